What follows belongs to an exercise in optimizing a design on an open flow for small area; a production flow would make more cautious choices. RTL that was checked went through simulation tests only; none was proved equivalent to the original. Order is by start time. A run may have started before the one above it ended, and the first run may already hold edits. Some runs may be left out. An edit can pass the tests and still lose a function that they never use. Only the layout flow was run in run 2; the RTL was not checked for function there.

[flow/design.v]
module kbd_protocol (reset, clock, tick, ps2clk, ps2data, rel, code);
  input        reset, clock, tick, ps2clk, ps2data;
  output       rel;      
  output [7:0] code;     
  reg    [7:0] ps2clksamples;  
  always @(posedge clock or posedge reset)
    if (reset) ps2clksamples <= 8'd0;
      else if (tick) ps2clksamples <= {ps2clksamples[6:0], ps2clk};
  wire fall_edge;  
  assign fall_edge = (ps2clksamples[7:4] == 4'hF) & (ps2clksamples[3:0] == 4'h0);
  reg    [9:0] shift;    
  reg    [3:0] cnt;      
  reg          f0;       
  wire good = (shift[0] == 0) && (ps2data == 1) && (^shift[9:1]==1);
  assign rel  = tick & fall_edge & (cnt == 4'd10) & good & f0;
  assign code = shift[8:1];
  always @(posedge clock or posedge reset)
    if (reset)
      begin
        cnt      <= 4'd0;
        shift    <= 10'd0;
        f0       <= 1'b0;
      end
     else if (tick & fall_edge)
         begin
           if (cnt == 4'd10)  
             begin
               cnt <= 0;
               if (good)  
                 begin
                   if (f0)  
                     f0 <= 0;
                    else if (shift[8:1] == 8'hF0) f0 <= 1'b1;
                 end  
             end
            else
             begin
               shift <= {ps2data, shift[9:1]};  
               cnt <= cnt+1;
             end
         end
endmodule
module VGA(clock, tick, clk05H, reset, h_sync, v_sync, r, g, b, rel, scancode);
input clock, tick, clk05H, reset, rel;
input [7:0]scancode;
output [2:0]r;
output [2:0]g;
output [2:0]b;
output h_sync, v_sync;
reg [9:0]x;
reg [8:0]y;
wire h_sync_end;
always@(posedge clock or posedge reset)
begin
	if(reset)
	begin
		x <= 10'b0;
		y <= 9'b0;
	end
	else if (tick)
	begin
		if (x < 10'd799)
			x <= x + 1;
		else
			x <= 10'b0;
		if (h_sync_end)
		begin
			if (y < 9'd448)
				y <= y + 1;
			else
				y <= 9'b0;
		end
	end
end
	reg [9:0]w;
	reg [8:0]h;
	reg f;
	reg i;
	always@(posedge clock or posedge reset)
	if (reset)
	begin
		h <= 9'd20;
		w <= 10'd20;
		f <= 1'b0;
		i <= 1'b0;
	end
	else if (rel)
	begin
		h <= (scancode == 'h75) ? ((h < 9'd190)  ? h + 'd5 : h) :
			  (scancode == 'h72) ? ((h > 9'd10)   ? h - 'd5 : h) : h ;
		w <= (scancode == 'h6b) ? ((w < 10'd300) ? w + 'd5 : w) :
			  (scancode == 'h74) ? ((w > 10'd10)  ? w - 'd5 : w) : w ;
		f <= (scancode == 'h2B) ? ~f : f;
		i <= (scancode == 'h2D) ? ~i : i;
	end
	assign {r, g, b} = ((x < 10'd160) || (y < 9'd49))? 9'b000000000 :
                      ((x > 10'd475 - w && x < 10'd480 - w) && (y > 9'd244 - h && y < 9'd249 + h)) ? 9'b100110100 ^ ({9{f & clk05H}} | {9{i}}) :
                      ((x > 10'd475 + w && x < 10'd480 + w) && (y > 9'd244 - h && y < 9'd249 + h)) ? 9'b100110100 ^ ({9{f & clk05H}} | {9{i}}) :
					  ((x > 10'd475 - w && x < 10'd480 + w) && (y > 9'd244 - h && y < 9'd249 - h)) ? 9'b100110100 ^ ({9{f & clk05H}} | {9{i}}) :
					  ((x > 10'd475 - w && x < 10'd480 + w) && (y > 9'd244 + h && y < 9'd249 + h)) ? 9'b100110100 ^ ({9{f & clk05H}} | {9{i}}) : 9'b000000000 ^ {9{i}};
	assign h_sync_end = (x == 10'd799) ? 1'b1 : 1'b0;
	assign h_sync = ((x > 10'd15) && (x < 10'd112)) ? 1'b0 : 1'b1;
    assign v_sync = ((y > 9'd11)   && (y < 9'd14))  ? 1'b1 : 1'b0;
endmodule
module divider(clock, tick, reset, en);
	input clock, reset, en;
	output tick;  
	reg [1:0]count;
	always@(posedge clock or posedge reset)
	begin
	if (reset) count <= 0;
	else if (en) count <= count + 1;
	end
	assign tick = en & (count == 2'b01);
endmodule
module cnt25 (reset, clk, enable, clkdiv25);  
input reset, clk, enable;
output clkdiv25;
reg [5:0] cnt;
assign clkdiv25 = (cnt==5'd4);
always @(posedge reset or posedge clk)
  if (reset) cnt <= 0;
   else if (enable)
          if (clkdiv25) cnt <= 0;
            else cnt <= cnt + 1;
endmodule
module cnt9b (reset, clk, enable, clkdiv512);
input reset, clk, enable;
output clkdiv512;
reg [9:0] cnt;
assign clkdiv512 = cnt[9];
always@(posedge clk)
  if (reset) cnt <= 0;
   else if (enable) cnt <= cnt + 1;
endmodule
module half_hertz(reset, clk, clk05H);
input clk, reset;
output clk05H;
wire clk05H;
wire first, second, third, fourth, fifth, sixth, seventh;
cnt25 i0 (reset, clk, 1'b1, first);
cnt25 i1 (reset, clk, first, second);
cnt25 i2 (reset, clk, first & second, third);
cnt25 i3 (reset, clk, first & second & third, fourth);
cnt25 i4 (reset, clk, first & second & third & fourth, fifth);
cnt25 i5 (reset, clk, first & second & third & fourth & fifth, sixth );
cnt25 i6 (reset, clk, first & second & third & fourth & fifth & sixth, seventh);
cnt9b i7 (reset, clk, first & second & third & fourth & fifth & sixth & seventh, clk05H);
endmodule
module top(reset, en, clock, ps2clk, ps2data, h_sync, v_sync, r, g, b);
	input reset, en, clock, ps2clk, ps2data;
	output h_sync, v_sync;
	output [2:0]r;
	output [2:0]g;
   output [2:0]b;
	wire tick;
	wire rel;
	wire [7:0]code;
	wire clk05H;
	divider div(clock, tick, reset, en);
	half_hertz hhz(reset, clock, clk05H);
	kbd_protocol keyboard(reset, clock, tick, ps2clk, ps2data, rel, code);
	VGA vga(clock, tick, clk05H, reset, h_sync, v_sync, r, g, b, rel, code);
endmodule
[flow/run.sh]
#!/bin/bash
# synth_recipe.tcl (not shown) runs the flow's synth.tcl, then flattens the netlist and writes it again
# the make line also repeats each setting of config.mk as NAME=value (left out here)
make -C /OpenROAD-flow-scripts/flow DESIGN_CONFIG=/design/flow/config.mk WORK_HOME=/design/flow/orfs CLKGATE_MAP_FILE= SYNTH_SCRIPT=/design/flow/synth_recipe.tcl finish
[flow/constraint.sdc]
create_clock -name core_clock -period 10.0 [get_ports {clock}]
set_input_delay 2.0000 -clock core_clock [delete_from_list [all_inputs] [get_ports {clock}]]
set_output_delay 2.0000 -clock core_clock [all_outputs]
set_load 0.01 [all_outputs]
[flow/config.mk]
export PLATFORM = sky130hd
export DESIGN_NAME = top
export DESIGN_NICKNAME = top
export VERILOG_FILES = /design/flow/design.v
export SDC_FILE = /design/flow/constraint.sdc
export NUM_CORES = 4
export LEC_CHECK = 0
export CAP_MARGIN = 20
export CORE_MARGIN = 2
export CORE_UTILIZATION = 40
export SLEW_MARGIN = 20
==> qor.log, run 1 <==
qor: cts.tritoncts_num_sinks 117
qor: setup_path.crit_path_start_kind register
qor: synthesis.post_synth_num_cell_types 66
qor: hold_path.holdPathStages 1
qor: cts.worstSkewPairLatency 420 ps
qor: synthesis.number_of_nets_produced_by_synthesis 1144
qor: route.drtIter0Drc 342
qor: sta.fin_skew 10.1 ps
qor: floorplan.core_region_area 0.0219 mm²
qor: cells_and_area.finish.utilization 44.9%
qor: cells_and_area.layout-area-overhead-vs-synth 10.0%
qor: sta.period_minus_slack 6570 ps
qor: cts.root_buffer sky130_fd_sc_hd__clkbuf_16
qor: sta.final_max_slew_viol_count 0
qor: grt.grt_pass1_vias 6551
qor: sta.fin_crit_sh 65.7%
qor: setup_path.r2r_start keyboard.shift[8]
qor: floorplan.rows 54
qor: route.via_count 6813
qor: route.ant_nets 0
qor: route.wirelength 18300 µm
qor: floorplan.io_pins 16
qor: synthesis.synth.cell_area 0.00893 mm²
qor: synthesis.synthesis.instances 1002
qor: sta.hold_viol_final 0
qor: sta.tns 0 ps
qor: synthesis.synth_edf_count 0
qor: grt.overflow 0
qor: sta.timing_worst_slew_pin_value 1010 ps
qor: synthesis.synth_warnings 5
qor: cells_and_area.antennaDiodeCount 0
qor: cts.cts-resized-gates 0
qor: hold_path.timing.hold.worst_endpoint hhz.i5.cnt[5]
qor: synthesis.synth-async-reset-ratio 91.5%
qor: grt.grt_antenna_before_repair 0
qor: setup_path.path_max_fanout 16
qor: route.detail_route.drc_violations 0
qor: setup_path.reg2reg_depth 11
qor: cts.clock_tree.buffer_depth 2
qor: setup_path.crit_arrival 4570 ps
qor: cells_and_area.drive_above_1_share 5.59%
qor: cells_and_area.most_common_cell_after_layout_fill_and_taps_aside sky130_fd_sc_hd__ha_1
qor: hold_path.holdCritStartpoint hhz.i5.cnt[5]
qor: cts.cts_made_buffers 17
qor: floorplan.die_y 153 µm
qor: synthesis.ys_seq_area_share 32.3%
qor: cts.tritoncts yes
qor: setup_path.required 8000 ps
qor: setup_path.worstSetupEndpointType primary output
qor: grt.pin_count_of_the_biggest_net_entering_global_routing 61
qor: setup_path.setup.worst_path.start vga.h[3]
qor: route.vias_per_cell 5.24
qor: synthesis.syn_area_per_cell 8.91 µm²
qor: setup_path.critical_path.reg2reg.endpoint vga.w[8]
qor: setup_path.rrSetupSlack 6310 ps
qor: floorplan.start_util 40.8%
qor: route.drt_pass1_iterations 4
qor: route.avgRoutedWirePerCell 14.1 µm
qor: place.place_hpwl 13300 µm
qor: grt.grt.total_usage 16.3%
qor: cts.postCtsHoldBufs 0
qor: floorplan.die-area 0.0235 mm²
qor: cells_and_area.final_net_count 1149
qor: cts.post_cts_setup_buffer_count 0
qor: place.port_buffers 15
qor: synthesis.number_of_register_bits_inferred_by_synthesis 117
qor: sta.rsz0062_at_grt no
qor: floorplan.chipWidth 153 µm
qor: cts.cts.reportedPaths.clkPinSlew 60 ps
qor: synthesis.yosys_most_used_dff sky130_fd_sc_hd__dfrtp_1
qor: setup_path.crit_type register to primary output
qor: flow_run.cap_violations 0
qor: sta.final-setup-viol-count 0
qor: place.pre_cts_slack 3850 ps
qor: outcome.status complete, no violations
qor: sta.fmax 152 MHz
qor: place.routabilityCongestion 0.817
qor: cells_and_area.layout_common_cells sky130_fd_sc_hd__ha_1, sky130_fd_sc_hd__nand2_1, sky130_fd_sc_hd__dfrtp_1, sky130_fd_sc_hd__nor2_1, sky130_fd_sc_hd__o21ai_0
qor: sta.slew-limit-headroom 32.4%
qor: cts.cts_htree_levels 4
qor: grt.wire_length_of_the_first_global_routing_pass 31900 µm
qor: sta.finalWorstSetupSlack 3430 ps
qor: hold_path.min_path_type register to register
layer usage:
metal	global-route usage, %	share of wire, %	vias up
met5	0	0	-
met4	5.11	1.9	0
met3	2.84	3.1	25
met2	26.0	45	94
met1	22.7	50	3155
li1	-	-	3539
kinds of logic (layout without fill, tap and decap cells):
family / Yosys count / count (layout) / share of synthesized area (%)
AOI/OAI and AO/OA: 186 / 186 / 12.3
xor gates and xnor gates: 105 / 105 / 10.5
adders and majority gates: 137 / 137 / 19.4
DFF: 117 / 117 / 32.3
and+or+nand+nor: 357 / 357 / 19.8
muxes: 14 / 14 / 1.72
buffers and inverters: 86 / 104 / 4.02
worst max-delay path, cell delays in order (launching register included):
cell and delay, ps:
sky130_fd_sc_hd__dfrtp_1 680, sky130_fd_sc_hd__inv_1 190, sky130_fd_sc_hd__ha_1 240, sky130_fd_sc_hd__a21oi_1 270, sky130_fd_sc_hd__nand3_1 130, sky130_fd_sc_hd__xnor2_1 160
sky130_fd_sc_hd__ha_1 300, sky130_fd_sc_hd__a21o_1 160, sky130_fd_sc_hd__a21o_1 170, sky130_fd_sc_hd__a211o_1 280, sky130_fd_sc_hd__o32a_1 190, sky130_fd_sc_hd__a32o_1 220
sky130_fd_sc_hd__a32oi_1 210, sky130_fd_sc_hd__mux2i_1 340, sky130_fd_sc_hd__clkdlybuf4s50_1 600
layout make-up:
class                   count  area [µm²]
repair buffers             17         165
multi-input cells         799        5690
flip-flops and latches    117        2880
clock inverters            12        82.6
fillers                  2151       12100
well taps                 280         350
clock buffers              20         447
inverters                  55         209
worst max path at each step:
stage / cells past startpoint / end
finish: 14 / g[2]
CTS: 14 / g[2]
global route: 14 / g[1]
floorplan: 15 / g[1]
detailed placement: 14 / g[2]
global placement: 14 / g[2]
per-stage QoR:
stage	hold WS [ps]	cell area [µm²]	cells
2_1_floorplan	435	8930	1002
3_3_place_gp	454	9290	1268
3_5_place_dp	455	9290	1268
4_1_cts	464	9820	1300
5_1_grt	476	9820	1300
6_report	464	9820	1300
state kept, by name (all words and copies together), names as in the netlist:
name and flops:
div.count 2, hhz.i0.cnt 6, hhz.i1.cnt 6, hhz.i2.cnt 6, hhz.i3.cnt 6, hhz.i4.cnt 6, hhz.i5.cnt 6, hhz.i6.cnt 6
hhz.i7.cnt 10, keyboard.cnt 4, keyboard.f0 1, keyboard.ps2clksamples 8, keyboard.shift 10, vga.f 1, vga.h 9, vga.i 1
vga.w 10, vga.x 10, vga.y 9
synth_stat cells (all sizes together) (2+ instances only):
master | instances | share of area, %
ha | 135 | 19
nand2 | 125 | 5.3
dfrtp | 103 | 29
nor2 | 78 | 3.3
o21ai | 74 | 4.1
xnor2 | 65 | 6.4
inv | 55 | 2.3
a21oi | 54 | 3.0
nand3 | 39 | 2.3
xor2 | 39 | 3.8
nand4 | 35 | 2.5
clkbuf | 18 | 0.76
nor3 | 18 | 1.0
a21o | 13 | 1.1
buf | 13 | 0.95
mux2 | 11 | 1.4
dfxtp | 10 | 2.2
and3 | 8 | 0.56
nand2b | 8 | 0.56
nor2b | 8 | 0.56
or3 | 7 | 0.50
a211oi | 6 | 0.50
and2 | 6 | 0.43
nor4b | 6 | 1.1
a31oi | 5 | 0.35
o41ai | 5 | 0.49
dfstp | 4 | 1.2
nand4b | 4 | 0.39
o31ai | 4 | 0.34
or4 | 4 | 0.34
a2111oi | 3 | 0.29
and4b | 3 | 0.34
mux2i | 3 | 0.34
o211ai | 3 | 0.25
o21bai | 3 | 0.25
and4 | 2 | 0.20
fa | 2 | 0.45
nor3b | 2 | 0.17
nor4 | 2 | 0.14
o2111ai | 2 | 0.20
Power of run 1 is not shown: the default activity estimate is doubtful for this run.
==> run 2, diff against run 1 <==
==> flow/design.v (replaced) <==
module top(reset, en, clock, ps2clk, ps2data, h_sync, v_sync, r, g, b);
  input reset, en, clock, ps2clk, ps2data;
  output h_sync, v_sync;
  output [2:0] r;
  output [2:0] g;
  output [2:0] b;
  genvar k;
  reg [1:0] dc;
  always @(posedge clock or posedge reset)
    if (reset) dc <= 2'd0;
    else dc <= {dc[1] ^ (dc[0] & en), dc[0] ^ en};
  wire tick = en & ~dc[1] & dc[0];
  reg [3:0] ks;
  reg [3:0] ks_n;
  always @(*)
    case (ks)
      4'd0, 4'd1, 4'd2, 4'd3: ks_n = ps2clk ? ks + 4'd1 : 4'd0;
      4'd4:                   ks_n = ps2clk ? 4'd4 : 4'd5;
      4'd5, 4'd6, 4'd7:       ks_n = ps2clk ? 4'd1 : ks + 4'd1;
      default:                ks_n = ps2clk ? 4'd1 : 4'd0;
    endcase
  always @(posedge clock or posedge reset)
    if (reset) ks <= 4'd0;
    else if (tick) ks <= ks_n;
  wire fe = tick & ks[3];
  reg [3:0] cnt;
  reg       f0;
  reg [2:0] cc;
  reg       par;
  wire start = ~cnt[3] & cnt[1];
  wire last  = ~cnt[3] & ~cnt[1] & cnt[0];
  wire [2:0] d = cnt[2:0];
  reg e1;
  always @(*)
    case (d)
      3'd0: e1 = 1'b1;
      3'd1: e1 = cc[0];
      3'd2: e1 = ~(cc[0] | cc[2]);
      3'd3: e1 = cc[2];
      3'd4: e1 = ~cc[2];
      3'd5: e1 = 1'b1;
      3'd6: e1 = ~(cc[2] & cc[1]);
      default: e1 = 1'b0;
    endcase
  wire e = f0 ? e1 : d[2];
  wire mis = (ps2data ^ e) & ~(cc[1] & cc[0]);
  reg [2:0] t;
  always @(*)
    if (!f0) t = 3'b011;
    else case ({cc, d})
      {3'b000, 3'd0}: t = 3'b001;
      {3'b000, 3'd1}: t = 3'b100;
      {3'b000, 3'd3}: t = 3'b110;
      {3'b001, 3'd1}: t = 3'b010;
      {3'b100, 3'd6}: t = 3'b101;
      default:        t = 3'b011;
    endcase
  wire [2:0] cn = start  ? {3{ps2data}} :
                  cnt[3] ? (mis ? t : cc) :
                  cc | {3{~(par ^ ps2data)}};
  always @(posedge clock)
    if (fe) begin
      cc  <= cn;
      par <= (start ? 1'b0 : par) ^ ps2data;
    end
  wire good = ~(cc[2] & cc[1] & cc[0]) & ps2data;
  wire rel  = fe & last & good & f0;
  always @(posedge clock or posedge reset)
    if (reset) begin
      cnt <= 4'b0111;
      f0  <= 1'b0;
    end else if (fe) begin
      cnt <= last ? 4'b0111 : cnt + 4'd1;
      if (last & good) f0 <= ~f0 & (cc == 3'b000);
    end
  wire hu = (cc == 3'b000), hd = (cc == 3'b001);
  wire wu = (cc == 3'b100), wd = (cc == 3'b010);
  wire ft = (cc == 3'b101), it = (cc == 3'b110);
  localparam [25:0] LR = 26'h30a1746;
  localparam [25:0] LD = 26'h3850ba3;
  reg [25:0] lf;
  reg        blink;
  wire       lwrap = (lf == LD);
  always @(posedge clock or posedge reset)
    if (reset) begin
      lf    <= LR;
      blink <= 1'b0;
    end else begin
      lf    <= {lf[24:0], ~(lf[25] ^ lf[5] ^ lf[1] ^ lf[0]) ^ lwrap};
      blink <= blink ^ lwrap;
    end
  reg [9:0] xp;
  reg [8:0] yp;
  wire xend = (xp == 10'd321);
  wire yend = (yp == 9'd201);
  wire xwrap = tick & xend;
  wire ywrap = xwrap & yend;
  wire [10:0] xc; assign xc[0] = tick;
  wire [9:0]  yc; assign yc[0] = xwrap;
  generate
    for (k = 0; k < 10; k = k + 1) begin : gx
      assign xc[k+1] = xc[k] & xp[k];
    end
    for (k = 0; k < 9; k = k + 1) begin : gy
      assign yc[k+1] = yc[k] & yp[k];
    end
  endgenerate
  always @(posedge clock or posedge reset)
    if (reset) begin
      xp <= 10'h222;   
      yp <= 9'h109;    
    end else begin
      xp <= xwrap ? 10'h222 : xp ^ xc[9:0];
      yp <= ywrap ? 9'h109 : yp ^ yc[8:0];
    end
  reg [8:0] W1;
  reg [7:0] H1;
  reg f, i;
  wire w_max = W1[8] & W1[5] & W1[2];           
  wire w_min = (W1[8:4] == 5'd0);               
  wire h_max = H1[7] & H1[4] & H1[3] & H1[0];   
  wire h_min = (H1[7:4] == 4'd0);               
  wire wch = rel & ((wu & ~w_max) | (wd & ~w_min));
  wire hch = rel & ((hu & ~h_max) | (hd & ~h_min));
  wire [8:0] kw = {{6{wch & ~wu}}, wch & wu, wch & ~wu, wch};
  wire [7:0] kh = {{5{hch & ~hu}}, hch & hu, hch & ~hu, hch};
  wire [9:0] cw; assign cw[0] = 1'b0;
  wire [8:0] ch; assign ch[0] = 1'b0;
  wire [8:0] W1n;
  wire [7:0] H1n;
  generate
    for (k = 0; k < 9; k = k + 1) begin : gw
      assign W1n[k] = W1[k] ^ kw[k] ^ cw[k];
      assign cw[k+1] = (W1[k] & kw[k]) | (W1[k] & cw[k]) | (kw[k] & cw[k]);
    end
    for (k = 0; k < 8; k = k + 1) begin : gh
      assign H1n[k] = H1[k] ^ kh[k] ^ ch[k];
      assign ch[k+1] = (H1[k] & kh[k]) | (H1[k] & ch[k]) | (kh[k] & ch[k]);
    end
  endgenerate
  always @(posedge clock or posedge reset)
    if (reset) begin
      W1 <= 9'd21;
      H1 <= 8'd21;
      f  <= 1'b0;
      i  <= 1'b0;
    end else begin
      W1 <= W1n;
      H1 <= H1n;
      f  <= f ^ (rel & ft);
      i  <= i ^ (rel & it);
    end
  wire [8:0] dx = xp[8:0] ^ {9{xp[9]}};
  wire [7:0] dy = yp[7:0] ^ {8{yp[8]}};
  wire [7:0] kx; assign kx[0] = (dx[1:0] <= W1[1:0]);
  wire [6:0] ky; assign ky[0] = (dy[1:0] <= H1[1:0]);
  wire [6:0] sx;
  wire [5:0] sy;
  generate
    for (k = 0; k < 7; k = k + 1) begin : gsx
      assign sx[k] = W1[k+2] ^ ~dx[k+2] ^ kx[k];
      assign kx[k+1] = (W1[k+2] & ~dx[k+2]) | (W1[k+2] & kx[k]) | (~dx[k+2] & kx[k]);
    end
    for (k = 0; k < 6; k = k + 1) begin : gsy
      assign sy[k] = H1[k+2] ^ ~dy[k+2] ^ ky[k];
      assign ky[k+1] = (H1[k+2] & ~dy[k+2]) | (H1[k+2] & ky[k]) | (~dy[k+2] & ky[k]);
    end
  endgenerate
  wire outer_x = kx[7];
  wire outer_y = ky[6];
  wire inner_x = (sx != 7'd0);
  wire inner_y = (sy != 6'd0);
  wire outline = outer_x & outer_y & ~(inner_x & inner_y);
  wire blank = ($signed(xp) < -10'sd318) | ($signed(yp) < -9'sd198);
  wire inv = (f & blink) | i;
  wire p1 = ~blank & (outline ? ~inv : i);
  wire p0 = ~blank & (outline ?  inv : i);
  assign r = {p1, p0, p0};
  assign g = {p1, p1, p0};
  assign b = {p1, p0, p0};
  assign h_sync = ~(($signed(xp) >= -10'sd462) & ($signed(xp) <= -10'sd367));
  assign v_sync = ($signed(yp) == -9'sd235) | ($signed(yp) == -9'sd234);
endmodule
==> run 2 against run 1 <==
  * Routed wire length fell by 57%
  * Via count decreased by 58%
  * Sequential share of layout area up 10 points
  * Flip-flop and latch count down 37
  * Setup slack got worse by 1600 ps
  * Synthesized cell count shrank 60%
==> qor.log, run 2 <==
qor: floorplan.die_y 112 µm [-27%]
qor: grt.routing_layer_with_the_top_usage_in_global_route met2
qor: synthesis.synth_edf_count 4 [+4]
qor: place.place.detailed.instances 540 [-57%]
qor: cells_and_area.most_common_cell_after_layout_fill_and_taps_aside sky130_fd_sc_hd__dfrtp_1
qor: cells_and_area.layout-area-overhead-vs-synth 11.4%
qor: floorplan.io_pins 16 [unchanged]
qor: setup_path.worstSetupEndpointType primary output
qor: place.port_buffers 15 [unchanged]
qor: synthesis.yosys-top-cells-area sky130_fd_sc_hd__dfrtp_1, sky130_fd_sc_hd__dfstp_2, sky130_fd_sc_hd__fa_1
qor: cts.worstSkewPairLatency 330 ps [-90 ps]
qor: floorplan.rows 39 [-28%]
qor: setup_path.crit_path_start_kind register
qor: sta.fin_skew 6.59 ps [-3.51 ps]
qor: synthesis.synth-async-reset-ratio 95.0% [+3.5 points]
qor: synthesis.synth.cell_area 0.00468 mm² [-48%]
qor: route.detail_route.drc_violations 0 [unchanged]
qor: flow_run.cap_violations 0 [unchanged]
qor: place.place_hpwl 5660 µm [-57%]
qor: cts.cts-resized-gates 0 [unchanged]
qor: cells_and_area.finish.utilization 45.6% [+0.77 points]
qor: synthesis.number_of_register_bits_inferred_by_synthesis 80 [-32%]
qor: grt.grtUsageMet2 21.5% [-4.5 points]
qor: cells_and_area.antennaDiodeCount 0 [unchanged]
qor: grt.overflow 0 [unchanged]
qor: synthesis.number_of_nets_produced_by_synthesis 467 [-59%]
qor: sta.fin_crit_sh 82.0% [+16 points]
qor: synthesis.post_synth_num_cell_types 58 [-12%]
qor: setup_path.crit_type register to primary output
qor: cts.clock_tree.buffer_depth 2 [unchanged]
qor: cells_and_area.drive_above_1_share 13.6% [+8.0 points]
qor: grt.grt_antenna_before_repair 0 [unchanged]
qor: place.routabilityCongestion 0.803 [-1.8%]
qor: grt.wire_length_of_the_first_global_routing_pass 13800 µm [-57%]
qor: sta.timing_worst_slew_pin_value 948 ps [-61.4 ps]
qor: sta.fmax 122 MHz [-20%]
qor: cts.post_cts_setup_buffer_count 0 [unchanged]
qor: synthesis.syn_area_per_cell 11.8 µm² [+32%]
qor: floorplan.die-area 0.0126 mm² [-47%]
qor: setup_path.required 8000 ps [about the same]
qor: floorplan.chipWidth 112 µm [-27%]
qor: cells_and_area.largest_register lf
qor: cells_and_area.final.fill_count 1070 [-50%]
qor: hold_path.holdCritStartpoint lf[24]
qor: grt.pin_count_of_the_biggest_net_entering_global_routing 77 [+26%]
qor: cts.cts_made_buffers 9 [-8]
qor: setup_path.path_delay_family adder cells
qor: sta.final_max_slew_viol_count 0 [unchanged]
qor: cells_and_area.instances_no_fill 556 [-57%]
qor: cts.cts.reportedPaths.clkPinSlew 60 ps [about the same]
qor: synthesis.netlist.top_cell.by_area sky130_fd_sc_hd__dfrtp_1
qor: route.vias_per_cell 5.11 [-2.5%]
qor: synthesis.synthesis.instances 397 [-60%]
qor: route.ant_nets 0 [unchanged]
qor: sta.hold_viol_final 0 [unchanged]
qor: sta.final-setup-viol-count 0 [unchanged]
qor: route.via_count 2840 [-58%]
qor: route.wirelength 7900 µm [-57%]
qor: floorplan.start_util 41.0% [+0.20 points]
qor: setup_path.crit_path_frequent_cell sky130_fd_sc_hd__fa_1
qor: cts.postCtsHoldBufs 0 [unchanged]
qor: setup_path.worstPathBufferInverterCount 2 [unchanged]
qor: route.drtIter0Drc 177 [-48%]
qor: floorplan.core_region_area 0.0114 mm² [-48%]
qor: sta.rsz0062_at_grt no
qor: outcome.status complete, no violations
qor: setup_path.path_max_fanout 14 [-2]
qor: cells_and_area.layout_common_cells sky130_fd_sc_hd__dfrtp_1, sky130_fd_sc_hd__ha_1, sky130_fd_sc_hd__dfstp_2, sky130_fd_sc_hd__fa_1, sky130_fd_sc_hd__inv_1
qor: cts.root_buffer sky130_fd_sc_hd__clkbuf_16
qor: synthesis.synthDominantCellAreaShare 26.7% [-2.1 points]
qor: cells_and_area.flip_flop_count_of_the_largest_register_after_layout 26
qor: cts.cts_htree_levels 3 [-1]
qor: setup_path.critical_path.max_stage_delay 740 ps [+60 ps]
qor: grt.grt_pass1_vias 2908 [-56%]
qor: cts.tritoncts yes
qor: cells_and_area.top_regs lf: 26 flops, xp: 10 flops
qor: cells_and_area.final_net_count 478 [-58%]
qor: setup_path.crit_arrival 6200 ps [+1630 ps]
qor: route.drt_pass1_iterations 4 [unchanged]
qor: synthesis.synth_warnings 1 [-4]
qor: sta.period_minus_slack 8200 ps [+1630 ps]
qor: synthesis.ys_seq_area_share 43.9% [+12 points]
qor: grt.grt.met3_usage 2.32% [-0.51 points]
qor: setup_path.crit_chain ha_1 -> ha_1 -> a21oi_1 -> fa_1 -> inv_1 -> fa_1 -> fa_1 -> fa_1 -> fa_1 -> fa_1 -> fa_1 -> nor4b_1 -> nand2_1 -> a21oi_1 -> a31oi_1 -> nor3_1 -> clkdlybuf4s50_1
qor: synthesis.yosys.cell_count.top_type sky130_fd_sc_hd__dfrtp_1
qor: setup_path.setup.worst_path.start xp[9]
qor: sta.tns 0 ps [unchanged]
qor: synthesis.yosys_most_used_dff sky130_fd_sc_hd__dfrtp_1
qor: hold_path.min_path_type register to register
qor: grt.globalRouteMet1Util 18.9% [-3.8 points]
qor: grt.grt.total_usage 13.7% [-2.6 points]
qor: synthesis.most_instantiated_cells_after_synthesis sky130_fd_sc_hd__dfrtp_1, sky130_fd_sc_hd__ha_1, sky130_fd_sc_hd__dfstp_2, sky130_fd_sc_hd__fa_1, sky130_fd_sc_hd__inv_1
qor: cts.tritoncts_num_sinks 80 [-32%]
qor: setup_path.timing.critical_path.slowest_stage_cell sky130_fd_sc_hd__dfstp_2
qor: sta.slew-limit-headroom 36.8% [+4.3 points]
qor: setup_path.r2r_start W1[5]
qor: route.avgRoutedWirePerCell 14.2 µm [+1.1%]
==> run 2: metal layers <==
metal	vias up	wire length, µm
li1	1404	-
met1	1379	3870
met2	45	3600
met3	12	273
met4	0	155
met5	-	0
==> run 2: worst paths after layout <==
| kind | end | slack (ps) | cells after the start |
|---|---|---|---|
| setup / recovery | r[0] | 1800 | 17 |
| hold / removal | lf[25] | 370 | 0 |
| setup reg to reg | W1[8] | 5230 | 14 |
| hold reg to reg | lf[25] | 370 | 0 |
| max in group asynchronous | ks[0] | 7110 | 3 |
| min in group asynchronous | lf[15] | 2280 | 3 |
==> run 2: cell families after synthesis <==
group                      after synthesis  synth area share (%)
AOI/OAI and AO/OA                       57                  8.37
xor gates and xnor gates                32                  5.99
adders and majority gates               65                  21.6
DFF                                     80                  43.9
buffers and inverters                   42                  4.22
and+or+nand+nor                        117                  15.1
muxes                                    4                 0.856
==> run 2: cell type report <==
cell class / count / area [µm²] / share of cell area (%)
timing repair buffer: 16 / 158 / 3.03
multi-input combinational: 275 / 2430 / 46.6
sequential: 80 / 2050 / 39.4
tap: 143 / 179 / 3.43
clock buffer: 10 / 239 / 4.59
clock inverter: 6 / 50.0 / 0.960
inverter: 26 / 104 / 1.99
==> run 2: worst reg2reg max path, cell delays in order, from the launching register on <==
cell and delay [ps]:
sky130_fd_sc_hd__dfrtp_1 440, sky130_fd_sc_hd__or4_1 540, sky130_fd_sc_hd__o21ai_0 230, sky130_fd_sc_hd__o21a_1 160, sky130_fd_sc_hd__nor2_1 40, sky130_fd_sc_hd__ha_1 190, sky130_fd_sc_hd__fa_1 390, sky130_fd_sc_hd__fa_1 390
sky130_fd_sc_hd__fa_1 400, sky130_fd_sc_hd__fa_1 400, sky130_fd_sc_hd__fa_1 400, sky130_fd_sc_hd__fa_1 390, sky130_fd_sc_hd__fa_1 380, sky130_fd_sc_hd__xnor2_1 190, sky130_fd_sc_hd__xnor2_1 80
==> run 2: per-stage QoR <==
step           hold slack, ps  instance area (µm²)  worst slack, ps
6_report                  366                 5210             1800
3_5_place_dp              358                 4920             2200
2_1_floorplan             347                 4680             2790
4_1_cts                   368                 5210             1820
3_3_place_gp              354                 4920             2370
5_1_grt                   372                 5210             1470
Power of run 2 is not shown: the default activity estimate is doubtful for this run.
==> run 3, diff against run 2 <==
--- a/flow/design.v
+++ b/flow/design.v
@@ -172,5 +172,5 @@
   wire inner_y = (sy != 6'd0);
   wire outline = outer_x & outer_y & ~(inner_x & inner_y);
-  wire blank = ($signed(xp) < -10'sd318) | ($signed(yp) < -9'sd198);
+  wire blank = (xp[9] & (xp[8:0] <= 9'd193)) | (yp[8] & (yp[7:0] <= 8'd57));
   wire inv = (f & blink) | i;
   wire p1 = ~blank & (outline ? ~inv : i);
@@ -179,5 +179,5 @@
   assign g = {p1, p1, p0};
   assign b = {p1, p0, p0};
-  assign h_sync = ~(($signed(xp) >= -10'sd462) & ($signed(xp) <= -10'sd367));
-  assign v_sync = ($signed(yp) == -9'sd235) | ($signed(yp) == -9'sd234);
+  assign h_sync = ~(xp[9] & (xp[8:0] >= 9'd50) & (xp[8:0] <= 9'd145));     
+  assign v_sync = (yp == 9'd277) | (yp == 9'd278);                          
 endmodule
==> run 3 against run 2 <==
  * Still clean
  * Sequential share of layout area up 0.66 points
  * Global-route usage is 0.60 points higher
  * Setup slack worse by 5.3 ps
  * Count of clock-buffer cells in the layout shrank 1
  * Flip-flop and latch count did not move
  * Clock skew is 1.4 ps higher
  * Design area shrank 1.7%
  * Cell count decreased by 3.1%
==> qor.log, run 3 <==
qor: synthesis.synthDominantCellAreaShare 27.4% [+0.68 points]
qor: cts.tritoncts_num_sinks 80 [unchanged]
qor: flow_run.cap_violations 0 [unchanged]
qor: setup_path.path_max_fanout 12 [-2]
qor: setup_path.crit_path_frequent_cell sky130_fd_sc_hd__fa_1
qor: floorplan.start_util 40.5% [-0.50 points]
qor: setup_path.path_delay_family adder cells
qor: setup_path.crit_type register to primary output
qor: setup_path.critical_path.max_stage_delay 700 ps [-40 ps]
qor: setup_path.required 8000 ps [about the same]
qor: sta.final-setup-viol-count 0 [unchanged]
qor: cells_and_area.layout_common_cells sky130_fd_sc_hd__dfrtp_1, sky130_fd_sc_hd__ha_1, sky130_fd_sc_hd__dfstp_2, sky130_fd_sc_hd__fa_1, sky130_fd_sc_hd__inv_1
qor: synthesis.synth-async-reset-ratio 95.0% [unchanged]
qor: cells_and_area.drive_above_1_share 14.1% [+0.58 points]
qor: route.detail_route.drc_violations 0 [unchanged]
qor: cts.clock_tree.buffer_depth 2 [unchanged]
qor: setup_path.timing.critical_path.slowest_stage_cell sky130_fd_sc_hd__dfstp_2
qor: route.avgRoutedWirePerCell 14.5 µm [+2.0%]
qor: route.drtIter0Drc 112 [-37%]
qor: route.vias_per_cell 5.15 [+0.79%]
qor: synthesis.synthesis.instances 384 [-3.3%]
qor: cells_and_area.final_net_count 456 [-4.6%]
qor: sta.rsz0062_at_grt no
qor: sta.period_minus_slack 8200 ps [+5.30 ps]
qor: floorplan.core_region_area 0.0113 mm² [-1.3%]
qor: synthesis.synth.cell_area 0.00456 mm² [-2.5%]
qor: synthesis.number_of_nets_produced_by_synthesis 449 [-3.9%]
qor: cts.cts_htree_levels 3 [unchanged]
qor: floorplan.io_pins 16 [unchanged]
qor: cts.cts-resized-gates 0 [unchanged]
qor: cts.cts.reportedPaths.clkPinSlew 70 ps [about the same]
qor: synthesis.yosys-top-cells-area sky130_fd_sc_hd__dfrtp_1, sky130_fd_sc_hd__dfstp_2, sky130_fd_sc_hd__fa_1
qor: cells_and_area.most_common_cell_after_layout_fill_and_taps_aside sky130_fd_sc_hd__dfrtp_1
qor: cts.tritoncts yes
qor: cts.root_buffer sky130_fd_sc_hd__clkbuf_16
qor: setup_path.worstSetupEndpointType primary output
qor: synthesis.post_synth_num_cell_types 60 [+3.4%]
qor: synthesis.synth.area.mux_share 0.219% [-0.64 points]
qor: setup_path.crit_chain xor2_1 -> ha_1 -> a21oi_1 -> a21oi_1 -> fa_1 -> inv_1 -> fa_1 -> fa_1 -> fa_1 -> fa_1 -> fa_1 -> fa_1 -> nor4b_1 -> a22oi_1 -> or4b_2 -> a21oi_1 -> clkdlybuf4s50_1
qor: grt.wire_length_of_the_first_global_routing_pass 14100 µm [+2.2%]
qor: cells_and_area.layout-area-overhead-vs-synth 12.3%
qor: grt.grt_antenna_before_repair 0 [unchanged]
qor: floorplan.rows 39 [unchanged]
qor: sta.fmax 122 MHz [about the same]
qor: grt.pin_count_of_the_biggest_net_entering_global_routing 77 [unchanged]
qor: setup_path.crit_path_start_kind register
qor: synthesis.ys_seq_area_share 45.0% [+1.1 points]
qor: synthesis.main_combinational_cell_family_by_area_after_synthesis adder cells
qor: cts.post_cts_setup_buffer_count 0 [unchanged]
qor: setup_path.worstPathBufferInverterCount 2 [unchanged]
qor: cells_and_area.antennaDiodeCount 0 [unchanged]
qor: cts.worstSkewPairLatency 340 ps [about the same]
qor: synthesis.synth_adder_area_share 20.7% [-0.82 points]
qor: place.port_buffers 15 [unchanged]
qor: cells_and_area.flip_flop_count_of_the_largest_register_after_layout 26 [unchanged]
qor: synthesis.synth_warnings 1 [unchanged]
qor: synthesis.most_instantiated_cells_after_synthesis sky130_fd_sc_hd__dfrtp_1, sky130_fd_sc_hd__ha_1, sky130_fd_sc_hd__dfstp_2, sky130_fd_sc_hd__fa_1, sky130_fd_sc_hd__inv_1
qor: cells_and_area.top_regs lf: 26 flops, xp: 10 flops
qor: grt.grt_pass1_vias 2860 [-1.7%]
qor: sta.final_max_slew_viol_count 0 [unchanged]
qor: route.wirelength 7810 µm [-1.1%]
qor: sta.slew-limit-headroom 37.3% [+0.53 points]
qor: synthesis.number_of_register_bits_inferred_by_synthesis 80 [unchanged]
qor: hold_path.min_path_type register to register
qor: synthesis.synth_edf_count 4 [unchanged]
qor: sta.hold_viol_final 0 [unchanged]
qor: synthesis.netlist.top_cell.by_area sky130_fd_sc_hd__dfrtp_1
qor: sta.fin_skew 8.02 ps [+1.44 ps]
qor: synthesis.synth_simple_gate_area_share 14.8% [-0.33 points]
qor: floorplan.die-area 0.0123 mm² [-2.4%]
qor: synthesis.yosys_most_used_dff sky130_fd_sc_hd__dfrtp_1
qor: synthesis.yosys.cell_count.top_type sky130_fd_sc_hd__dfrtp_1
qor: synthesis.synth_xor_area_share 6.14% [+0.15 points]
qor: route.drt_pass1_iterations 4 [unchanged]
qor: cells_and_area.largest_register lf
qor: grt.overflow 0 [unchanged]
qor: cts.postCtsHoldBufs 0 [unchanged]
qor: sta.fin_crit_sh 82.0% [about the same]
qor: place.place_hpwl 5680 µm [+0.26%]
qor: route.ant_nets 0 [unchanged]
qor: place.routabilityCongestion 0.814 [+1.5%]
qor: cts.cts_made_buffers 9 [unchanged]
qor: setup_path.crit_arrival 6200 ps [about the same]
qor: floorplan.chipWidth 111 µm [-1.2%]
qor: synthesis.syn_area_per_cell 11.9 µm² [+0.81%]
qor: synthesis.synth_compound_gate_area_share 8.58% [+0.21 points]
qor: floorplan.die_y 111 µm [-1.2%]
qor: sta.tns 0 ps [unchanged]
qor: grt.grt.total_usage 14.3% [+0.60 points]
qor: sta.timing_worst_slew_pin_value 940 ps [-7.98 ps]
qor: route.via_count 2775 [-2.3%]
qor: outcome.status complete, no violations
==> run 3: kinds of logic (layout without fill, tap and decap cells) <==
kind of cell,count (synthesis),in the layout
compound gates,59,59
xor+xnor,32,32
fa+ha+maj,60,60
buf+inv,46,58
flops,80,80
mux,1,1
simple gates,106,106
==> run 3: per-layer routing <==
layer / track usage (%) / routed length [µm] / vias to the layer above
met3: 2.62 / 125 / 6
met2: 21.2 / 3700 / 18
met5: 0 / 0 / -
met1: 20.5 / 3930 / 1403
met4: 6.50 / 50 / 0
li1: - / - / 1348
==> run 3: final timing paths <==
kind / from / endpoint / slack [ps] / cells after the start
max: xp[9] / g[1] / 1800 / 17
min: lf[8] / lf[9] / 370 / 0
max reg2reg: dc[0] / W1[8] / 4920 / 16
min reg2reg: lf[8] / lf[9] / 370 / 0
max in group asynchronous: reset / lf[3] / 7130 / 3
min in group asynchronous: reset / yp[2] / 2260 / 3
==> run 3: per-stage QoR <==
stage,setup slack [ps],hold slack [ps],util [%],cell area (µm²),std cells
CTS,1770,368,45.5,5120,539
detailed placement,2140,355,42.5,4790,523
finish,1800,368,45.5,5120,539
global placement,2260,354,42.5,4790,523
global route,1540,377,45.5,5120,539
floorplan,2550,347,-,4560,384
==> run 3: final cells by class <==
cell class                 instances  area (µm²)
clock buffer                       9         225
clock inverter                     7         109
inverter                          26        97.6
tap                              143         179
fill                            1016        6150
multi-input combinational        258        2300
sequential                        80        2050
timing repair buffer              16         158
Power of run 3 is not shown: the default activity estimate is doubtful for this run.
==> run 4, diff against run 3 <==
--- a/flow/config.mk
+++ b/flow/config.mk
@@ -9,3 +9,6 @@
 export CORE_MARGIN = 2
 export CORE_UTILIZATION = 40
+export CTS_BUF_LIST = sky130_fd_sc_hd__clkbuf_8
+export CTS_CLUSTER_DIAMETER = 100
+export CTS_CLUSTER_SIZE = 30
 export SLEW_MARGIN = 20
==> run 4 against run 3 <==
  * Sequential share of layout area increased by 0.81 points
  * Register-to-register slack is essentially flat
  * Worst hold slack improved by 2.7 ps
  * Non-clock buffer count unchanged
  * Design area decreased by 2.0%
  * Routed wire length decreased by 1.6%
  * Clock skew up 5.7 ps
  * Maximum frequency fell by 0.28%
  * Die area is the same
  * Setup slack worse by 23 ps
  * Flip-flop and latch count unchanged
  * First-iteration DRC count up 13%
==> qor.log, run 4 <==
qor: floorplan.die-area 0.0123 mm² [unchanged]
qor: cells_and_area.largest_register lf
qor: route.ant_nets 0 [unchanged]
qor: floorplan.io_pins 16 [unchanged]
qor: sta.fin_skew 13.7 ps [+5.72 ps]
qor: synthesis.yosys_most_used_dff sky130_fd_sc_hd__dfrtp_1
qor: sta.final-setup-viol-count 0 [unchanged]
qor: setup_path.crit_chain xor2_1 -> ha_1 -> a21oi_1 -> a21oi_1 -> fa_1 -> inv_1 -> fa_1 -> fa_1 -> fa_1 -> fa_1 -> fa_1 -> fa_1 -> nor4b_1 -> a22oi_1 -> or4b_2 -> a21oi_1 -> clkdlybuf4s50_1
qor: cells_and_area.flip_flop_count_of_the_largest_register_after_layout 26 [unchanged]
qor: setup_path.crit_arrival 6230 ps [+30 ps]
qor: sta.slew-limit-headroom 36.9% [-0.42 points]
qor: synthesis.synth_adder_area_share 20.7% [unchanged]
qor: route.vias_per_cell 5.17 [+0.36%]
qor: synthesis.synth_warnings 1 [unchanged]
qor: synthesis.yosys-top-cells-area sky130_fd_sc_hd__dfrtp_1, sky130_fd_sc_hd__dfstp_2, sky130_fd_sc_hd__fa_1
qor: route.drtIter0Drc 127 [+13%]
qor: synthesis.synthesis.instances 384 [unchanged]
qor: synthesis.synth_compound_gate_area_share 8.58% [unchanged]
qor: floorplan.core_region_area 0.0113 mm² [unchanged]
qor: cells_and_area.final.fill_count 1025 [+0.89%]
qor: cells_and_area.seqCellArea 0.00205 mm² [unchanged]
qor: setup_path.r2r_start dc[0]
qor: cts.postCtsHoldBufs 0 [unchanged]
qor: cts.cts_htree_levels 3 [unchanged]
qor: floorplan.start_util 40.5% [unchanged]
qor: cells_and_area.layout-area-overhead-vs-synth 10.1%
qor: synthesis.netlist.top_cell.by_area sky130_fd_sc_hd__dfrtp_1
qor: sta.period_minus_slack 8230 ps [+23.1 ps]
qor: place.place_hpwl 5680 µm [unchanged]
qor: floorplan.chipWidth 111 µm [unchanged]
qor: setup_path.worstSetupEndpointType primary output
qor: outcome.status complete, no violations
qor: setup_path.crit_path_start_kind register
qor: route.via_count 2785 [+0.36%]
qor: hold_path.holdCritStartpoint lf[8]
qor: grt.grt_pass1_vias 2856 [-0.14%]
qor: synthesis.ys_seq_area_share 45.0% [unchanged]
qor: setup_path.worstPathBufferInverterCount 2 [unchanged]
qor: setup_path.timing.critical_path.slowest_stage_cell sky130_fd_sc_hd__dfstp_2
qor: setup_path.critical_path.reg2reg.endpoint W1[8]
qor: cells_and_area.finish.utilization 44.6% [-0.90 points]
qor: floorplan.die_y 111 µm [unchanged]
qor: cts.tritoncts yes
qor: cts.worstSkewPairLatency 350 ps [about the same]
qor: grt.pin_count_of_the_biggest_net_entering_global_routing 77 [unchanged]
qor: synthesis.synth_xor_area_share 6.14% [unchanged]
qor: sta.hold_viol_final 0 [unchanged]
qor: cts.tritoncts_num_sinks 80 [unchanged]
qor: place.port_buffers 15 [unchanged]
qor: setup_path.path_delay_family adder cells
qor: synthesis.synth-async-reset-ratio 95.0% [unchanged]
qor: place.pre_cts_slack 2140 ps [unchanged]
qor: sta.fmax 122 MHz [-0.28%]
qor: flow_run.cap_violations 0 [unchanged]
qor: cells_and_area.multi_input_comb_area 0.00230 mm² [unchanged]
qor: synthesis.number_of_register_bits_inferred_by_synthesis 80 [unchanged]
qor: grt.grt_antenna_before_repair 0 [unchanged]
qor: synthesis.synth.area.mux_share 0.219% [unchanged]
qor: setup_path.crit_path_frequent_cell sky130_fd_sc_hd__fa_1
qor: synthesis.synthDominantCellAreaShare 27.4% [unchanged]
qor: sta.finalWorstSetupSlack 1770 ps [-23.1 ps]
qor: cells_and_area.most_common_cell_after_layout_fill_and_taps_aside sky130_fd_sc_hd__dfrtp_1
qor: cts.clock_tree.buffer_depth 2 [unchanged]
qor: floorplan.rows 39 [unchanged]
qor: cells_and_area.layout.cell_area.non_filler 0.00502 mm² [-2.0%]
qor: setup_path.crit_type register to primary output
qor: sta.rsz0062_at_grt no
qor: grt.wire_length_of_the_first_global_routing_pass 13900 µm [-1.2%]
qor: synthesis.syn_area_per_cell 11.9 µm² [unchanged]
qor: synthesis.yosys.cell_count.top_type sky130_fd_sc_hd__dfrtp_1
qor: synthesis.main_combinational_cell_family_by_area_after_synthesis adder cells
qor: cts.cts.reportedPaths.clkPinSlew 90 ps [+20 ps]
qor: cts.post_cts_setup_buffer_count 0 [unchanged]
qor: synthesis.number_of_nets_produced_by_synthesis 449 [unchanged]
qor: cells_and_area.drive_above_1_share 14.1% [unchanged]
qor: cts.root_buffer sky130_fd_sc_hd__clkbuf_8
qor: cts.cts-resized-gates 0 [unchanged]
qor: cells_and_area.antennaDiodeCount 0 [unchanged]
qor: cells_and_area.layout_common_cells sky130_fd_sc_hd__dfrtp_1, sky130_fd_sc_hd__ha_1, sky130_fd_sc_hd__dfstp_2, sky130_fd_sc_hd__fa_1, sky130_fd_sc_hd__inv_1
qor: cells_and_area.final_net_count 456 [unchanged]
qor: route.drt_pass1_iterations 4 [unchanged]
qor: sta.final_max_slew_viol_count 0 [unchanged]
qor: sta.tns 0 ps [unchanged]
qor: synthesis.synth_edf_count 4 [unchanged]
qor: synthesis.post_synth_num_cell_types 60 [unchanged]
qor: hold_path.timing.hold.worst_endpoint lf[9]
qor: route.avgRoutedWirePerCell 14.3 µm [-1.6%]
qor: cts.cts_made_buffers 9 [unchanged]
qor: sta.fin_crit_sh 82.3% [+0.23 points]
qor: sta.timing_worst_slew_pin_value 947 ps [+6.28 ps]
qor: setup_path.path_max_fanout 12 [unchanged]
qor: route.detail_route.drc_violations 0 [unchanged]
qor: hold_path.holdPathStages 0 [unchanged]
qor: hold_path.min_path_type register to register
qor: place.routabilityCongestion 0.814 [unchanged]
qor: setup_path.rrSetupSlack 4920 ps [about the same]
qor: synthesis.synth.cell_area 0.00456 mm² [unchanged]
qor: synthesis.most_instantiated_cells_after_synthesis sky130_fd_sc_hd__dfrtp_1, sky130_fd_sc_hd__ha_1, sky130_fd_sc_hd__dfstp_2, sky130_fd_sc_hd__fa_1, sky130_fd_sc_hd__inv_1
qor: setup_path.critical_path.max_stage_delay 710 ps [about the same]
qor: place.dpl-instance-area 0.00479 mm² [unchanged]
qor: grt.overflow 0 [unchanged]
qor: route.wirelength 7680 µm [-1.6%]
qor: setup_path.reg2reg_depth 16 [unchanged]
qor: synthesis.synth_simple_gate_area_share 14.8% [unchanged]
qor: grt.grt.total_usage 14.0% [-0.33 points]
qor: setup_path.required 8000 ps [about the same]
qor: cells_and_area.top_regs lf: 26 flops, xp: 10 flops
[run 4: changes by cell type in the layout (fill, tap and decap cells not counted)]
cell / before / now
sky130_fd_sc_hd__clkbuf_16: 9 / 0
sky130_fd_sc_hd__clkbuf_8: 0 / 9
[run 4: stage by stage]
stage               std cells  hold slack [ps]
finish                    539              370
floorplan                 384              347
CTS                       539              372
detailed placement        523              355
global route              539              381
global placement          523              354
[run 4: worst max-delay path by stage]
stage,to,slack (ps),cells after the start,start
floorplan,b[2],2550,18,xp[9]
global placement,g[1],2260,17,xp[9]
detailed placement,b[2],2140,17,xp[9]
CTS,b[2],1740,17,xp[9]
global route,g[2],1500,17,xp[9]
finish,g[1],1770,17,xp[9]
[run 4: kinds of logic (layout without fill, tap and decap cells)]
kind of cell	Yosys count	after routing
simple gates	106	106
flops	80	80
fa+ha+maj	60	60
compound gates	59	59
buf+inv	46	58
xor+xnor	32	32
mux	1	1
[run 4: layout make-up]
cell class | count | area share [%]
well taps | 143 | 3.56
clock buffers | 9 | 2.47
repair buffers | 16 | 3.14
clock inverters | 7 | 2.17
flip-flops and latches | 80 | 40.9
inverters | 26 | 1.94
multi-input cells | 258 | 45.8
[run 4: routing by layer]
metal | global-route usage [%] | share of wire [%]
met5 | 0 | 0
met4 | 4.50 | 0.85
met3 | 2.95 | 2.0
met2 | 21.1 | 47
met1 | 20.2 | 50
[run 4: worst reg2reg max path, stage by stage, from the launching register on]
cell	delay, ps
sky130_fd_sc_hd__dfrtp_1	390
sky130_fd_sc_hd__nand3b_1	250
sky130_fd_sc_hd__inv_1	210
sky130_fd_sc_hd__nand2_1	190
sky130_fd_sc_hd__clkinv_1	280
sky130_fd_sc_hd__nand4_4	270
sky130_fd_sc_hd__a211oi_1	90
sky130_fd_sc_hd__ha_1	220
sky130_fd_sc_hd__fa_1	410
sky130_fd_sc_hd__fa_1	400
sky130_fd_sc_hd__fa_1	390
sky130_fd_sc_hd__fa_1	400
sky130_fd_sc_hd__fa_1	410
sky130_fd_sc_hd__fa_1	400
sky130_fd_sc_hd__fa_1	390
sky130_fd_sc_hd__xnor2_1	190
sky130_fd_sc_hd__xnor2_1	80
Power of run 4 is not shown: the default activity estimate is doubtful for this run.
==> run 5, diff against run 4 <==
--- a/flow/design.v
+++ b/flow/design.v
@@ -90,87 +90,99 @@
       blink <= blink ^ lwrap;
     end
-  reg [9:0] xp;
-  reg [8:0] yp;
-  wire xend = (xp == 10'd321);
-  wire yend = (yp == 9'd201);
+  reg f, i;
+  always @(posedge clock or posedge reset)
+    if (reset) begin
+      f <= 1'b0;
+      i <= 1'b0;
+    end else begin
+      f <= f ^ (rel & ft);
+      i <= i ^ (rel & it);
+    end
+  reg [7:0] xq; reg [2:0] xr;
+  reg [6:0] yq; reg [2:0] yr;
+  wire xr4 = xr[2] & ~xr[0];
+  wire yr4 = yr[2] & ~yr[0];
+  wire xend = ~xq[7] & xq[6] & xr[0] & ~xr[1];     
+  wire yend = ~yq[6] & yq[5] & yq[3] & yr[0] & ~yr[1];   
   wire xwrap = tick & xend;
   wire ywrap = xwrap & yend;
-  wire [10:0] xc; assign xc[0] = tick;
-  wire [9:0]  yc; assign yc[0] = xwrap;
+  wire xt = tick & ~xend;
+  wire yt = xwrap & ~yend;
+  wire [8:0] xc; assign xc[0] = xt & xr4;
+  wire [7:0] yc; assign yc[0] = yt & yr4;
   generate
-    for (k = 0; k < 10; k = k + 1) begin : gx
-      assign xc[k+1] = xc[k] & xp[k];
+    for (k = 0; k < 8; k = k + 1) begin : gx
+      assign xc[k+1] = xc[k] & xq[k];
     end
-    for (k = 0; k < 9; k = k + 1) begin : gy
-      assign yc[k+1] = yc[k] & yp[k];
+    for (k = 0; k < 7; k = k + 1) begin : gy
+      assign yc[k+1] = yc[k] & yq[k];
     end
   endgenerate
   always @(posedge clock or posedge reset)
     if (reset) begin
-      xp <= 10'h222;   
-      yp <= 9'h109;    
+      xq <= 8'd160; xr <= 3'b011;    
+      yq <= 7'd78;  yr <= 3'b111;    
     end else begin
-      xp <= xwrap ? 10'h222 : xp ^ xc[9:0];
-      yp <= ywrap ? 9'h109 : yp ^ yc[8:0];
+      if (xwrap) begin xq <= 8'd160; xr <= 3'b011; end
+      else begin
+        xq <= xq ^ xc[7:0];
+        if (xt) xr <= {xr[1] & xr[0], xr[0], ~xr[2]};
+      end
+      if (ywrap) begin yq <= 7'd78; yr <= 3'b111; end
+      else begin
+        yq <= yq ^ yc[6:0];
+        if (yt) yr <= {yr[1] & yr[0], yr[0], ~yr[2]};
+      end
     end
-  reg [8:0] W1;
-  reg [7:0] H1;
-  reg f, i;
-  wire w_max = W1[8] & W1[5] & W1[2];           
-  wire w_min = (W1[8:4] == 5'd0);               
-  wire h_max = H1[7] & H1[4] & H1[3] & H1[0];   
-  wire h_min = (H1[7:4] == 4'd0);               
-  wire wch = rel & ((wu & ~w_max) | (wd & ~w_min));
-  wire hch = rel & ((hu & ~h_max) | (hd & ~h_min));
-  wire [8:0] kw = {{6{wch & ~wu}}, wch & wu, wch & ~wu, wch};
-  wire [7:0] kh = {{5{hch & ~hu}}, hch & hu, hch & ~hu, hch};
-  wire [9:0] cw; assign cw[0] = 1'b0;
-  wire [8:0] ch; assign ch[0] = 1'b0;
-  wire [8:0] W1n;
-  wire [7:0] H1n;
+  reg [5:0] m, n;
+  wire m_max = m[5] & m[4] & m[3] & m[2];       
+  wire m_min = (m[5:2] == 4'd0) & ~(m[1] & m[0]);  
+  wire n_max = n[5] & n[2] & n[1];              
+  wire n_min = (n[5:2] == 4'd0) & ~(n[1] & n[0]);
+  wire mch = rel & ((wu & ~m_max) | (wd & ~m_min));
+  wire nch = rel & ((hu & ~n_max) | (hd & ~n_min));
+  wire [6:0] mc; assign mc[0] = mch;
+  wire [6:0] nc; assign nc[0] = nch;
   generate
-    for (k = 0; k < 9; k = k + 1) begin : gw
-      assign W1n[k] = W1[k] ^ kw[k] ^ cw[k];
-      assign cw[k+1] = (W1[k] & kw[k]) | (W1[k] & cw[k]) | (kw[k] & cw[k]);
-    end
-    for (k = 0; k < 8; k = k + 1) begin : gh
-      assign H1n[k] = H1[k] ^ kh[k] ^ ch[k];
-      assign ch[k+1] = (H1[k] & kh[k]) | (H1[k] & ch[k]) | (kh[k] & ch[k]);
+    for (k = 0; k < 6; k = k + 1) begin : gm
+      assign mc[k+1] = mc[k] & (m[k] ^ ~wu);
+      assign nc[k+1] = nc[k] & (n[k] ^ ~hu);
     end
   endgenerate
   always @(posedge clock or posedge reset)
     if (reset) begin
-      W1 <= 9'd21;
-      H1 <= 8'd21;
-      f  <= 1'b0;
-      i  <= 1'b0;
+      m <= 6'd4; n <= 6'd4;
     end else begin
-      W1 <= W1n;
-      H1 <= H1n;
-      f  <= f ^ (rel & ft);
-      i  <= i ^ (rel & it);
+      m <= m ^ mc[5:0];
+      n <= n ^ nc[5:0];
     end
-  wire [8:0] dx = xp[8:0] ^ {9{xp[9]}};
-  wire [7:0] dy = yp[7:0] ^ {8{yp[8]}};
-  wire [7:0] kx; assign kx[0] = (dx[1:0] <= W1[1:0]);
-  wire [6:0] ky; assign ky[0] = (dy[1:0] <= H1[1:0]);
-  wire [6:0] sx;
-  wire [5:0] sy;
+  wire sx = xq[7], sy = yq[6];
+  wire [6:0] qx = xq[6:0] ^ {7{sx}};
+  wire [5:0] qy = yq[5:0] ^ {6{sy}};
+  wire c1x = sx ? xr[2] : ~xr[1];      
+  wire c1y = sy ? yr[2] : ~yr[1];
+  wire r2x = xr[1] & ~xr[2];           
+  wire r2y = yr[1] & ~yr[2];
+  wire [7:0] kx; assign kx[0] = c1x;
+  wire [6:0] ky; assign ky[0] = c1y;
+  wire [6:0] tx; wire [5:0] ty;
+  wire [6:0] mx = {1'b0, m};
   generate
     for (k = 0; k < 7; k = k + 1) begin : gsx
-      assign sx[k] = W1[k+2] ^ ~dx[k+2] ^ kx[k];
-      assign kx[k+1] = (W1[k+2] & ~dx[k+2]) | (W1[k+2] & kx[k]) | (~dx[k+2] & kx[k]);
+      assign tx[k] = mx[k] ^ ~qx[k] ^ kx[k];
+      assign kx[k+1] = (mx[k] & ~qx[k]) | (mx[k] & kx[k]) | (~qx[k] & kx[k]);
     end
     for (k = 0; k < 6; k = k + 1) begin : gsy
-      assign sy[k] = H1[k+2] ^ ~dy[k+2] ^ ky[k];
-      assign ky[k+1] = (H1[k+2] & ~dy[k+2]) | (H1[k+2] & ky[k]) | (~dy[k+2] & ky[k]);
+      assign ty[k] = n[k] ^ ~qy[k] ^ ky[k];
+      assign ky[k+1] = (n[k] & ~qy[k]) | (n[k] & ky[k]) | (~qy[k] & ky[k]);
     end
   endgenerate
   wire outer_x = kx[7];
   wire outer_y = ky[6];
-  wire inner_x = (sx != 7'd0);
-  wire inner_y = (sy != 6'd0);
+  wire inner_x = r2x | (tx != 7'd0);
+  wire inner_y = r2y | (ty != 6'd0);
   wire outline = outer_x & outer_y & ~(inner_x & inner_y);
-  wire blank = (xp[9] & (xp[8:0] <= 9'd193)) | (yp[8] & (yp[7:0] <= 8'd57));
+  wire blank = (xq[7] & ~xq[6]) | ((xq == 8'd192) & ~xr[1]) |
+               (yq[6] & (yq[5:0] < 6'd24)) | ((yq == 7'd88) & ~yr[1]);
   wire inv = (f & blink) | i;
   wire p1 = ~blank & (outline ? ~inv : i);
@@ -179,5 +191,7 @@
   assign g = {p1, p1, p0};
   assign b = {p1, p0, p0};
-  assign h_sync = ~(xp[9] & (xp[8:0] >= 9'd50) & (xp[8:0] <= 9'd145));     
-  assign v_sync = (yp == 9'd277) | (yp == 9'd278);                          
+  wire xge = ((xq > 8'd163) & ~xq[6]) | ((xq == 8'd163) & xr[2]);
+  wire xle = ((xq < 8'd182) & xq[7]) | ((xq == 8'd182) & ~(xr[2] & ~xr[0]));
+  assign h_sync = ~(xge & xle);
+  assign v_sync = (yq == 7'd81) & ~yr[1];
 endmodule
--- a/flow/config.mk
+++ b/flow/config.mk
@@ -9,6 +9,3 @@
 export CORE_MARGIN = 2
 export CORE_UTILIZATION = 40
-export CTS_BUF_LIST = sky130_fd_sc_hd__clkbuf_8
-export CTS_CLUSTER_DIAMETER = 100
-export CTS_CLUSTER_SIZE = 30
 export SLEW_MARGIN = 20
==> run 5 against run 4 <==
  * Highest routed layer unchanged
  * Design area fell by 5.2%
  * Sequential share of layout area rose by 0.67 points
  * Maximum frequency is 9.2% higher
  * Critical endpoint is now g[0]
  * Still clean on timing, DRC and antenna
==> qor.log, run 5 <==
qor: cells_and_area.antennaDiodeCount 0 [unchanged]
qor: setup_path.crit_chain inv_1 -> mux2_2 -> fa_1 -> inv_1 -> fa_1 -> inv_1 -> fa_1 -> fa_1 -> fa_1 -> fa_1 -> ha_1 -> nor4_1 -> o2111ai_1 -> a21oi_1 -> a31oi_1 -> nor2b_1 -> clkdlybuf4s50_1
qor: sta.hold_viol_final 0 [unchanged]
qor: setup_path.crit_path_start_kind register
qor: flow_run.cap_violations 0 [unchanged]
qor: synthesis.synth_xor_area_share 7.67% [+1.5 points]
qor: floorplan.die_y 108 µm [-2.4%]
qor: cells_and_area.largest_register lf
qor: synthesis.netlist.top_cell.by_area sky130_fd_sc_hd__dfrtp_1
qor: setup_path.critical_path.max_stage_delay 690 ps [-20 ps]
qor: setup_path.crit_type register to primary output
qor: cts.worstSkewPairLatency 350 ps [about the same]
qor: cells_and_area.layout_common_cells sky130_fd_sc_hd__dfrtp_1, sky130_fd_sc_hd__nand2_1, sky130_fd_sc_hd__ha_1, sky130_fd_sc_hd__dfstp_2, sky130_fd_sc_hd__xnor2_1
qor: cts.postCtsHoldBufs 0 [unchanged]
qor: synthesis.most_instantiated_cells_after_synthesis sky130_fd_sc_hd__dfrtp_1, sky130_fd_sc_hd__nand2_1, sky130_fd_sc_hd__ha_1, sky130_fd_sc_hd__dfstp_2, sky130_fd_sc_hd__xnor2_1
qor: sta.timing_worst_slew_pin_value 918 ps [-29.0 ps]
qor: cts.cts_made_buffers 9 [unchanged]
qor: synthesis.main_combinational_cell_family_by_area_after_synthesis simple AND/OR/NAND/NOR gates
qor: hold_path.holdCritStartpoint lf[15]
qor: synthesis.yosys.cell_count.top_type sky130_fd_sc_hd__dfrtp_1
qor: place.port_buffers 15 [unchanged]
qor: cells_and_area.finish.utilization 44.5% [about the same]
qor: floorplan.die-area 0.0117 mm² [-4.7%]
qor: setup_path.crit_path_frequent_cell sky130_fd_sc_hd__fa_1
qor: route.vias_per_cell 5.13 [-0.76%]
qor: sta.final-setup-viol-count 0 [unchanged]
qor: synthesis.yosys_most_used_dff sky130_fd_sc_hd__dfrtp_1
qor: hold_path.min_path_type register to register
qor: route.via_count 2815 [+1.1%]
qor: grt.routing_layer_with_the_top_usage_in_global_route met2
qor: synthesis.synth_warnings 1 [unchanged]
qor: cts.clock_tree.buffer_depth 2 [unchanged]
qor: place.routabilityCongestion 0.827 [+1.6%]
qor: grt.overflow 0 [unchanged]
qor: synthesis.synth.cell_area 0.00434 mm² [-4.9%]
qor: grt.grt.total_usage 14.8% [+0.89 points]
qor: synthesis.synthesis.instances 397 [+3.4%]
qor: synthesis.ys_seq_area_share 45.6% [+0.60 points]
qor: route.ant_nets 0 [unchanged]
qor: synthesis.post_synth_num_cell_types 65 [+8.3%]
qor: grt.grt_antenna_before_repair 0 [unchanged]
qor: sta.period_minus_slack 7540 ps [-692 ps]
qor: setup_path.worstSetupEndpointType primary output
qor: sta.tns 0 ps [unchanged]
qor: sta.fin_hold_ws 375 ps [+4.47 ps]
qor: setup_path.rrSetupSlack 7020 ps [+2100 ps]
qor: cells_and_area.drive_above_1_share 13.7% [-0.45 points]
qor: synthesis.syn_area_per_cell 10.9 µm² [-8.0%]
qor: setup_path.path_max_fanout 11 [-1]
qor: cts.post_cts_setup_buffer_count 0 [unchanged]
qor: sta.fin_crit_sh 75.4% [-6.9 points]
qor: floorplan.core_region_area 0.0107 mm² [-5.1%]
qor: sta.fin_skew 9.12 ps [-4.63 ps]
qor: floorplan.io_pins 16 [unchanged]
qor: synthesis.synth.area.mux_share 1.21% [+0.99 points]
qor: route.wirelength 7880 µm [+2.6%]
qor: route.drt_pass1_iterations 4 [unchanged]
qor: synthesis.number_of_nets_produced_by_synthesis 442 [-1.6%]
qor: synthesis.synth_compound_gate_area_share 10.4% [+1.8 points]
qor: grt.wire_length_of_the_first_global_routing_pass 13600 µm [-2.2%]
qor: hold_path.holdPathStages 0 [unchanged]
qor: synthesis.synth_edf_count 4 [unchanged]
qor: place.place_hpwl 5580 µm [-1.7%]
qor: cts.cts-resized-gates 0 [unchanged]
qor: setup_path.reg2reg_depth 12 [-4]
qor: route.detail_route.drc_violations 0 [unchanged]
qor: cts.cts.reportedPaths.clkPinSlew 80 ps [about the same]
qor: floorplan.start_util 40.6% [+0.10 points]
qor: grt.globalRouteMet1Util 19.9% [-0.32 points]
qor: setup_path.critical_path.reg2reg.endpoint yq[5]
qor: route.avgRoutedWirePerCell 14.4 µm [+0.77%]
qor: synthesis.synth_adder_area_share 13.6% [-7.1 points]
qor: grt.grt.met3_usage 3.38% [+0.42 points]
qor: setup_path.required 8000 ps [about the same]
qor: sta.fmax 133 MHz [+9.2%]
qor: setup_path.r2r_start xq[7]
qor: cells_and_area.flip_flop_count_of_the_largest_register_after_layout 26 [unchanged]
qor: cts.tritoncts yes
qor: cells_and_area.final_net_count 449 [-1.5%]
qor: sta.finalWorstSetupSlack 2460 ps [+692 ps]
qor: grt.grt_pass1_vias 2892 [+1.3%]
qor: outcome.status complete, no violations
qor: setup_path.timing.critical_path.slowest_stage_cell sky130_fd_sc_hd__dfstp_2
qor: floorplan.rows 38 [-2.6%]
qor: cells_and_area.top_regs lf: 26 flops, xq: 8 flops, yq: 7 flops
qor: cells_and_area.layout-area-overhead-vs-synth 9.74%
qor: synthesis.synth_simple_gate_area_share 16.6% [+1.8 points]
qor: synthesis.number_of_register_bits_inferred_by_synthesis 77 [-3.8%]
qor: synthesis.yosys-top-cells-area sky130_fd_sc_hd__dfrtp_1, sky130_fd_sc_hd__dfstp_2, sky130_fd_sc_hd__ha_1
qor: sta.final_max_slew_viol_count 0 [unchanged]
qor: place.pre_cts_slack 2820 ps [+675 ps]
qor: cells_and_area.most_common_cell_after_layout_fill_and_taps_aside sky130_fd_sc_hd__dfrtp_1
qor: setup_path.crit_arrival 5540 ps [-690 ps]
qor: hold_path.timing.hold.worst_endpoint lf[16]
qor: grt.grtUsageMet2 24.2% [+3.1 points]
qor: route.drtIter0Drc 117 [-7.9%]
qor: cts.tritoncts_num_sinks 77 [-3.8%]
qor: cts.cts_htree_levels 3 [unchanged]
qor: grt.pin_count_of_the_biggest_net_entering_global_routing 74 [-3.9%]
qor: sta.slew-limit-headroom 38.8% [+1.9 points]
qor: synthesis.synth-async-reset-ratio 94.8% [-0.19 points]
qor: cts.root_buffer sky130_fd_sc_hd__clkbuf_8
qor: synthesis.synthDominantCellAreaShare 26.5% [-0.91 points]
qor: sta.rsz0062_at_grt no
qor: floorplan.chipWidth 108 µm [-2.4%]
## run 5: cell types whose count changed in the layout (fill, tap and decap cells not counted), moves of 4 or more
cell,change
sky130_fd_sc_hd__fa_1,-14
sky130_fd_sc_hd__nand2_1,+14
sky130_fd_sc_hd__ha_1,-6
sky130_fd_sc_hd__and3_1,+4
sky130_fd_sc_hd__dfrtp_1,-4
sky130_fd_sc_hd__nor2_1,+4
sky130_fd_sc_hd__o21ai_0,+4
## run 5: final cells by class
type	instances	area, µm²
Tap cell	140	175
Sequential cell	77	1980
Timing Repair Buffer	16	158
Clock buffer	12	155
Inverter	24	90.1
Clock inverter	4	55.1
Fill cell	1007	5930
Multi-Input combinational cell	276	2150
## run 5: logic make-up (layout without fill, tap and decap cells)
logic type,count (synthesis),count (layout)
compound gates,67,67
fa+ha+maj,40,40
buf+inv,44,56
xor+xnor,38,38
flops,77,77
mux,5,5
simple gates,126,126
## run 5: worst max path at each step
stage	startpoint	end	cells past startpoint
finish	xq[7]	g[0]	17
global route	xq[7]	g[0]	17
CTS	xq[7]	g[0]	17
detailed placement	xq[7]	g[0]	17
global placement	xq[7]	b[0]	17
floorplan	xq[7]	b[0]	18
## run 5: critical path, delay by kind of cell, from the launching register on
kind,cells,cell delay [ps]
AND/OR/NAND/NOR,2,440
buffers and inverters,4,840
flip-flops,1,690
adder cells (fa/ha/maj),7,2370
multiplexers,1,290
AO/OA/AOI/OAI,3,560
## run 5: metal layers
metal / share of wire [%] / vias up
met5: 0 / -
met4: 0.81 / 0
met3: 3.2 / 6
met2: 47 / 39
met1: 49 / 1368
li1: - / 1402
## run 5: through the flow
stage | cell area, µm² | instances
after detailed placement | 4550 | 533
after global placement | 4550 | 533
after floorplan | 4340 | 397
after global routing | 4760 | 549
final | 4760 | 549
after CTS | 4760 | 549
Power of run 5 is not shown: the default activity estimate is doubtful for this run.
==> run 6, diff against run 5 <==
--- a/flow/config.mk
+++ b/flow/config.mk
@@ -9,3 +9,6 @@
 export CORE_MARGIN = 2
 export CORE_UTILIZATION = 40
+export CTS_BUF_LIST = sky130_fd_sc_hd__clkbuf_8
+export CTS_CLUSTER_DIAMETER = 100
+export CTS_CLUSTER_SIZE = 30
 export SLEW_MARGIN = 20
==> run 6 against run 5 <==
  * Flip-flop and latch count unchanged
  * Die area unchanged
  * Largest cell class unchanged
  * Critical endpoint unchanged
  * Still clean on timing, DRC and antenna
  * Routed wire length barely moved
  * Non-clock buffer count unchanged
==> qor.log, run 6 <==
qor: place.port_buffers 15 [unchanged]
qor: cts.tritoncts_num_sinks 77 [unchanged]
qor: cts.cts_htree_levels 3 [unchanged]
qor: setup_path.reg2reg_depth 12 [unchanged]
qor: hold_path.holdPathStages 0 [unchanged]
qor: place.place_hpwl 5580 µm [unchanged]
qor: cts.post_cts_setup_buffer_count 0 [unchanged]
qor: sta.fin_crit_sh 75.4% [about the same]
qor: cells_and_area.flip_flop_count_of_the_largest_register_after_layout 26 [unchanged]
qor: synthesis.synthesis.instances 397 [unchanged]
qor: synthesis.syn_area_per_cell 10.9 µm² [unchanged]
qor: hold_path.min_path_type register to register
qor: setup_path.critical_path.max_stage_delay 690 ps [about the same]
qor: route.m1WireLength 3830 µm [about the same]
qor: floorplan.core_region_area 0.0107 mm² [unchanged]
qor: setup_path.rrSetupSlack 7010 ps [about the same]
qor: synthesis.most_instantiated_cells_after_synthesis sky130_fd_sc_hd__dfrtp_1, sky130_fd_sc_hd__nand2_1, sky130_fd_sc_hd__ha_1, sky130_fd_sc_hd__dfstp_2, sky130_fd_sc_hd__xnor2_1
qor: cts.root_buffer sky130_fd_sc_hd__clkbuf_8
qor: synthesis.synth-async-reset-ratio 94.8% [unchanged]
qor: cells_and_area.layout_common_cells sky130_fd_sc_hd__dfrtp_1, sky130_fd_sc_hd__nand2_1, sky130_fd_sc_hd__ha_1, sky130_fd_sc_hd__dfstp_2, sky130_fd_sc_hd__xnor2_1
qor: synthesis.number_of_nets_produced_by_synthesis 442 [unchanged]
qor: sta.fin_hold_ws 375 ps [-0.00200 ps]
qor: synthesis.synthDominantCellAreaShare 26.5% [unchanged]
qor: setup_path.timing.critical_path.slowest_stage_cell sky130_fd_sc_hd__dfstp_2
qor: sta.fin_skew 9.10 ps [-0.0130 ps]
qor: sta.final_max_slew_viol_count 0 [unchanged]
qor: cells_and_area.final_net_count 449 [unchanged]
qor: route.ant_nets 0 [unchanged]
qor: setup_path.path_max_fanout 11 [unchanged]
qor: route.via_count 2815 [unchanged]
qor: floorplan.rows 38 [unchanged]
qor: synthesis.ys_seq_area_share 45.6% [unchanged]
qor: cts.cts.reportedPaths.clkPinSlew 80 ps [about the same]
qor: synthesis.synth.cell_area 0.00434 mm² [unchanged]
qor: hold_path.holdCritStartpoint lf[15]
qor: sta.final-setup-viol-count 0 [unchanged]
qor: cts.postCtsHoldBufs 0 [unchanged]
qor: route.vias_per_cell 5.13 [unchanged]
qor: setup_path.critical_path.reg2reg.endpoint yq[5]
qor: cts.tritoncts yes
qor: sta.hold_viol_final 0 [unchanged]
qor: flow_run.cap_violations 0 [unchanged]
qor: cells_and_area.layout-area-overhead-vs-synth 9.74% [unchanged]
qor: floorplan.die_y 108 µm [unchanged]
qor: route.drtIter0Drc 117 [unchanged]
qor: cts.clock_tree.buffer_depth 2 [unchanged]
qor: sta.timing_worst_slew_pin_value 917 ps [-0.786 ps]
qor: route.wl_met2 3730 µm [-0.19%]
qor: setup_path.r2r_start xq[7]
qor: cells_and_area.antennaDiodeCount 0 [unchanged]
qor: place.routabilityCongestion 0.827 [unchanged]
qor: route.detail_route.drc_violations 0 [unchanged]
qor: floorplan.die-area 0.0117 mm² [unchanged]
qor: outcome.status complete, no violations
qor: hold_path.timing.hold.worst_endpoint lf[16]
qor: synthesis.post_synth_num_cell_types 65 [unchanged]
qor: route.wirelength 7880 µm [about the same]
qor: grt.grt_antenna_before_repair 0 [unchanged]
qor: cells_and_area.largest_register lf
qor: setup_path.required 8000 ps [about the same]
qor: route.top_signal_layer_used met4
qor: cells_and_area.finish.utilization 44.5% [unchanged]
qor: sta.slew-limit-headroom 38.9% [+0.052 points]
qor: place.dpl-instance-area 0.00455 mm² [unchanged]
qor: setup_path.crit_type register to primary output
qor: grt.grt_pass1_vias 2892 [unchanged]
qor: synthesis.yosys_most_used_dff sky130_fd_sc_hd__dfrtp_1
qor: sta.fmax 133 MHz [about the same]
qor: synthesis.yosys-top-cells-area sky130_fd_sc_hd__dfrtp_1, sky130_fd_sc_hd__dfstp_2, sky130_fd_sc_hd__ha_1
qor: route.route.met3.wl 254 µm [+0.40%]
qor: grt.pin_count_of_the_biggest_net_entering_global_routing 74 [unchanged]
qor: route.drt_pass1_iterations 4 [unchanged]
qor: synthesis.number_of_register_bits_inferred_by_synthesis 77 [unchanged]
qor: setup_path.crit_arrival 5540 ps [about the same]
qor: grt.overflow 0 [unchanged]
qor: setup_path.worstSetupEndpointType primary output
qor: floorplan.start_util 40.6% [unchanged]
qor: sta.rsz0062_at_grt no
qor: cells_and_area.top_regs lf: 26 flops, xq: 8 flops, yq: 7 flops
qor: cts.cts-resized-gates 0 [unchanged]
qor: floorplan.io_pins 16 [unchanged]
qor: grt.grt.total_usage 14.8% [unchanged]
qor: setup_path.crit_chain inv_1 -> mux2_2 -> fa_1 -> inv_1 -> fa_1 -> inv_1 -> fa_1 -> fa_1 -> fa_1 -> fa_1 -> ha_1 -> nor4_1 -> o2111ai_1 -> a21oi_1 -> a31oi_1 -> nor2b_1 -> clkdlybuf4s50_1
qor: sta.period_minus_slack 7540 ps [+4.53 ps]
qor: floorplan.chipWidth 108 µm [unchanged]
qor: setup_path.crit_path_frequent_cell sky130_fd_sc_hd__fa_1
qor: cells_and_area.drive_above_1_share 13.7% [unchanged]
qor: cts.worstSkewPairLatency 350 ps [about the same]
qor: cells_and_area.layout.cell_area.non_filler 0.00476 mm² [unchanged]
qor: route.avgRoutedWirePerCell 14.4 µm [about the same]
qor: cts.cts_made_buffers 9 [unchanged]
qor: synthesis.yosys.cell_count.top_type sky130_fd_sc_hd__dfrtp_1
qor: grt.wire_length_of_the_first_global_routing_pass 13600 µm [unchanged]
qor: synthesis.synth_warnings 1 [unchanged]
qor: synthesis.netlist.top_cell.by_area sky130_fd_sc_hd__dfrtp_1
qor: cells_and_area.most_common_cell_after_layout_fill_and_taps_aside sky130_fd_sc_hd__dfrtp_1
qor: setup_path.crit_path_start_kind register
qor: sta.tns 0 ps [unchanged]
qor: synthesis.synth_edf_count 4 [unchanged]
## run 6: worst max-delay path by stage
stage	from	end	slack (ps)
2_1_floorplan	xq[7]	b[0]	3350
3_3_place_gp	xq[7]	b[0]	2970
3_5_place_dp	xq[7]	g[0]	2820
4_1_cts	xq[7]	g[0]	2420
5_1_grt	xq[7]	g[0]	2100
6_report	xq[7]	g[0]	2460
## run 6: layer usage
metal / vias up / GRT usage (%)
met2: 39 / 24.2
met3: 6 / 3.38
li1: 1403 / -
met4: 0 / 4.21
met1: 1367 / 19.9
met5: - / 0
## run 6: layout make-up
cell class,count,area (µm²)
sequential,77,1980
fill,1007,5930
tap,140,175
timing repair buffer,16,158
inverter,24,90.1
multi-input combinational,276,2150
clock inverter,5,58.8
clock buffer,11,151
## run 6: logic make-up after synthesis
family          count (synthesis)  synth area share, %
xor+xnor                       38                 7.67
compound gates                 67                 10.4
buf+inv                        44                 4.84
simple gates                  126                 16.6
flops                          77                 45.6
mux                             5                 1.21
fa+ha+maj                      40                 13.6
## run 6: through the flow
step	cells	setup WS (ps)
2_1_floorplan	397	3350
3_3_place_gp	533	2970
3_5_place_dp	533	2820
4_1_cts	549	2420
5_1_grt	549	2100
6_report	549	2460
## run 6: worst max-delay path, delay by kind of cell, from the launching register on
kind / cells / cell delay (ps)
compound gates: 3 / 560
fa+ha+maj: 7 / 2370
buf+inv: 4 / 850
flops: 1 / 690
mux: 1 / 290
simple gates: 2 / 440
Power of run 6 is not shown: the default activity estimate is doubtful for this run.
==> run 7, diff against run 6 <==
--- a/flow/config.mk
+++ b/flow/config.mk
@@ -8,7 +8,7 @@
 export CAP_MARGIN = 20
 export CORE_MARGIN = 2
-export CORE_UTILIZATION = 40
+export CORE_UTILIZATION = 65
 export CTS_BUF_LIST = sky130_fd_sc_hd__clkbuf_8
-export CTS_CLUSTER_DIAMETER = 100
-export CTS_CLUSTER_SIZE = 30
+export CTS_CLUSTER_DIAMETER = 150
+export CTS_CLUSTER_SIZE = 40
 export SLEW_MARGIN = 20
==> run 7 against run 6 <==
  * Synthesized area unchanged
  * Global-route usage increased by 8.4 points
  * Still clean
  * Largest cell class unchanged
  * Critical path depth unchanged
  * Critical endpoint is now r[1]
  * Worst hold slack got worse by 5.5 ps
  * Count of clock-buffer cells in the layout decreased by 2
==> qor.log, run 7 <==
qor: outcome.status complete, no violations
qor: floorplan.die-area 0.00735 mm² [-37%]
qor: setup_path.worstSetupEndpointType primary output
qor: place.port_buffers 15 [unchanged]
qor: setup_path.rrSetupSlack 7000 ps [about the same]
qor: grt.grt_antenna_before_repair 0 [unchanged]
qor: sta.hold_viol_final 0 [unchanged]
qor: setup_path.path_max_fanout 11 [unchanged]
qor: synthesis.most_instantiated_cells_after_synthesis sky130_fd_sc_hd__dfrtp_1, sky130_fd_sc_hd__nand2_1, sky130_fd_sc_hd__ha_1, sky130_fd_sc_hd__dfstp_2, sky130_fd_sc_hd__xnor2_1
qor: route.ant_nets 0 [unchanged]
qor: cts.clock_tree.buffer_depth 2 [unchanged]
qor: synthesis.netlist.top_cell.by_area sky130_fd_sc_hd__dfrtp_1
qor: synthesis.synth.cell_area 0.00434 mm² [unchanged]
qor: sta.fin_crit_sh 74.9% [-0.54 points]
qor: sta.final_max_slew_viol_count 0 [unchanged]
qor: synthesis.synth_warnings 1 [unchanged]
qor: sta.tns 0 ps [unchanged]
qor: cells_and_area.flip_flop_count_of_the_largest_register_after_layout 26 [unchanged]
qor: synthesis.post_synth_num_cell_types 65 [unchanged]
qor: cells_and_area.drive_above_1_share 13.9% [+0.24 points]
qor: cells_and_area.top_regs lf: 26 flops, xq: 8 flops, yq: 7 flops
qor: place.place.detailed.instances 470 [-12%]
qor: route.drt_pass1_iterations 6 [+2]
qor: synthesis.syn_area_per_cell 10.9 µm² [unchanged]
qor: cells_and_area.layout_common_cells sky130_fd_sc_hd__dfrtp_1, sky130_fd_sc_hd__nand2_1, sky130_fd_sc_hd__ha_1, sky130_fd_sc_hd__dfstp_2, sky130_fd_sc_hd__xnor2_1
qor: setup_path.r2r_start xq[7]
qor: route.avgRoutedWirePerCell 15.7 µm [+9.1%]
qor: setup_path.crit_type register to primary output
qor: route.wirelength 7610 µm [-3.4%]
qor: cts.root_buffer sky130_fd_sc_hd__clkbuf_8
qor: setup_path.required 8000 ps [about the same]
qor: cts.tritoncts yes
qor: synthesis.synth.area.mux_share 1.21% [unchanged]
qor: setup_path.critical_path.reg2reg.endpoint yq[5]
qor: synthesis.number_of_nets_produced_by_synthesis 442 [unchanged]
qor: setup_path.crit_chain inv_1 -> mux2_2 -> fa_1 -> inv_1 -> fa_1 -> inv_1 -> fa_1 -> fa_1 -> fa_1 -> fa_1 -> ha_1 -> nor4_1 -> o2111ai_1 -> a21oi_1 -> a31oi_1 -> nor2b_1 -> clkdlybuf4s50_1
qor: sta.final-setup-viol-count 0 [unchanged]
qor: setup_path.crit_path_start_kind register
qor: hold_path.min_path_type register to register
qor: cells_and_area.final_net_count 449 [unchanged]
qor: synthesis.main_combinational_cell_family_by_area_after_synthesis simple AND/OR/NAND/NOR gates
qor: hold_path.holdCritStartpoint lf[8]
qor: setup_path.crit_arrival 5490 ps [-50 ps]
qor: cts.cts-resized-gates 0 [unchanged]
qor: place.routabilityCongestion 0.820 [-0.87%]
qor: floorplan.rows 29 [-24%]
qor: synthesis.synthesis.instances 397 [unchanged]
qor: route.vias_per_cell 5.92 [+15%]
qor: setup_path.critical_path.max_stage_delay 690 ps [about the same]
qor: floorplan.start_util 67.6% [+27 points]
qor: sta.slew-limit-headroom 41.3% [+2.5 points]
qor: floorplan.die_y 85.7 µm [-21%]
qor: cells_and_area.layout-area-overhead-vs-synth 7.41%
qor: setup_path.reg2reg_depth 12 [unchanged]
qor: setup_path.path_delay_family adder cells
qor: floorplan.chipWidth 85.7 µm [-21%]
qor: cts.tritoncts_num_sinks 77 [unchanged]
qor: setup_path.timing.critical_path.slowest_stage_cell sky130_fd_sc_hd__dfstp_2
qor: sta.fmax 134 MHz [+0.72%]
qor: cts.postCtsHoldBufs 0 [unchanged]
qor: cts.cts.reportedPaths.clkPinSlew 90 ps [about the same]
qor: cts.worstSkewPairLatency 360 ps [about the same]
qor: hold_path.timing.hold.worst_endpoint lf[9]
qor: synthesis.ys_seq_area_share 45.6% [unchanged]
qor: synthesis.synth-async-reset-ratio 94.8% [unchanged]
qor: route.via_count 2877 [+2.2%]
qor: synthesis.synth_compound_gate_area_share 10.4% [unchanged]
qor: floorplan.core_region_area 0.00642 mm² [-40%]
qor: cells_and_area.antennaDiodeCount 0 [unchanged]
qor: setup_path.crit_path_frequent_cell sky130_fd_sc_hd__fa_1
qor: sta.period_minus_slack 7490 ps [-53.7 ps]
qor: synthesis.yosys.cell_count.top_type sky130_fd_sc_hd__dfrtp_1
qor: synthesis.synth_xor_area_share 7.67% [unchanged]
qor: synthesis.yosys_most_used_dff sky130_fd_sc_hd__dfrtp_1
qor: grt.wire_length_of_the_first_global_routing_pass 13400 µm [-1.5%]
qor: sta.timing_worst_slew_pin_value 880 ps [-37.0 ps]
qor: cells_and_area.most_common_cell_after_layout_fill_and_taps_aside sky130_fd_sc_hd__dfrtp_1
qor: cts.cts_htree_levels 3 [unchanged]
qor: sta.fin_skew 12.6 ps [+3.49 ps]
qor: flow_run.cap_violations 0 [unchanged]
qor: cells_and_area.largest_register lf
qor: route.detail_route.drc_violations 0 [unchanged]
qor: synthesis.synth_adder_area_share 13.6% [unchanged]
qor: sta.rsz0062_at_grt no
qor: cts.post_cts_setup_buffer_count 0 [unchanged]
qor: cells_and_area.instances_no_fill 486 [-11%]
qor: grt.grt.total_usage 23.3% [+8.4 points]
qor: hold_path.holdPathStages 0 [unchanged]
qor: route.drtIter0Drc 147 [+26%]
qor: synthesis.synth_simple_gate_area_share 16.6% [unchanged]
qor: floorplan.io_pins 16 [unchanged]
qor: place.place_hpwl 5490 µm [-1.6%]
qor: grt.pin_count_of_the_biggest_net_entering_global_routing 74 [unchanged]
qor: grt.overflow 0 [unchanged]
qor: grt.grt_pass1_vias 2854 [-1.3%]
qor: synthesis.synth_edf_count 4 [unchanged]
qor: setup_path.worstPathBufferInverterCount 4 [unchanged]
qor: synthesis.synthDominantCellAreaShare 26.5% [unchanged]
qor: synthesis.number_of_register_bits_inferred_by_synthesis 77 [unchanged]
qor: cts.cts_made_buffers 9 [unchanged]
qor: synthesis.yosys-top-cells-area sky130_fd_sc_hd__dfrtp_1, sky130_fd_sc_hd__dfstp_2, sky130_fd_sc_hd__ha_1
==> run 7: cell families after synthesis <==
logic type      after synthesis
mux                           5
flops                        77
simple gates                126
fa+ha+maj                    40
buf+inv                      44
xor+xnor                     38
compound gates               67
==> run 7: worst max path at each step <==
| stage | startpoint | end | slack [ps] | depth (start not counted) |
|---|---|---|---|---|
| floorplan | xq[7] | b[0] | 3350 | 18 |
| global placement | xq[7] | b[1] | 3010 | 17 |
| detailed placement | xq[7] | r[1] | 2870 | 17 |
| CTS | xq[7] | r[1] | 2470 | 17 |
| global route | xq[7] | r[1] | 2200 | 17 |
| finish | xq[7] | r[1] | 2510 | 17 |
==> run 7: worst reg2reg max path, cell delays in order, from the launching register on <==
cell,delay [ps]
sky130_fd_sc_hd__dfstp_2,690
sky130_fd_sc_hd__inv_1,100
sky130_fd_sc_hd__ha_1,200
sky130_fd_sc_hd__nor2b_1,150
sky130_fd_sc_hd__nand3_1,330
sky130_fd_sc_hd__nor3b_1,100
sky130_fd_sc_hd__ha_1,200
sky130_fd_sc_hd__ha_1,180
sky130_fd_sc_hd__ha_1,180
sky130_fd_sc_hd__ha_1,180
sky130_fd_sc_hd__ha_1,180
sky130_fd_sc_hd__ha_1,260
sky130_fd_sc_hd__nor2b_1,130
==> run 7: metal layers <==
| metal | share of wire, % | global-route usage, % | vias up |
|---|---|---|---|
| met5 | 0 | 0 | - |
| met4 | 1.1 | 7.36 | 0 |
| met3 | 2.8 | 4.04 | 9 |
| met2 | 50 | 37.0 | 38 |
| met1 | 46 | 32.9 | 1428 |
| li1 | - | - | 1402 |
==> run 7: stage by stage <==
step,setup slack [ps],hold slack (ps),util [%],cell area (µm²)
floorplan,3350,347,-,4340
global placement,3010,351,69.7,4480
detailed placement,2870,356,69.7,4480
CTS,2470,371,72.6,4660
global route,2200,374,72.6,4660
finish,2510,369,72.6,4660
==> run 7: cell type report <==
cell class                      count  area, µm²
Fill cell                         457       1760
Multi-Input combinational cell    276       2150
Clock inverter                      7       63.8
Timing Repair Buffer               16        158
Tap cell                           77       96.3
Sequential cell                    77       1980
Clock buffer                        9        124
Inverter                           24       90.1
Power of run 7 is not shown: the default activity estimate is doubtful for this run.
==> run 8, diff against run 7 <==
==> flow/flow/run.sh (new file) <==
#!/bin/bash
# Standard layout flow with single-strength port buffers, a clock tree
# with a clkbuf_8 root and clkbuf_4 branches without dummy loads, and downsizing of gates
# off the critical paths after global routing.
set -euo pipefail
export BUFFER_PORTS_ARGS="-buffer_cell sky130_fd_sc_hd__buf_1"
export CTS_ARGS="-sink_clustering_enable -repair_clock_nets -root_buf sky130_fd_sc_hd__clkbuf_8 -buf_list sky130_fd_sc_hd__clkbuf_4 -dont_use_dummy_load"
export RECOVER_POWER=100
bash standard.sh > standard.log 2>&1
==> flow/standard.sh (new file) <==
#!/bin/bash
# synth_recipe.tcl (not shown) runs the flow's synth.tcl, then flattens the netlist and writes it again
# the make line also repeats each setting of config.mk as NAME=value (left out here)
make -C /OpenROAD-flow-scripts/flow DESIGN_CONFIG=/design/flow/config.mk WORK_HOME=/design/flow/orfs CLKGATE_MAP_FILE= SYNTH_SCRIPT=/design/flow/synth_recipe.tcl "${@:-finish}"
--- a/flow/config.mk
+++ b/flow/config.mk
@@ -9,6 +9,3 @@
 export CORE_MARGIN = 2
 export CORE_UTILIZATION = 65
-export CTS_BUF_LIST = sky130_fd_sc_hd__clkbuf_8
-export CTS_CLUSTER_DIAMETER = 150
-export CTS_CLUSTER_SIZE = 40
 export SLEW_MARGIN = 20
removed: flow/run.sh
==> run 8 against run 7 <==
  * Now fails the layout checks on capacitance limit, slew limit
  * Die area unchanged
  * First-iteration DRC count shrank 31%
  * Via count fell by 1.4%
  * Critical path depth did not move
  * Clock skew grew 17 ps
  * Flip-flop and latch count unchanged
  * Critical endpoint is now b[1]
  * Setup slack improved by 280 ps
  * Register-to-register slack worse by 110 ps
  * Non-clock buffer count unchanged
==> qor.log, run 8 <==
qor: synthesis.most_instantiated_cells_after_synthesis sky130_fd_sc_hd__dfrtp_1, sky130_fd_sc_hd__nand2_1, sky130_fd_sc_hd__ha_1, sky130_fd_sc_hd__dfstp_2, sky130_fd_sc_hd__xnor2_1
qor: synthesis.yosys-top-cells-area sky130_fd_sc_hd__dfrtp_1, sky130_fd_sc_hd__dfstp_2, sky130_fd_sc_hd__ha_1
qor: setup_path.worstSetupEndpointType primary output
qor: cts.worstSkewPairLatency 350 ps [about the same]
qor: cts.cts_made_buffers 9 [unchanged]
qor: cells_and_area.layout_common_cells sky130_fd_sc_hd__dfrtp_1, sky130_fd_sc_hd__nand2_1, sky130_fd_sc_hd__ha_1, sky130_fd_sc_hd__xnor2_1, sky130_fd_sc_hd__inv_1
qor: setup_path.crit_arrival 5210 ps [-280 ps]
qor: route.avgRoutedWirePerCell 15.7 µm [+0.17%]
qor: synthesis.synth_warnings 1 [unchanged]
qor: cts.post_cts_setup_buffer_count 0 [unchanged]
qor: sta.slew-limit-headroom -147% [-190 points]
qor: grt.pin_count_of_the_biggest_net_entering_global_routing 74 [unchanged]
qor: cells_and_area.instances_no_fill 479 [-1.4%]
qor: sta.fin_skew 29.5 ps [+16.9 ps]
qor: setup_path.reg2reg_depth 12 [unchanged]
qor: setup_path.path_max_fanout 11 [unchanged]
qor: cells_and_area.antennaDiodeCount 0 [unchanged]
qor: floorplan.io_pins 16 [unchanged]
qor: synthesis.synth_edf_count 4 [unchanged]
qor: route.vias_per_cell 5.92 [about the same]
qor: sta.tns 0 ps [unchanged]
qor: synthesis.number_of_register_bits_inferred_by_synthesis 77 [unchanged]
qor: sta.hold_viol_final 0 [unchanged]
qor: flow_run.cap_violations 1 [+1]
qor: cells_and_area.drive_above_1_share 9.95% [-4.0 points]
qor: cts.tritoncts_num_sinks 77 [unchanged]
qor: cts.cts.reportedPaths.clkPinSlew 80 ps [about the same]
qor: synthesis.number_of_nets_produced_by_synthesis 442 [unchanged]
qor: hold_path.holdPathStages 0 [unchanged]
qor: grt.overflow 0 [unchanged]
qor: place.place_hpwl 5470 µm [-0.38%]
qor: cells_and_area.final_net_count 449 [unchanged]
qor: grt.grt_antenna_before_repair 0 [unchanged]
qor: floorplan.chipWidth 85.7 µm [unchanged]
qor: cells_and_area.largest_register lf
qor: cells_and_area.final.fill_count 503 [+10%]
qor: route.ant_nets 0 [unchanged]
qor: grt.grt_pass1_vias 2891 [+1.3%]
qor: route.drtIter0Drc 101 [-31%]
qor: synthesis.post_synth_num_cell_types 65 [unchanged]
qor: sta.final_max_slew_viol_count 74 [+74]
qor: outcome.check-failures capacitance limit, slew limit
qor: synthesis.syn_area_per_cell 10.9 µm² [unchanged]
qor: cts.tritoncts yes
qor: synthesis.yosys_most_used_dff sky130_fd_sc_hd__dfrtp_1
qor: synthesis.synth.cell_area 0.00434 mm² [unchanged]
qor: floorplan.start_util 67.6% [unchanged]
qor: sta.fmax 139 MHz [+3.9%]
qor: floorplan.die_y 85.7 µm [unchanged]
qor: sta.rsz0062_at_grt no
qor: synthesis.synthesis.instances 397 [unchanged]
qor: cells_and_area.flip_flop_count_of_the_largest_register_after_layout 26 [unchanged]
qor: route.drt_pass1_iterations 17 [+11]
qor: sta.fin_crit_sh 72.1% [-2.8 points]
qor: setup_path.required 8000 ps [about the same]
qor: route.wirelength 7510 µm [-1.3%]
qor: floorplan.core_region_area 0.00642 mm² [unchanged]
qor: grt.wire_length_of_the_first_global_routing_pass 13800 µm [+3.0%]
qor: grt.grt.total_usage 23.7% [+0.46 points]
qor: cts.root_buffer sky130_fd_sc_hd__clkbuf_8
qor: cells_and_area.layout-area-overhead-vs-synth 2.85%
qor: synthesis.netlist.top_cell.by_area sky130_fd_sc_hd__dfrtp_1
qor: cells_and_area.top_regs lf: 26 flops, xq: 8 flops, yq: 7 flops
qor: cts.cts_htree_levels 3 [unchanged]
qor: cts.clock_tree.buffer_depth 2 [unchanged]
qor: place.port_buffers 15 [unchanged]
qor: synthesis.yosys.cell_count.top_type sky130_fd_sc_hd__dfrtp_1
qor: place.routabilityCongestion 0.871 [+6.2%]
qor: route.detail_route.drc_violations 0 [unchanged]
qor: synthesis.synth-async-reset-ratio 94.8% [unchanged]
qor: cells_and_area.most_common_cell_after_layout_fill_and_taps_aside sky130_fd_sc_hd__dfrtp_1
qor: sta.timing_worst_slew_pin_value 3700 ps [+2820 ps]
qor: place.place.detailed.instances 470 [unchanged]
qor: cts.postCtsHoldBufs 0 [unchanged]
qor: synthesis.synthDominantCellAreaShare 26.5% [unchanged]
qor: cells_and_area.finish.utilization 69.5% [-3.1 points]
qor: synthesis.ys_seq_area_share 45.6% [unchanged]
qor: floorplan.rows 29 [unchanged]
qor: sta.final-setup-viol-count 0 [unchanged]
qor: floorplan.die-area 0.00735 mm² [unchanged]
qor: route.via_count 2838 [-1.4%]
qor: setup_path.crit_path_start_kind register
qor: cts.cts-resized-gates 0 [unchanged]
qor: outcome.status finished with violations
qor: setup_path.crit_type register to primary output
qor: sta.period_minus_slack 7210 ps [-281 ps]
qor: hold_path.min_path_type register to register
## run 8: cell counts after synthesis
No cell type changed its count.
## run 8: logic make-up after synthesis
| kind of cell | share of synthesized area [%] |
|---|---|
| XOR/XNOR | 7.67 |
| adder cells (fa/ha/maj) | 13.6 |
| AND/OR/NAND/NOR | 16.6 |
| AO/OA/AOI/OAI | 10.4 |
| multiplexers | 1.21 |
| flip-flops | 45.6 |
| buffers and inverters | 4.84 |
## run 8: area by class of cell
class	instances	area, µm²	area share (%)
clock buffers	9	124	2.77
inverters	24	90.1	2.02
repair buffers	16	60.1	1.34
well taps	77	96.3	2.16
flip-flops and latches	77	1980	44.4
multi-input cells	276	2110	47.4
## run 8: worst max-delay path, stage by stage, from the launching register on
cell	delay, ps
sky130_fd_sc_hd__dfstp_1	800
sky130_fd_sc_hd__inv_1	130
sky130_fd_sc_hd__mux2_2	300
sky130_fd_sc_hd__fa_1	360
sky130_fd_sc_hd__inv_1	80
sky130_fd_sc_hd__fa_1	160
sky130_fd_sc_hd__inv_1	50
sky130_fd_sc_hd__fa_1	370
sky130_fd_sc_hd__fa_1	390
sky130_fd_sc_hd__fa_1	390
sky130_fd_sc_hd__fa_1	370
sky130_fd_sc_hd__ha_1	280
sky130_fd_sc_hd__nor4_1	180
sky130_fd_sc_hd__o2111ai_1	150
sky130_fd_sc_hd__a21oi_1	270
sky130_fd_sc_hd__a31oi_1	120
sky130_fd_sc_hd__nor2b_1	280
sky130_fd_sc_hd__buf_1	200
## run 8: path summary, 6_finish.rpt
path,start,end,slack (ps)
max reg2reg,xq[7],yq[5],6890
max in group asynchronous,reset,xq[6],4860
min,lf[3],lf[4],360
min in group asynchronous,reset,lf[16],3040
max,xq[7],b[1],2790
min reg2reg,lf[3],lf[4],360
## run 8: layer usage
layer,GRT usage (%),wire length (µm),vias up
li1,-,-,1395
met1,34.2,3740,1397
met2,37.1,3500,34
met3,4.04,166,12
met4,7.79,114,0
met5,0,0,-
## run 8: metrics by stage
step / hold WS, ps / setup slack [ps] / instance area [µm²]
6_report: 361 / 2790 / 4470
5_1_grt: 370 / 2440 / 4470
4_1_cts: 359 / 2930 / 4510
3_5_place_dp: 360 / 3280 / 4380
3_3_place_gp: 355 / 3420 / 4380
2_1_floorplan: 347 / 3350 / 4340
Power of run 8 is not shown: the default activity estimate is doubtful for this run.
==> run 9, diff against run 8 <==
==> flow/flow/run.sh (replaced) <==
#!/bin/bash
# Standard layout flow with single-strength port buffers, a clock tree
# built from clkbuf_8 cells without dummy loads, and downsizing of gates
# off the critical paths after global routing.
set -euo pipefail
export BUFFER_PORTS_ARGS="-buffer_cell sky130_fd_sc_hd__buf_1"
export CTS_ARGS="-sink_clustering_enable -repair_clock_nets -buf_list sky130_fd_sc_hd__clkbuf_8 -dont_use_dummy_load"
export RECOVER_POWER=100
bash standard.sh > standard.log 2>&1
==> run 9 against run 8 <==
  * The layout still fails its checks (capacitance limit, slew limit)
  * Synthesized cell count did not move
  * Utilization did not move
  * Cell count did not move
  * Via count did not move
  * Critical path depth did not move
  * Sequential share of layout area did not move
  * Synthesized area did not move
  * Routed wire length did not move
  * Global-route usage did not move
  * Die area did not move
  * Count of clock-buffer cells in the layout did not move
  * Non-clock buffer count did not move
  * Critical path type unchanged
  * Largest cell class unchanged
==> qor.log, run 9 <==
qor: synthesis.yosys.cell_count.top_type sky130_fd_sc_hd__dfrtp_1
qor: setup_path.crit_path_start_kind register
qor: cells_and_area.layout_common_cells sky130_fd_sc_hd__dfrtp_1, sky130_fd_sc_hd__nand2_1, sky130_fd_sc_hd__ha_1, sky130_fd_sc_hd__xnor2_1, sky130_fd_sc_hd__inv_1
qor: cells_and_area.antennaDiodeCount 0 [unchanged]
qor: cells_and_area.top_regs lf: 26 flops, xq: 8 flops, yq: 7 flops
qor: cells_and_area.largest_register lf
qor: synthesis.post_synth_num_cell_types 65 [unchanged]
qor: floorplan.io_pins 16 [unchanged]
qor: grt.pin_count_of_the_biggest_net_entering_global_routing 74 [unchanged]
qor: setup_path.crit_arrival 5210 ps [about the same]
qor: synthesis.synth-async-reset-ratio 94.8% [unchanged]
qor: route.wirelength 7510 µm [unchanged]
qor: floorplan.chipWidth 85.7 µm [unchanged]
qor: cells_and_area.seqCellArea 0.00198 mm² [unchanged]
qor: floorplan.start_util 67.6% [unchanged]
qor: synthesis.synth_warnings 1 [unchanged]
qor: sta.timing_worst_slew_pin_value 3700 ps [unchanged]
qor: cells_and_area.finish.utilization 69.5% [unchanged]
qor: synthesis.number_of_register_bits_inferred_by_synthesis 77 [unchanged]
qor: setup_path.setup.worst_path.start xq[7]
qor: cells_and_area.most_common_cell_after_layout_fill_and_taps_aside sky130_fd_sc_hd__dfrtp_1
qor: outcome.status finished with violations
qor: floorplan.die-area 0.00735 mm² [unchanged]
qor: sta.fin_skew 29.5 ps [unchanged]
qor: outcome.check-failures capacitance limit, slew limit
qor: cts.tritoncts_num_sinks 77 [unchanged]
qor: hold_path.holdPathStages 0 [unchanged]
qor: floorplan.core_region_area 0.00642 mm² [unchanged]
qor: sta.hold_viol_final 0 [unchanged]
qor: setup_path.crit_type register to primary output
qor: synthesis.syn_area_per_cell 10.9 µm² [unchanged]
qor: sta.period_minus_slack 7210 ps [unchanged]
qor: synthesis.synthesis.instances 397 [unchanged]
qor: route.vias_per_cell 5.92 [unchanged]
qor: grt.overflow 0 [unchanged]
qor: synthesis.synth_edf_count 4 [unchanged]
qor: setup_path.crit_path_frequent_cell sky130_fd_sc_hd__fa_1
qor: sta.fin_hold_ws 361 ps [unchanged]
qor: cells_and_area.layout-area-overhead-vs-synth 2.85% [unchanged]
qor: route.ant_nets 0 [unchanged]
qor: place.place_hpwl 5470 µm [unchanged]
qor: cts.worstSkewPairLatency 350 ps [about the same]
qor: synthesis.most_instantiated_cells_after_synthesis sky130_fd_sc_hd__dfrtp_1, sky130_fd_sc_hd__nand2_1, sky130_fd_sc_hd__ha_1, sky130_fd_sc_hd__dfstp_2, sky130_fd_sc_hd__xnor2_1
qor: sta.tns 0 ps [unchanged]
qor: setup_path.required 8000 ps [about the same]
qor: route.via_count 2838 [unchanged]
qor: cts.root_buffer sky130_fd_sc_hd__clkbuf_8
qor: cts.cts-resized-gates 0 [unchanged]
qor: hold_path.min_path_type register to register
qor: hold_path.timing.hold.worst_endpoint lf[4]
qor: setup_path.timing.critical_path.slowest_stage_cell sky130_fd_sc_hd__dfstp_1
qor: grt.grt_antenna_before_repair 0 [unchanged]
qor: synthesis.synth.cell_area 0.00434 mm² [unchanged]
qor: sta.fin_crit_sh 72.1% [unchanged]
qor: place.port_buffers 15 [unchanged]
qor: sta.rsz0062_at_grt no
qor: flow_run.cap_violations 1 [unchanged]
qor: grt.wire_length_of_the_first_global_routing_pass 13800 µm [unchanged]
qor: synthesis.ys_seq_area_share 45.6% [unchanged]
qor: cts.postCtsHoldBufs 0 [unchanged]
qor: cts.post_cts_setup_buffer_count 0 [unchanged]
qor: setup_path.worstSetupEndpointType primary output
qor: cells_and_area.final.fill_count 503 [unchanged]
qor: route.drtIter0Drc 101 [unchanged]
qor: floorplan.rows 29 [unchanged]
qor: setup_path.critical_path.max_stage_delay 800 ps [about the same]
qor: cells_and_area.flip_flop_count_of_the_largest_register_after_layout 26 [unchanged]
qor: grt.grt_pass1_vias 2891 [unchanged]
qor: cts.cts_htree_levels 3 [unchanged]
qor: cells_and_area.final_net_count 449 [unchanged]
qor: cts.cts.reportedPaths.clkPinSlew 80 ps [about the same]
qor: setup_path.crit_chain inv_1 -> mux2_2 -> fa_1 -> inv_1 -> fa_1 -> inv_1 -> fa_1 -> fa_1 -> fa_1 -> fa_1 -> ha_1 -> nor4_1 -> o2111ai_1 -> a21oi_1 -> a31oi_1 -> nor2b_1 -> buf_1
qor: route.avgRoutedWirePerCell 15.7 µm [unchanged]
qor: place.routabilityCongestion 0.871 [unchanged]
qor: setup_path.critical_path.reg2reg.endpoint yq[5]
qor: route.detail_route.drc_violations 0 [unchanged]
qor: setup_path.r2r_start xq[7]
qor: sta.slew-limit-headroom -147% [unchanged]
qor: synthesis.yosys-top-cells-area sky130_fd_sc_hd__dfrtp_1, sky130_fd_sc_hd__dfstp_2, sky130_fd_sc_hd__ha_1
qor: cts.tritoncts yes
qor: cells_and_area.drive_above_1_share 9.95% [unchanged]
qor: synthesis.synthDominantCellAreaShare 26.5% [unchanged]
qor: floorplan.die_y 85.7 µm [unchanged]
qor: cts.cts_made_buffers 9 [unchanged]
qor: setup_path.rrSetupSlack 6890 ps [about the same]
qor: sta.fmax 139 MHz [unchanged]
qor: synthesis.yosys_most_used_dff sky130_fd_sc_hd__dfrtp_1
qor: setup_path.reg2reg_depth 12 [unchanged]
qor: synthesis.netlist.top_cell.by_area sky130_fd_sc_hd__dfrtp_1
qor: cells_and_area.multi_input_comb_area 0.00211 mm² [unchanged]
qor: sta.final-setup-viol-count 0 [unchanged]
qor: grt.grt.total_usage 23.7% [unchanged]
qor: route.drt_pass1_iterations 17 [unchanged]
qor: cts.clock_tree.buffer_depth 2 [unchanged]
qor: synthesis.number_of_nets_produced_by_synthesis 442 [unchanged]
qor: sta.final_max_slew_viol_count 74 [unchanged]
qor: setup_path.path_max_fanout 11 [unchanged]
qor: hold_path.holdCritStartpoint lf[3]
-- run 9: cell counts after synthesis --
No cell type changed its count.
-- run 9: how the worst max path moves through the flow --
stage                      end  cells past startpoint  slack (ps)
after detailed placement  b[1]                     17        3280
after floorplan           b[0]                     18        3350
after global routing      b[1]                     17        2440
after global placement    b[1]                     17        3420
final                     b[1]                     17        2790
after CTS                 b[1]                     17        2930
-- run 9: area by class of cell --
| class | count | area share, % |
|---|---|---|
| timing repair buffer | 16 | 1.34 |
| inverter | 24 | 2.02 |
| tap | 77 | 2.16 |
| clock buffer | 9 | 2.77 |
| multi-input combinational | 276 | 47.4 |
| sequential | 77 | 44.4 |
-- run 9: critical path, delay by kind of cell, from the launching register on --
| kind | cells | cell delay [ps] |
|---|---|---|
| AO/OA/AOI/OAI | 3 | 540 |
| multiplexers | 1 | 300 |
| flip-flops | 1 | 800 |
| AND/OR/NAND/NOR | 2 | 460 |
| buffers and inverters | 4 | 460 |
| adder cells (fa/ha/maj) | 7 | 2320 |
-- run 9: through the flow --
step                setup slack, ps  instances  cell area (µm²)
finish                         2790        479             4470
global route                   2440        479             4470
detailed placement             3280        470             4380
CTS                            2930        479             4510
floorplan                      3350        397             4340
global placement               3420        470             4380
-- run 9: cells by family after synthesis --
kind of cell | synth area share (%)
and+or+nand+nor | 16.6
DFF | 45.6
AOI/OAI and AO/OA | 10.4
buffers and inverters | 4.84
adders and majority gates | 13.6
xor gates and xnor gates | 7.67
muxes | 1.21
-- run 9: layer usage --
layer  vias to the layer above  global-route usage [%]  share of wire (%)  wire, µm
li1                       1395                       -                  -         -
met4                         0                    7.79                1.5       114
met3                        12                    4.04                2.2       166
met1                      1397                    34.2                 50      3740
met2                        34                    37.1                 47      3500
met5                         -                       0                  0         0
Power of run 9 is not shown: the default activity estimate is doubtful for this run.
==> run 10, diff against run 9 <==
==> flow/flow/run.sh (replaced) <==
#!/bin/bash
# Standard layout flow with single-strength port buffers and a clock tree
# built from clkbuf_8 cells without dummy loads.
set -euo pipefail
export BUFFER_PORTS_ARGS="-buffer_cell sky130_fd_sc_hd__buf_1"
export CTS_ARGS="-sink_clustering_enable -repair_clock_nets -buf_list sky130_fd_sc_hd__clkbuf_8 -dont_use_dummy_load"
bash standard.sh > standard.log 2>&1
==> run 10 against run 9 <==
  * Now clean on timing, DRC and antenna
  * Cell count stayed put
  * Register-to-register slack better by 170 ps
  * Count of clock-buffer cells in the layout did not move
  * Via count grew 0.18%
  * Largest cell class unchanged
  * Design area grew 0.90%
  * Synthesized cell count unchanged
  * Clock skew barely moved
  * Routed wire length fell by 0.44%
  * Worst hold slack got worse by 2.3 ps
  * Critical path depth unchanged
==> qor.log, run 10 <==
qor: outcome.status complete, no violations
qor: floorplan.die_y 85.7 µm [unchanged]
qor: synthesis.syn_area_per_cell 10.9 µm² [unchanged]
qor: grt.wire_length_of_the_first_global_routing_pass 13800 µm [unchanged]
qor: synthesis.netlist.top_cell.by_area sky130_fd_sc_hd__dfrtp_1
qor: route.avgRoutedWirePerCell 15.6 µm [-0.44%]
qor: sta.hold_viol_final 0 [unchanged]
qor: setup_path.crit_type register to primary output
qor: cells_and_area.top_regs lf: 26 flops, xq: 8 flops, yq: 7 flops
qor: setup_path.last_element_of_the_critical_path b[1]
qor: synthesis.yosys.cell_count.top_type sky130_fd_sc_hd__dfrtp_1
qor: setup_path.critical_path.max_stage_delay 680 ps [-120 ps]
qor: setup_path.path_max_fanout 11 [unchanged]
qor: synthesis.number_of_register_bits_inferred_by_synthesis 77 [unchanged]
qor: place.dpl-instance-area 0.00438 mm² [unchanged]
qor: cts.post_cts_setup_buffer_count 0 [unchanged]
qor: synthesis.number_of_nets_produced_by_synthesis 442 [unchanged]
qor: route.drtIter0Drc 88 [-13%]
qor: setup_path.critical_path.reg2reg.endpoint yq[5]
qor: cells_and_area.seqCellArea 0.00198 mm² [unchanged]
qor: setup_path.setup.worst_path.start xq[7]
qor: grt.overflow 0 [unchanged]
qor: synthesis.synth-async-reset-ratio 94.8% [unchanged]
qor: setup_path.crit_path_start_kind register
qor: route.wirelength 7480 µm [-0.44%]
qor: synthesis.synth.cell_area 0.00434 mm² [unchanged]
qor: cells_and_area.final.fill_count 496 [-1.4%]
qor: setup_path.worstSetupEndpointType primary output
qor: cts.root_buffer sky130_fd_sc_hd__clkbuf_8
qor: sta.tns 0 ps [unchanged]
qor: setup_path.crit_chain inv_1 -> mux2_2 -> fa_1 -> inv_1 -> fa_1 -> inv_1 -> fa_1 -> fa_1 -> fa_1 -> fa_1 -> ha_1 -> nor4_1 -> o2111ai_1 -> a21oi_1 -> a31oi_1 -> nor2b_1 -> buf_1
qor: cts.clock_tree.buffer_depth 2 [unchanged]
qor: setup_path.r2r_start xq[7]
qor: setup_path.reg2reg_depth 12 [unchanged]
qor: cells_and_area.layout_common_cells sky130_fd_sc_hd__dfrtp_1, sky130_fd_sc_hd__nand2_1, sky130_fd_sc_hd__ha_1, sky130_fd_sc_hd__dfstp_2, sky130_fd_sc_hd__xnor2_1
qor: sta.fmax 142 MHz [+2.2%]
qor: place.place_hpwl 5470 µm [unchanged]
qor: synthesis.ys_seq_area_share 45.6% [unchanged]
qor: floorplan.io_pins 16 [unchanged]
qor: cells_and_area.layout-area-overhead-vs-synth 3.78%
qor: cells_and_area.antennaDiodeCount 0 [unchanged]
qor: floorplan.core_region_area 0.00642 mm² [unchanged]
qor: cells_and_area.most_common_cell_after_layout_fill_and_taps_aside sky130_fd_sc_hd__dfrtp_1
qor: floorplan.rows 29 [unchanged]
qor: sta.fin_hold_ws 359 ps [-2.31 ps]
qor: sta.slew-limit-headroom 41.7% [+190 points]
qor: cts.tritoncts_num_sinks 77 [unchanged]
qor: place.port_buffers 15 [unchanged]
qor: cts.worstSkewPairLatency 350 ps [about the same]
qor: synthesis.synth_edf_count 4 [unchanged]
qor: hold_path.holdPathStages 0 [unchanged]
qor: grt.grt_antenna_before_repair 0 [unchanged]
qor: cts.cts_htree_levels 3 [unchanged]
qor: setup_path.crit_path_frequent_cell sky130_fd_sc_hd__fa_1
qor: sta.fin_crit_sh 70.5% [-1.6 points]
qor: cells_and_area.instances_no_fill 479 [unchanged]
qor: route.ant_nets 0 [unchanged]
qor: synthesis.synthDominantCellAreaShare 26.5% [unchanged]
qor: sta.timing_worst_slew_pin_value 875 ps [-2830 ps]
qor: synthesis.yosys_most_used_dff sky130_fd_sc_hd__dfrtp_1
qor: cts.cts-resized-gates 0 [unchanged]
qor: setup_path.required 8000 ps [about the same]
qor: cells_and_area.flip_flop_count_of_the_largest_register_after_layout 26 [unchanged]
qor: place.place.detailed.instances 470 [unchanged]
qor: route.detail_route.drc_violations 0 [unchanged]
qor: route.drt_pass1_iterations 17 [unchanged]
qor: route.via_count 2843 [+0.18%]
qor: grt.pin_count_of_the_biggest_net_entering_global_routing 74 [unchanged]
qor: synthesis.most_instantiated_cells_after_synthesis sky130_fd_sc_hd__dfrtp_1, sky130_fd_sc_hd__nand2_1, sky130_fd_sc_hd__ha_1, sky130_fd_sc_hd__dfstp_2, sky130_fd_sc_hd__xnor2_1
qor: synthesis.post_synth_num_cell_types 65 [unchanged]
qor: flow_run.cap_violations 0 [-1]
qor: synthesis.synth_warnings 1 [unchanged]
qor: cells_and_area.largest_register lf
qor: setup_path.rrSetupSlack 7060 ps [+170 ps]
qor: cells_and_area.final_net_count 449 [unchanged]
qor: cells_and_area.drive_above_1_share 12.4% [+2.5 points]
qor: cts.cts_made_buffers 9 [unchanged]
qor: sta.fin_skew 29.2 ps [-0.319 ps]
qor: cts.tritoncts yes
qor: synthesis.yosys-top-cells-area sky130_fd_sc_hd__dfrtp_1, sky130_fd_sc_hd__dfstp_2, sky130_fd_sc_hd__ha_1
qor: sta.final-setup-viol-count 0 [unchanged]
qor: cts.postCtsHoldBufs 0 [unchanged]
qor: sta.period_minus_slack 7050 ps [-158 ps]
qor: setup_path.crit_arrival 5050 ps [-160 ps]
qor: route.vias_per_cell 5.94 [+0.18%]
qor: cells_and_area.layout.cell_area.non_filler 0.00451 mm² [+0.90%]
qor: floorplan.chipWidth 85.7 µm [unchanged]
qor: sta.rsz0062_at_grt no
qor: synthesis.synthesis.instances 397 [unchanged]
qor: cells_and_area.multi_input_comb_area 0.00215 mm² [+1.7%]
qor: setup_path.timing.critical_path.slowest_stage_cell sky130_fd_sc_hd__dfstp_2
qor: grt.grt_pass1_vias 2891 [unchanged]
qor: floorplan.start_util 67.6% [unchanged]
qor: floorplan.die-area 0.00735 mm² [unchanged]
qor: cts.cts.reportedPaths.clkPinSlew 80 ps [about the same]
qor: place.routabilityCongestion 0.871 [unchanged]
qor: sta.final_max_slew_viol_count 0 [-100%]
qor: grt.grt.total_usage 23.7% [unchanged]
qor: hold_path.min_path_type register to register
run 10: cell counts after synthesis:
No cell type changed its count.
run 10: kinds of logic (layout without fill, tap and decap cells):
kind of cell | Yosys count | in the layout | share of synthesized area [%]
buf+inv | 44 | 49 | 4.84
mux | 5 | 5 | 1.21
fa+ha+maj | 40 | 40 | 13.6
simple gates | 126 | 126 | 16.6
xor+xnor | 38 | 38 | 7.67
compound gates | 67 | 67 | 10.4
flops | 77 | 77 | 45.6
run 10: final cells by class:
| cell class | instances | area share, % |
|---|---|---|
| multi-input combinational | 276 | 47.7 |
| sequential | 77 | 44.0 |
| clock buffer | 9 | 2.75 |
| tap | 77 | 2.14 |
| inverter | 24 | 2.00 |
| timing repair buffer | 16 | 1.42 |
run 10: worst max-delay path, delay by kind of cell (launching register included):
family / cells / cell delay, ps
fa+ha+maj: 7 / 2320
mux: 1 / 290
compound gates: 3 / 540
flops: 1 / 680
simple gates: 2 / 460
buf+inv: 4 / 430
run 10: how the worst min path moves through the flow:
stage | slack [ps] | from | end
floorplan | 350 | lf[16] | lf[17]
global placement | 350 | lf[8] | lf[9]
detailed placement | 360 | lf[24] | lf[25]
CTS | 360 | lf[3] | lf[4]
global route | 370 | lf[3] | lf[4]
finish | 360 | lf[3] | lf[4]
run 10: stage by stage:
| stage | utilization (%) | setup slack, ps |
|---|---|---|
| floorplan | - | 3350 |
| global placement | 68.2 | 3420 |
| detailed placement | 68.2 | 3280 |
| CTS | 70.2 | 2930 |
| global route | 70.2 | 2620 |
| finish | 70.2 | 2950 |
run 10: metal layers:
layer | up-vias | wire length [µm] | GRT usage [%]
li1 | 1400 | - | -
met1 | 1403 | 3760 | 34.2
met2 | 33 | 3500 | 37.1
met3 | 7 | 147 | 4.04
met4 | 0 | 77 | 7.79
met5 | - | 0 | 0
Power of run 10 is not shown: the default activity estimate is doubtful for this run.
==> run 11, diff against run 10 <==
--- a/flow/config.mk
+++ b/flow/config.mk
@@ -6,6 +6,6 @@
 export NUM_CORES = 4
 export LEC_CHECK = 0
-export CAP_MARGIN = 20
+export CAP_MARGIN = 5
 export CORE_MARGIN = 2
 export CORE_UTILIZATION = 65
-export SLEW_MARGIN = 20
+export SLEW_MARGIN = 5
==> run 11 against run 10 <==
  * Global-route usage did not move
  * Design area did not move
  * Via count did not move
  * Register-to-register slack barely moved
  * First-iteration DRC count did not move
  * Die area did not move
  * Still clean
  * Sequential share of layout area did not move
  * Maximum frequency did not move
  * Worst hold slack did not move
  * Synthesized cell count did not move
  * Clock skew did not move
  * Utilization did not move
==> qor.log, run 11 <==
qor: synthesis.synthDominantCellAreaShare 26.5% [unchanged]
qor: route.vias_per_cell 5.94 [unchanged]
qor: synthesis.synth_edf_count 4 [unchanged]
qor: synthesis.number_of_nets_produced_by_synthesis 442 [unchanged]
qor: cells_and_area.flip_flop_count_of_the_largest_register_after_layout 26 [unchanged]
qor: route.ant_nets 0 [unchanged]
qor: cts.root_buffer sky130_fd_sc_hd__clkbuf_8
qor: cts.clock_tree.buffer_depth 2 [unchanged]
qor: place.routabilityCongestion 0.871 [unchanged]
qor: synthesis.synth_warnings 1 [unchanged]
qor: floorplan.rows 29 [unchanged]
qor: synthesis.main_combinational_cell_family_by_area_after_synthesis simple AND/OR/NAND/NOR gates
qor: setup_path.path_max_fanout 11 [unchanged]
qor: synthesis.yosys_most_used_dff sky130_fd_sc_hd__dfrtp_1
qor: cts.worstSkewPairLatency 350 ps [about the same]
qor: cts.cts-resized-gates 0 [unchanged]
qor: cts.tritoncts yes
qor: grt.grt_antenna_before_repair 0 [unchanged]
qor: cts.tritoncts_num_sinks 77 [unchanged]
qor: grt.wire_length_of_the_first_global_routing_pass 13800 µm [unchanged]
qor: synthesis.yosys-top-cells-area sky130_fd_sc_hd__dfrtp_1, sky130_fd_sc_hd__dfstp_2, sky130_fd_sc_hd__ha_1
qor: sta.fin_skew 29.2 ps [unchanged]
qor: synthesis.most_instantiated_cells_after_synthesis sky130_fd_sc_hd__dfrtp_1, sky130_fd_sc_hd__nand2_1, sky130_fd_sc_hd__ha_1, sky130_fd_sc_hd__dfstp_2, sky130_fd_sc_hd__xnor2_1
qor: sta.final-setup-viol-count 0 [unchanged]
qor: synthesis.number_of_register_bits_inferred_by_synthesis 77 [unchanged]
qor: floorplan.core_region_area 0.00642 mm² [unchanged]
qor: outcome.status complete, no violations
qor: synthesis.yosys.cell_count.top_type sky130_fd_sc_hd__dfrtp_1
qor: synthesis.synthesis.instances 397 [unchanged]
qor: sta.timing_worst_slew_pin_value 875 ps [unchanged]
qor: cts.postCtsHoldBufs 0 [unchanged]
qor: synthesis.synth.area.mux_share 1.21% [unchanged]
qor: setup_path.worstSetupEndpointType primary output
qor: synthesis.synth_simple_gate_area_share 16.6% [unchanged]
qor: synthesis.synth_xor_area_share 7.67% [unchanged]
qor: place.place_hpwl 5470 µm [unchanged]
qor: setup_path.path_delay_family adder cells
qor: sta.fmax 142 MHz [unchanged]
qor: grt.grt.total_usage 23.7% [unchanged]
qor: cts.cts_made_buffers 9 [unchanged]
qor: cells_and_area.largest_register lf
qor: synthesis.post_synth_num_cell_types 65 [unchanged]
qor: sta.tns 0 ps [unchanged]
qor: cts.cts_htree_levels 3 [unchanged]
qor: setup_path.critical_path.max_stage_delay 680 ps [about the same]
qor: synthesis.synth-async-reset-ratio 94.8% [unchanged]
qor: cells_and_area.layout-area-overhead-vs-synth 3.78% [unchanged]
qor: cts.post_cts_setup_buffer_count 0 [unchanged]
qor: route.avgRoutedWirePerCell 15.6 µm [unchanged]
qor: floorplan.chipWidth 85.7 µm [unchanged]
qor: hold_path.min_path_type register to register
qor: cts.cts.reportedPaths.clkPinSlew 80 ps [about the same]
qor: sta.rsz0062_at_grt no
qor: route.detail_route.drc_violations 0 [unchanged]
qor: cells_and_area.final.fill_count 496 [unchanged]
qor: grt.overflow 0 [unchanged]
qor: sta.period_minus_slack 7050 ps [unchanged]
qor: synthesis.synth.cell_area 0.00434 mm² [unchanged]
qor: synthesis.netlist.top_cell.by_area sky130_fd_sc_hd__dfrtp_1
qor: setup_path.crit_path_frequent_cell sky130_fd_sc_hd__fa_1
qor: cells_and_area.antennaDiodeCount 0 [unchanged]
qor: cells_and_area.final_net_count 449 [unchanged]
qor: place.port_buffers 15 [unchanged]
qor: place.place.detailed.instances 470 [unchanged]
qor: route.wirelength 7480 µm [unchanged]
qor: flow_run.cap_violations 0 [unchanged]
qor: grt.pin_count_of_the_biggest_net_entering_global_routing 74 [unchanged]
qor: cells_and_area.instances_no_fill 479 [unchanged]
qor: cells_and_area.layout_common_cells sky130_fd_sc_hd__dfrtp_1, sky130_fd_sc_hd__nand2_1, sky130_fd_sc_hd__ha_1, sky130_fd_sc_hd__dfstp_2, sky130_fd_sc_hd__xnor2_1
qor: setup_path.crit_type register to primary output
qor: floorplan.start_util 67.6% [unchanged]
qor: synthesis.syn_area_per_cell 10.9 µm² [unchanged]
qor: setup_path.worstPathBufferInverterCount 4 [unchanged]
qor: place.dpl-instance-area 0.00438 mm² [unchanged]
qor: sta.final_max_slew_viol_count 0 [unchanged]
qor: setup_path.crit_chain inv_1 -> mux2_2 -> fa_1 -> inv_1 -> fa_1 -> inv_1 -> fa_1 -> fa_1 -> fa_1 -> fa_1 -> ha_1 -> nor4_1 -> o2111ai_1 -> a21oi_1 -> a31oi_1 -> nor2b_1 -> buf_1
qor: setup_path.crit_path_start_kind register
qor: sta.slew-limit-headroom 41.7% [unchanged]
qor: grt.grt_pass1_vias 2891 [unchanged]
qor: sta.fin_crit_sh 70.5% [unchanged]
qor: floorplan.io_pins 16 [unchanged]
qor: setup_path.required 8000 ps [about the same]
qor: sta.hold_viol_final 0 [unchanged]
qor: cells_and_area.drive_above_1_share 12.4% [unchanged]
qor: synthesis.synth_adder_area_share 13.6% [unchanged]
qor: floorplan.die_y 85.7 µm [unchanged]
qor: synthesis.ys_seq_area_share 45.6% [unchanged]
qor: route.drt_pass1_iterations 17 [unchanged]
qor: setup_path.timing.critical_path.slowest_stage_cell sky130_fd_sc_hd__dfstp_2
qor: cells_and_area.layout.cell_area.non_filler 0.00451 mm² [unchanged]
qor: cells_and_area.most_common_cell_after_layout_fill_and_taps_aside sky130_fd_sc_hd__dfrtp_1
qor: route.via_count 2843 [unchanged]
qor: route.drtIter0Drc 88 [unchanged]
qor: floorplan.die-area 0.00735 mm² [unchanged]
qor: setup_path.crit_arrival 5050 ps [about the same]
qor: cells_and_area.top_regs lf: 26 flops, xq: 8 flops, yq: 7 flops
qor: synthesis.synth_compound_gate_area_share 10.4% [unchanged]
[run 11: metal layers]
layer | up-vias | global-route usage [%] | share of wire [%]
li1 | 1400 | - | -
met5 | - | 0 | 0
met3 | 7 | 4.04 | 2.0
met2 | 33 | 37.1 | 47
met4 | 0 | 7.79 | 1.0
met1 | 1403 | 34.2 | 50
[run 11: final timing paths]
| check | start | end | slack (ps) | depth (start not counted) |
|---|---|---|---|---|
| worst min register to register | lf[3] | lf[4] | 360 | 0 |
| min in group asynchronous | reset | lf[16] | 1890 | 3 |
| max in group asynchronous | reset | xq[6] | 7530 | 3 |
| worst min-delay path | lf[3] | lf[4] | 360 | 0 |
| worst max register to register | xq[7] | yq[5] | 7060 | 12 |
| worst max-delay path | xq[7] | b[1] | 2950 | 17 |
[run 11: layout make-up]
type / count / area (µm²) / share of cell area, %
multi-input combinational: 276 / 2150 / 47.7
sequential: 77 / 1980 / 44.0
clock buffer: 9 / 124 / 2.75
tap: 77 / 96.3 / 2.14
inverter: 24 / 90.1 / 2.00
timing repair buffer: 16 / 63.8 / 1.42
[run 11: cells by family (layout without fill, tap and decap cells)]
group           Yosys count  in the layout
simple gates            126            126
flops                    77             77
compound gates           67             67
buf+inv                  44             49
fa+ha+maj                40             40
xor+xnor                 38             38
mux                       5              5
[run 11: metrics by stage]
| stage | util [%] | worst slack (ps) | hold WS [ps] |
|---|---|---|---|
| floorplan | - | 3350 | 347 |
| global placement | 68.2 | 3420 | 355 |
| detailed placement | 68.2 | 3280 | 360 |
| CTS | 70.2 | 2930 | 359 |
| global route | 70.2 | 2620 | 370 |
| finish | 70.2 | 2950 | 359 |
Power of run 11 is not shown: the default activity estimate is doubtful for this run.
==> run 12, diff against run 11 <==
--- a/flow/config.mk
+++ b/flow/config.mk
@@ -6,6 +6,6 @@
 export NUM_CORES = 4
 export LEC_CHECK = 0
-export CAP_MARGIN = 5
+export CAP_MARGIN = 20
 export CORE_MARGIN = 2
-export CORE_UTILIZATION = 65
-export SLEW_MARGIN = 5
+export CORE_UTILIZATION = 40
+export SLEW_MARGIN = 20
==> run 12 against run 11 <==
  * Critical endpoint is now b[0]
  * Global-route usage is 8.9 points lower
  * Flip-flop and latch count is the same
  * Largest cell class unchanged
  * Maximum frequency grew 0.39%
  * Die area is 59% higher
  * Register-to-register slack got worse by 40 ps
==> qor.log, run 12 <==
qor: sta.hold_viol_final 0 [unchanged]
qor: route.ant_nets 0 [unchanged]
qor: sta.fin_skew 19.9 ps [-9.26 ps]
qor: synthesis.ys_seq_area_share 45.6% [unchanged]
qor: synthesis.synth_edf_count 4 [unchanged]
qor: synthesis.synth-async-reset-ratio 94.8% [unchanged]
qor: cells_and_area.finish.utilization 42.9% [-27 points]
qor: synthesis.yosys_most_used_dff sky130_fd_sc_hd__dfrtp_1
qor: sta.final-setup-viol-count 0 [unchanged]
qor: place.place_hpwl 5500 µm [+0.59%]
qor: sta.rsz0062_at_grt no
qor: flow_run.cap_violations 0 [unchanged]
qor: hold_path.holdCritStartpoint lf[8]
qor: floorplan.chipWidth 108 µm [+26%]
qor: cts.worstSkewPairLatency 340 ps [about the same]
qor: setup_path.timing.critical_path.slowest_stage_cell sky130_fd_sc_hd__dfstp_2
qor: synthesis.syn_area_per_cell 10.9 µm² [unchanged]
qor: grt.wire_length_of_the_first_global_routing_pass 13800 µm [-0.30%]
qor: place.port_buffers 15 [unchanged]
qor: setup_path.worstSetupEndpointType primary output
qor: route.wirelength 7730 µm [+3.3%]
qor: cts.postCtsHoldBufs 0 [unchanged]
qor: route.detail_route.drc_violations 0 [unchanged]
qor: cts.cts-resized-gates 0 [unchanged]
qor: sta.period_minus_slack 7020 ps [-27.5 ps]
qor: grt.grt_antenna_before_repair 0 [unchanged]
qor: synthesis.yosys.cell_count.top_type sky130_fd_sc_hd__dfrtp_1
qor: floorplan.die-area 0.0117 mm² [+59%]
qor: place.place.detailed.instances 533 [+13%]
qor: grt.overflow 0 [unchanged]
qor: cells_and_area.instances_no_fill 542 [+13%]
qor: setup_path.crit_arrival 5020 ps [-30 ps]
qor: cells_and_area.layout-area-overhead-vs-synth 5.59%
qor: synthesis.synth_warnings 1 [unchanged]
qor: sta.slew-limit-headroom 39.3% [-2.4 points]
qor: cells_and_area.drive_above_1_share 12.4% [unchanged]
qor: route.via_count 2880 [+1.3%]
qor: cts.post_cts_setup_buffer_count 0 [unchanged]
qor: sta.timing_worst_slew_pin_value 911 ps [+36.2 ps]
qor: floorplan.die_y 108 µm [+26%]
qor: cells_and_area.flip_flop_count_of_the_largest_register_after_layout 26 [unchanged]
qor: synthesis.yosys-top-cells-area sky130_fd_sc_hd__dfrtp_1, sky130_fd_sc_hd__dfstp_2, sky130_fd_sc_hd__ha_1
qor: cells_and_area.final_net_count 449 [unchanged]
qor: route.drt_pass1_iterations 5 [-12]
qor: cts.tritoncts yes
qor: floorplan.start_util 40.6% [-27 points]
qor: sta.tns 0 ps [unchanged]
qor: cts.cts.reportedPaths.clkPinSlew 70 ps [about the same]
qor: grt.grt.total_usage 14.8% [-8.9 points]
qor: setup_path.worstPathBufferInverterCount 4 [unchanged]
qor: place.routabilityCongestion 0.827 [-5.1%]
qor: setup_path.crit_path_start_kind register
qor: synthesis.most_instantiated_cells_after_synthesis sky130_fd_sc_hd__dfrtp_1, sky130_fd_sc_hd__nand2_1, sky130_fd_sc_hd__ha_1, sky130_fd_sc_hd__dfstp_2, sky130_fd_sc_hd__xnor2_1
qor: cts.tritoncts_num_sinks 77 [unchanged]
qor: sta.fin_crit_sh 70.2% [-0.27 points]
qor: cells_and_area.layout_common_cells sky130_fd_sc_hd__dfrtp_1, sky130_fd_sc_hd__nand2_1, sky130_fd_sc_hd__ha_1, sky130_fd_sc_hd__dfstp_2, sky130_fd_sc_hd__xnor2_1
qor: cells_and_area.antennaDiodeCount 0 [unchanged]
qor: setup_path.r2r_start xq[7]
qor: synthesis.synthesis.instances 397 [unchanged]
qor: setup_path.path_max_fanout 11 [unchanged]
qor: setup_path.critical_path.max_stage_delay 680 ps [about the same]
qor: cts.cts_made_buffers 9 [unchanged]
qor: setup_path.required 8000 ps [about the same]
qor: synthesis.synthDominantCellAreaShare 26.5% [unchanged]
qor: floorplan.core_region_area 0.0107 mm² [+67%]
qor: grt.pin_count_of_the_biggest_net_entering_global_routing 74 [unchanged]
qor: route.vias_per_cell 5.31 [-10%]
qor: cells_and_area.most_common_cell_after_layout_fill_and_taps_aside sky130_fd_sc_hd__dfrtp_1
qor: setup_path.setup.worst_path.start xq[7]
qor: synthesis.number_of_register_bits_inferred_by_synthesis 77 [unchanged]
qor: sta.final_max_slew_viol_count 0 [unchanged]
qor: sta.fin_hold_ws 370 ps [+11.5 ps]
qor: grt.grt_pass1_vias 2926 [+1.2%]
qor: route.avgRoutedWirePerCell 14.3 µm [-8.7%]
qor: synthesis.synth.cell_area 0.00434 mm² [unchanged]
qor: synthesis.netlist.top_cell.by_area sky130_fd_sc_hd__dfrtp_1
qor: cts.root_buffer sky130_fd_sc_hd__clkbuf_8
qor: setup_path.crit_chain inv_1 -> mux2_2 -> fa_1 -> inv_1 -> fa_1 -> inv_1 -> fa_1 -> fa_1 -> fa_1 -> fa_1 -> ha_1 -> nor4_1 -> o2111ai_1 -> a21oi_1 -> a31oi_1 -> nor2b_1 -> buf_1
qor: cells_and_area.largest_register lf
qor: hold_path.min_path_type register to register
qor: setup_path.crit_type register to primary output
qor: setup_path.path_delay_family adder cells
qor: route.drtIter0Drc 149 [+69%]
qor: synthesis.number_of_nets_produced_by_synthesis 442 [unchanged]
qor: setup_path.crit_path_frequent_cell sky130_fd_sc_hd__fa_1
qor: outcome.status complete, no violations
qor: sta.fmax 142 MHz [+0.39%]
qor: cells_and_area.top_regs lf: 26 flops, xq: 8 flops, yq: 7 flops
qor: cts.clock_tree.buffer_depth 2 [unchanged]
qor: floorplan.io_pins 16 [unchanged]
qor: synthesis.post_synth_num_cell_types 65 [unchanged]
qor: floorplan.rows 38 [+31%]
qor: cts.cts_htree_levels 3 [unchanged]
## run 12: final cells by class
type / count / area, µm²
timing repair buffer: 16 / 63.8
sequential: 77 / 1980
clock buffer: 9 / 124
inverter: 24 / 90.1
multi-input combinational: 276 / 2150
fill: 1030 / 6110
tap: 140 / 175
## run 12: per-layer routing
| layer | share of wire, % | GRT usage (%) | up-vias | routed length [µm] |
|---|---|---|---|---|
| met5 | 0 | 0 | - | 0 |
| met4 | 1.1 | 3.85 | 0 | 87 |
| met3 | 3.5 | 3.50 | 9 | 269 |
| met2 | 47 | 23.9 | 50 | 3600 |
| met1 | 49 | 20.0 | 1422 | 3770 |
| li1 | - | - | 1399 | - |
## run 12: per-stage QoR
stage / setup slack, ps / cell area, µm²
detailed placement: 3310 / 4460
floorplan: 3350 / 4340
CTS: 2940 / 4580
global placement: 3410 / 4460
finish: 2980 / 4580
global route: 2550 / 4580
## run 12: worst paths after layout
kind                                to  slack (ps)  depth (start not counted)
worst max-delay path              b[0]        2980                         17
worst min register to register   lf[9]         370                          0
max in group asynchronous        xq[4]        7480                          3
worst max register to register   yq[5]        7020                         12
worst min-delay path             lf[9]         370                          0
min in group asynchronous       lf[15]        1910                          3
## run 12: cells by family after synthesis
logic type | synth area share (%)
AO/OA/AOI/OAI | 10.4
XOR/XNOR | 7.67
adder cells (fa/ha/maj) | 13.6
buffers and inverters | 4.84
flip-flops | 45.6
multiplexers | 1.21
AND/OR/NAND/NOR | 16.6
Power of run 12 is not shown: the default activity estimate is doubtful for this run.
==> run 13, diff against run 12 <==
==> flow/flow/run.sh (replaced) <==
#!/bin/bash
# Layout flow: the standard flow (standard.sh) with three changes.
#  - Synthesis is synth_recipe.tcl unchanged except that ABC maps the
#    combinational logic with an area-oriented script (area.abc) instead of
#    the speed script; registers are mapped exactly as in the standard flow.
#  - The ports get single-strength buffers (buf_1).
#  - The clock tree is built from clkbuf_8 cells, without dummy loads.
set -euo pipefail
here=$(pwd)
export AREA_ABC_SCRIPT="$here/flow/area.abc"
export FLOW_SYNTH_TCL="$here/synth_recipe.tcl"
export BUFFER_PORTS_ARGS="-buffer_cell sky130_fd_sc_hd__buf_1"
export CTS_ARGS="-sink_clustering_enable -repair_clock_nets -buf_list sky130_fd_sc_hd__clkbuf_8 -dont_use_dummy_load"
sed "s#SYNTH_SCRIPT=[^ ]*#SYNTH_SCRIPT=$here/flow/area_synth.tcl#" standard.sh > area_standard.sh
grep -q "SYNTH_SCRIPT=$here/flow/area_synth.tcl" area_standard.sh
bash area_standard.sh > standard.log 2>&1
==> flow/flow/area.abc (new file) <==
strash
&get -n
&deepsyn -J 200 -T 300
&put
dch -f
amap
==> flow/flow/area_synth.tcl (new file) <==
# synth_recipe.tcl with one change: the abc call uses the script in
# $AREA_ABC_SCRIPT (area-oriented) in place of ORFS's speed script.
proc abc {args} {
  set i [lsearch -exact $args -script]
  if { $i >= 0 } { lset args [expr {$i + 1}] $::env(AREA_ABC_SCRIPT) }
  yosys abc {*}$args
}
source $::env(FLOW_SYNTH_TCL)
==> run 13 against run 12 <==
  * Utilization rose by 1.7 points
  * Cell count increased by 4.1%
  * Critical path depth decreased by 2
  * Synthesized cell count rose by 4.5%
==> qor.log, run 13 <==
qor: outcome.status complete, no violations
qor: route.drt_pass1_iterations 4 [-1]
qor: cts.postCtsHoldBufs 0 [unchanged]
qor: place.place_hpwl 5710 µm [+3.7%]
qor: cells_and_area.layout_common_cells sky130_fd_sc_hd__clkinv_1, sky130_fd_sc_hd__nor2_1, sky130_fd_sc_hd__dfrtp_1, sky130_fd_sc_hd__nand2_1, sky130_fd_sc_hd__ha_1
qor: setup_path.crit_type register to primary output
qor: grt.pin_count_of_the_biggest_net_entering_global_routing 74 [unchanged]
qor: cts.cts_htree_levels 3 [unchanged]
qor: setup_path.required 8000 ps [about the same]
qor: route.avgRoutedWirePerCell 13.7 µm [-3.9%]
qor: cells_and_area.final_net_count 478 [+6.5%]
qor: cts.tritoncts_num_sinks 77 [unchanged]
qor: synthesis.main_combinational_cell_family_by_area_after_synthesis simple AND/OR/NAND/NOR gates
qor: sta.fmax 133 MHz [-6.7%]
qor: synthesis.synth_simple_gate_area_share 16.5% [-0.078 points]
qor: setup_path.path_max_fanout 11 [unchanged]
qor: cells_and_area.top_regs lf: 26 flops, xq: 8 flops, yq: 7 flops
qor: cells_and_area.drive_above_1_share 8.82% [-3.6 points]
qor: cts.root_buffer sky130_fd_sc_hd__clkbuf_8
qor: floorplan.core_region_area 0.00986 mm² [-7.8%]
qor: hold_path.min_path_type register to register
qor: setup_path.path_depth 15 [-2]
qor: cts.post_cts_setup_buffer_count 0 [unchanged]
qor: synthesis.post_synth_num_cell_types 40 [-38%]
qor: synthesis.synthDominantCellAreaShare 28.0% [+1.5 points]
qor: synthesis.synth.area.mux_share 0% [-1.2 points]
qor: cells_and_area.largest_register lf
qor: floorplan.start_util 41.6% [+1.0 points]
qor: cts.clock_tree.buffer_depth 2 [unchanged]
qor: setup_path.crit_chain clkinv_1 -> o22ai_1 -> fa_1 -> clkinv_1 -> fa_1 -> fa_1 -> fa_1 -> fa_1 -> fa_1 -> or4_1 -> a2111oi_0 -> o211ai_1 -> a211o_1 -> nor2_1 -> buf_1
qor: route.ant_nets 0 [unchanged]
qor: setup_path.worstPathBufferInverterCount 3 [-1]
qor: sta.final-setup-viol-count 0 [unchanged]
qor: floorplan.die-area 0.0111 mm² [-5.3%]
qor: sta.hold_viol_final 0 [unchanged]
qor: floorplan.io_pins 16 [unchanged]
qor: setup_path.crit_path_frequent_cell sky130_fd_sc_hd__fa_1
qor: synthesis.synth-async-reset-ratio 94.8% [unchanged]
qor: place.place.detailed.instances 555 [+4.1%]
qor: setup_path.rrSetupSlack 6270 ps [-750 ps]
qor: cts.cts_made_buffers 9 [unchanged]
qor: sta.rsz0062_at_grt no
qor: grt.grt.total_usage 15.6% [+0.80 points]
qor: flow_run.cap_violations 0 [unchanged]
qor: setup_path.worstSetupEndpointType primary output
qor: synthesis.synth_edf_count 4 [unchanged]
qor: grt.grt_antenna_before_repair 0 [unchanged]
qor: synthesis.yosys-top-cells-area sky130_fd_sc_hd__dfrtp_1, sky130_fd_sc_hd__dfstp_2, sky130_fd_sc_hd__ha_1
qor: setup_path.critical_path.max_stage_delay 600 ps [-80 ps]
qor: grt.globalRouteMet1Util 20.6% [+0.56 points]
qor: sta.fin_crit_sh 75.3% [+5.0 points]
qor: setup_path.crit_arrival 5530 ps [+510 ps]
qor: grt.grt.met3_usage 4.70% [+1.2 points]
qor: sta.fin_hold_ws 356 ps [-14.5 ps]
qor: setup_path.crit_path_start_kind register
qor: place.port_buffers 15 [unchanged]
qor: cts.worstSkewPairLatency 350 ps [about the same]
qor: route.wirelength 7730 µm [unchanged]
qor: cells_and_area.flip_flop_count_of_the_largest_register_after_layout 26 [unchanged]
qor: setup_path.reg2reg_depth 10 [-2]
qor: cts.cts.reportedPaths.clkPinSlew 90 ps [+20 ps]
qor: setup_path.path_delay_family adder cells
qor: sta.timing_worst_slew_pin_value 934 ps [+23.1 ps]
qor: floorplan.die_y 105 µm [-2.7%]
qor: grt.routing_layer_with_the_top_usage_in_global_route met2
qor: synthesis.number_of_nets_produced_by_synthesis 460 [+4.1%]
qor: place.routabilityCongestion 0.838 [+1.3%]
qor: synthesis.syn_area_per_cell 9.89 µm² [-9.5%]
qor: sta.final_max_slew_viol_count 0 [unchanged]
qor: synthesis.number_of_register_bits_inferred_by_synthesis 77 [unchanged]
qor: synthesis.synth.cell_area 0.00411 mm² [-5.4%]
qor: synthesis.yosys.cell_count.top_type sky130_fd_sc_hd__clkinv_1
qor: synthesis.synth_adder_area_share 14.4% [+0.78 points]
qor: cells_and_area.antennaDiodeCount 0 [unchanged]
qor: synthesis.synth_xor_area_share 0% [-7.7 points]
qor: sta.period_minus_slack 7530 ps [+505 ps]
qor: setup_path.r2r_start dc[1]
qor: cells_and_area.layout-area-overhead-vs-synth 6.98%
qor: route.via_count 2923 [+1.5%]
qor: floorplan.chipWidth 105 µm [-2.7%]
qor: grt.grtUsageMet2 24.4% [+0.43 points]
qor: route.vias_per_cell 5.18 [-2.5%]
qor: cts.tritoncts yes
qor: route.detail_route.drc_violations 0 [unchanged]
qor: synthesis.synth_compound_gate_area_share 14.0% [+3.5 points]
qor: synthesis.synth_warnings 1 [unchanged]
qor: cts.cts-resized-gates 0 [unchanged]
qor: synthesis.yosys_most_used_dff sky130_fd_sc_hd__dfrtp_1
qor: cells_and_area.most_common_cell_after_layout_fill_and_taps_aside sky130_fd_sc_hd__clkinv_1
qor: grt.grt_pass1_vias 2967 [+1.4%]
qor: setup_path.last_element_of_the_critical_path r[1]
qor: place.pre_cts_slack 2800 ps [-510 ps]
qor: cells_and_area.instances_no_fill 564 [+4.1%]
qor: setup_path.timing.critical_path.slowest_stage_cell sky130_fd_sc_hd__dfstp_2
qor: synthesis.netlist.top_cell.by_area sky130_fd_sc_hd__dfrtp_1
qor: sta.tns 0 ps [unchanged]
qor: grt.wire_length_of_the_first_global_routing_pass 13900 µm [+0.85%]
qor: setup_path.setup.worst_path.start yq[6]
qor: synthesis.most_instantiated_cells_after_synthesis sky130_fd_sc_hd__clkinv_1, sky130_fd_sc_hd__nor2_1, sky130_fd_sc_hd__dfrtp_1, sky130_fd_sc_hd__nand2_1, sky130_fd_sc_hd__ha_1
qor: synthesis.synthesis.instances 415 [+4.5%]
qor: sta.slew-limit-headroom 37.7% [-1.5 points]
qor: setup_path.critical_path.reg2reg.endpoint n[5]
qor: route.drtIter0Drc 126 [-15%]
qor: floorplan.rows 36 [-5.3%]
qor: sta.fin_skew 26.1 ps [+6.17 ps]
qor: synthesis.ys_seq_area_share 48.2% [+2.6 points]
qor: sta.finalWorstSetupSlack 2470 ps [-505 ps]
qor: grt.overflow 0 [unchanged]
run 13: changes by cell type after synthesis, sizes merged, moves of 8 or more:
cell	before	now
a21oi	11	20
nor2	17	47
clkinv	0	57
xor2	12	0
xnor2	26	0
inv	24	0
and2	9	0
o22ai	5	13
run 13: kinds of logic after synthesis:
group           after synthesis
buf+inv                      66
flops                        77
compound gates               89
fa+ha+maj                    40
simple gates                143
run 13: layout make-up:
class | instances | area (µm²)
sequential | 77 | 1980
fill | 916 | 5470
clock buffer | 9 | 124
inverter | 57 | 214
timing repair buffer | 16 | 63.8
multi-input combinational | 272 | 1840
tap | 133 | 166
run 13: how the worst min path moves through the flow:
stage	start	to	cells after the start
6_report	lf[1]	lf[2]	0
5_1_grt	lf[1]	lf[2]	0
3_5_place_dp	lf[14]	lf[15]	0
4_1_cts	lf[1]	lf[2]	0
2_1_floorplan	lf[3]	lf[4]	0
3_3_place_gp	lf[14]	lf[15]	0
run 13: worst reg2reg max path, stage by stage, from the launching register on:
cell	delay (ps)
sky130_fd_sc_hd__dfrtp_1	400
sky130_fd_sc_hd__nor2_1	490
sky130_fd_sc_hd__nand2_1	330
sky130_fd_sc_hd__clkinv_1	200
sky130_fd_sc_hd__nand3_1	140
sky130_fd_sc_hd__or3_1	450
sky130_fd_sc_hd__a2111oi_0	570
sky130_fd_sc_hd__o221ai_1	310
sky130_fd_sc_hd__nor2_1	260
sky130_fd_sc_hd__o21ai_0	220
sky130_fd_sc_hd__o22a_1	250
run 13: per-layer routing:
layer  part of all wire (%)  vias to the layer above  wire length, µm
met2                     45                       52             3500
met5                      0                        -                0
met4                    1.4                        0              106
li1                       -                     1470                -
met1                     50                     1390             3830
met3                    3.7                       11              287
run 13: stage by stage:
step	util, %	area [µm²]
after CTS	44.5	4390
after global routing	44.5	4390
after floorplan	-	4110
after global placement	43.3	4270
final	44.5	4390
after detailed placement	43.3	4270
Power of run 13 is not shown: the default activity estimate is doubtful for this run.
==> run 14, diff against run 13 <==
--- a/flow/flow/run.sh
+++ b/flow/flow/run.sh
@@ -11,5 +11,5 @@
 export FLOW_SYNTH_TCL="$here/synth_recipe.tcl"
 export BUFFER_PORTS_ARGS="-buffer_cell sky130_fd_sc_hd__buf_1"
-export CTS_ARGS="-sink_clustering_enable -repair_clock_nets -buf_list sky130_fd_sc_hd__clkbuf_8 -dont_use_dummy_load"
+export CTS_ARGS="-sink_clustering_enable -repair_clock_nets -buf_list sky130_fd_sc_hd__clkbuf_8 -dont_use_dummy_load -sink_clustering_size 40 -sink_clustering_max_diameter 400 -sink_clustering_levels 1"
 sed "s#SYNTH_SCRIPT=[^ ]*#SYNTH_SCRIPT=$here/flow/area_synth.tcl#" standard.sh > area_standard.sh
 grep -q "SYNTH_SCRIPT=$here/flow/area_synth.tcl" area_standard.sh
==> run 14 against run 13 <==
  * Still clean on timing, DRC and antenna
  * Via count unchanged
  * Global-route usage unchanged
  * Critical path depth unchanged
  * Setup slack unchanged
  * Flip-flop and latch count unchanged
  * Routed wire length unchanged
  * Cell count unchanged
==> qor.log, run 14 <==
qor: outcome.status complete, no violations
qor: synthesis.number_of_nets_produced_by_synthesis 460 [unchanged]
qor: route.drt_pass1_iterations 4 [unchanged]
qor: cells_and_area.antennaDiodeCount 0 [unchanged]
qor: setup_path.crit_type register to primary output
qor: synthesis.most_instantiated_cells_after_synthesis sky130_fd_sc_hd__clkinv_1, sky130_fd_sc_hd__nor2_1, sky130_fd_sc_hd__dfrtp_1, sky130_fd_sc_hd__nand2_1, sky130_fd_sc_hd__ha_1
qor: cells_and_area.most_common_cell_after_layout_fill_and_taps_aside sky130_fd_sc_hd__clkinv_1
qor: synthesis.yosys-top-cells-area sky130_fd_sc_hd__dfrtp_1, sky130_fd_sc_hd__dfstp_2, sky130_fd_sc_hd__ha_1
qor: synthesis.synth-async-reset-ratio 94.8% [unchanged]
qor: place.place.detailed.instances 555 [unchanged]
qor: sta.final-setup-viol-count 0 [unchanged]
qor: route.avgRoutedWirePerCell 13.7 µm [unchanged]
qor: grt.overflow 0 [unchanged]
qor: floorplan.rows 36 [unchanged]
qor: sta.fin_skew 26.1 ps [unchanged]
qor: sta.hold_viol_final 0 [unchanged]
qor: synthesis.yosys.cell_count.top_type sky130_fd_sc_hd__clkinv_1
qor: cts.tritoncts_num_sinks 77 [unchanged]
qor: sta.slew-limit-headroom 37.7% [unchanged]
qor: grt.grt.total_usage 15.6% [unchanged]
qor: cts.worstSkewPairLatency 350 ps [about the same]
qor: synthesis.syn_area_per_cell 9.89 µm² [unchanged]
qor: cts.cts_htree_levels 3 [unchanged]
qor: sta.final_max_slew_viol_count 0 [unchanged]
qor: cells_and_area.final.fill_count 916 [unchanged]
qor: setup_path.crit_arrival 5530 ps [about the same]
qor: hold_path.min_path_type register to register
qor: setup_path.critical_path.max_stage_delay 600 ps [about the same]
qor: setup_path.crit_path_frequent_cell sky130_fd_sc_hd__fa_1
qor: sta.tns 0 ps [unchanged]
qor: grt.wire_length_of_the_first_global_routing_pass 13900 µm [unchanged]
qor: synthesis.yosys_most_used_dff sky130_fd_sc_hd__dfrtp_1
qor: cells_and_area.instances_no_fill 564 [unchanged]
qor: setup_path.worstSetupEndpointType primary output
qor: floorplan.start_util 41.6% [unchanged]
qor: grt.grt_pass1_vias 2967 [unchanged]
qor: setup_path.crit_path_start_kind register
qor: cells_and_area.drive_above_1_share 8.82% [unchanged]
qor: cts.cts_made_buffers 9 [unchanged]
qor: cts.cts-resized-gates 0 [unchanged]
qor: setup_path.path_max_fanout 11 [unchanged]
qor: synthesis.synthesis.instances 415 [unchanged]
qor: setup_path.required 8000 ps [about the same]
qor: place.place_hpwl 5710 µm [unchanged]
qor: flow_run.cap_violations 0 [unchanged]
qor: sta.rsz0062_at_grt no
qor: synthesis.synth_warnings 1 [unchanged]
qor: cts.post_cts_setup_buffer_count 0 [unchanged]
qor: synthesis.ys_seq_area_share 48.2% [unchanged]
qor: sta.period_minus_slack 7530 ps [unchanged]
qor: place.port_buffers 15 [unchanged]
qor: cells_and_area.layout_common_cells sky130_fd_sc_hd__clkinv_1, sky130_fd_sc_hd__nor2_1, sky130_fd_sc_hd__dfrtp_1, sky130_fd_sc_hd__nand2_1, sky130_fd_sc_hd__ha_1
qor: sta.fin_hold_ws 356 ps [unchanged]
qor: floorplan.die_y 105 µm [unchanged]
qor: sta.finalWorstSetupSlack 2470 ps [unchanged]
qor: synthesis.post_synth_num_cell_types 40 [unchanged]
qor: synthesis.synth_edf_count 4 [unchanged]
qor: setup_path.timing.critical_path.slowest_stage_cell sky130_fd_sc_hd__dfstp_2
qor: route.detail_route.drc_violations 0 [unchanged]
qor: floorplan.core_region_area 0.00986 mm² [unchanged]
qor: route.wirelength 7730 µm [unchanged]
qor: route.ant_nets 0 [unchanged]
qor: cts.root_buffer sky130_fd_sc_hd__clkbuf_8
qor: floorplan.chipWidth 105 µm [unchanged]
qor: grt.grt_antenna_before_repair 0 [unchanged]
qor: cts.tritoncts yes
qor: cells_and_area.final_net_count 478 [unchanged]
qor: synthesis.netlist.top_cell.by_area sky130_fd_sc_hd__dfrtp_1
qor: cts.postCtsHoldBufs 0 [unchanged]
qor: cells_and_area.largest_register lf
qor: cts.clock_tree.buffer_depth 2 [unchanged]
qor: floorplan.io_pins 16 [unchanged]
qor: sta.fmax 133 MHz [unchanged]
qor: place.routabilityCongestion 0.838 [unchanged]
qor: setup_path.crit_chain clkinv_1 -> o22ai_1 -> fa_1 -> clkinv_1 -> fa_1 -> fa_1 -> fa_1 -> fa_1 -> fa_1 -> or4_1 -> a2111oi_0 -> o211ai_1 -> a211o_1 -> nor2_1 -> buf_1
qor: cts.cts.reportedPaths.clkPinSlew 90 ps [about the same]
qor: route.vias_per_cell 5.18 [unchanged]
qor: cells_and_area.flip_flop_count_of_the_largest_register_after_layout 26 [unchanged]
qor: route.via_count 2923 [unchanged]
qor: synthesis.number_of_register_bits_inferred_by_synthesis 77 [unchanged]
qor: cells_and_area.layout-area-overhead-vs-synth 6.98% [unchanged]
qor: synthesis.synth.cell_area 0.00411 mm² [unchanged]
qor: route.drtIter0Drc 126 [unchanged]
qor: sta.timing_worst_slew_pin_value 934 ps [unchanged]
qor: sta.fin_crit_sh 75.3% [unchanged]
qor: floorplan.die-area 0.0111 mm² [unchanged]
qor: grt.pin_count_of_the_biggest_net_entering_global_routing 74 [unchanged]
qor: cells_and_area.top_regs lf: 26 flops, xq: 8 flops, yq: 7 flops
qor: place.pre_cts_slack 2800 ps [unchanged]
qor: synthesis.synthDominantCellAreaShare 28.0% [unchanged]
## run 14: cell counts after synthesis
Identical to the previous run, type by type.
## run 14: cell type report
class                           count  area, µm²  area share (%)
Multi-Input combinational cell    272       1840            42.0
Timing Repair Buffer               16       63.8            1.45
Clock buffer                        9        124            2.82
Inverter                           57        214            4.87
Tap cell                          133        166            3.79
Sequential cell                    77       1980            45.1
## run 14: final timing paths
kind / from / slack (ps) / endpoint / cells after the start
worst min register to register: lf[1] / 360 / lf[2] / 0
worst max register to register: dc[1] / 6270 / n[5] / 10
worst min-delay path: lf[1] / 360 / lf[2] / 0
max in group asynchronous: reset / 7470 / m[3] / 3
min in group asynchronous: reset / 1900 / lf[5] / 3
worst max-delay path: yq[6] / 2470 / r[1] / 15
## run 14: layer usage
| metal | GRT usage (%) | routed length [µm] | vias up |
|---|---|---|---|
| li1 | - | - | 1470 |
| met1 | 20.6 | 3830 | 1390 |
| met2 | 24.4 | 3500 | 52 |
| met3 | 4.70 | 287 | 11 |
| met4 | 5.33 | 106 | 0 |
| met5 | 0 | 0 | - |
## run 14: cells by family after synthesis
family                     count (synthesis)  synth area share [%]
AOI/OAI and AO/OA                         89                  14.0
and+or+nand+nor                          143                  16.6
DFF                                       77                  48.2
buffers and inverters                     66                  6.86
adders and majority gates                 40                  14.4
## run 14: per-stage QoR
stage	utilization, %	area (µm²)
2_1_floorplan	-	4110
3_3_place_gp	43.3	4270
3_5_place_dp	43.3	4270
4_1_cts	44.5	4390
5_1_grt	44.5	4390
6_report	44.5	4390
## run 14: critical path, delay by kind of cell, from the launching register on
kind            cells  cell delay (ps)
simple gates        2              680
buf+inv             3              510
compound gates      4             1190
fa+ha+maj           6             2200
flops               1              600
Power of run 14 is not shown: the default activity estimate is doubtful for this run.
==> run 15, diff against run 14 <==
--- a/flow/flow/run.sh
+++ b/flow/flow/run.sh
@@ -11,5 +11,5 @@
 export FLOW_SYNTH_TCL="$here/synth_recipe.tcl"
 export BUFFER_PORTS_ARGS="-buffer_cell sky130_fd_sc_hd__buf_1"
-export CTS_ARGS="-sink_clustering_enable -repair_clock_nets -buf_list sky130_fd_sc_hd__clkbuf_8 -dont_use_dummy_load -sink_clustering_size 40 -sink_clustering_max_diameter 400 -sink_clustering_levels 1"
+export CTS_ARGS="-sink_clustering_enable -repair_clock_nets -buf_list sky130_fd_sc_hd__clkbuf_16 -dont_use_dummy_load"
 sed "s#SYNTH_SCRIPT=[^ ]*#SYNTH_SCRIPT=$here/flow/area_synth.tcl#" standard.sh > area_standard.sh
 grep -q "SYNTH_SCRIPT=$here/flow/area_synth.tcl" area_standard.sh
==> run 15 against run 14 <==
  * Still clean
  * Critical path depth unchanged
  * Highest routed layer unchanged
  * Register-to-register slack got worse by 30 ps
  * First-iteration DRC count is 22% higher
==> qor.log, run 15 <==
qor: outcome.status complete, no violations
qor: setup_path.worstSetupEndpointType primary output
qor: setup_path.required 8000 ps [about the same]
qor: route.drt_pass1_iterations 4 [unchanged]
qor: grt.routing_layer_with_the_top_usage_in_global_route met2
qor: setup_path.crit_arrival 5620 ps [+90 ps]
qor: setup_path.rrSetupSlack 6240 ps [-30 ps]
qor: synthesis.netlist.top_cell.by_area sky130_fd_sc_hd__dfrtp_1
qor: cts.clock_tree.buffer_depth 2 [unchanged]
qor: cells_and_area.top_regs lf: 26 flops, xq: 8 flops, yq: 7 flops
qor: setup_path.crit_path_start_kind register
qor: floorplan.die-area 0.0111 mm² [unchanged]
qor: cells_and_area.drive_above_1_share 8.82% [unchanged]
qor: route.ant_nets 0 [unchanged]
qor: synthesis.yosys_most_used_dff sky130_fd_sc_hd__dfrtp_1
qor: setup_path.critical_path.max_stage_delay 590 ps [about the same]
qor: cts.post_cts_setup_buffer_count 0 [unchanged]
qor: grt.grtUsageMet2 24.7% [+0.32 points]
qor: sta.slew-limit-headroom 37.9% [+0.19 points]
qor: cts.cts_htree_levels 3 [unchanged]
qor: floorplan.rows 36 [unchanged]
qor: setup_path.crit_type register to primary output
qor: place.port_buffers 15 [unchanged]
qor: cts.tritoncts yes
qor: grt.grt_antenna_before_repair 0 [unchanged]
qor: setup_path.r2r_start dc[1]
qor: place.place_hpwl 5710 µm [unchanged]
qor: grt.pin_count_of_the_biggest_net_entering_global_routing 74 [unchanged]
qor: synthesis.yosys-top-cells-area sky130_fd_sc_hd__dfrtp_1, sky130_fd_sc_hd__dfstp_2, sky130_fd_sc_hd__ha_1
qor: route.detail_route.drc_violations 0 [unchanged]
qor: grt.globalRouteMet1Util 20.9% [+0.26 points]
qor: cells_and_area.final_net_count 478 [unchanged]
qor: route.wirelength 7840 µm [+1.5%]
qor: cells_and_area.layout_common_cells sky130_fd_sc_hd__clkinv_1, sky130_fd_sc_hd__nor2_1, sky130_fd_sc_hd__dfrtp_1, sky130_fd_sc_hd__nand2_1, sky130_fd_sc_hd__ha_1
qor: hold_path.timing.hold.worst_endpoint lf[2]
qor: grt.grt_pass1_vias 2987 [+0.67%]
qor: hold_path.min_path_type register to register
qor: setup_path.crit_path_frequent_cell sky130_fd_sc_hd__fa_1
qor: synthesis.syn_area_per_cell 9.89 µm² [unchanged]
qor: place.routabilityCongestion 0.838 [unchanged]
qor: setup_path.timing.critical_path.slowest_stage_cell sky130_fd_sc_hd__dfstp_2
qor: route.vias_per_cell 5.24 [+1.0%]
qor: synthesis.yosys.cell_count.top_type sky130_fd_sc_hd__clkinv_1
qor: hold_path.holdPathStages 0 [unchanged]
qor: route.via_count 2953 [+1.0%]
qor: synthesis.synth.cell_area 0.00411 mm² [unchanged]
qor: synthesis.post_synth_num_cell_types 40 [unchanged]
qor: synthesis.ys_seq_area_share 48.2% [unchanged]
qor: floorplan.start_util 41.6% [unchanged]
qor: setup_path.path_max_fanout 11 [unchanged]
qor: cts.cts-resized-gates 0 [unchanged]
qor: synthesis.most_instantiated_cells_after_synthesis sky130_fd_sc_hd__clkinv_1, sky130_fd_sc_hd__nor2_1, sky130_fd_sc_hd__dfrtp_1, sky130_fd_sc_hd__nand2_1, sky130_fd_sc_hd__ha_1
qor: synthesis.synthDominantCellAreaShare 28.0% [unchanged]
qor: cts.postCtsHoldBufs 0 [unchanged]
qor: cells_and_area.layout-area-overhead-vs-synth 9.45%
qor: cells_and_area.flip_flop_count_of_the_largest_register_after_layout 26 [unchanged]
qor: sta.fin_crit_sh 76.2% [+0.92 points]
qor: synthesis.synth-async-reset-ratio 94.8% [unchanged]
qor: grt.grt.total_usage 15.6% [about the same]
qor: sta.final-setup-viol-count 0 [unchanged]
qor: sta.tns 0 ps [unchanged]
qor: synthesis.synth_warnings 1 [unchanged]
qor: floorplan.chipWidth 105 µm [unchanged]
qor: synthesis.number_of_register_bits_inferred_by_synthesis 77 [unchanged]
qor: grt.wire_length_of_the_first_global_routing_pass 14000 µm [+0.70%]
qor: grt.overflow 0 [unchanged]
qor: grt.grt.met3_usage 4.14% [-0.56 points]
qor: cts.worstSkewPairLatency 330 ps [-20 ps]
qor: sta.timing_worst_slew_pin_value 931 ps [-2.86 ps]
qor: cells_and_area.antennaDiodeCount 0 [unchanged]
qor: sta.hold_viol_final 0 [unchanged]
qor: floorplan.die_y 105 µm [unchanged]
qor: cts.root_buffer sky130_fd_sc_hd__clkbuf_16
qor: sta.fin_skew 20.5 ps [-5.59 ps]
qor: floorplan.io_pins 16 [unchanged]
qor: cts.tritoncts_num_sinks 77 [unchanged]
qor: flow_run.cap_violations 0 [unchanged]
qor: cells_and_area.most_common_cell_after_layout_fill_and_taps_aside sky130_fd_sc_hd__clkinv_1
qor: sta.final_max_slew_viol_count 0 [unchanged]
qor: setup_path.reg2reg_depth 10 [unchanged]
qor: floorplan.core_region_area 0.00986 mm² [unchanged]
qor: cts.cts.reportedPaths.clkPinSlew 70 ps [-20 ps]
qor: sta.rsz0062_at_grt no
qor: hold_path.holdCritStartpoint lf[1]
qor: route.avgRoutedWirePerCell 13.9 µm [+1.5%]
qor: setup_path.critical_path.reg2reg.endpoint n[5]
qor: route.drtIter0Drc 154 [+22%]
qor: synthesis.number_of_nets_produced_by_synthesis 460 [unchanged]
qor: synthesis.synthesis.instances 415 [unchanged]
qor: cts.cts_made_buffers 9 [unchanged]
qor: sta.period_minus_slack 7620 ps [+92.4 ps]
qor: synthesis.synth_edf_count 4 [unchanged]
qor: setup_path.crit_chain clkinv_1 -> o22ai_1 -> fa_1 -> clkinv_1 -> fa_1 -> fa_1 -> fa_1 -> fa_1 -> fa_1 -> or4_1 -> a2111oi_0 -> o211ai_1 -> a211o_1 -> nor2_1 -> buf_1
qor: sta.fmax 131 MHz [-1.2%]
qor: cells_and_area.largest_register lf
run 15: critical path: cells and delay by family (launching register included):
family | cells | cell delay, ps
adders and majority gates | 6 | 2200
AOI/OAI and AO/OA | 4 | 1300
and+or+nand+nor | 2 | 680
DFF | 1 | 590
buffers and inverters | 3 | 510
run 15: how the worst max path moves through the flow:
stage / from / end / slack, ps / depth (start not counted)
detailed placement: yq[6] / r[1] / 2800 / 15
global route: yq[6] / r[0] / 2040 / 15
floorplan: yq[6] / b[0] / 3250 / 15
global placement: yq[6] / b[0] / 3030 / 15
finish: yq[6] / r[1] / 2380 / 15
CTS: yq[6] / r[1] / 2330 / 15
run 15: final cells by class:
class	instances	area (µm²)
fillers	908	5370
inverters	57	214
well taps	133	166
flip-flops and latches	77	1980
multi-input cells	272	1840
clock buffers	9	225
repair buffers	16	63.8
run 15: kinds of logic after synthesis:
group / synth area share [%]
AOI/OAI and AO/OA: 14.0
adders and majority gates: 14.4
buffers and inverters: 6.86
DFF: 48.2
and+or+nand+nor: 16.6
run 15: stage by stage:
step | worst slack, ps | instance area, µm² | hold slack (ps) | utilization, % | instances
after global routing | 2040 | 4490 | 358 | 45.5 | 564
after global placement | 3030 | 4270 | 354 | 43.3 | 555
after CTS | 2330 | 4490 | 361 | 45.5 | 564
final | 2380 | 4490 | 358 | 45.5 | 564
after detailed placement | 2800 | 4270 | 359 | 43.3 | 555
after floorplan | 3250 | 4110 | 346 | - | 415
run 15: layer usage:
metal	wire length, µm	vias to the layer above
li1	-	1474
met1	3850	1416
met2	3590	52
met3	294	11
met4	108	0
met5	0	-
Power of run 15 is not shown: the default activity estimate is doubtful for this run.
==> run 16, diff against run 15 <==
--- a/flow/design.v
+++ b/flow/design.v
@@ -99,44 +99,58 @@
       i <= i ^ (rel & it);
     end
-  reg [7:0] xq; reg [2:0] xr;
-  reg [6:0] yq; reg [2:0] yr;
-  wire xr4 = xr[2] & ~xr[0];
-  wire yr4 = yr[2] & ~yr[0];
-  wire xend = ~xq[7] & xq[6] & xr[0] & ~xr[1];     
-  wire yend = ~yq[6] & yq[5] & yq[3] & yr[0] & ~yr[1];   
+  reg       sx, sy;
+  reg [6:0] xq;
+  reg [5:0] yq;
+  reg [2:0] xr, yr;
+  wire xr0 = ~xr[2] & ~xr[0];
+  wire xr3 =  xr[2] &  xr[0];
+  wire xr4 =  xr[2] & ~xr[0];
+  wire yr0 = ~yr[2] & ~yr[0];
+  wire yr3 =  yr[2] &  yr[0];
+  wire yr4 =  yr[2] & ~yr[0];
+  wire xturn = sx & (xq == 7'd0) & xr3;      
+  wire xend  = ~sx & xq[6] & xr4;            
+  wire yturn = sy & (yq == 6'd0) & yr3;      
+  wire yend  = ~sy & yq[5] & yq[3] & yr4;    
   wire xwrap = tick & xend;
   wire ywrap = xwrap & yend;
-  wire xt = tick & ~xend;
-  wire yt = xwrap & ~yend;
-  wire [8:0] xc; assign xc[0] = xt & xr4;
-  wire [7:0] yc; assign yc[0] = yt & yr4;
+  wire xstep = tick & ~xend & ~xturn;
+  wire ystep = xwrap & ~yend & ~yturn;
+  wire [7:0] xc; assign xc[0] = xstep & (sx ? xr0 : xr4);
+  wire [6:0] yc; assign yc[0] = ystep & (sy ? yr0 : yr4);
   generate
-    for (k = 0; k < 8; k = k + 1) begin : gx
-      assign xc[k+1] = xc[k] & xq[k];
-    end
-    for (k = 0; k < 7; k = k + 1) begin : gy
-      assign yc[k+1] = yc[k] & yq[k];
+    for (k = 0; k < 7; k = k + 1) begin : gx
+      assign xc[k+1] = xc[k] & (xq[k] ^ sx);
+    end
+    for (k = 0; k < 6; k = k + 1) begin : gy
+      assign yc[k+1] = yc[k] & (yq[k] ^ sy);
     end
   endgenerate
   always @(posedge clock or posedge reset)
     if (reset) begin
-      xq <= 8'd160; xr <= 3'b011;    
-      yq <= 7'd78;  yr <= 3'b111;    
-    end else begin
-      if (xwrap) begin xq <= 8'd160; xr <= 3'b011; end
-      else begin
-        xq <= xq ^ xc[7:0];
-        if (xt) xr <= {xr[1] & xr[0], xr[0], ~xr[2]};
+      sx <= 1'b1; xq <= 7'd96; xr <= 3'b000;    
+      sy <= 1'b1; yq <= 6'd49; yr <= 3'b110;    
+    end else begin
+      if (xwrap) begin
+        sx <= 1'b1; xq <= 7'd96; xr <= 3'b000;
+      end else begin
+        if (tick & xturn) sx <= 1'b0;
+        xq <= xq ^ xc[6:0];
+        if (xstep) xr <= sx ? {~xr[0], xr[2] | ~xr[0], xr[1]}
+                            : {xr[1] & xr[0], xr[0], ~xr[2]};
       end
-      if (ywrap) begin yq <= 7'd78; yr <= 3'b111; end
-      else begin
-        yq <= yq ^ yc[6:0];
-        if (yt) yr <= {yr[1] & yr[0], yr[0], ~yr[2]};
+      if (ywrap) begin
+        sy <= 1'b1; yq <= 6'd49; yr <= 3'b110;
+      end else begin
+        if (xwrap & yturn) sy <= 1'b0;
+        yq <= yq ^ yc[5:0];
+        if (ystep) yr <= sy ? {~yr[0], yr[2] | ~yr[0], yr[1]}
+                            : {yr[1] & yr[0], yr[0], ~yr[2]};
       end
     end
   reg [5:0] m, n;
-  wire m_max = m[5] & m[4] & m[3] & m[2];       
+  wire m_max = m[5] & m[4] & m[3] & m[2];          
   wire m_min = (m[5:2] == 4'd0) & ~(m[1] & m[0]);  
-  wire n_max = n[5] & n[2] & n[1];              
+  wire n_max = n[5] & n[2] & n[1];                 
   wire n_min = (n[5:2] == 4'd0) & ~(n[1] & n[0]);
   wire mch = rel & ((wu & ~m_max) | (wd & ~m_min));
@@ -152,37 +166,28 @@
   always @(posedge clock or posedge reset)
     if (reset) begin
-      m <= 6'd4; n <= 6'd4;
+      m <= 6'd4;
+      n <= 6'd4;
     end else begin
       m <= m ^ mc[5:0];
       n <= n ^ nc[5:0];
     end
-  wire sx = xq[7], sy = yq[6];
-  wire [6:0] qx = xq[6:0] ^ {7{sx}};
-  wire [5:0] qy = yq[5:0] ^ {6{sy}};
-  wire c1x = sx ? xr[2] : ~xr[1];      
-  wire c1y = sy ? yr[2] : ~yr[1];
-  wire r2x = xr[1] & ~xr[2];           
-  wire r2y = yr[1] & ~yr[2];
-  wire [7:0] kx; assign kx[0] = c1x;
-  wire [6:0] ky; assign ky[0] = c1y;
-  wire [6:0] tx; wire [5:0] ty;
   wire [6:0] mx = {1'b0, m};
+  wire [7:0] ox; assign ox[0] = 1'b1;
+  wire [7:0] ix; assign ix[0] = xr0;
+  wire [6:0] oy; assign oy[0] = 1'b1;
+  wire [6:0] iy; assign iy[0] = yr0;
   generate
-    for (k = 0; k < 7; k = k + 1) begin : gsx
-      assign tx[k] = mx[k] ^ ~qx[k] ^ kx[k];
-      assign kx[k+1] = (mx[k] & ~qx[k]) | (mx[k] & kx[k]) | (~qx[k] & kx[k]);
-    end
-    for (k = 0; k < 6; k = k + 1) begin : gsy
-      assign ty[k] = n[k] ^ ~qy[k] ^ ky[k];
-      assign ky[k+1] = (n[k] & ~qy[k]) | (n[k] & ky[k]) | (~qy[k] & ky[k]);
+    for (k = 0; k < 7; k = k + 1) begin : gcx
+      assign ox[k+1] = (mx[k] & ~xq[k]) | ((mx[k] | ~xq[k]) & ox[k]);
+      assign ix[k+1] = (mx[k] & ~xq[k]) | ((mx[k] | ~xq[k]) & ix[k]);
+    end
+    for (k = 0; k < 6; k = k + 1) begin : gcy
+      assign oy[k+1] = (n[k] & ~yq[k]) | ((n[k] | ~yq[k]) & oy[k]);
+      assign iy[k+1] = (n[k] & ~yq[k]) | ((n[k] | ~yq[k]) & iy[k]);
     end
   endgenerate
-  wire outer_x = kx[7];
-  wire outer_y = ky[6];
-  wire inner_x = r2x | (tx != 7'd0);
-  wire inner_y = r2y | (ty != 6'd0);
-  wire outline = outer_x & outer_y & ~(inner_x & inner_y);
-  wire blank = (xq[7] & ~xq[6]) | ((xq == 8'd192) & ~xr[1]) |
-               (yq[6] & (yq[5:0] < 6'd24)) | ((yq == 7'd88) & ~yr[1]);
+  wire outline = ox[7] & oy[6] & ~(ix[7] & iy[6]);
+  wire blank = (sx & ((xq > 7'd64) | ((xq == 7'd64) & ~xr0))) |
+               (sy & ((yq > 6'd40) | ((yq == 6'd40) & ~yr0)));
   wire inv = (f & blink) | i;
   wire p1 = ~blank & (outline ? ~inv : i);
@@ -191,7 +196,5 @@
   assign g = {p1, p1, p0};
   assign b = {p1, p0, p0};
-  wire xge = ((xq > 8'd163) & ~xq[6]) | ((xq == 8'd163) & xr[2]);
-  wire xle = ((xq < 8'd182) & xq[7]) | ((xq == 8'd182) & ~(xr[2] & ~xr[0]));
-  assign h_sync = ~(xge & xle);
-  assign v_sync = (yq == 7'd81) & ~yr[1];
+  assign h_sync = ~(sx & (((xq == 7'd73) & xr4) | ((xq >= 7'd74) & (xq <= 7'd92))));
+  assign v_sync = sy & (yq == 6'd47) & yr[0] & ~yr[2];
 endmodule
--- a/flow/flow/run.sh
+++ b/flow/flow/run.sh
@@ -11,5 +11,5 @@
 export FLOW_SYNTH_TCL="$here/synth_recipe.tcl"
 export BUFFER_PORTS_ARGS="-buffer_cell sky130_fd_sc_hd__buf_1"
-export CTS_ARGS="-sink_clustering_enable -repair_clock_nets -buf_list sky130_fd_sc_hd__clkbuf_16 -dont_use_dummy_load"
+export CTS_ARGS="-sink_clustering_enable -repair_clock_nets -buf_list sky130_fd_sc_hd__clkbuf_8 -dont_use_dummy_load"
 sed "s#SYNTH_SCRIPT=[^ ]*#SYNTH_SCRIPT=$here/flow/area_synth.tcl#" standard.sh > area_standard.sh
 grep -q "SYNTH_SCRIPT=$here/flow/area_synth.tcl" area_standard.sh
==> run 16 against run 15 <==
  * Flip-flop and latch count is the same
  * Worst hold slack gained 4.6 ps
  * Design area shrank 6.2%
  * Utilization shrank 1.8 points
  * Clock skew grew 4.4 ps
  * First-iteration DRC count shrank 32%
  * Synthesized cell count grew 7.2%
  * Non-clock buffer count is the same
  * Global-route usage grew 1.6 points
  * Via count grew 7.1%
  * Synthesized area shrank 4.3%
  * Critical path depth grew 2
==> qor.log, run 16 <==
qor: setup_path.critical_path.reg2reg.endpoint m[5]
qor: place.routabilityCongestion 0.891 [+6.3%]
qor: grt.grt.met3_usage 4.34% [+0.20 points]
qor: place.port_buffers 15 [unchanged]
qor: synthesis.yosys.cell_count.top_type sky130_fd_sc_hd__nor2_1
qor: setup_path.r2r_start dc[1]
qor: synthesis.most_instantiated_cells_after_synthesis sky130_fd_sc_hd__nor2_1, sky130_fd_sc_hd__clkinv_1, sky130_fd_sc_hd__dfrtp_1, sky130_fd_sc_hd__o21ai_0, sky130_fd_sc_hd__nand2_1
qor: sta.slew-limit-headroom 39.8% [+1.9 points]
qor: synthesis.synthesis.instances 445 [+7.2%]
qor: floorplan.core_region_area 0.00964 mm² [-2.3%]
qor: place.place_hpwl 5940 µm [+4.1%]
qor: cts.root_buffer sky130_fd_sc_hd__clkbuf_8
qor: hold_path.holdCritStartpoint lf[16]
qor: floorplan.die_y 103 µm [-2.1%]
qor: route.avgRoutedWirePerCell 13.7 µm [-1.3%]
qor: synthesis.number_of_nets_produced_by_synthesis 460 [unchanged]
qor: cells_and_area.layout_common_cells sky130_fd_sc_hd__nor2_1, sky130_fd_sc_hd__clkinv_1, sky130_fd_sc_hd__dfrtp_1, sky130_fd_sc_hd__o21ai_0, sky130_fd_sc_hd__nand2_1
qor: floorplan.die-area 0.0106 mm² [-4.1%]
qor: route.drt_pass1_iterations 4 [unchanged]
qor: setup_path.crit_path_start_kind input pin
qor: sta.fmax 186 MHz [+42%]
qor: synthesis.synth.cell_area 0.00393 mm² [-4.3%]
qor: grt.grt.total_usage 17.1% [+1.6 points]
qor: grt.grtUsageMet2 26.7% [+2.0 points]
qor: floorplan.start_util 40.8% [-0.86 points]
qor: setup_path.critical_path.max_stage_delay 460 ps [-130 ps]
qor: setup_path.worstSetupEndpointType register
qor: cts.postCtsHoldBufs 0 [unchanged]
qor: synthesis.yosys_most_used_dff sky130_fd_sc_hd__dfrtp_1
qor: grt.pin_count_of_the_biggest_net_entering_global_routing 74 [unchanged]
qor: setup_path.timing.critical_path.slowest_stage_cell sky130_fd_sc_hd__or3_1
qor: grt.globalRouteMet1Util 22.7% [+1.9 points]
qor: cells_and_area.flip_flop_count_of_the_largest_register_after_layout 26 [unchanged]
qor: synthesis.number_of_register_bits_inferred_by_synthesis 77 [unchanged]
qor: synthesis.yosys-top-cells-area sky130_fd_sc_hd__dfrtp_1, sky130_fd_sc_hd__dfstp_2, sky130_fd_sc_hd__nor2_1
qor: hold_path.holdPathStages 0 [unchanged]
qor: route.vias_per_cell 5.33 [+1.7%]
qor: synthesis.synth-async-reset-ratio 94.8% [unchanged]
qor: sta.rsz0062_at_grt no
qor: route.via_count 3164 [+7.1%]
qor: cells_and_area.drive_above_1_share 7.81% [-1.0 points]
qor: cells_and_area.layout-area-overhead-vs-synth 7.29%
qor: cts.cts-resized-gates 0 [unchanged]
qor: sta.final-setup-viol-count 0 [unchanged]
qor: cells_and_area.top_regs lf: 26 flops, xq: 7 flops
qor: grt.overflow 0 [unchanged]
qor: setup_path.crit_path_frequent_cell sky130_fd_sc_hd__nor2_1
qor: setup_path.path_delay_family simple AND/OR/NAND/NOR gates
qor: sta.fin_skew 24.9 ps [+4.43 ps]
qor: cells_and_area.antennaDiodeCount 0 [unchanged]
qor: route.drtIter0Drc 104 [-32%]
qor: outcome.status complete, no violations
qor: cts.cts.reportedPaths.clkPinSlew 90 ps [+20 ps]
qor: sta.timing_worst_slew_pin_value 902 ps [-28.7 ps]
qor: route.ant_nets 0 [unchanged]
qor: setup_path.crit_arrival 5620 ps [about the same]
qor: cts.clock_tree.buffer_depth 2 [unchanged]
qor: sta.tns 0 ps [unchanged]
qor: sta.fin_crit_sh 53.8% [-22 points]
qor: cells_and_area.most_common_cell_after_layout_fill_and_taps_aside sky130_fd_sc_hd__nor2_1
qor: cells_and_area.largest_register lf
qor: setup_path.path_max_fanout 7 [-4]
qor: grt.grt_antenna_before_repair 0 [unchanged]
qor: hold_path.min_path_type register to register
qor: setup_path.rrSetupSlack 6030 ps [-210 ps]
qor: grt.wire_length_of_the_first_global_routing_pass 14100 µm [+0.64%]
qor: cts.worstSkewPairLatency 350 ps [+20 ps]
qor: cells_and_area.final_net_count 478 [unchanged]
qor: cts.tritoncts_num_sinks 77 [unchanged]
qor: setup_path.crit_chain buf_1 -> nand2_1 -> nor2_1 -> clkinv_1 -> nor2_1 -> nand3_1 -> or3_1 -> nor3_1 -> o311ai_0 -> o41ai_1 -> o221ai_1 -> nor2_1 -> o221ai_1 -> a21oi_1 -> clkinv_1 -> nor2_1 -> o21ai_0
qor: synthesis.synth_warnings 1 [unchanged]
qor: cts.cts_made_buffers 9 [unchanged]
qor: sta.fin_hold_ws 363 ps [+4.58 ps]
qor: grt.routing_layer_with_the_top_usage_in_global_route met2
qor: floorplan.io_pins 16 [unchanged]
qor: cts.cts_htree_levels 3 [unchanged]
qor: cts.post_cts_setup_buffer_count 0 [unchanged]
qor: sta.period_minus_slack 5380 ps [-2240 ps]
qor: synthesis.ys_seq_area_share 50.4% [+2.1 points]
qor: floorplan.rows 36 [unchanged]
qor: flow_run.cap_violations 0 [unchanged]
qor: setup_path.required 10240 ps [+2240 ps]
qor: synthesis.syn_area_per_cell 8.83 µm² [-11%]
qor: hold_path.timing.hold.worst_endpoint lf[17]
qor: setup_path.worstPathBufferInverterCount 3 [unchanged]
qor: sta.final_max_slew_viol_count 0 [unchanged]
qor: setup_path.reg2reg_depth 15 [+5]
qor: cts.tritoncts yes
qor: route.wirelength 8150 µm [+4.0%]
qor: route.detail_route.drc_violations 0 [unchanged]
qor: setup_path.crit_type input pin to register
qor: sta.hold_viol_final 0 [unchanged]
qor: grt.grt_pass1_vias 3008 [+0.70%]
qor: synthesis.netlist.top_cell.by_area sky130_fd_sc_hd__dfrtp_1
qor: synthesis.synth_edf_count 4 [unchanged]
qor: floorplan.chipWidth 103 µm [-2.1%]
qor: synthesis.synthDominantCellAreaShare 30.6% [+2.5 points]
qor: synthesis.post_synth_num_cell_types 42 [+5.0%]
## run 16: worst max path at each step
stage | end | startpoint | cells after the start
after floorplan | m[5] | en | 16
after global placement | m[5] | en | 17
after detailed placement | m[5] | en | 17
after CTS | m[5] | en | 17
after global routing | m[5] | en | 17
final | m[5] | en | 17
## run 16: per-stage QoR
stage | instance area (µm²) | worst slack, ps | instances | util [%]
finish | 4220 | 4620 | 594 | 43.7
global route | 4220 | 4140 | 594 | 43.7
CTS | 4220 | 4630 | 594 | 43.7
detailed placement | 4090 | 4290 | 585 | 42.4
global placement | 4090 | 4510 | 585 | 42.4
floorplan | 3930 | 5020 | 445 | -
## run 16: layout make-up
cell class	count	area, µm²
Fill cell	952	5420
Sequential cell	77	1980
Multi-Input combinational cell	292	1630
Inverter	67	251
Tap cell	133	166
Clock buffer	9	124
Timing Repair Buffer	16	63.8
## run 16: logic make-up after synthesis
group,after synthesis,synth area share [%]
fa+ha+maj,10,3.18
flops,77,50.4
buf+inv,76,8.12
simple gates,160,18.2
compound gates,122,20.1
## run 16: routing by layer
metal	up-vias	part of all wire [%]
met5	-	0
met1	1492	47
met2	53	47
met3	10	3.7
li1	1609	-
met4	0	1.5
Power of run 16 is not shown: the default activity estimate is doubtful for this run.
==> run 17, diff against run 16 <==
--- a/flow/design.v
+++ b/flow/design.v
@@ -149,5 +149,7 @@
       end
     end
-  reg [5:0] m, n;
+  reg [5:0] mn, nn;          
+  wire [5:0] m = ~mn;
+  wire [5:0] n = ~nn;
   wire m_max = m[5] & m[4] & m[3] & m[2];          
   wire m_min = (m[5:2] == 4'd0) & ~(m[1] & m[0]);  
@@ -166,9 +168,9 @@
   always @(posedge clock or posedge reset)
     if (reset) begin
-      m <= 6'd4;
-      n <= 6'd4;
-    end else begin
-      m <= m ^ mc[5:0];
-      n <= n ^ nc[5:0];
+      mn <= ~6'd4;
+      nn <= ~6'd4;
+    end else begin
+      mn <= mn ^ mc[5:0];
+      nn <= nn ^ nc[5:0];
     end
   wire [6:0] mx = {1'b0, m};
==> run 17 against run 16 <==
  * Routed wire length is 3.3% lower
  * Register-to-register slack better by 180 ps
  * Design area shrank 1.1%
  * Still clean on timing, DRC and antenna
  * Setup slack gained 200 ps
  * Synthesized cell count rose by 0.22%
  * Synthesized area fell by 1.1%
==> qor.log, run 17 <==
qor: cells_and_area.top_regs lf: 26 flops, xq: 7 flops
qor: cells_and_area.drive_above_1_share 9.52% [+1.7 points]
qor: floorplan.rows 35 [-2.8%]
qor: cts.post_cts_setup_buffer_count 0 [unchanged]
qor: place.routabilityCongestion 0.881 [-1.1%]
qor: sta.fin_skew 15.0 ps [-9.96 ps]
qor: synthesis.synth_compound_gate_area_share 19.5% [-0.59 points]
qor: synthesis.synth-async-reset-ratio 94.8% [unchanged]
qor: cts.postCtsHoldBufs 0 [unchanged]
qor: route.drt_pass1_iterations 4 [unchanged]
qor: setup_path.crit_path_frequent_cell sky130_fd_sc_hd__nand2_1
qor: setup_path.critical_path.max_stage_delay 560 ps [+100 ps]
qor: sta.slew-limit-headroom 35.6% [-4.2 points]
qor: sta.timing_worst_slew_pin_value 957 ps [+54.7 ps]
qor: sta.fmax 193 MHz [+3.8%]
qor: setup_path.worstSetupEndpointType register
qor: synthesis.number_of_register_bits_inferred_by_synthesis 77 [unchanged]
qor: sta.rsz0062_at_grt no
qor: grt.pin_count_of_the_biggest_net_entering_global_routing 59 [-20%]
qor: route.detail_route.drc_violations 0 [unchanged]
qor: cts.clock_tree.buffer_depth 2 [unchanged]
qor: sta.period_minus_slack 5180 ps [-199 ps]
qor: synthesis.synthDominantCellAreaShare 25.7% [-4.8 points]
qor: hold_path.min_path_type register to register
qor: route.wirelength 7890 µm [-3.3%]
qor: route.avgRoutedWirePerCell 13.3 µm [-2.8%]
qor: flow_run.cap_violations 0 [unchanged]
qor: synthesis.ys_seq_area_share 51.1% [+0.79 points]
qor: grt.grt_antenna_before_repair 0 [unchanged]
qor: sta.hold_viol_final 0 [unchanged]
qor: floorplan.io_pins 16 [unchanged]
qor: sta.final-setup-viol-count 0 [unchanged]
qor: grt.wire_length_of_the_first_global_routing_pass 13800 µm [-2.3%]
qor: route.vias_per_cell 5.31 [-0.29%]
qor: grt.grt.total_usage 16.6% [-0.59 points]
qor: cts.root_buffer sky130_fd_sc_hd__clkbuf_8
qor: place.place_hpwl 5910 µm [-0.51%]
qor: cts.worstSkewPairLatency 340 ps [about the same]
qor: cells_and_area.most_common_cell_after_layout_fill_and_taps_aside sky130_fd_sc_hd__nor2_1
qor: cells_and_area.final_net_count 479 [+0.21%]
qor: synthesis.netlist.top_cell.by_area sky130_fd_sc_hd__dfrtp_1
qor: synthesis.yosys.cell_count.top_type sky130_fd_sc_hd__nor2_1
qor: setup_path.crit_path_start_kind input pin
qor: synthesis.yosys-top-cells-area sky130_fd_sc_hd__dfrtp_1, sky130_fd_sc_hd__dfstp_2, sky130_fd_sc_hd__nor2_1
qor: route.ant_nets 0 [unchanged]
qor: synthesis.most_instantiated_cells_after_synthesis sky130_fd_sc_hd__nor2_1, sky130_fd_sc_hd__clkinv_1, sky130_fd_sc_hd__dfrtp_1, sky130_fd_sc_hd__o21ai_0, sky130_fd_sc_hd__nand2_1
qor: cells_and_area.antennaDiodeCount 0 [unchanged]
qor: cts.tritoncts_num_sinks 77 [unchanged]
qor: cells_and_area.largest_register lf
qor: synthesis.synth_xor_area_share 0.225% [+0.23 points]
qor: outcome.status complete, no violations
qor: cts.cts-resized-gates 0 [unchanged]
qor: floorplan.chipWidth 103 µm [-0.50%]
qor: sta.tns 0 ps [unchanged]
qor: cts.tritoncts yes
qor: floorplan.die-area 0.0105 mm² [-1.0%]
qor: synthesis.synth_adder_area_share 3.22% [+0.034 points]
qor: setup_path.path_max_fanout 9 [+2]
qor: synthesis.number_of_nets_produced_by_synthesis 461 [+0.22%]
qor: grt.overflow 0 [unchanged]
qor: synthesis.synth.cell_area 0.00389 mm² [-1.1%]
qor: synthesis.synth_warnings 1 [unchanged]
qor: setup_path.crit_arrival 5450 ps [-170 ps]
qor: synthesis.yosys_most_used_dff sky130_fd_sc_hd__dfrtp_1
qor: cts.cts_htree_levels 3 [unchanged]
qor: cells_and_area.flip_flop_count_of_the_largest_register_after_layout 26 [unchanged]
qor: cells_and_area.layout-area-overhead-vs-synth 7.24% [about the same]
qor: cells_and_area.layout_common_cells sky130_fd_sc_hd__nor2_1, sky130_fd_sc_hd__clkinv_1, sky130_fd_sc_hd__dfrtp_1, sky130_fd_sc_hd__o21ai_0, sky130_fd_sc_hd__nand2_1
qor: synthesis.post_synth_num_cell_types 37 [-12%]
qor: route.via_count 3139 [-0.79%]
qor: synthesis.synth.area.mux_share 0% [unchanged]
qor: synthesis.synth_simple_gate_area_share 17.8% [-0.45 points]
qor: sta.final_max_slew_viol_count 0 [unchanged]
qor: floorplan.core_region_area 0.00933 mm² [-3.2%]
qor: floorplan.die_y 103 µm [-0.50%]
qor: synthesis.synth_edf_count 4 [unchanged]
qor: synthesis.main_combinational_cell_family_by_area_after_synthesis compound AO/OA/AOI/OAI gates
qor: setup_path.crit_chain buf_1 -> nand2_1 -> nor2_1 -> clkinv_1 -> nor2_1 -> nand2_1 -> nor3_1 -> nand2_1 -> a2111oi_0 -> o221ai_1 -> nor2_1 -> o221ai_1 -> clkinv_1 -> nand2_1 -> o21a_1
qor: cts.cts_made_buffers 9 [unchanged]
qor: place.port_buffers 15 [unchanged]
qor: setup_path.crit_type input pin to register
qor: route.drtIter0Drc 159 [+53%]
qor: setup_path.required 10270 ps [+30 ps]
qor: floorplan.start_util 41.7% [+0.92 points]
qor: synthesis.syn_area_per_cell 8.72 µm² [-1.3%]
qor: grt.grt_pass1_vias 3031 [+0.76%]
qor: synthesis.synthesis.instances 446 [+0.22%]
qor: sta.fin_crit_sh 51.8% [-2.0 points]
qor: setup_path.timing.critical_path.slowest_stage_cell sky130_fd_sc_hd__a2111oi_0
qor: cts.cts.reportedPaths.clkPinSlew 80 ps [about the same]
[run 17: area by class of cell]
class	instances	area, µm²
clock buffer	9	124
multi-input combinational	294	1580
timing repair buffer	16	63.8
tap	129	161
fill	942	5160
inverter	66	248
sequential	77	1990
[run 17: stage by stage]
step	hold slack, ps	instances	utilization (%)	cell area, µm²	worst slack, ps
floorplan	346	446	-	3890	5280
global placement	360	582	43.4	4050	4630
detailed placement	356	582	43.4	4050	4480
CTS	369	591	44.7	4170	4830
global route	377	591	44.7	4170	4370
finish	369	591	44.7	4170	4820
[run 17: path summary, 6_finish.rpt]
| path | from | endpoint | slack [ps] | depth (start not counted) |
|---|---|---|---|---|
| hold / removal | lf[9] | lf[10] | 370 | 0 |
| hold reg to reg | lf[9] | lf[10] | 370 | 0 |
| setup reg to reg | dc[1] | nn[4] | 6210 | 13 |
| min in group asynchronous | reset | dc[1] | 1600 | 2 |
| setup / recovery | en | nn[4] | 4820 | 15 |
| max in group asynchronous | reset | lf[23] | 7380 | 3 |
[run 17: kinds of logic after synthesis]
| group | after synthesis |
|---|---|
| compound gates | 123 |
| xor+xnor | 1 |
| fa+ha+maj | 10 |
| buf+inv | 75 |
| flops | 77 |
| simple gates | 160 |
[run 17: per-layer routing]
layer | wire (µm) | vias up | GRT usage (%)
met4 | 86 | 0 | 5.03
met3 | 262 | 9 | 4.14
li1 | - | 1581 | -
met5 | 0 | - | 0
met2 | 3940 | 60 | 28.4
met1 | 3600 | 1489 | 20.6
[run 17: critical path, delay by kind of cell]
| family | cells | cell delay, ps |
|---|---|---|
| and+or+nand+nor | 8 | 1810 |
| AOI/OAI and AO/OA | 4 | 1170 |
| buffers and inverters | 3 | 440 |
Power of run 17 is not shown: the default activity estimate is doubtful for this run.
==> run 18, diff against run 17 <==
--- a/flow/flow/run.sh
+++ b/flow/flow/run.sh
@@ -11,5 +11,5 @@
 export FLOW_SYNTH_TCL="$here/synth_recipe.tcl"
 export BUFFER_PORTS_ARGS="-buffer_cell sky130_fd_sc_hd__buf_1"
-export CTS_ARGS="-sink_clustering_enable -repair_clock_nets -buf_list sky130_fd_sc_hd__clkbuf_8 -dont_use_dummy_load"
+export CTS_ARGS="-repair_clock_nets -buf_list sky130_fd_sc_hd__clkbuf_8 -dont_use_dummy_load"
 sed "s#SYNTH_SCRIPT=[^ ]*#SYNTH_SCRIPT=$here/flow/area_synth.tcl#" standard.sh > area_standard.sh
 grep -q "SYNTH_SCRIPT=$here/flow/area_synth.tcl" area_standard.sh
==> run 18 against run 17 <==
  * Still clean
  * Synthesized area unchanged
  * Die area unchanged
  * Critical path depth unchanged
  * Flip-flop and latch count unchanged
  * Via count unchanged
  * First-iteration DRC count unchanged
  * Synthesized cell count unchanged
  * Global-route usage unchanged
  * Routed wire length unchanged
  * Non-clock buffer count unchanged
  * Critical endpoint unchanged
==> qor.log, run 18 <==
qor: cells_and_area.top_regs lf: 26 flops, xq: 7 flops
qor: route.drt_pass1_iterations 4 [unchanged]
qor: cts.cts-resized-gates 0 [unchanged]
qor: sta.final_max_slew_viol_count 0 [unchanged]
qor: setup_path.crit_chain buf_1 -> nand2_1 -> nor2_1 -> clkinv_1 -> nor2_1 -> nand2_1 -> nor3_1 -> nand2_1 -> a2111oi_0 -> o221ai_1 -> nor2_1 -> o221ai_1 -> clkinv_1 -> nand2_1 -> o21a_1
qor: setup_path.path_max_fanout 9 [unchanged]
qor: grt.routing_layer_with_the_top_usage_in_global_route met2
qor: cts.post_cts_setup_buffer_count 0 [unchanged]
qor: synthesis.number_of_register_bits_inferred_by_synthesis 77 [unchanged]
qor: floorplan.chipWidth 103 µm [unchanged]
qor: synthesis.number_of_nets_produced_by_synthesis 461 [unchanged]
qor: grt.grt.met3_usage 4.14% [unchanged]
qor: cts.cts.reportedPaths.clkPinSlew 80 ps [about the same]
qor: setup_path.crit_type input pin to register
qor: cts.worstSkewPairLatency 340 ps [about the same]
qor: floorplan.io_pins 16 [unchanged]
qor: place.routabilityCongestion 0.881 [unchanged]
qor: route.drtIter0Drc 159 [unchanged]
qor: grt.grtUsageMet2 28.4% [unchanged]
qor: floorplan.die-area 0.0105 mm² [unchanged]
qor: sta.fin_hold_ws 369 ps [unchanged]
qor: sta.rsz0062_at_grt no
qor: cts.cts_made_buffers 9 [unchanged]
qor: sta.final-setup-viol-count 0 [unchanged]
qor: synthesis.most_instantiated_cells_after_synthesis sky130_fd_sc_hd__nor2_1, sky130_fd_sc_hd__clkinv_1, sky130_fd_sc_hd__dfrtp_1, sky130_fd_sc_hd__o21ai_0, sky130_fd_sc_hd__nand2_1
qor: cts.cts_htree_levels 3 [unchanged]
qor: cells_and_area.layout_common_cells sky130_fd_sc_hd__nor2_1, sky130_fd_sc_hd__clkinv_1, sky130_fd_sc_hd__dfrtp_1, sky130_fd_sc_hd__o21ai_0, sky130_fd_sc_hd__nand2_1
qor: cells_and_area.antennaDiodeCount 0 [unchanged]
qor: cells_and_area.final.fill_count 942 [unchanged]
qor: sta.tns 0 ps [unchanged]
qor: cts.postCtsHoldBufs 0 [unchanged]
qor: cells_and_area.most_common_cell_after_layout_fill_and_taps_aside sky130_fd_sc_hd__nor2_1
qor: setup_path.reg2reg_depth 13 [unchanged]
qor: cts.tritoncts_num_sinks 77 [unchanged]
qor: synthesis.synthesis.instances 446 [unchanged]
qor: cells_and_area.instances_no_fill 591 [unchanged]
qor: setup_path.timing.critical_path.slowest_stage_cell sky130_fd_sc_hd__a2111oi_0
qor: route.detail_route.drc_violations 0 [unchanged]
qor: floorplan.core_region_area 0.00933 mm² [unchanged]
qor: place.place_hpwl 5910 µm [unchanged]
qor: place.port_buffers 15 [unchanged]
qor: outcome.status complete, no violations
qor: cts.tritoncts yes
qor: grt.grt_pass1_vias 3031 [unchanged]
qor: synthesis.post_synth_num_cell_types 37 [unchanged]
qor: cells_and_area.finish.utilization 44.7% [unchanged]
qor: route.avgRoutedWirePerCell 13.3 µm [unchanged]
qor: cells_and_area.layout-area-overhead-vs-synth 7.24% [unchanged]
qor: hold_path.holdPathStages 0 [unchanged]
qor: synthesis.yosys_most_used_dff sky130_fd_sc_hd__dfrtp_1
qor: grt.globalRouteMet1Util 20.6% [unchanged]
qor: setup_path.crit_path_frequent_cell sky130_fd_sc_hd__nand2_1
qor: grt.grt.total_usage 16.6% [unchanged]
qor: cells_and_area.multi_input_comb_area 0.00158 mm² [unchanged]
qor: cts.root_buffer sky130_fd_sc_hd__clkbuf_8
qor: sta.slew-limit-headroom 35.6% [unchanged]
qor: setup_path.crit_path_start_kind input pin
qor: synthesis.synth_edf_count 4 [unchanged]
qor: cells_and_area.final_net_count 479 [unchanged]
qor: floorplan.rows 35 [unchanged]
qor: synthesis.synth.cell_area 0.00389 mm² [unchanged]
qor: hold_path.min_path_type register to register
qor: setup_path.critical_path.max_stage_delay 560 ps [about the same]
qor: synthesis.yosys.cell_count.top_type sky130_fd_sc_hd__nor2_1
qor: grt.wire_length_of_the_first_global_routing_pass 13800 µm [unchanged]
qor: cells_and_area.flip_flop_count_of_the_largest_register_after_layout 26 [unchanged]
qor: synthesis.ys_seq_area_share 51.1% [unchanged]
qor: synthesis.synth_warnings 1 [unchanged]
qor: sta.timing_worst_slew_pin_value 957 ps [unchanged]
qor: synthesis.syn_area_per_cell 8.72 µm² [unchanged]
qor: grt.overflow 0 [unchanged]
qor: sta.fin_crit_sh 51.8% [unchanged]
qor: synthesis.synthDominantCellAreaShare 25.7% [unchanged]
qor: sta.fmax 193 MHz [unchanged]
qor: setup_path.worstSetupEndpointType register
qor: synthesis.synth-async-reset-ratio 94.8% [unchanged]
qor: setup_path.crit_arrival 5450 ps [about the same]
qor: route.vias_per_cell 5.31 [unchanged]
qor: sta.hold_viol_final 0 [unchanged]
qor: route.via_count 3139 [unchanged]
qor: grt.pin_count_of_the_biggest_net_entering_global_routing 59 [unchanged]
qor: floorplan.start_util 41.7% [unchanged]
qor: cells_and_area.largest_register lf
qor: synthesis.netlist.top_cell.by_area sky130_fd_sc_hd__dfrtp_1
qor: cts.clock_tree.buffer_depth 2 [unchanged]
qor: synthesis.yosys-top-cells-area sky130_fd_sc_hd__dfrtp_1, sky130_fd_sc_hd__dfstp_2, sky130_fd_sc_hd__nor2_1
qor: cells_and_area.drive_above_1_share 9.52% [unchanged]
qor: route.wirelength 7890 µm [unchanged]
qor: grt.grt_antenna_before_repair 0 [unchanged]
qor: cells_and_area.seqCellArea 0.00199 mm² [unchanged]
qor: flow_run.cap_violations 0 [unchanged]
qor: sta.period_minus_slack 5180 ps [unchanged]
qor: setup_path.required 10270 ps [about the same]
qor: route.ant_nets 0 [unchanged]
qor: sta.fin_skew 15.0 ps [unchanged]
qor: floorplan.die_y 103 µm [unchanged]
qor: place.place.detailed.instances 582 [unchanged]
## run 18: stage by stage
| stage | setup WS, ps | cell area [µm²] |
|---|---|---|
| after floorplan | 5280 | 3890 |
| after global routing | 4370 | 4170 |
| final | 4820 | 4170 |
| after global placement | 4630 | 4050 |
| after detailed placement | 4480 | 4050 |
| after CTS | 4830 | 4170 |
## run 18: final timing paths
kind	start	endpoint	slack [ps]
min in group asynchronous	reset	dc[1]	1600
worst max register to register	dc[1]	nn[4]	6210
worst min register to register	lf[9]	lf[10]	370
worst min-delay path	lf[9]	lf[10]	370
worst max-delay path	en	nn[4]	4820
max in group asynchronous	reset	lf[23]	7380
## run 18: cell type report
cell class / instances / area share [%]
Sequential cell: 77 / 47.7
Multi-Input combinational cell: 294 / 38.0
Inverter: 66 / 5.94
Tap cell: 129 / 3.87
Clock buffer: 9 / 2.97
Timing Repair Buffer: 16 / 1.53
## run 18: per-layer routing
layer  vias up  wire, µm
li1       1581         -
met1      1489      3600
met2        60      3940
met3         9       262
met4         0        86
met5         -         0
## run 18: kinds of logic after synthesis
logic type                 after synthesis  share of synthesized area [%]
adders and majority gates               10                           3.22
DFF                                     77                           51.1
xor gates and xnor gates                 1                          0.225
AOI/OAI and AO/OA                      123                           19.5
buffers and inverters                   75                           8.11
and+or+nand+nor                        160                           17.8
## run 18: worst max-delay path: cells and delay by family
family,cells,cell delay [ps]
buffers and inverters,3,440
AND/OR/NAND/NOR,8,1810
AO/OA/AOI/OAI,4,1170
Power of run 18 is not shown: the default activity estimate is doubtful for this run.
==> run 19, diff against run 18 <==
--- a/flow/flow/run.sh
+++ b/flow/flow/run.sh
@@ -11,5 +11,5 @@
 export FLOW_SYNTH_TCL="$here/synth_recipe.tcl"
 export BUFFER_PORTS_ARGS="-buffer_cell sky130_fd_sc_hd__buf_1"
-export CTS_ARGS="-repair_clock_nets -buf_list sky130_fd_sc_hd__clkbuf_8 -dont_use_dummy_load"
+export CTS_ARGS="-sink_clustering_enable -repair_clock_nets -buf_list sky130_fd_sc_hd__clkbuf_8 -dont_use_dummy_load -num_static_layers 1 -sink_clustering_levels 2"
 sed "s#SYNTH_SCRIPT=[^ ]*#SYNTH_SCRIPT=$here/flow/area_synth.tcl#" standard.sh > area_standard.sh
 grep -q "SYNTH_SCRIPT=$here/flow/area_synth.tcl" area_standard.sh
==> run 19 against run 18 <==
  * Register-to-register slack barely moved
  * Synthesized cell count did not move
  * Count of clock-buffer cells in the layout stayed put
  * Maximum frequency shrank 0.27%
  * Synthesized area unchanged
  * Flip-flop and latch count did not move
  * Design area did not move
  * Via count shrank 0.38%
  * First-iteration DRC count is 12% higher
  * Routed wire length increased by 0.23%
  * Critical path depth unchanged
  * Sequential share of layout area unchanged
  * Largest cell class unchanged
==> qor.log, run 19 <==
qor: grt.wire_length_of_the_first_global_routing_pass 13800 µm [+0.30%]
qor: cts.postCtsHoldBufs 0 [unchanged]
qor: synthesis.synth_warnings 1 [unchanged]
qor: sta.final_max_slew_viol_count 0 [unchanged]
qor: synthesis.number_of_nets_produced_by_synthesis 461 [unchanged]
qor: sta.final-setup-viol-count 0 [unchanged]
qor: route.wirelength 7910 µm [+0.23%]
qor: sta.rsz0062_at_grt no
qor: place.place.detailed.instances 582 [unchanged]
qor: sta.fin_crit_sh 52.0% [+0.14 points]
qor: cts.clock_tree.buffer_depth 2 [unchanged]
qor: route.drt_pass1_iterations 4 [unchanged]
qor: cts.worstSkewPairLatency 340 ps [about the same]
qor: synthesis.synth-async-reset-ratio 94.8% [unchanged]
qor: setup_path.crit_path_start_kind input pin
qor: sta.slew-limit-headroom 35.6% [about the same]
qor: grt.grt_pass1_vias 3047 [+0.53%]
qor: grt.overflow 0 [unchanged]
qor: sta.hold_viol_final 0 [unchanged]
qor: route.avgRoutedWirePerCell 13.4 µm [+0.23%]
qor: sta.finalWorstSetupSlack 4800 ps [-13.9 ps]
qor: synthesis.syn_area_per_cell 8.72 µm² [unchanged]
qor: route.via_count 3127 [-0.38%]
qor: floorplan.die_y 103 µm [unchanged]
qor: synthesis.number_of_register_bits_inferred_by_synthesis 77 [unchanged]
qor: floorplan.start_util 41.7% [unchanged]
qor: synthesis.synthesis.instances 446 [unchanged]
qor: cells_and_area.instances_no_fill 591 [unchanged]
qor: setup_path.worstSetupEndpointType register
qor: hold_path.min_path_type register to register
qor: place.port_buffers 15 [unchanged]
qor: floorplan.chipWidth 103 µm [unchanged]
qor: setup_path.crit_type input pin to register
qor: sta.timing_worst_slew_pin_value 957 ps [-0.00757 ps]
qor: sta.tns 0 ps [unchanged]
qor: synthesis.netlist.top_cell.by_area sky130_fd_sc_hd__dfrtp_1
qor: sta.fmax 192 MHz [-0.27%]
qor: place.routabilityCongestion 0.881 [unchanged]
qor: route.detail_route.drc_violations 0 [unchanged]
qor: cts.cts_htree_levels 3 [unchanged]
qor: cts.tritoncts_num_sinks 77 [unchanged]
qor: synthesis.yosys-top-cells-area sky130_fd_sc_hd__dfrtp_1, sky130_fd_sc_hd__dfstp_2, sky130_fd_sc_hd__nor2_1
qor: setup_path.required 10270 ps [about the same]
qor: setup_path.path_max_fanout 9 [unchanged]
qor: cells_and_area.layout-area-overhead-vs-synth 7.24% [unchanged]
qor: floorplan.rows 35 [unchanged]
qor: floorplan.io_pins 16 [unchanged]
qor: sta.fin_skew 14.1 ps [-0.903 ps]
qor: cts.cts.reportedPaths.clkPinSlew 80 ps [about the same]
qor: cts.cts-resized-gates 0 [unchanged]
qor: synthesis.post_synth_num_cell_types 37 [unchanged]
qor: cells_and_area.final_net_count 479 [unchanged]
qor: synthesis.yosys.cell_count.top_type sky130_fd_sc_hd__nor2_1
qor: synthesis.yosys_most_used_dff sky130_fd_sc_hd__dfrtp_1
qor: cts.root_buffer sky130_fd_sc_hd__clkbuf_8
qor: grt.grt_antenna_before_repair 0 [unchanged]
qor: synthesis.ys_seq_area_share 51.1% [unchanged]
qor: cts.post_cts_setup_buffer_count 0 [unchanged]
qor: synthesis.synthDominantCellAreaShare 25.7% [unchanged]
qor: sta.period_minus_slack 5200 ps [+13.9 ps]
qor: flow_run.cap_violations 0 [unchanged]
qor: synthesis.synth.cell_area 0.00389 mm² [unchanged]
qor: cells_and_area.most_common_cell_after_layout_fill_and_taps_aside sky130_fd_sc_hd__nor2_1
qor: cts.tritoncts yes
qor: outcome.status complete, no violations
qor: cells_and_area.top_regs lf: 26 flops, xq: 7 flops
qor: floorplan.core_region_area 0.00933 mm² [unchanged]
qor: cells_and_area.flip_flop_count_of_the_largest_register_after_layout 26 [unchanged]
qor: setup_path.crit_arrival 5460 ps [about the same]
qor: route.drtIter0Drc 178 [+12%]
qor: cells_and_area.drive_above_1_share 9.52% [unchanged]
qor: place.pre_cts_slack 4480 ps [unchanged]
qor: cts.cts_made_buffers 9 [unchanged]
qor: floorplan.die-area 0.0105 mm² [unchanged]
qor: cells_and_area.layout_common_cells sky130_fd_sc_hd__nor2_1, sky130_fd_sc_hd__clkinv_1, sky130_fd_sc_hd__dfrtp_1, sky130_fd_sc_hd__o21ai_0, sky130_fd_sc_hd__nand2_1
qor: cells_and_area.antennaDiodeCount 0 [unchanged]
qor: grt.pin_count_of_the_biggest_net_entering_global_routing 59 [unchanged]
qor: cells_and_area.largest_register lf
qor: route.vias_per_cell 5.29 [-0.38%]
qor: grt.grt.total_usage 16.6% [+0.086 points]
qor: route.ant_nets 0 [unchanged]
qor: cells_and_area.finish.utilization 44.7% [unchanged]
qor: synthesis.synth_edf_count 4 [unchanged]
qor: place.place_hpwl 5910 µm [unchanged]
qor: synthesis.most_instantiated_cells_after_synthesis sky130_fd_sc_hd__nor2_1, sky130_fd_sc_hd__clkinv_1, sky130_fd_sc_hd__dfrtp_1, sky130_fd_sc_hd__o21ai_0, sky130_fd_sc_hd__nand2_1
==> run 19: logic make-up (layout without fill, tap and decap cells) <==
logic type | count (synthesis) | after routing | synth area share [%]
fa+ha+maj | 10 | 10 | 3.22
xor+xnor | 1 | 1 | 0.225
buf+inv | 75 | 91 | 8.11
flops | 77 | 77 | 51.1
compound gates | 123 | 123 | 19.5
simple gates | 160 | 160 | 17.8
==> run 19: final timing paths <==
path                            startpoint     end  slack, ps  cells past startpoint
worst max register to register       dc[1]   nn[4]       6200                     13
max in group asynchronous            reset  lf[23]       7390                      3
worst max-delay path                    en   nn[4]       4800                     15
min in group asynchronous            reset   yr[0]       1590                      2
worst min-delay path                 lf[9]  lf[10]        370                      0
worst min register to register       lf[9]  lf[10]        370                      0
==> run 19: cell type report <==
class | count | area [µm²]
clock buffers | 9 | 124
fillers | 941 | 5160
multi-input cells | 294 | 1580
flip-flops and latches | 77 | 1990
well taps | 129 | 161
inverters | 66 | 248
repair buffers | 16 | 63.8
==> run 19: routing by layer <==
layer | share of wire, % | vias up | track usage [%]
met4 | 1.2 | 0 | 5.33
met2 | 50 | 55 | 28.7
met5 | 0 | - | 0
met1 | 46 | 1482 | 20.6
li1 | - | 1581 | -
met3 | 3.4 | 9 | 4.14
==> run 19: stage by stage <==
stage                     hold slack (ps)  area [µm²]
final                                 369        4170
after global routing                  377        4170
after CTS                             369        4170
after detailed placement              356        4050
after global placement                360        4050
after floorplan                       346        3890
==> run 19: critical path: stages <==
cell and delay, ps:
sky130_fd_sc_hd__buf_1 90, sky130_fd_sc_hd__nand2_1 50, sky130_fd_sc_hd__nor2_1 400, sky130_fd_sc_hd__clkinv_1 260, sky130_fd_sc_hd__nor2_1 410, sky130_fd_sc_hd__nand2_1 160, sky130_fd_sc_hd__nor3_1 310, sky130_fd_sc_hd__nand2_1 150
sky130_fd_sc_hd__a2111oi_0 560, sky130_fd_sc_hd__o221ai_1 320, sky130_fd_sc_hd__nor2_1 280, sky130_fd_sc_hd__o221ai_1 190, sky130_fd_sc_hd__clkinv_1 100, sky130_fd_sc_hd__nand2_1 60, sky130_fd_sc_hd__o21a_1 110
Power of run 19 is not shown: the default activity estimate is doubtful for this run.

[static timing again, ports no longer ideal]
The flow's constraints put no driver on any port. The routed layouts listed below were extracted and timed again, unchanged, in two steps.
Step 1 (the two cells are an assumption about what drives the block):
set clk [get_ports {clock}]
set_driving_cell -lib_cell sky130_fd_sc_hd__clkbuf_16 $clk
set_driving_cell -lib_cell sky130_fd_sc_hd__buf_2 [delete_from_list [all_inputs] $clk]
Step 2 adds t to the input delays and takes it off the output delays; t is the mean of the earliest and latest rising clock arrival at the registers after step 1. Input paths then give back, and output paths get back, about the clock's delay inside the block.
Slacks: ideal / step 1 / step 2; pairs: ideal / step 1.
| run | t (ns) | setup slack, ns | clock arrival spread, ns | worst slew at a driven data input, ns |
|---|---|---|---|---|
| run 1 | 0.454 | 3.433 / 3.394 / 3.848 | 0.010 / 0.010 | 0.04 |
| run 2 | 0.365 | 1.800 / 1.765 / 2.130 | 0.008 / 0.008 | 0.03 |
| run 3 | 0.373 | 1.795 / 1.757 / 2.130 | 0.008 / 0.009 | 0.03 |
| run 4 | 0.380 | 1.772 / 1.739 / 2.119 | 0.013 / 0.014 | 0.03 |
| run 5 | 0.371 | 2.464 / 2.432 / 2.804 | 0.009 / 0.009 | 0.03 |
| run 6 | 0.372 | 2.459 / 2.428 / 2.800 | 0.010 / 0.009 | 0.03 |
| run 7 | 0.379 | 2.513 / 2.483 / 2.862 | 0.013 / 0.012 | 0.03 |
| run 8 | 0.368 | 2.794 / 2.764 / 3.132 | 0.030 / 0.030 | 0.03 |
| run 9 | 0.368 | 2.794 / 2.764 / 3.132 | 0.030 / 0.030 | 0.03 |
| run 10 | 0.365 | 2.952 / 2.922 / 3.287 | 0.030 / 0.030 | 0.03 |
| run 11 | 0.365 | 2.952 / 2.922 / 3.287 | 0.030 / 0.030 | 0.03 |
| run 12 | 0.359 | 2.980 / 2.950 / 3.309 | 0.020 / 0.020 | 0.04 |
| run 13 | 0.372 | 2.475 / 2.444 / 2.817 | 0.027 / 0.027 | 0.03 |
| run 14 | 0.372 | 2.475 / 2.444 / 2.817 | 0.027 / 0.027 | 0.03 |
| run 15 | 0.360 | 2.383 / 2.347 / 2.708 | 0.022 / 0.021 | 0.03 |
| run 16 | 0.371 | 4.618 / 4.629 / 4.257 | 0.025 / 0.025 | 0.03 |
| run 17 | 0.362 | 4.817 / 4.826 / 4.464 | 0.024 / 0.024 | 0.03 |
| run 18 | 0.362 | 4.817 / 4.826 / 4.464 | 0.024 / 0.024 | 0.03 |
| run 19 | 0.364 | 4.803 / 4.812 / 4.447 | 0.023 / 0.023 | 0.03 |
The setup slack of run 16, which loses most, moves by +0.011 ns with the drivers and by -0.361 ns with both steps.
